This is an optimization exercise on Yosys and OpenROAD, whose aim is small area, not a production implementation.
At most, simulation tests tie the RTL to the original design; equivalence was not proved.
Runs are listed by start time; runs that overlapped did not see each other's results, and the first one shown may already differ from the original design.
Some runs may be left out. An edit can pass the tests and still lose a function that they never use.
Only the layout flow was run in run 5; the RTL was not checked for function there.
Power and IR drop assume default switching activity.

File: config.mk
export PLATFORM = sky130hd
export DESIGN_NAME = calc_lab10
export DESIGN_NICKNAME = calc_lab10
export VERILOG_FILES = /design/flow/design.v
export SDC_FILE = /design/flow/constraint.sdc
export NUM_CORES = 4
export LEC_CHECK = 0
export CAP_MARGIN = 20
export CORE_MARGIN = 2
export CORE_UTILIZATION = 40
export SLEW_MARGIN = 20
File: constraint.sdc
create_clock -name core_clock -period 20.0 [get_ports {clk}]
set_input_delay 4.0000 -clock core_clock [delete_from_list [all_inputs] [get_ports {clk}]]
set_output_delay 4.0000 -clock core_clock [all_outputs]
set_load 0.01 [all_outputs]
File: design.v
`timescale 1ns / 1ps
module add3(
    input [3:0] in,
    output [3:0] out
    );
    assign out = in > 4'b0100 ? in + 4'b0011 : in;
endmodule
`timescale 1ns / 1ps
module bcd11(
    input [10:0] in,
    output [3:0] ones, tens, hundreds, thousands
    );
    assign thousands[3:2] = 2'b00;
    wire [3:0] tmpC1;
    add3 c1(
        .in({1'b0 , in[10:8]}),
        .out(tmpC1)
    );
    wire [3:0] tmpC2;
    add3 c2(
        .in({tmpC1[2:0],in[7]}),
        .out(tmpC2)
    );
    wire [3:0] tmpC3;
    add3 c3(
        .in({tmpC2[2:0],in[6]}),
        .out(tmpC3)
    );
    wire [3:0] tmpC4;
    add3 c4(
        .in({tmpC3[2:0],in[5]}),
        .out(tmpC4)
    );
    wire [3:0] tmpC5;
    add3 c5(
        .in({tmpC4[2:0],in[4]}),
        .out(tmpC5)
    );
    wire [3:0] tmpC6;
    add3 c6(
        .in({tmpC5[2:0],in[3]}),
        .out(tmpC6)
    );
    wire [3:0] tmpC7;
    add3 c7(
        .in({tmpC6[2:0],in[2]}),
        .out(tmpC7)
    );
    add3 c8(
        .in({tmpC7[2:0],in[1]}),
        .out({tens[0], ones[3:1]})
    );
    assign ones[0] = in[0];
    wire [3:0] tmpC9;
    add3 c9(
        .in({1'b0,tmpC1[3],tmpC2[3],tmpC3[3]}),
        .out(tmpC9)
    );
    wire [3:0] tmpC10;
    add3 c10(
        .in({tmpC9[2:0],tmpC4[3]}),
        .out(tmpC10)
    );
    wire [3:0] tmpC11;
    add3 c11(
        .in({tmpC10[2:0],tmpC5[3]}),
        .out(tmpC11)
    );
    wire [3:0] tmpC12;
    add3 c12(
        .in({tmpC11[2:0],tmpC6[3]}),
        .out(tmpC12)
    );
    add3 c13(
        .in({tmpC12[2:0],tmpC7[3]}),
        .out({hundreds[0], tens[3:1]})
    );
    wire [3:0] tmpC14;
    add3 c14(
        .in({1'b0,tmpC9[3],tmpC10[3],tmpC9[3]}),
        .out({thousands[1], tmpC14[2:0]})
    );
    add3 c15(
        .in({tmpC14[2:0],tmpC12[3]}),
        .out({thousands[0],hundreds[3:1]})
    );
endmodule
`timescale 1ns / 1ps
module mux2
    #(parameter BITS=4)
    (
    input sel,
    input [BITS-1:0] in0, in1,
    output [BITS-1:0] out
    );
    assign out = sel ? in1 : in0;
endmodule
`timescale 1ns / 1ps
module mux4(
    input [1:0] sel,
    input [3:0] in0, in1, in2, in3,
    output reg [3:0] out
    );
    always @*
        begin
            case (sel)
                2'b00: out = in0;
                2'b01: out = in1;
                2'b10: out = in2;
                2'b11: out = in3;
            endcase 
        end
endmodule
`timescale 1ns / 1ps
module an_decoder (
    input [1:0] in,
    output reg [3:0] out
    );
    always @*
        begin
            case (in)
                2'b00: out = 4'b1110;
                2'b01: out = 4'b1101;
                2'b10: out = 4'b1011;
                2'b11: out = 4'b0111;
            endcase
        end
endmodule
`timescale 1ns / 1ps
module sseg_decoder(
    input [3:0] num,
    output reg [6:0] sseg
    );
    always @*
        case(num)
            4'h0: sseg = 7'b1000000;
            4'h1: sseg = 7'b1111001;
            4'h2: sseg = 7'b0100100;
            4'h3: sseg = 7'b0110000;
            4'h4: sseg = 7'b0011001;
            4'h5: sseg = 7'b0010010;
            4'h6: sseg = 7'b0000010;
            4'h7: sseg = 7'b1111000;
            4'h8: sseg = 7'b0000000;
            4'h9: sseg = 7'b0010000;
            4'hA: sseg = 7'b0001000;
            4'hB: sseg = 7'b0000011;
            4'hC: sseg = 7'b1000110;
            4'hD: sseg = 7'b0100001;
            4'hE: sseg = 7'b0000110;
            4'hF: sseg = 7'b0001110;
        endcase
endmodule
`timescale 1ns / 1ps
module sseg4(
    input [15:0] data,
    input [1:0] digit_sel,
    input hex_dec, sign, 
    output [6:0] seg,
    output [3:0] an,
    output dp  
    );
    assign dp = 1'b1;
    an_decoder an_decoder_0(
        .in(digit_sel),
        .out(an)
    );
    wire sel_mux2_7;
    assign sel_mux2_7 = sign & ~an[3]; 
    wire [15:0] bcd_mux2;
    bcd11 bcd11_0(
        .in(data[10:0]),
        .ones(bcd_mux2[3:0]),
        .tens(bcd_mux2[7:4]),
        .hundreds(bcd_mux2[11:8]),
        .thousands(bcd_mux2[15:12])
    );
    wire [15:0] mux2_mux4;
    mux2 #(.BITS(16)) mux2_0(
        .sel(hex_dec),
        .in0(bcd_mux2),
        .in1(data[15:0]),
        .out(mux2_mux4)
    );
    wire [4:0] mux4_decoder;
    mux4 mux4_0(
        .sel(digit_sel),
        .in0(mux2_mux4[3:0]),
        .in1(mux2_mux4[7:4]),
        .in2(mux2_mux4[11:8]),
        .in3(mux2_mux4[15:12]),
        .out(mux4_decoder)
    );
    wire[6:0] decoder_mux2;
    sseg_decoder decoder0(
        .num(mux4_decoder),
        .sseg(decoder_mux2)
    );
    mux2 #(.BITS(7)) mux2_1(
        .sel(sel_mux2_7),
        .in0(decoder_mux2),
        .in1(7'b0111111),
        .out(seg)
    );
endmodule
`timescale 1ns / 1ps
module counter #(parameter N=1)(
    input clk, rst, en,
    output [1:0] msb
    );
    reg [N-1:0] Qnext, Qreg;
    always @(posedge clk, posedge rst)
        begin
            if(rst)
                Qreg <= 0;
            else 
                Qreg <= Qnext;
        end
     always @*
        begin
            if (en)
                Qnext = Qreg+1;
            else
                Qnext = Qreg;
        end
     assign msb = Qreg[N-1:N-2];
endmodule
`timescale 1ns / 1ps
module show_2c(
    input [7:0] Din,
    output reg [15:0] Dout,
    output sign
    );
    assign sign = Din[7];
    always @*
        begin
            if (sign)
                Dout = ~{{8{1'b1}},Din} + 1'b1;
            else
                Dout = {{8{1'b0}},Din};
        end
endmodule
`timescale 1ns / 1ps
module register #( parameter N =1)(
    input clk , rst , en ,
    input [N -1:0] D,
    output reg [N -1:0] Q
    );
    always @( posedge clk , posedge rst)
    begin
        if (rst ==1)
            Q <= 0;
        else if (en ==1)
            Q <= D;
    end
endmodule
`timescale 1ns / 1ps
module alu #( parameter N =8)(
    input [N-1:0] in0,
    input [N-1:0] in1,
    input [3:0] op,
    output reg [N-1:0] out
    );
    parameter ADD =0;
    parameter SUB =1;
    parameter AND =2;
    parameter OR =3;
    parameter XOR =4;
    always @*
        begin
            case(op)
                ADD: out = in0 + in1;
                SUB: out = in0 - in1;
                AND: out = in0 & in1;
                OR: out = in0 | in1;
                XOR: out = in0 ^ in1;
                default : out = in0 ; 
            endcase
        end
endmodule
`timescale 1ns / 1ps
module top_lab9(
        input [11:0] sw,
        input btnU, btnD, btnC, clk,
        output [15:0] led
    );
    wire [7:0] regist_alu;
    register #(.N(8)) register0(
        .D(sw[7:0]),
        .en(btnD),
        .clk(clk),
        .rst(btnC),
        .Q(regist_alu)
        );
    assign led[7:0] = regist_alu;
    wire [7:0] alu_regist;
    alu #(.N(8)) alu0(
        .in0(sw[7:0]),
        .in1(regist_alu),        
        .op(sw[11:8]),
        .out(alu_regist)
        );
    register #(.N(8)) register1(
        .D(alu_regist),
        .en(btnU),
        .clk(clk),
        .rst(btnC),
        .Q(led[15:8])
        );
endmodule
`timescale 1ns / 1ps
module calc_lab10(
        input [15:0]sw,
        input btnC, btnD, btnU, clk,
        output [15:0] led,
        output [6:0] seg,
        output [3:0] an,
        output dp
    );
    top_lab9 dut(
        .sw(sw[11:0]),
        .btnU(btnU),
        .btnD(btnD),
        .btnC(btnC),
        .clk(clk),
        .led(led)
        );
    wire [15:0] Dout_sseg4;
    wire sign_sseg4;
    show_2c show0(
        .Din(led[15:8]),
        .Dout(Dout_sseg4),
        .sign(sign_sseg4)
        );
    wire [1:0] msb_sseg4;
    counter #(.N(21)) c(
        .clk(clk),
        .en(1'b1),
        .rst(btnC),
        .msb(msb_sseg4)
        );
    sseg4 main(
        .data(Dout_sseg4),
        .sign(sign_sseg4),
        .hex_dec(sw[15]),
        .digit_sel(msb_sseg4),
        .seg(seg),
        .dp(dp),
        .an(an)
        );
endmodule
File: run.sh
#!/bin/bash
# synth_recipe.tcl (not shown) runs the flow's synth.tcl, then flattens the netlist and writes it again
# the make line also repeats each setting of config.mk as NAME=value (left out here)
make -C /OpenROAD-flow-scripts/flow DESIGN_CONFIG=/design/flow/config.mk WORK_HOME=/design/flow/orfs CLKGATE_MAP_FILE= SYNTH_SCRIPT=/design/flow/synth_recipe.tcl finish
==> impl_table.tex, run 1 <==
\begin{tabular}{lr}
\hline
Metric & Value \\
\hline
\multicolumn{2}{l}{\textbf{Worst hold path}} \\
\quad Classification of the worst-slack hold path & reg -> reg \\
\multicolumn{2}{l}{\textbf{Placed design}} \\
\quad Placed Instance Area & about 5500 um2 \\
\quad Routability congestion estimate from global placement & 0.846 \\
\quad Half-perimeter wire length of the detailed placement result & approximately 9.4 mm \\
\quad Number of buffer cells added on primary ports & 43 \\
\multicolumn{2}{l}{\textbf{Critical path}} \\
\quad Startpoint-to-endpoint class of the critical path & reg -> out \\
\quad Kind of launch point of the worst setup path & register \\
\quad Data arrival, critical path & around 8.5 ns \\
\quad Crit-path leading delay family & compound AO/OA/AOI/OAI gates \\
\quad Required time reported for the critical path endpoint & about 16 ns \\
\quad Bufs and invs on worst path & 2 \\
\quad Slowest cell on the critical path & sky130\_fd\_sc\_hd\_\_a211oi\_1 \\
\quad Delay contributed by the slowest stage of the critical path & about 0.64 ns \\
\quad Crit. End Element & primary output \\
\quad Maximum net fanout on the critical path & 12 \\
\quad Most frequent CP cell & sky130\_fd\_sc\_hd\_\_ha\_1 \\
\multicolumn{2}{l}{\textbf{GRT}} \\
\quad Pin count of the biggest net entering global routing & 38 \\
\quad Via count of the first global-routing pass & around 4,500 \\
\quad Overall routing resource usage & a little under a fifth \\
\quad Initial antenna violation count & 0 \\
\quad Wire length of the first global-routing pass & between 20 and 25 mm \\
\quad Global route overflow & 0 \\
\multicolumn{2}{l}{\textbf{Detailed routing}} \\
\quad Number of DRC markers after the initial detailed-route iteration & between 400 and 500 \\
\quad DRC errors left & 0 \\
\quad Total routed wirelength & 12.3 mm \\
\quad Routed WL per cell & 15.2 um \\
\quad Post-DR vias/cell & about 5.7 \\
\quad Vias after detailed routing & about 4,600 \\
\quad Antenna Violating Nets Remaining & 0 \\
\quad Length of the first detailed-routing pass in iterations & 5 \\
\multicolumn{2}{l}{\textbf{Cells and area}} \\
\quad FF+latch area & approximately 930 um2 \\
\quad Share of cells above drive strength 1 & approximately 7\% \\
\quad Post-route cell area & between 5000 and 6000 um2 \\
\quad Number of nets in the final layout & 708 \\
\quad Layout overhead on the synthesized area & 13.9\% \\
\quad Multi-input logic area & around 3700 um2 \\
\quad Filler cell count & roughly 1,200 \\
\quad ANT cells & 0 \\
\multicolumn{2}{l}{\textbf{Die}} \\
\quad \# rows & 40 \\
\quad Die area & 13,400 um2 \\
\quad Area inside the core boundary & 12,100 um2 \\
\quad Boundary pin count & 48 \\
\quad Overall die height & about 120 um \\
\quad Die boundary width & 116 um \\
\quad Starting density of the core & roughly two fifths \\
\multicolumn{2}{l}{\textbf{Timing}} \\
\quad Worst hold-check slack & 0.464 ns \\
\quad Final count of hold timing violations & 0 \\
\quad Slew at the pin with the worst max-slew slack & about 0.94 ns \\
\quad Final-report setup violation count & 0 \\
\quad Max Clock Freq & roughly 0.080 GHz \\
\quad Final critical path time including I/O delays and setup & between 10 and 15 ns \\
\quad Worst Skew & roughly 0.0050 ns \\
\quad Share of the cycle needed by the critical path after routing & between 60 and 70\% \\
\quad Relative slew margins & between 30\% and 40\% \\
\quad RSZ-0062 raised after global routing & false \\
\quad Slew Viols, Final & 0 \\
\quad Setup total negative slack & 0 ns \\
\multicolumn{2}{l}{\textbf{Logic synthesis}} \\
\quad Avg Synthesized Cell Area & 8.08 um2 \\
\quad Number of enable-type register cells in the synthesized netlist & 0 \\
\quad Predominant post-synthesis flop cell & sky130\_fd\_sc\_hd\_\_dfrtp\_1 \\
\quad Post-synthesis cell count & 616 \\
\quad Total of warnings raised by yosys & 9 \\
\quad FFs w/ async S/R, synth & 100\% \\
\quad Seq/Total Area, Yosys & between 10\% and 20\% \\
\quad Count of state elements after synthesis & 37 \\
\quad Synthesized cell area & about 5000 um2 \\
\quad Number of library cell types mapped by synthesis & 94 \\
\multicolumn{2}{l}{\textbf{Outcome}} \\
\quad Run status & timing/DRC/antenna clean \\
\multicolumn{2}{l}{\textbf{Pwr}} \\
\quad Post-layout power & approximately 760 uW \\
\quad Ratio of total power to cell area & 134 nW/um2 \\
\quad Lkg Pwr & around 0.0024 uW \\
\quad Maximum ir drop on the vdd rail & 0.0000455 V \\
\multicolumn{2}{l}{\textbf{Clocking}} \\
\quad Clock tree from TritonCTS & yes \\
\quad Post-CTS sizing & 0 \\
\quad Buffers inserted during post-CTS setup optimization & 0 \\
\quad Number of buffers inserted during clock tree synthesis & 5 \\
\quad Clock Latency Late Sink & around 0.28 ns \\
\quad CTS Root Buffer Type & sky130\_fd\_sc\_hd\_\_clkbuf\_16 \\
\quad Number of buffers added to fix hold violations after cts & 0 \\
\quad Clock tree buffer depth & 2 \\
\quad H-tree depth & 2 \\
\quad Clock Pin Slew Worst Setup and Hold Paths & around 0.060 ns \\
\quad Clock sink total & 37 \\
\multicolumn{2}{l}{\textbf{Flow run}} \\
\quad Total of max-cap violations & 0 \\
\hline
\end{tabular}
-- final timing paths --
kind	slack, ns	start	end	cells after the start
max	7.52	dut.register1.Q[2]	seg[6]	26
min	0.46	c.Qreg[5]	c.Qreg[5]	1
max reg2reg	16.90	dut.register0.Q[0]	dut.register1.Q[7]	17
min reg2reg	0.46	c.Qreg[5]	c.Qreg[5]	1
max in group asynchronous	15.55	btnC	dut.register0.Q[0]	3
min in group asynchronous	4.12	btnC	dut.register0.Q[5]	3
-- layer usage --
| layer | track usage, % | up-vias | share of wire, % |
|---|---|---|---|
| met5 | 0 | - | 0 |
| met1 | 25.4 | 2223 | 48 |
| met2 | 33.6 | 75 | 49 |
| li1 | - | 2307 | - |
| met4 | 3.61 | 0 | 0.88 |
| met3 | 1.57 | 13 | 2.4 |
-- area by class of cell --
class / count / area share [%]
flip-flops and latches: 37 / 16.3
clock inverters: 3 / 1.21
well taps: 168 / 3.71
multi-input cells: 510 / 66.1
clock buffers: 5 / 2.21
repair buffers: 44 / 7.73
inverters: 41 / 2.72
-- registers in the layout, indices dropped and copies added, names as in the netlist --
signal           cells
c.Qreg              21
dut.register0.Q      8
dut.register1.Q      8
-- cells by family after synthesis --
| family | count (synthesis) | share of synthesized area [%] |
|---|---|---|
| and+or+nand+nor | 225 | 25.7 |
| AOI/OAI and AO/OA | 164 | 24.5 |
| buffers and inverters | 76 | 6.79 |
| adders and majority gates | 49 | 12.5 |
| xor gates and xnor gates | 44 | 7.74 |
| DFF | 37 | 18.6 |
| muxes | 19 | 4.07 |
| other | 2 | 0.151 |
-- layout by cell type, fill, tap and decap left out, types with 4 or more instances in the layout --
cell / netlist / layout
sky130_fd_sc_hd__a211oi_1: 7 / 7
sky130_fd_sc_hd__a21o_1: 9 / 9
sky130_fd_sc_hd__a21oi_1: 17 / 17
sky130_fd_sc_hd__a221oi_1: 4 / 4
sky130_fd_sc_hd__a22oi_1: 4 / 4
sky130_fd_sc_hd__a31oi_1: 11 / 11
sky130_fd_sc_hd__and2_1: 11 / 11
sky130_fd_sc_hd__and3_1: 6 / 6
sky130_fd_sc_hd__and4b_1: 4 / 4
sky130_fd_sc_hd__clkbuf_16: 0 / 5
sky130_fd_sc_hd__clkdlybuf4s50_1: 0 / 43
sky130_fd_sc_hd__conb_1: 2 / 9
sky130_fd_sc_hd__dfrtp_1: 37 / 37
sky130_fd_sc_hd__ha_1: 48 / 48
sky130_fd_sc_hd__inv_1: 40 / 40
sky130_fd_sc_hd__mux2_2: 5 / 5
sky130_fd_sc_hd__mux2i_1: 12 / 12
sky130_fd_sc_hd__nand2_1: 49 / 49
sky130_fd_sc_hd__nand2b_1: 11 / 11
sky130_fd_sc_hd__nand3_1: 20 / 20
sky130_fd_sc_hd__nand3b_1: 4 / 4
sky130_fd_sc_hd__nand4_1: 7 / 7
sky130_fd_sc_hd__nor2_1: 38 / 38
sky130_fd_sc_hd__nor2b_1: 7 / 7
sky130_fd_sc_hd__nor3_1: 18 / 18
sky130_fd_sc_hd__nor3b_1: 5 / 5
sky130_fd_sc_hd__nor4b_1: 5 / 4
sky130_fd_sc_hd__o211ai_1: 11 / 11
sky130_fd_sc_hd__o21a_1: 5 / 5
sky130_fd_sc_hd__o21ai_0: 30 / 30
sky130_fd_sc_hd__o21ai_1: 4 / 4
sky130_fd_sc_hd__o22ai_1: 6 / 6
sky130_fd_sc_hd__o31ai_1: 6 / 6
sky130_fd_sc_hd__or3_1: 8 / 8
sky130_fd_sc_hd__xnor2_1: 29 / 29
sky130_fd_sc_hd__xor2_1: 15 / 15
-- Yosys cell counts (all sizes together), types with 4 or more instances --
cell / count / area share, %
a211oi: 9 / 1.7
a21o: 9 / 1.4
a21oi: 17 / 1.7
a221oi: 5 / 1.0
a22oi: 4 / 0.60
a311oi: 4 / 1.1
a31oi: 12 / 1.6
and2: 11 / 1.4
and3: 6 / 0.75
and4b: 4 / 0.80
buf: 15 / 2.2
clkbuf: 20 / 1.5
dfrtp: 37 / 19
ha: 48 / 12
inv: 41 / 3.1
mux2: 7 / 1.7
mux2i: 12 / 2.4
nand2: 49 / 3.7
nand2b: 11 / 1.4
nand3: 20 / 2.0
nand3b: 4 / 0.60
nand4: 8 / 1.1
nor2: 38 / 2.9
nor2b: 7 / 0.88
nor3: 20 / 2.2
nor3b: 5 / 0.75
nor4: 5 / 1.2
nor4b: 6 / 1.2
o211ai: 11 / 1.7
o21a: 5 / 0.75
o21ai: 35 / 3.6
o221a: 4 / 0.90
o221ai: 4 / 0.83
o22ai: 6 / 0.75
o31ai: 6 / 0.90
or2: 7 / 0.93
or3: 8 / 1.0
xnor2: 29 / 5.1
xor2: 15 / 2.6
-- per-stage QoR --
stage / utilization (%) / worst slack (ns) / cells
global route: 47.0 / 6.78 / 808
floorplan: - / 9.34 / 623
detailed placement: 45.3 / 7.80 / 800
finish: 47.0 / 7.52 / 808
CTS: 46.9 / 7.46 / 808
global placement: 45.3 / 8.01 / 800
-- report_power, final --
group          switching (uW)  internal [uW]  total, uW  leakage (uW)
Sequential               9.03           78.4       87.4      0.000469
Clock                    32.2           71.9        104     0.0000944
Combinational             314            253        567       0.00182
==> run 2: changes to the inputs <==
==> design.v (replaced) <==
module calc_lab10(
        input [15:0] sw,
        input btnC, btnD, btnU, clk,
        output [15:0] led,
        output [6:0] seg,
        output [3:0] an,
        output dp
    );
    reg [7:0] A, R;
    reg [18:0] P;       
    reg [1:0] S;        
    wire [7:0] X = sw[7:0];
    wire [3:0] op = sw[11:8];
    wire arith = ~|op[3:1];                  
    wire o_sub = arith & op[0];
    wire o_add = arith & ~op[0];
    wire o_and = (op == 4'd2);
    wire o_or  = (op == 4'd3);
    wire o_xor = (op == 4'd4);
    wire [7:0] B = ({8{o_add | o_xor}} & A) | ({8{o_sub}} & ~A) |
                   ({8{o_and}} & X & ~A) | ({8{o_or}} & ~X & A);
    wire [8:0] c;
    assign c[0] = o_sub;
    genvar i;
    generate for (i = 0; i < 8; i = i + 1) begin : carry
        assign c[i+1] = arith & ((X[i] & B[i]) | (c[i] & (X[i] | B[i])));
    end endgenerate
    wire [7:0] alu = X ^ B ^ c[7:0];
    wire z = ~|P[17:0];
    wire fb = P[18] ^ P[4] ^ P[1] ^ P[0] ^ z;
    wire wrap = P[18] & z;                   
    always @(posedge clk, posedge btnC) begin
        if (btnC) begin
            A <= 8'd0; R <= 8'd0; P <= 19'd0; S <= 2'd0;
        end else begin
            if (btnD) A <= X;
            if (btnU) R <= alu;
            P <= {P[17:0], fb};
            if (wrap) S <= S + 2'd1;
        end
    end
    assign led = {R, A};
    assign dp = 1'b1;
    assign an = ~(4'b0001 << S);
    wire neg = R[7];
    wire [7:0] M = neg ? -R : R;
    function [11:0] bcd8(input [7:0] v);
        integer k;
        reg [11:0] b;
        begin
            b = 12'd0;
            for (k = 7; k >= 0; k = k - 1) begin
                if (b[3:0] > 4'd4) b[3:0] = b[3:0] + 4'd3;
                if (b[7:4] > 4'd4) b[7:4] = b[7:4] + 4'd3;
                b = {b[10:0], v[k]};
            end
            bcd8 = b;
        end
    endfunction
    wire [11:0] dec = bcd8(M);
    reg [3:0] d;
    always @* begin
        case (S)
            2'd0: d = sw[15] ? M[3:0] : dec[3:0];
            2'd1: d = sw[15] ? M[7:4] : dec[7:4];
            2'd2: d = sw[15] ? 4'd0 : dec[11:8];
            default: d = 4'd0;
        endcase
    end
    reg [6:0] pat;
    always @* begin
        case (d)
            4'h0: pat = 7'b1000000;
            4'h1: pat = 7'b1111001;
            4'h2: pat = 7'b0100100;
            4'h3: pat = 7'b0110000;
            4'h4: pat = 7'b0011001;
            4'h5: pat = 7'b0010010;
            4'h6: pat = 7'b0000010;
            4'h7: pat = 7'b1111000;
            4'h8: pat = 7'b0000000;
            4'h9: pat = 7'b0010000;
            4'hA: pat = 7'b0001000;
            4'hB: pat = 7'b0000011;
            4'hC: pat = 7'b1000110;
            4'hD: pat = 7'b0100001;
            4'hE: pat = 7'b0000110;
            default: pat = 7'b0001110;
        endcase
    end
    assign seg = (neg && S == 2'd3) ? 7'b0111111 : pat;
endmodule
--- a/config.mk
+++ b/config.mk
@@ -5,7 +5,9 @@
 export SDC_FILE = /design/flow/constraint.sdc
 export NUM_CORES = 4
 export LEC_CHECK = 0
+export ABC_AREA = 1
 export CAP_MARGIN = 20
 export CORE_MARGIN = 2
 export CORE_UTILIZATION = 40
+export CTS_BUF_LIST = sky130_fd_sc_hd__clkbuf_1 sky130_fd_sc_hd__clkbuf_2 sky130_fd_sc_hd__clkbuf_4
 export SLEW_MARGIN = 20
==> run 2 against run 1 <==
Area after synthesis shrank 33%. Global-route usage shrank 3.0 points. Count of clock-buffer cells in the layout is the same. Still clean on timing, DRC and antenna. Setup slack gained 1.8 ns. Critical path type is now in -> out. First-iteration DRC count shrank 72%. Critical endpoint unchanged. Sequential cell count is the same. Fmax grew 17%. Largest power group unchanged.
==> impl_table.tex, run 2 <==
\begin{tabular}{lr}
\hline
Metric & Value \\
\hline
\multicolumn{2}{l}{\textbf{Logic synthesis}} \\
\quad Count of state elements after synthesis & 37 (unchanged) \\
\quad Simple logic cell fraction of the synthesized area & 34.6\% (was 25.7\%) \\
\quad Number of library cell types mapped by synthesis & 39 (was 94) \\
\quad XOR/XNOR share of the synthesized area & 3.07\% (was 7.74\%) \\
\quad Number of enable-type register cells in the synthesized netlist & 0 (unchanged) \\
\quad FFs w/ async S/R, synth & 100\% (unchanged) \\
\quad Top post-synthesis cells by count & sky130\_fd\_sc\_hd\_\_nand2\_1, sky130\_fd\_sc\_hd\_\_inv\_1, sky130\_fd\_sc\_hd\_\_nand3\_1 (was sky130\_fd\_sc\_hd\_\_nand2\_1, sky130\_fd\_sc\_hd\_\_ha\_1, sky130\_fd\_sc\_hd\_\_inv\_1) \\
\quad Post-synthesis cell count & 456 (was 616) \\
\quad Avg Synthesized Cell Area & 7.33 um2 (was 8.08 um2) \\
\quad Main area contributors after synthesis & sky130\_fd\_sc\_hd\_\_dfrtp\_1, sky130\_fd\_sc\_hd\_\_nand2\_1, sky130\_fd\_sc\_hd\_\_ha\_1, sky130\_fd\_sc\_hd\_\_inv\_1, sky130\_fd\_sc\_hd\_\_nand3\_1 (was sky130\_fd\_sc\_hd\_\_dfrtp\_1, sky130\_fd\_sc\_hd\_\_ha\_1, sky130\_fd\_sc\_hd\_\_xnor2\_1, sky130\_fd\_sc\_hd\_\_nand2\_1, sky130\_fd\_sc\_hd\_\_inv\_1) \\
\quad Adder and majority cell fraction of the synthesized area & 13.9\% (was 12.5\%) \\
\quad Synthesized cell area & 3340 um2 (was 4980 um2) \\
\quad Post-synthesis cell type with the largest combined area & sky130\_fd\_sc\_hd\_\_dfrtp\_1 (unchanged) \\
\quad Seq/Total Area, Yosys & 27.7\% (was 18.6\%) \\
\quad Share of the synthesized area in the top cell type & 27.7\% (was 18.6\%) \\
\quad Main combinational cell family by area after synthesis & simple AND/OR/NAND/NOR gates (unchanged) \\
\quad Mux share of post-synthesis cell area & 0.337\% (was 4.07\%) \\
\quad Most frequent cell after synthesis & sky130\_fd\_sc\_hd\_\_nand2\_1 (unchanged) \\
\quad Total of warnings raised by yosys & 1 (was 9) \\
\quad Fraction of the mapped netlist area in compound gates & 10.1\% (was 24.5\%) \\
\quad Predominant post-synthesis flop cell & sky130\_fd\_sc\_hd\_\_dfrtp\_1 (unchanged) \\
\multicolumn{2}{l}{\textbf{Detailed routing}} \\
\quad Antenna Violating Nets Remaining & 0 (unchanged) \\
\quad Routed WL per cell & 11.3 um (was 15.2 um) \\
\quad Number of DRC markers after the initial detailed-route iteration & 115 (was 405) \\
\quad Post-DR vias/cell & 4.80 (was 5.72) \\
\quad Total routed wirelength & 6.87 mm (was 12.3 mm) \\
\quad DRC errors left & 0 (unchanged) \\
\quad Length of the first detailed-routing pass in iterations & 5 (unchanged) \\
\quad Vias after detailed routing & 2,920 (was 4,618) \\
\multicolumn{2}{l}{\textbf{Cells and area}} \\
\quad Biggest register & P (was c.Qreg) \\
\quad Multi-input logic area & 2080 um2 (was 3750 um2) \\
\quad Filler cell count & 830 (was 1,226) \\
\quad Number of nets in the final layout & 555 (was 708) \\
\quad Post-route cell area & 3940 um2 (was 5670 um2) \\
\quad Commonest cells after routing, fill and taps aside & sky130\_fd\_sc\_hd\_\_nand2\_1, sky130\_fd\_sc\_hd\_\_inv\_1, sky130\_fd\_sc\_hd\_\_clkdlybuf4s50\_1 (was sky130\_fd\_sc\_hd\_\_nand2\_1, sky130\_fd\_sc\_hd\_\_ha\_1, sky130\_fd\_sc\_hd\_\_clkdlybuf4s50\_1) \\
\quad Share of cells above drive strength 1 & 13.9\% (was 6.88\%) \\
\quad FF+latch area & 926 um2 (unchanged) \\
\quad Largest registers & P (19), A (8), R (8) (was c.Qreg (21), dut.register0.Q (8), dut.register1.Q (8)) \\
\quad Core utilization of the finished layout & 48.2\% (was 47.0\%) \\
\quad ANT cells & 0 (unchanged) \\
\quad Layout overhead on the synthesized area & 17.9\% (was 13.9\%) \\
\quad Number of flip-flops in the largest register & 19 (was 21) \\
\quad Most common cell after layout, fill and taps aside & sky130\_fd\_sc\_hd\_\_nand2\_1 (unchanged) \\
\multicolumn{2}{l}{\textbf{Critical path}} \\
\quad Kind of launch point of the worst setup path & primary input (was register) \\
\quad Maximum net fanout on the critical path & 12 (unchanged) \\
\quad Bufs and invs on worst path & 4 (was 2) \\
\quad Slowest cell on the critical path & sky130\_fd\_sc\_hd\_\_clkdlybuf4s50\_1 (was sky130\_fd\_sc\_hd\_\_a211oi\_1) \\
\quad Data arrival, critical path & 6.64 ns (was 8.48 ns) \\
\quad Most frequent CP cell & sky130\_fd\_sc\_hd\_\_nand2\_1 (was sky130\_fd\_sc\_hd\_\_ha\_1) \\
\quad Startpoint-to-endpoint class of the critical path & in -> out (was reg -> out) \\
\quad Crit. End Element & primary output (unchanged) \\
\quad Sequence of cells on the critical path & clkdlybuf4s50\_1, inv\_1, nand4\_1, nor2\_1, nor2\_1, nand2\_1, nand2\_1, inv\_1, ha\_1, nand3\_1, nand2\_1, nand2\_1, a21oi\_2, clkdlybuf4s50\_1 \\
\quad Delay contributed by the slowest stage of the critical path & 0.54 ns (was 0.64 ns) \\
\quad Crit-path leading delay family & buffers and inverters (was compound AO/OA/AOI/OAI gates) \\
\quad Required time reported for the critical path endpoint & 16.00 ns (about the same) \\
\multicolumn{2}{l}{\textbf{Pwr}} \\
\quad Lkg Pwr & 0.00193 uW (was 0.00238 uW) \\
\quad Maximum ir drop on the vdd rail & 0.0000496 V (was 0.0000455 V) \\
\quad Ratio of total power to cell area & 127 nW/um2 (was 134 nW/um2) \\
\quad Post-layout power & 498 uW (was 758 uW) \\
\multicolumn{2}{l}{\textbf{GRT}} \\
\quad Global route overflow & 0 (unchanged) \\
\quad Overall routing resource usage & 15.9\% (was 19.0\%) \\
\quad Pin count of the biggest net entering global routing & 38 (unchanged) \\
\quad Initial antenna violation count & 0 (unchanged) \\
\quad Wire length of the first global-routing pass & 11.7 mm (was 21.3 mm) \\
\quad Via count of the first global-routing pass & 2,611 (was 4,524) \\
\multicolumn{2}{l}{\textbf{Clocking}} \\
\quad H-tree depth & 2 (unchanged) \\
\quad Buffers inserted during post-CTS setup optimization & 0 (unchanged) \\
\quad Number of buffers added to fix hold violations after cts & 0 (unchanged) \\
\quad Clock Latency Late Sink & 0.34 ns (was 0.28 ns) \\
\quad Clock tree buffer depth & 2 (unchanged) \\
\quad Clock sink total & 37 (unchanged) \\
\quad Clock tree from TritonCTS & yes (unchanged) \\
\quad Number of buffers inserted during clock tree synthesis & 5 (unchanged) \\
\quad Clock Pin Slew Worst Setup and Hold Paths & 0.12 ns (was 0.06 ns) \\
\quad CTS Root Buffer Type & sky130\_fd\_sc\_hd\_\_clkbuf\_4 (was sky130\_fd\_sc\_hd\_\_clkbuf\_16) \\
\quad Post-CTS sizing & 0 (unchanged) \\
\multicolumn{2}{l}{\textbf{Timing}} \\
\quad Worst Skew & 0.0120 ns (was 0.00497 ns) \\
\quad Slew Viols, Final & 0 (unchanged) \\
\quad Relative slew margins & 47.1\% (was 36.4\%) \\
\quad Share of the cycle needed by the critical path after routing & 53.2\% (was 62.4\%) \\
\quad Max Clock Freq & 0.0940 GHz (was 0.0801 GHz) \\
\quad RSZ-0062 raised after global routing & false (unchanged) \\
\quad Setup total negative slack & 0 ns (unchanged) \\
\quad Final-report setup violation count & 0 (unchanged) \\
\quad Final worst slack & 9.36 ns (was 7.52 ns) \\
\quad Slew at the pin with the worst max-slew slack & 0.786 ns (was 0.940 ns) \\
\quad Final count of hold timing violations & 0 (unchanged) \\
\quad Final critical path time including I/O delays and setup & 10.64 ns (was 12.48 ns) \\
\multicolumn{2}{l}{\textbf{Flow run}} \\
\quad Total of max-cap violations & 0 (unchanged) \\
\multicolumn{2}{l}{\textbf{Placed design}} \\
\quad Number of buffer cells added on primary ports & 43 (unchanged) \\
\quad Routability congestion estimate from global placement & 0.840 (was 0.846) \\
\quad Placed Instance Area & 3880 um2 (was 5470 um2) \\
\quad DP Worst Slack & 9.37 ns (was 7.80 ns) \\
\quad Half-perimeter wire length of the detailed placement result & 5.52 mm (was 9.37 mm) \\
\multicolumn{2}{l}{\textbf{Die}} \\
\quad \# rows & 33 (was 40) \\
\quad Die area & 9100 um2 (was 13,400 um2) \\
\quad Starting density of the core & 40.9\% (was 41.3\%) \\
\quad Overall die height & 95.4 um (was 116 um) \\
\quad Area inside the core boundary & 8180 um2 (was 12,100 um2) \\
\quad Die boundary width & 95.4 um (was 116 um) \\
\quad Boundary pin count & 48 (unchanged) \\
\multicolumn{2}{l}{\textbf{Outcome}} \\
\quad Run status & timing/DRC/antenna clean (unchanged) \\
\multicolumn{2}{l}{\textbf{Worst hold path}} \\
\quad Classification of the worst-slack hold path & reg -> reg (unchanged) \\
\hline
\end{tabular}
==> run 2: cell count changes after synthesis, sizes merged, moves of 9 or more <==
cell,delta
a211oi,-9
a21o,-9
and2,-10
buf,-11
clkbuf,-18
ha,-22
inv,+40
mux2i,-12
nand2,+75
nand2b,-11
nand3,+31
nor3,-16
o211ai,-10
xnor2,-26
==> run 2: power breakdown <==
group,total [uW],leakage [uW],switching [uW],internal (uW)
Combinational,376,0.00147,226,149
Sequential,84.1,0.000427,5.17,78.9
Clock,38.7,0.0000326,25.3,13.3
==> run 2: worst paths after layout <==
path | from | endpoint | slack, ns | cells after the start
setup / recovery | sw[15] | seg[6] | 9.36 | 14
hold / removal | P[14] | P[15] | 0.38 | 0
setup reg to reg | A[0] | R[7] | 15.76 | 24
hold reg to reg | P[14] | P[15] | 0.38 | 0
max in group asynchronous | btnC | P[6] | 15.63 | 3
min in group asynchronous | btnC | A[6] | 4.04 | 3
==> run 2: final cells by class <==
cell class	count	area share, %
clock buffers	5	0.953
clock inverters	3	0.445
inverters	81	7.72
multi-input cells	332	52.7
flip-flops and latches	37	23.5
well taps	105	3.34
repair buffers	45	11.3
==> run 2: per-layer routing <==
layer	wire [um]	track usage [%]	up-vias
li1	-	-	1533
met3	267	1.98	10
met2	3290	26.8	57
met4	86	4.17	0
met1	3230	21.8	1320
met5	0	0	-
==> run 2: logic make-up (layout without fill, tap and decap cells) <==
group	count (synthesis)	after routing
other cells	1	1
buf+inv	87	134
simple gates	231	231
xor+xnor	10	10
fa+ha+maj	33	33
flops	37	37
mux	1	1
compound gates	56	56
==> run 2: through the flow <==
stage,hold slack [ns],std cells
floorplan,0.354,456
global placement,0.358,600
detailed placement,0.361,600
CTS,0.385,608
global route,0.386,608
finish,0.376,608
==> run 3: changes to the inputs <==
==> flow/run.sh (new file) <==
#!/bin/bash
# Own layout flow: the standard ORFS flow (standard.sh) with
#  - synthesis through flow/my_synth.tcl, which is synth_recipe.tcl with an
#    area-oriented ABC script (flow/area.abc) and no adder extraction,
#  - minimum-size port buffers, small clock buffers and no CTS dummy loads,
#  - power recovery (downsizing of non-critical gates) after global routing.
# Each make step writes its full log under orfs/logs/; make's own output
# goes to flow_make.log.
set -euo pipefail
W=$PWD
export MY_ABC_SCRIPT=$W/flow/area.abc
bash standard.sh \
  SYNTH_SCRIPT=$W/flow/my_synth.tcl \
  ABC_AREA=1 \
  ADDER_MAP_FILE= \
  "BUFFER_PORTS_ARGS=-buffer_cell sky130_fd_sc_hd__buf_1" \
  "CTS_ARGS=-sink_clustering_enable -repair_clock_nets -dont_use_dummy_load -buf_list {sky130_fd_sc_hd__clkbuf_1 sky130_fd_sc_hd__clkbuf_2 sky130_fd_sc_hd__clkbuf_4}" \
  RECOVER_POWER=100 \
  finish > $W/flow_make.log 2>&1
==> flow/area.abc (new file) <==
strash
&get -n
&deepsyn -T 30
&put
dch -f
amap
==> flow/my_synth.tcl (new file) <==
# The standard flow's synthesis (synth_recipe.tcl) with an area-oriented ABC script:
# the abc call of ORFS's synth.tcl gets the script in MY_ABC_SCRIPT.
proc synth {args} { yosys synth -nofsm -noshare {*}$args }
proc abc {args} {
  set i [lsearch -exact $args -script]
  if { $i >= 0 && [info exists ::env(MY_ABC_SCRIPT)] } {
    lset args [expr {$i + 1}] $::env(MY_ABC_SCRIPT)
  }
  yosys abc {*}$args
}
source $::env(SCRIPTS_DIR)/synth.tcl
# left out here: clear keep_hierarchy, flatten, clean up, hide names made inside functions, write 1_2_yosys.v
==> standard.sh (new file) <==
#!/bin/bash
# synth_recipe.tcl (not shown) runs the flow's synth.tcl, then flattens the netlist and writes it again
# the make line also repeats each setting of config.mk as NAME=value (left out here)
make -C /OpenROAD-flow-scripts/flow DESIGN_CONFIG=/design/flow/config.mk WORK_HOME=/design/flow/orfs CLKGATE_MAP_FILE= SYNTH_SCRIPT=/design/flow/synth_recipe.tcl "${@:-finish}"
==> config.mk (replaced) <==
export PLATFORM = sky130hd
export DESIGN_NAME = calc_lab10
export DESIGN_NICKNAME = calc_lab10
export VERILOG_FILES = /design/flow/design.v
export SDC_FILE = /design/flow/constraint.sdc
export NUM_CORES = 4
export LEC_CHECK = 0
export CAP_MARGIN = 20
export CORE_MARGIN = 2
export CORE_UTILIZATION = 40
export SLEW_MARGIN = 20
removed: run.sh
==> run 3 against run 2 <==
Now fails the layout checks on capacitance limit, slew limit. Core utilization decreased by 2.2 points. Total power decreased by 60%. Register-to-register slack improved by 0.55 ns. Area after synthesis down 34%. Synthesized cell count is 35% lower. Non-clock buffer count decreased by 1. Via count shrank 27%. Final cell count is 31% lower. Design area fell by 37%. Critical path type unchanged. Critical endpoint is now seg[1]. Highest routed layer unchanged.
==> impl_table.tex, run 3 <==
\begin{tabular}{lr}
\hline
Metric & Value \\
\hline
\multicolumn{2}{l}{\textbf{Detailed routing}} \\
\quad Length of routed met2 wiring & 2.13 mm (was 3.29 mm) \\
\quad DRC errors left & 0 (unchanged) \\
\quad Top Metal Used & met4 (unchanged) \\
\quad Met3 layer wire length in the routed design & 192 um (was 267 um) \\
\quad Antenna Violating Nets Remaining & 0 (unchanged) \\
\quad Length of the first detailed-routing pass in iterations & 4 (was 5) \\
\quad Metal-1 WL & 2.46 mm (was 3.23 mm) \\
\quad Number of DRC markers after the initial detailed-route iteration & 58 (was 115) \\
\quad Post-DR vias/cell & 5.11 (was 4.80) \\
\quad Vias after detailed routing & 2,129 (was 2,920) \\
\quad Routed WL per cell & 11.6 um (was 11.3 um) \\
\quad Total routed wirelength & 4.84 mm (was 6.87 mm) \\
\multicolumn{2}{l}{\textbf{Logic synthesis}} \\
\quad Post-synthesis cell count & 298 (was 456) \\
\quad Seq/Total Area, Yosys & 42.0\% (was 27.7\%) \\
\quad Count of state elements after synthesis & 37 (unchanged) \\
\quad FFs w/ async S/R, synth & 100\% (unchanged) \\
\quad Number of enable-type register cells in the synthesized netlist & 0 (unchanged) \\
\quad Share of the synthesized area in the top cell type & 42.0\% (was 27.7\%) \\
\quad Post-synthesis cell type with the largest combined area & sky130\_fd\_sc\_hd\_\_dfrtp\_1 (unchanged) \\
\quad Number of library cell types mapped by synthesis & 31 (was 39) \\
\quad Main area contributors after synthesis & sky130\_fd\_sc\_hd\_\_dfrtp\_1, sky130\_fd\_sc\_hd\_\_nor2\_1, sky130\_fd\_sc\_hd\_\_clkinv\_1, sky130\_fd\_sc\_hd\_\_o22ai\_1, sky130\_fd\_sc\_hd\_\_o21ai\_0 (was sky130\_fd\_sc\_hd\_\_dfrtp\_1, sky130\_fd\_sc\_hd\_\_nand2\_1, sky130\_fd\_sc\_hd\_\_ha\_1, sky130\_fd\_sc\_hd\_\_inv\_1, sky130\_fd\_sc\_hd\_\_nand3\_1) \\
\quad Predominant post-synthesis flop cell & sky130\_fd\_sc\_hd\_\_dfrtp\_1 (unchanged) \\
\quad Total of warnings raised by yosys & 1 (unchanged) \\
\quad Top post-synthesis cells by count & sky130\_fd\_sc\_hd\_\_nor2\_1, sky130\_fd\_sc\_hd\_\_clkinv\_1, sky130\_fd\_sc\_hd\_\_dfrtp\_1 (was sky130\_fd\_sc\_hd\_\_nand2\_1, sky130\_fd\_sc\_hd\_\_inv\_1, sky130\_fd\_sc\_hd\_\_nand3\_1) \\
\quad Avg Synthesized Cell Area & 7.41 um2 (was 7.33 um2) \\
\quad Synthesized cell area & 2210 um2 (was 3340 um2) \\
\quad Most frequent cell after synthesis & sky130\_fd\_sc\_hd\_\_nor2\_1 (was sky130\_fd\_sc\_hd\_\_nand2\_1) \\
\multicolumn{2}{l}{\textbf{Cells and area}} \\
\quad Post-route cell area & 2480 um2 (was 3940 um2) \\
\quad Number of nets in the final layout & 367 (was 555) \\
\quad Share of cells above drive strength 1 & 1.45\% (was 13.9\%) \\
\quad Most common cell after layout, fill and taps aside & sky130\_fd\_sc\_hd\_\_nor2\_1 (was sky130\_fd\_sc\_hd\_\_nand2\_1) \\
\quad ANT cells & 0 (unchanged) \\
\quad Filler cell count & 573 (was 830) \\
\quad Multi-input logic area & 1100 um2 (was 2080 um2) \\
\quad Largest registers & P (19), A (8), R (8) (unchanged) \\
\quad Commonest cells after routing, fill and taps aside & sky130\_fd\_sc\_hd\_\_nor2\_1, sky130\_fd\_sc\_hd\_\_clkinv\_1, sky130\_fd\_sc\_hd\_\_buf\_1 (was sky130\_fd\_sc\_hd\_\_nand2\_1, sky130\_fd\_sc\_hd\_\_inv\_1, sky130\_fd\_sc\_hd\_\_clkdlybuf4s50\_1) \\
\quad FF+latch area & 926 um2 (unchanged) \\
\quad Number of flip-flops in the largest register & 19 (unchanged) \\
\quad Biggest register & P (unchanged) \\
\quad Layout overhead on the synthesized area & 12.6\% (was 17.9\%) \\
\quad Core utilization of the finished layout & 46.0\% (was 48.2\%) \\
\multicolumn{2}{l}{\textbf{Clocking}} \\
\quad Clock tree buffer depth & 2 (unchanged) \\
\quad Clock tree from TritonCTS & yes (unchanged) \\
\quad Number of buffers inserted during clock tree synthesis & 5 (unchanged) \\
\quad H-tree depth & 2 (unchanged) \\
\quad Clock Latency Late Sink & 0.34 ns (about the same) \\
\quad Clock sink total & 37 (unchanged) \\
\quad Post-CTS sizing & 0 (unchanged) \\
\quad Buffers inserted during post-CTS setup optimization & 0 (unchanged) \\
\quad CTS Root Buffer Type & sky130\_fd\_sc\_hd\_\_clkbuf\_4 (unchanged) \\
\quad Clock Pin Slew Worst Setup and Hold Paths & 0.12 ns (about the same) \\
\quad Number of buffers added to fix hold violations after cts & 0 (unchanged) \\
\multicolumn{2}{l}{\textbf{Timing}} \\
\quad Relative slew margins & -26.7\% (was 47.1\%) \\
\quad Final critical path time including I/O delays and setup & 9.96 ns (was 10.64 ns) \\
\quad Final worst slack & 10.04 ns (was 9.36 ns) \\
\quad Setup total negative slack & 0 ns (unchanged) \\
\quad Slew Viols, Final & 38 (was 0) \\
\quad RSZ-0062 raised after global routing & false (unchanged) \\
\quad Worst hold-check slack & 0.351 ns (was 0.376 ns) \\
\quad Slew at the pin with the worst max-slew slack & 1.90 ns (was 0.786 ns) \\
\quad Worst Skew & 0.0239 ns (was 0.0120 ns) \\
\quad Max Clock Freq & 0.100 GHz (was 0.0940 GHz) \\
\quad Final-report setup violation count & 0 (unchanged) \\
\quad Share of the cycle needed by the critical path after routing & 49.8\% (was 53.2\%) \\
\quad Final count of hold timing violations & 0 (unchanged) \\
\multicolumn{2}{l}{\textbf{Critical path}} \\
\quad Sequence of cells on the critical path & buf\_1, clkinv\_1, nor2\_1, nor3\_1, a21oi\_1, clkinv\_1, o221ai\_1, o21ai\_0, o21ai\_0, buf\_1 (was clkdlybuf4s50\_1, inv\_1, nand4\_1, nor2\_1, nor2\_1, nand2\_1, nand2\_1, inv\_1, ha\_1, nand3\_1, nand2\_1, nand2\_1, a21oi\_2, clkdlybuf4s50\_1) \\
\quad Startpoint-to-endpoint class of the critical path & in -> out (unchanged) \\
\quad Crit. End Element & primary output (unchanged) \\
\quad Maximum net fanout on the critical path & 7 (was 12) \\
\quad Slowest cell on the critical path & sky130\_fd\_sc\_hd\_\_o221ai\_1 (was sky130\_fd\_sc\_hd\_\_clkdlybuf4s50\_1) \\
\quad Required time reported for the critical path endpoint & 16.00 ns (about the same) \\
\quad Kind of launch point of the worst setup path & primary input (unchanged) \\
\quad Delay contributed by the slowest stage of the critical path & 0.37 ns (was 0.54 ns) \\
\quad Data arrival, critical path & 5.96 ns (was 6.64 ns) \\
\multicolumn{2}{l}{\textbf{GRT}} \\
\quad Pin count of the biggest net entering global routing & 38 (unchanged) \\
\quad Global route overflow & 0 (unchanged) \\
\quad Overall routing resource usage & 16.7\% (was 15.9\%) \\
\quad Via count of the first global-routing pass & 1,885 (was 2,611) \\
\quad Initial antenna violation count & 0 (unchanged) \\
\quad Wire length of the first global-routing pass & 8.26 mm (was 11.7 mm) \\
\multicolumn{2}{l}{\textbf{Die}} \\
\quad Area inside the core boundary & 5410 um2 (was 8180 um2) \\
\quad Starting density of the core & 40.8\% (was 40.9\%) \\
\quad Boundary pin count & 48 (unchanged) \\
\quad Overall die height & 78.3 um (was 95.4 um) \\
\quad Die boundary width & 78.3 um (was 95.4 um) \\
\quad \# rows & 27 (was 33) \\
\quad Die area & 6130 um2 (was 9100 um2) \\
\multicolumn{2}{l}{\textbf{Pwr}} \\
\quad Lkg Pwr & 0.000897 uW (was 0.00193 uW) \\
\quad Ratio of total power to cell area & 79.8 nW/um2 (was 127 nW/um2) \\
\quad Maximum ir drop on the vdd rail & 0.0000349 V (was 0.0000496 V) \\
\multicolumn{2}{l}{\textbf{Worst hold path}} \\
\quad Classification of the worst-slack hold path & reg -> reg (unchanged) \\
\multicolumn{2}{l}{\textbf{Placed design}} \\
\quad Routability congestion estimate from global placement & 0.836 (was 0.840) \\
\quad Number of buffer cells added on primary ports & 43 (unchanged) \\
\quad DP Worst Slack & 10.07 ns (was 9.37 ns) \\
\quad Placed Instance Area & 2450 um2 (was 3880 um2) \\
\quad Half-perimeter wire length of the detailed placement result & 3.67 mm (was 5.52 mm) \\
\multicolumn{2}{l}{\textbf{Flow run}} \\
\quad Total of max-cap violations & 1 (was 0) \\
\multicolumn{2}{l}{\textbf{Outcome}} \\
\quad Layout check failures & capacitance limit, slew limit \\
\quad Run status & finished with violations (was timing/DRC/antenna clean) \\
\hline
\end{tabular}
-- run 3: changes by cell type after synthesis, moves of 26 or more --
cell,previous run,this run
sky130_fd_sc_hd__nand2_1,100,29
sky130_fd_sc_hd__nor2_1,29,64
sky130_fd_sc_hd__clkinv_1,0,44
sky130_fd_sc_hd__ha_1,26,0
sky130_fd_sc_hd__inv_1,74,0
sky130_fd_sc_hd__nand3_1,41,3
-- run 3: worst paths after layout --
kind                           to  cells after the start  slack, ns    from
setup reg to reg             R[7]                     22      16.31    A[0]
min in group asynchronous    P[6]                      3       4.28    btnC
setup / recovery           seg[1]                     10      10.04  sw[15]
hold reg to reg             P[16]                      0       0.35   P[15]
max in group asynchronous    R[5]                      3      14.60    btnC
hold / removal              P[16]                      0       0.35   P[15]
-- run 3: logic make-up after synthesis --
kind of cell	synth area share, %
buf+inv	8.16
flops	42.0
compound gates	26.7
simple gates	23.0
other cells	0.170
-- run 3: through the flow --
| stage | total power [uW] | instances |
|---|---|---|
| 4_1_cts | 201 | 417 |
| 3_3_place_gp | 166 | 412 |
| 5_1_grt | 217 | 417 |
| 6_report | 198 | 417 |
| 2_1_floorplan | 145 | 298 |
| 3_5_place_dp | 167 | 412 |
-- run 3: final cells by class --
cell class / count / area share [%]
timing repair buffer: 44 / 6.65
clock buffer: 5 / 1.51
inverter: 44 / 6.65
sequential: 37 / 37.3
multi-input combinational: 215 / 44.3
tap: 72 / 3.63
-- run 3: power breakdown --
group	internal (uW)	switching, uW	total (uW)	leakage [uW]
Sequential	78.2	3.47	81.7	0.000424
Clock	11.7	21.4	33.2	0.0000230
Combinational	28.3	55.3	83.6	0.000450
Total	118	80.2	198	0.000897
-- run 3: critical path: cells and delay by family --
kind / cells / cell delay, ns
simple gates: 2 / 0.19
buf+inv: 4 / 0.82
compound gates: 4 / 0.94
-- run 3: routing by layer --
| metal | vias up | track usage (%) |
|---|---|---|
| li1 | 1140 | - |
| met1 | 946 | 23.2 |
| met2 | 37 | 26.2 |
| met3 | 6 | 3.68 |
| met4 | 0 | 5.26 |
| met5 | - | 0 |
==> run 4: changes to the inputs <==
--- a/flow/run.sh
+++ b/flow/run.sh
@@ -3,7 +3,7 @@
 #  - synthesis through flow/my_synth.tcl, which is synth_recipe.tcl with an
 #    area-oriented ABC script (flow/area.abc) and no adder extraction,
 #  - minimum-size port buffers, small clock buffers and no CTS dummy loads,
-#  - power recovery (downsizing of non-critical gates) after global routing.
+
 # Each make step writes its full log under orfs/logs/; make's own output
 # goes to flow_make.log.
 set -euo pipefail
@@ -15,5 +15,4 @@
   ADDER_MAP_FILE= \
   "BUFFER_PORTS_ARGS=-buffer_cell sky130_fd_sc_hd__buf_1" \
   "CTS_ARGS=-sink_clustering_enable -repair_clock_nets -dont_use_dummy_load -buf_list {sky130_fd_sc_hd__clkbuf_1 sky130_fd_sc_hd__clkbuf_2 sky130_fd_sc_hd__clkbuf_4}" \
-  RECOVER_POWER=100 \
   finish > $W/flow_make.log 2>&1
==> run 4 against run 3 <==
Critical path depth unchanged. The run now finishes clean. Fmax about the same. Core utilization increased by 0.070 points. Synthesized cell count unchanged. First-iteration DRC count decreased by 14%. Highest routed layer unchanged. Final cell count unchanged.
==> impl_table.tex, run 4 <==
\begin{tabular}{lr}
\hline
Metric & Value \\
\hline
\multicolumn{2}{l}{\textbf{GRT}} \\
\quad Via count of the first global-routing pass & 1,885 (unchanged) \\
\quad Overall routing resource usage & 16.7\% (unchanged) \\
\quad Global route overflow & 0 (unchanged) \\
\quad Initial antenna violation count & 0 (unchanged) \\
\quad Wire length of the first global-routing pass & 8.26 mm (unchanged) \\
\quad Pin count of the biggest net entering global routing & 38 (unchanged) \\
\multicolumn{2}{l}{\textbf{Timing}} \\
\quad Worst Skew & 0.0248 ns (was 0.0239 ns) \\
\quad Final count of hold timing violations & 0 (unchanged) \\
\quad Max Clock Freq & 0.100 GHz (about the same) \\
\quad Setup total negative slack & 0 ns (unchanged) \\
\quad Slew Viols, Final & 0 (was 38) \\
\quad Final-report setup violation count & 0 (unchanged) \\
\quad Share of the cycle needed by the critical path after routing & 49.8\% (about the same) \\
\quad Final critical path time including I/O delays and setup & 9.95 ns (was 9.96 ns) \\
\quad RSZ-0062 raised after global routing & false (unchanged) \\
\multicolumn{2}{l}{\textbf{Placed design}} \\
\quad Placed Instance Area & 2450 um2 (unchanged) \\
\quad Number of buffer cells added on primary ports & 43 (unchanged) \\
\quad Half-perimeter wire length of the detailed placement result & 3.67 mm (unchanged) \\
\quad Routability congestion estimate from global placement & 0.836 (unchanged) \\
\multicolumn{2}{l}{\textbf{Cells and area}} \\
\quad Share of cells above drive strength 1 & 1.74\% (was 1.45\%) \\
\quad Number of flip-flops in the largest register & 19 (unchanged) \\
\quad Biggest register & P (unchanged) \\
\quad Most common cell after layout, fill and taps aside & sky130\_fd\_sc\_hd\_\_nor2\_1 (unchanged) \\
\quad Commonest cells after routing, fill and taps aside & sky130\_fd\_sc\_hd\_\_nor2\_1, sky130\_fd\_sc\_hd\_\_clkinv\_1, sky130\_fd\_sc\_hd\_\_buf\_1 (unchanged) \\
\quad Layout overhead on the synthesized area & 12.8\% (was 12.6\%) \\
\quad Number of nets in the final layout & 367 (unchanged) \\
\quad Post-route cell area & 2490 um2 (was 2480 um2) \\
\quad ANT cells & 0 (unchanged) \\
\quad Largest registers & P (19), A (8), R (8) (unchanged) \\
\multicolumn{2}{l}{\textbf{Flow run}} \\
\quad Total of max-cap violations & 0 (was 1) \\
\multicolumn{2}{l}{\textbf{Worst hold path}} \\
\quad Worst hold endpoint & P[16] (unchanged) \\
\quad Number of instances on the worst hold path & 0 (unchanged) \\
\quad Classification of the worst-slack hold path & reg -> reg (unchanged) \\
\quad Launch point of the worst hold path & P[15] (unchanged) \\
\multicolumn{2}{l}{\textbf{Critical path}} \\
\quad Required time reported for the critical path endpoint & 16.00 ns (about the same) \\
\quad Data arrival, critical path & 5.95 ns (was 5.96 ns) \\
\quad Crit. End Element & primary output (unchanged) \\
\quad Crit Reg-Reg Endpoint & R[7] (unchanged) \\
\quad Startpoint of the worst-slack reg-to-reg timing path & A[0] (unchanged) \\
\quad R2r worst-path depth & 22 (unchanged) \\
\quad Flop2flop setup slack & 16.31 ns (about the same) \\
\quad Startpoint-to-endpoint class of the critical path & in -> out (unchanged) \\
\quad Maximum net fanout on the critical path & 7 (unchanged) \\
\quad Kind of launch point of the worst setup path & primary input (unchanged) \\
\multicolumn{2}{l}{\textbf{Clocking}} \\
\quad Buffers inserted during post-CTS setup optimization & 0 (unchanged) \\
\quad Clock Pin Slew Worst Setup and Hold Paths & 0.12 ns (about the same) \\
\quad Number of buffers added to fix hold violations after cts & 0 (unchanged) \\
\quad Number of buffers inserted during clock tree synthesis & 5 (unchanged) \\
\quad H-tree depth & 2 (unchanged) \\
\quad Clock Latency Late Sink & 0.35 ns (was 0.34 ns) \\
\quad CTS Root Buffer Type & sky130\_fd\_sc\_hd\_\_clkbuf\_4 (unchanged) \\
\quad Post-CTS sizing & 0 (unchanged) \\
\quad Clock sink total & 37 (unchanged) \\
\quad Clock tree from TritonCTS & yes (unchanged) \\
\quad Clock tree buffer depth & 2 (unchanged) \\
\multicolumn{2}{l}{\textbf{Logic synthesis}} \\
\quad FFs w/ async S/R, synth & 100\% (unchanged) \\
\quad Post-synthesis cell count & 298 (unchanged) \\
\quad Predominant post-synthesis flop cell & sky130\_fd\_sc\_hd\_\_dfrtp\_1 (unchanged) \\
\quad Avg Synthesized Cell Area & 7.41 um2 (unchanged) \\
\quad Number of enable-type register cells in the synthesized netlist & 0 (unchanged) \\
\quad Count of state elements after synthesis & 37 (unchanged) \\
\quad Post-synthesis cell type with the largest combined area & sky130\_fd\_sc\_hd\_\_dfrtp\_1 (unchanged) \\
\quad Total of warnings raised by yosys & 1 (unchanged) \\
\quad Synthesized cell area & 2210 um2 (unchanged) \\
\quad Seq/Total Area, Yosys & 42.0\% (unchanged) \\
\quad Number of library cell types mapped by synthesis & 31 (unchanged) \\
\quad Top post-synthesis cells by count & sky130\_fd\_sc\_hd\_\_nor2\_1, sky130\_fd\_sc\_hd\_\_clkinv\_1, sky130\_fd\_sc\_hd\_\_dfrtp\_1 (unchanged) \\
\quad Main area contributors after synthesis & sky130\_fd\_sc\_hd\_\_dfrtp\_1, sky130\_fd\_sc\_hd\_\_nor2\_1, sky130\_fd\_sc\_hd\_\_clkinv\_1, sky130\_fd\_sc\_hd\_\_o22ai\_1, sky130\_fd\_sc\_hd\_\_o21ai\_0 (unchanged) \\
\quad Most frequent cell after synthesis & sky130\_fd\_sc\_hd\_\_nor2\_1 (unchanged) \\
\quad Share of the synthesized area in the top cell type & 42.0\% (unchanged) \\
\multicolumn{2}{l}{\textbf{Detailed routing}} \\
\quad Length of the first detailed-routing pass in iterations & 4 (unchanged) \\
\quad Antenna Violating Nets Remaining & 0 (unchanged) \\
\quad Routed WL per cell & 11.6 um (about the same) \\
\quad Post-DR vias/cell & 5.13 (was 5.11) \\
\quad Vias after detailed routing & 2,140 (was 2,129) \\
\quad DRC errors left & 0 (unchanged) \\
\quad Total routed wirelength & 4.84 mm (about the same) \\
\quad Number of DRC markers after the initial detailed-route iteration & 50 (was 58) \\
\multicolumn{2}{l}{\textbf{Pwr}} \\
\quad Net Sw Frac & 40.4\% (about the same) \\
\quad Relative contribution of the clock network to total power & 16.7\% (about the same) \\
\quad Ratio of total power to cell area & 79.8 nW/um2 (about the same) \\
\quad Lkg Pwr & 0.000900 uW (was 0.000897 uW) \\
\quad Net switching power figure & 80.2 uW (about the same) \\
\quad Cell-internal power & 118 uW (about the same) \\
\quad Maximum ir drop on the vdd rail & 0.0000349 V (about the same) \\
\quad Combinational share of power & 42.2\% (was 42.1\%) \\
\quad Sequential Power Share & 41.1\% (was 41.2\%) \\
\multicolumn{2}{l}{\textbf{Outcome}} \\
\quad Run status & timing/DRC/antenna clean (was finished with violations) \\
\multicolumn{2}{l}{\textbf{Die}} \\
\quad \# rows & 27 (unchanged) \\
\quad Overall die height & 78.3 um (unchanged) \\
\quad Boundary pin count & 48 (unchanged) \\
\quad Die boundary width & 78.3 um (unchanged) \\
\quad Area inside the core boundary & 5410 um2 (unchanged) \\
\quad Die area & 6130 um2 (unchanged) \\
\quad Starting density of the core & 40.8\% (unchanged) \\
\hline
\end{tabular}
run 4: cells by family after synthesis:
group / share of synthesized area [%]
DFF: 42.0
buffers and inverters: 8.16
AOI/OAI and AO/OA: 26.7
and+or+nand+nor: 23.0
other: 0.170
run 4: area by class of cell:
class                           count  area [um2]
Timing Repair Buffer               44         169
Inverter                           44         165
Tap cell                           72        90.1
Fill cell                         573        2920
Clock buffer                        5        37.5
Multi-Input combinational cell    215        1100
Sequential cell                    37         926
run 4: how the worst max path moves through the flow:
stage                start     end  slack (ns)  depth (start not counted)
floorplan           sw[15]  seg[1]       10.63                          8
global placement    sw[15]  seg[1]       10.06                         10
detailed placement  sw[15]  seg[1]       10.07                         10
CTS                 sw[15]  seg[1]       10.07                         10
global route          R[1]  seg[1]        9.06                         33
finish              sw[15]  seg[1]       10.05                         10
run 4: critical path, stage by stage:
cell                       delay, ns
sky130_fd_sc_hd__buf_1          0.23
sky130_fd_sc_hd__clkinv_1       0.19
sky130_fd_sc_hd__nor2_1         0.14
sky130_fd_sc_hd__nor3_1         0.05
sky130_fd_sc_hd__a21oi_1        0.29
sky130_fd_sc_hd__clkinv_1       0.24
sky130_fd_sc_hd__o221ai_1       0.37
sky130_fd_sc_hd__o21ai_0        0.13
sky130_fd_sc_hd__o21ai_0        0.15
sky130_fd_sc_hd__buf_1          0.16
run 4: power by group through the flow:
stage / clock network (uW) / logic (uW) / registers (uW)
final: 33.2 / 83.7 / 81.7
after global routing: 38.9 / 96.3 / 82.3
after global placement: 0 / 83.0 / 83.2
after detailed placement: 0 / 83.3 / 83.2
after CTS: 35.9 / 83.7 / 81.7
after floorplan: 0 / 60.8 / 84.1
run 4: metrics by stage:
step                      instances  setup slack, ns  utilization, %  total power [uW]  hold WS [ns]
after floorplan                 298            10.63               -               145         0.346
after global placement          412            10.06            45.3               166         0.350
after detailed placement        412            10.07            45.3               167         0.356
after CTS                       417            10.07            46.0               201         0.349
after global routing            417             9.06            46.0               217         0.361
final                           417            10.05            46.0               199         0.350
run 4: per-layer routing:
layer,GRT usage (%),routed length [um],up-vias,share of wire [%]
met1,23.2,2460,957,51
met2,26.2,2130,35,44
met3,3.68,183,6,3.8
met4,5.26,65,0,1.3
met5,0,0,-,0
li1,-,-,1142,-
==> run 5: changes to the inputs <==
--- a/design.v
+++ b/design.v
@@ -11,21 +11,28 @@
     reg [1:0] S;        
     wire [7:0] X = sw[7:0];
     wire [3:0] op = sw[11:8];
-    wire arith = ~|op[3:1];                  
+    wire arith = ~|op[3:1];
     wire o_sub = arith & op[0];
-    wire o_add = arith & ~op[0];
-    wire o_and = (op == 4'd2);
-    wire o_or  = (op == 4'd3);
-    wire o_xor = (op == 4'd4);
-    wire [7:0] B = ({8{o_add | o_xor}} & A) | ({8{o_sub}} & ~A) |
-                   ({8{o_and}} & X & ~A) | ({8{o_or}} & ~X & A);
+    reg [3:0] T;    
+    always @* begin
+        case (op)
+            4'd0: T = 4'b0110;
+            4'd1: T = 4'b1001;
+            4'd2: T = 4'b1000;
+            4'd3: T = 4'b1110;
+            4'd4: T = 4'b0110;
+            default: T = 4'b1100;
+        endcase
+    end
     wire [8:0] c;
     assign c[0] = o_sub;
+    wire [7:0] alu;
     genvar i;
-    generate for (i = 0; i < 8; i = i + 1) begin : carry
-        assign c[i+1] = arith & ((X[i] & B[i]) | (c[i] & (X[i] | B[i])));
+    generate for (i = 0; i < 8; i = i + 1) begin : bits
+        wire b = A[i] ^ o_sub;
+        assign c[i+1] = arith & ((X[i] & b) | (c[i] & (X[i] | b)));
+        assign alu[i] = T[{X[i], A[i]}] ^ c[i];
     end endgenerate
-    wire [7:0] alu = X ^ B ^ c[7:0];
     wire z = ~|P[17:0];
     wire fb = P[18] ^ P[4] ^ P[1] ^ P[0] ^ z;
     wire wrap = P[18] & z;                   
@@ -43,7 +50,7 @@
     assign dp = 1'b1;
     assign an = ~(4'b0001 << S);
     wire neg = R[7];
-    wire [7:0] M = neg ? -R : R;
+    wire [7:0] M = (R ^ {8{neg}}) + neg;
     function [11:0] bcd8(input [7:0] v);
         integer k;
         reg [11:0] b;
==> flow/run.sh (replaced) <==
#!/bin/bash
# Own layout flow: the standard ORFS flow (standard.sh) with
#  - synthesis through flow/my_synth.tcl, which is synth_recipe.tcl with an
#    area-oriented ABC script (flow/area.abc) and no adder extraction; the
#    script is tried with 8 deepsyn seeds and the seed giving the smallest
#    synthesized area is used for the layout,
#  - minimum-size port buffers, small clock buffers and no CTS dummy loads.
# Each make run writes its full logs under its WORK_HOME's logs/ folder
# (trial_N/ for the seed trials, orfs/ for the layout); make's own output
# goes to trial_N.log and flow_make.log.
set -euo pipefail
W=$PWD
SYN_ARGS=(SYNTH_SCRIPT=$W/flow/my_synth.tcl ABC_AREA=1 ADDER_MAP_FILE=)

best_seed=1
best_area=
for batch in "1 2 3 4" "5 6 7 8"; do
  for s in $batch; do
    sed "s/SEED/$s/" $W/flow/area.abc > $W/area_$s.abc
    MY_ABC_SCRIPT=$W/area_$s.abc bash standard.sh WORK_HOME=$W/trial_$s \
      "${SYN_ARGS[@]}" synth > $W/trial_$s.log 2>&1 &
  done
  wait
done
for s in 1 2 3 4 5 6 7 8; do
  f=$W/trial_$s/reports/sky130hd/calc_lab10/base/synth_stat.txt
  [[ -f $f ]] || continue
  a=$(grep "Chip area for module" $f | tail -1 | awk '{print $NF}')
  echo "seed $s: synth area $a" | tee -a $W/seeds.log
  if [[ -z "$best_area" ]] || awk "BEGIN{exit !($a < $best_area)}"; then
    best_area=$a; best_seed=$s
  fi
done
echo "using seed $best_seed ($best_area)" | tee -a $W/seeds.log

export MY_ABC_SCRIPT=$W/area_$best_seed.abc
bash standard.sh \
  "${SYN_ARGS[@]}" \
  "BUFFER_PORTS_ARGS=-buffer_cell sky130_fd_sc_hd__buf_1" \
  "CTS_ARGS=-sink_clustering_enable -repair_clock_nets -dont_use_dummy_load -buf_list {sky130_fd_sc_hd__clkbuf_1 sky130_fd_sc_hd__clkbuf_2 sky130_fd_sc_hd__clkbuf_4}" \
  finish > $W/flow_make.log 2>&1
grep "Chip area for module" $W/orfs/reports/sky130hd/calc_lab10/base/synth_stat.txt | tee -a $W/seeds.log
==> flow/area.abc (replaced) <==
strash
balance
resub -K 6
rewrite
resub -K 6 -N 2
refactor -z
resub -K 8
rewrite -z
resub -K 10 -N 2 -z
balance
&get -n
&deepsyn -T 60 -S SEED
&put
dch -f
amap
==> run 5 against run 4 <==
Sequential share of layout area is 0.63 points higher. Critical path type unchanged. Non-clock buffer count stayed put. Highest routed layer unchanged. Clock skew is 0.0024 ns lower. Core utilization is 1.3 points higher. Via count is 0.61% lower. Die area is 1.7% lower.
==> impl_table.tex, run 5 <==
\begin{tabular}{lr}
\hline
Metric & Value \\
\hline
\multicolumn{2}{l}{\textbf{Critical path}} \\
\quad Kind of launch point of the worst setup path & primary input (unchanged) \\
\quad Startpoint-to-endpoint class of the critical path & in -> out (unchanged) \\
\quad Required time reported for the critical path endpoint & 16.00 ns (about the same) \\
\quad Data arrival, critical path & 6.48 ns (was 5.95 ns) \\
\quad Delay contributed by the slowest stage of the critical path & 0.45 ns (was 0.37 ns) \\
\quad Slowest cell on the critical path & sky130\_fd\_sc\_hd\_\_o21ai\_0 (was sky130\_fd\_sc\_hd\_\_o221ai\_1) \\
\quad Sequence of cells on the critical path & buf\_1, clkinv\_1, nor2\_1, a221oi\_1, o21ai\_0, clkinv\_1, o21ai\_0, o21ai\_0, nor2b\_1, o31ai\_1, buf\_1 (was buf\_1, clkinv\_1, nor2\_1, nor3\_1, a21oi\_1, clkinv\_1, o221ai\_1, o21ai\_0, o21ai\_0, buf\_1) \\
\quad Crit. End Element & primary output (unchanged) \\
\quad Most frequent CP cell & sky130\_fd\_sc\_hd\_\_o21ai\_0 \\
\quad Maximum net fanout on the critical path & 7 (unchanged) \\
\multicolumn{2}{l}{\textbf{Cells and area}} \\
\quad Layout overhead on the synthesized area & 12.9\% (was 12.8\%) \\
\quad Post-route cell area & 2450 um2 (was 2490 um2) \\
\quad Number of nets in the final layout & 354 (was 367) \\
\quad Number of flip-flops in the largest register & 19 (unchanged) \\
\quad ANT cells & 0 (unchanged) \\
\quad Core utilization of the finished layout & 47.3\% (was 46.0\%) \\
\quad Commonest cells after routing, fill and taps aside & sky130\_fd\_sc\_hd\_\_clkinv\_1, sky130\_fd\_sc\_hd\_\_buf\_1, sky130\_fd\_sc\_hd\_\_nor2\_1 (was sky130\_fd\_sc\_hd\_\_nor2\_1, sky130\_fd\_sc\_hd\_\_clkinv\_1, sky130\_fd\_sc\_hd\_\_buf\_1) \\
\quad Share of cells above drive strength 1 & 1.81\% (was 1.74\%) \\
\quad Most common cell after layout, fill and taps aside & sky130\_fd\_sc\_hd\_\_clkinv\_1 (was sky130\_fd\_sc\_hd\_\_nor2\_1) \\
\quad Biggest register & P (unchanged) \\
\quad Largest registers & P (19), A (8), R (8) (unchanged) \\
\multicolumn{2}{l}{\textbf{Clocking}} \\
\quad CTS Root Buffer Type & sky130\_fd\_sc\_hd\_\_clkbuf\_4 (unchanged) \\
\quad H-tree depth & 2 (unchanged) \\
\quad Number of buffers added to fix hold violations after cts & 0 (unchanged) \\
\quad Clock Latency Late Sink & 0.34 ns (was 0.35 ns) \\
\quad Post-CTS sizing & 0 (unchanged) \\
\quad Clock tree buffer depth & 2 (unchanged) \\
\quad Number of buffers inserted during clock tree synthesis & 5 (unchanged) \\
\quad Clock tree from TritonCTS & yes (unchanged) \\
\quad Clock Pin Slew Worst Setup and Hold Paths & 0.12 ns (about the same) \\
\quad Buffers inserted during post-CTS setup optimization & 0 (unchanged) \\
\quad Clock sink total & 37 (unchanged) \\
\multicolumn{2}{l}{\textbf{Logic synthesis}} \\
\quad Top post-synthesis cells by count & sky130\_fd\_sc\_hd\_\_clkinv\_1, sky130\_fd\_sc\_hd\_\_nor2\_1, sky130\_fd\_sc\_hd\_\_dfrtp\_1, sky130\_fd\_sc\_hd\_\_nand2\_1, sky130\_fd\_sc\_hd\_\_o21ai\_0 (was sky130\_fd\_sc\_hd\_\_nor2\_1, sky130\_fd\_sc\_hd\_\_clkinv\_1, sky130\_fd\_sc\_hd\_\_dfrtp\_1) \\
\quad Main area contributors after synthesis & sky130\_fd\_sc\_hd\_\_dfrtp\_1, sky130\_fd\_sc\_hd\_\_clkinv\_1, sky130\_fd\_sc\_hd\_\_nor2\_1, sky130\_fd\_sc\_hd\_\_nand2\_1, sky130\_fd\_sc\_hd\_\_o21ai\_0 (was sky130\_fd\_sc\_hd\_\_dfrtp\_1, sky130\_fd\_sc\_hd\_\_nor2\_1, sky130\_fd\_sc\_hd\_\_clkinv\_1, sky130\_fd\_sc\_hd\_\_o22ai\_1, sky130\_fd\_sc\_hd\_\_o21ai\_0) \\
\quad Number of enable-type register cells in the synthesized netlist & 0 (unchanged) \\
\quad Post-synthesis cell type with the largest combined area & sky130\_fd\_sc\_hd\_\_dfrtp\_1 (unchanged) \\
\quad Avg Synthesized Cell Area & 7.61 um2 (was 7.41 um2) \\
\quad Share of the synthesized area in the top cell type & 42.7\% (was 42.0\%) \\
\quad Total of warnings raised by yosys & 1 (unchanged) \\
\quad Synthesized cell area & 2170 um2 (was 2210 um2) \\
\quad Post-synthesis cell count & 285 (was 298) \\
\quad Seq/Total Area, Yosys & 42.7\% (was 42.0\%) \\
\quad Most frequent cell after synthesis & sky130\_fd\_sc\_hd\_\_clkinv\_1 (was sky130\_fd\_sc\_hd\_\_nor2\_1) \\
\quad Count of state elements after synthesis & 37 (unchanged) \\
\quad FFs w/ async S/R, synth & 100\% (unchanged) \\
\quad Predominant post-synthesis flop cell & sky130\_fd\_sc\_hd\_\_dfrtp\_1 (unchanged) \\
\quad Number of library cell types mapped by synthesis & 30 (was 31) \\
\multicolumn{2}{l}{\textbf{Pwr}} \\
\quad Lkg Pwr & 0.000904 uW (was 0.000900 uW) \\
\quad Post-layout power & 211 uW (was 199 uW) \\
\quad Ratio of total power to cell area & 86.2 nW/um2 (was 79.8 nW/um2) \\
\quad Maximum ir drop on the vdd rail & 0.0000393 V (was 0.0000349 V) \\
\multicolumn{2}{l}{\textbf{Placed design}} \\
\quad Number of buffer cells added on primary ports & 43 (unchanged) \\
\quad Half-perimeter wire length of the detailed placement result & 3.85 mm (was 3.67 mm) \\
\quad Routability congestion estimate from global placement & 0.857 (was 0.836) \\
\quad Placed Instance Area & 2410 um2 (was 2450 um2) \\
\multicolumn{2}{l}{\textbf{Die}} \\
\quad Area inside the core boundary & 5170 um2 (was 5410 um2) \\
\quad Starting density of the core & 41.9\% (was 40.8\%) \\
\quad Overall die height & 77.6 um (was 78.3 um) \\
\quad Die area & 6030 um2 (was 6130 um2) \\
\quad Die boundary width & 77.6 um (was 78.3 um) \\
\quad Boundary pin count & 48 (unchanged) \\
\quad \# rows & 26 (was 27) \\
\multicolumn{2}{l}{\textbf{Detailed routing}} \\
\quad DRC errors left & 0 (unchanged) \\
\quad Vias after detailed routing & 2,127 (was 2,140) \\
\quad Antenna Violating Nets Remaining & 0 (unchanged) \\
\quad Length of the first detailed-routing pass in iterations & 4 (unchanged) \\
\quad Number of DRC markers after the initial detailed-route iteration & 75 (was 50) \\
\quad Post-DR vias/cell & 5.29 (was 5.13) \\
\quad Total routed wirelength & 4.90 mm (was 4.84 mm) \\
\quad Routed WL per cell & 12.2 um (was 11.6 um) \\
\multicolumn{2}{l}{\textbf{Timing}} \\
\quad Slew at the pin with the worst max-slew slack & about 0.58 ns \\
\quad Final-report setup violation count & 0 (unchanged) \\
\quad Slew Viols, Final & 0 (unchanged) \\
\quad Setup total negative slack & 0 ns (unchanged) \\
\quad Worst Skew & 0.0224 ns (was 0.0248 ns) \\
\quad Final count of hold timing violations & 0 (unchanged) \\
\quad Max Clock Freq & 0.0954 GHz (was 0.100 GHz) \\
\quad Relative slew margins & between 60 and 70\% \\
\quad Share of the cycle needed by the critical path after routing & 52.4\% (was 49.8\%) \\
\quad Worst hold-check slack & 0.363 ns (was 0.350 ns) \\
\quad RSZ-0062 raised after global routing & false (unchanged) \\
\quad Final critical path time including I/O delays and setup & 10.48 ns (was 9.95 ns) \\
\multicolumn{2}{l}{\textbf{GRT}} \\
\quad Via count of the first global-routing pass & 1,989 (was 1,885) \\
\quad Global route overflow & 0 (unchanged) \\
\quad Pin count of the biggest net entering global routing & 38 (unchanged) \\
\quad Initial antenna violation count & 0 (unchanged) \\
\quad Wire length of the first global-routing pass & 9.03 mm (was 8.26 mm) \\
\quad Overall routing resource usage & 18.3\% (was 16.7\%) \\
\multicolumn{2}{l}{\textbf{Worst hold path}} \\
\quad Classification of the worst-slack hold path & reg -> reg (unchanged) \\
\multicolumn{2}{l}{\textbf{Flow run}} \\
\quad Total of max-cap violations & 0 (unchanged) \\
\multicolumn{2}{l}{\textbf{Outcome}} \\
\quad Run status & timing/DRC/antenna clean (unchanged) \\
\hline
\end{tabular}
## run 5: cell count changes after synthesis, sizes merged, moves of 4 or more
| cell | change |
|---|---|
| o22ai | -6 |
| nor2 | -26 |
| clkinv | +4 |
| o21a | -10 |
| nand2 | +8 |
| nor2b | +4 |
| a31oi | +7 |
| a221oi | +7 |
## run 5: cell type report
class,instances,area [um2]
tap,70,87.6
multi-input combinational,198,1050
timing repair buffer,44,169
fill,538,2730
clock buffer,5,37.5
inverter,48,180
sequential,37,926
## run 5: per-stage QoR
step	std cells	setup WS (ns)
after floorplan	285	10.25
after global placement	397	9.67
after detailed placement	397	9.62
after CTS	402	9.62
after global routing	402	9.22
final	402	9.52
## run 5: per-layer routing
layer / vias to the layer above / share of wire (%) / GRT usage (%)
li1: 1108 / - / -
met1: 950 / 48 / 24.2
met2: 63 / 46 / 30.3
met3: 6 / 5.5 / 3.60
met4: 0 / 1.3 / 5.89
met5: - / 0 / 0
## run 5: final timing paths
path,start,endpoint,slack (ns),cells past startpoint
min reg2reg,P[15],P[16],0.36,0
max in group asynchronous,btnC,A[3],15.94,3
max,sw[15],seg[0],9.52,11
max reg2reg,A[0],R[7],16.32,18
min in group asynchronous,btnC,P[6],3.70,3
min,P[15],P[16],0.36,0
## run 5: logic make-up after synthesis
logic type,share of synthesized area [%]
buffers and inverters,9.00
AO/OA/AOI/OAI,28.3
AND/OR/NAND/NOR,19.8
other,0.173
flip-flops,42.7
## run 5: report_power, final
group | leakage (uW) | internal [uW] | switching (uW) | total [uW]
Sequential | 0.000426 | 78.4 | 4.04 | 82.4
Combinational | 0.000455 | 32.1 | 63.6 | 95.7
Clock | 0.0000230 | 11.7 | 21.1 | 32.8
Total | 0.000904 | 122 | 88.7 | 211
## run 5: worst max-delay path, delay by kind of cell
| family | cells | cell delay [ns] |
|---|---|---|
| AOI/OAI and AO/OA | 5 | 1.24 |
| and+or+nand+nor | 2 | 0.38 |
| buffers and inverters | 4 | 0.86 |
==> run 6: changes to the inputs <==
--- a/design.v
+++ b/design.v
@@ -50,7 +50,12 @@
     assign dp = 1'b1;
     assign an = ~(4'b0001 << S);
     wire neg = R[7];
-    wire [7:0] M = (R ^ {8{neg}}) + neg;
+    wire [7:0] t;                            
+    assign t[0] = 1'b0;
+    generate for (i = 1; i < 8; i = i + 1) begin : nz
+        assign t[i] = t[i-1] | R[i-1];
+    end endgenerate
+    wire [7:0] M = R ^ ({8{neg}} & t);       
     function [11:0] bcd8(input [7:0] v);
         integer k;
         reg [11:0] b;
--- a/flow/run.sh
+++ b/flow/run.sh
@@ -11,10 +11,13 @@
 set -euo pipefail
 W=$PWD
 SYN_ARGS=(SYNTH_SCRIPT=$W/flow/my_synth.tcl ABC_AREA=1 ADDER_MAP_FILE=)
+SEED_BATCHES=("1 2 3 4" "5 6 7 8")
+CTS="-sink_clustering_enable -repair_clock_nets -dont_use_dummy_load -buf_list {sky130_fd_sc_hd__clkbuf_1 sky130_fd_sc_hd__clkbuf_2 sky130_fd_sc_hd__clkbuf_4}"
+[[ -f $W/flow/settings.sh ]] && source $W/flow/settings.sh
 
 best_seed=1
 best_area=
-for batch in "1 2 3 4" "5 6 7 8"; do
+for batch in "${SEED_BATCHES[@]}"; do
   for s in $batch; do
     sed "s/SEED/$s/" $W/flow/area.abc > $W/area_$s.abc
     MY_ABC_SCRIPT=$W/area_$s.abc bash standard.sh WORK_HOME=$W/trial_$s \
@@ -22,7 +25,7 @@
   done
   wait
 done
-for s in 1 2 3 4 5 6 7 8; do
+for s in ${SEED_BATCHES[@]}; do
   f=$W/trial_$s/reports/sky130hd/calc_lab10/base/synth_stat.txt
   [[ -f $f ]] || continue
   a=$(grep "Chip area for module" $f | tail -1 | awk '{print $NF}')
@@ -37,6 +40,6 @@
 bash standard.sh \
   "${SYN_ARGS[@]}" \
   "BUFFER_PORTS_ARGS=-buffer_cell sky130_fd_sc_hd__buf_1" \
-  "CTS_ARGS=-sink_clustering_enable -repair_clock_nets -dont_use_dummy_load -buf_list {sky130_fd_sc_hd__clkbuf_1 sky130_fd_sc_hd__clkbuf_2 sky130_fd_sc_hd__clkbuf_4}" \
+  "CTS_ARGS=$CTS" \
   finish > $W/flow_make.log 2>&1
 grep "Chip area for module" $W/orfs/reports/sky130hd/calc_lab10/base/synth_stat.txt | tee -a $W/seeds.log
==> flow/settings.sh (new file) <==
SEED_BATCHES=("1")
CTS="-sink_clustering_enable -repair_clock_nets -dont_use_dummy_load -buf_list {sky130_fd_sc_hd__clkbuf_8} -sink_clustering_size 40 -sink_clustering_max_diameter 300"
==> run 6 against run 5 <==
Critical path depth grew 19. Non-clock buffer count unchanged. Global-route usage decreased by 0.70 points. Still clean on timing, DRC and antenna. Clock power rose by 39%. Register-to-register slack improved by 0.75 ns. Fmax rose by 0.15%. Core utilization grew 0.44 points. Hold slack worse by 0.0069 ns. Area after synthesis down 0.40%.
==> impl_table.tex, run 6 <==
\begin{tabular}{lr}
\hline
Metric & Value \\
\hline
\multicolumn{2}{l}{\textbf{Cells and area}} \\
\quad Layout overhead on the synthesized area & 14.4\% (was 12.9\%) \\
\quad Number of flip-flops in the largest register & 19 (unchanged) \\
\quad Commonest cells after routing, fill and taps aside & sky130\_fd\_sc\_hd\_\_nor2\_1, sky130\_fd\_sc\_hd\_\_buf\_1, sky130\_fd\_sc\_hd\_\_dfrtp\_1, sky130\_fd\_sc\_hd\_\_clkinv\_1, sky130\_fd\_sc\_hd\_\_nand2\_1 (was sky130\_fd\_sc\_hd\_\_clkinv\_1, sky130\_fd\_sc\_hd\_\_buf\_1, sky130\_fd\_sc\_hd\_\_nor2\_1) \\
\quad Share of cells above drive strength 1 & 1.81\% (unchanged) \\
\quad Largest registers & P (19), A (8), R (8) (unchanged) \\
\quad ANT cells & 0 (unchanged) \\
\quad Number of nets in the final layout & 354 (unchanged) \\
\quad Biggest register & P (unchanged) \\
\quad Most common cell after layout, fill and taps aside & sky130\_fd\_sc\_hd\_\_nor2\_1 (was sky130\_fd\_sc\_hd\_\_clkinv\_1) \\
\quad Layout Cells excl Fill & 402 (unchanged) \\
\multicolumn{2}{l}{\textbf{Logic synthesis}} \\
\quad Post-synthesis cell count & 285 (unchanged) \\
\quad Main area contributors after synthesis & sky130\_fd\_sc\_hd\_\_dfrtp\_1, sky130\_fd\_sc\_hd\_\_nor2\_1, sky130\_fd\_sc\_hd\_\_o21ai\_0, sky130\_fd\_sc\_hd\_\_clkinv\_1, sky130\_fd\_sc\_hd\_\_a21oi\_1 (was sky130\_fd\_sc\_hd\_\_dfrtp\_1, sky130\_fd\_sc\_hd\_\_clkinv\_1, sky130\_fd\_sc\_hd\_\_nor2\_1, sky130\_fd\_sc\_hd\_\_nand2\_1, sky130\_fd\_sc\_hd\_\_o21ai\_0) \\
\quad Total of warnings raised by yosys & 1 (unchanged) \\
\quad Count of state elements after synthesis & 37 (unchanged) \\
\quad Number of library cell types mapped by synthesis & 32 (was 30) \\
\quad Share of the synthesized area in the top cell type & 42.9\% (was 42.7\%) \\
\quad FFs w/ async S/R, synth & 100\% (unchanged) \\
\quad Number of enable-type register cells in the synthesized netlist & 0 (unchanged) \\
\quad Seq/Total Area, Yosys & 42.9\% (was 42.7\%) \\
\quad Most frequent cell after synthesis & sky130\_fd\_sc\_hd\_\_nor2\_1 (was sky130\_fd\_sc\_hd\_\_clkinv\_1) \\
\quad Avg Synthesized Cell Area & 7.58 um2 (was 7.61 um2) \\
\quad Post-synthesis cell type with the largest combined area & sky130\_fd\_sc\_hd\_\_dfrtp\_1 (unchanged) \\
\quad Predominant post-synthesis flop cell & sky130\_fd\_sc\_hd\_\_dfrtp\_1 (unchanged) \\
\quad Synthesized cell area & 2160 um2 (was 2170 um2) \\
\quad Top post-synthesis cells by count & sky130\_fd\_sc\_hd\_\_nor2\_1, sky130\_fd\_sc\_hd\_\_clkinv\_1, sky130\_fd\_sc\_hd\_\_dfrtp\_1 (was sky130\_fd\_sc\_hd\_\_clkinv\_1, sky130\_fd\_sc\_hd\_\_nor2\_1, sky130\_fd\_sc\_hd\_\_dfrtp\_1, sky130\_fd\_sc\_hd\_\_nand2\_1, sky130\_fd\_sc\_hd\_\_o21ai\_0) \\
\multicolumn{2}{l}{\textbf{Timing}} \\
\quad Final count of hold timing violations & 0 (unchanged) \\
\quad Max Clock Freq & 0.0956 GHz (was 0.0954 GHz) \\
\quad Share of the cycle needed by the critical path after routing & 52.3\% (was 52.4\%) \\
\quad Final critical path time including I/O delays and setup & 10.46 ns (was 10.48 ns) \\
\quad Slew Viols, Final & 0 (unchanged) \\
\quad Setup total negative slack & 0 ns (unchanged) \\
\quad Worst Skew & 0.0161 ns (was 0.0224 ns) \\
\quad Final-report setup violation count & 0 (unchanged) \\
\quad RSZ-0062 raised after global routing & false (unchanged) \\
\quad Slew at the pin with the worst max-slew slack & 0.688 ns (was 0.576 ns) \\
\quad Relative slew margins & 53.7\% (was 61.3\%) \\
\multicolumn{2}{l}{\textbf{Detailed routing}} \\
\quad Antenna Violating Nets Remaining & 0 (unchanged) \\
\quad Post-DR vias/cell & 5.32 (was 5.29) \\
\quad DRC errors left & 0 (unchanged) \\
\quad Routed WL per cell & 12.2 um (about the same) \\
\quad Vias after detailed routing & 2,139 (was 2,127) \\
\quad Number of DRC markers after the initial detailed-route iteration & 87 (was 75) \\
\quad Total routed wirelength & 4.91 mm (was 4.90 mm) \\
\quad Length of the first detailed-routing pass in iterations & 4 (unchanged) \\
\multicolumn{2}{l}{\textbf{Die}} \\
\quad Die boundary width & 77.5 um (was 77.6 um) \\
\quad Overall die height & 77.5 um (was 77.6 um) \\
\quad Die area & 6000 um2 (was 6030 um2) \\
\quad Starting density of the core & 41.8\% (was 41.9\%) \\
\quad Boundary pin count & 48 (unchanged) \\
\quad \# rows & 26 (unchanged) \\
\quad Area inside the core boundary & 5170 um2 (unchanged) \\
\multicolumn{2}{l}{\textbf{Critical path}} \\
\quad Flop2flop setup slack & 17.07 ns (was 16.32 ns) \\
\quad Startpoint-to-endpoint class of the critical path & reg -> out (was in -> out) \\
\quad R2r worst-path depth & 17 (was 18) \\
\quad Startpoint of the worst-slack reg-to-reg timing path & A[1] (was A[0]) \\
\quad Slowest cell on the critical path & sky130\_fd\_sc\_hd\_\_nor3\_1 (was sky130\_fd\_sc\_hd\_\_o21ai\_0) \\
\quad Most frequent CP cell & sky130\_fd\_sc\_hd\_\_nor2\_1 (was sky130\_fd\_sc\_hd\_\_o21ai\_0) \\
\quad Data arrival, critical path & 6.46 ns (was 6.48 ns) \\
\quad Delay contributed by the slowest stage of the critical path & 0.56 ns (was 0.45 ns) \\
\quad Kind of launch point of the worst setup path & register (was primary input) \\
\quad Crit Reg-Reg Endpoint & R[7] (unchanged) \\
\quad Maximum net fanout on the critical path & 6 (was 7) \\
\quad Crit. End Element & primary output (unchanged) \\
\quad Required time reported for the critical path endpoint & 16.00 ns (about the same) \\
\multicolumn{2}{l}{\textbf{Worst hold path}} \\
\quad Worst hold endpoint & P[16] (unchanged) \\
\quad Classification of the worst-slack hold path & reg -> reg (unchanged) \\
\quad Number of instances on the worst hold path & 0 (unchanged) \\
\quad Launch point of the worst hold path & P[15] (unchanged) \\
\multicolumn{2}{l}{\textbf{Pwr}} \\
\quad Ratio of total power to cell area & 91.7 nW/um2 (was 86.2 nW/um2) \\
\quad Lkg Pwr & 0.000905 uW (was 0.000904 uW) \\
\quad Maximum ir drop on the vdd rail & 0.0000486 V (was 0.0000393 V) \\
\multicolumn{2}{l}{\textbf{Clocking}} \\
\quad Number of buffers inserted during clock tree synthesis & 5 (unchanged) \\
\quad Buffers inserted during post-CTS setup optimization & 0 (unchanged) \\
\quad Number of buffers added to fix hold violations after cts & 0 (unchanged) \\
\quad Clock Pin Slew Worst Setup and Hold Paths & 0.08 ns (was 0.12 ns) \\
\quad Clock sink total & 37 (unchanged) \\
\quad CTS Root Buffer Type & sky130\_fd\_sc\_hd\_\_clkbuf\_8 (was sky130\_fd\_sc\_hd\_\_clkbuf\_4) \\
\quad Clock tree from TritonCTS & yes (unchanged) \\
\quad Clock tree buffer depth & 2 (unchanged) \\
\quad H-tree depth & 2 (unchanged) \\
\quad Post-CTS sizing & 0 (unchanged) \\
\quad Clock Latency Late Sink & 0.29 ns (was 0.34 ns) \\
\multicolumn{2}{l}{\textbf{GRT}} \\
\quad Pin count of the biggest net entering global routing & 38 (unchanged) \\
\quad Overall routing resource usage & 17.6\% (was 18.3\%) \\
\quad Global route overflow & 0 (unchanged) \\
\quad Via count of the first global-routing pass & 1,939 (was 1,989) \\
\quad Wire length of the first global-routing pass & 8.71 mm (was 9.03 mm) \\
\quad Initial antenna violation count & 0 (unchanged) \\
\multicolumn{2}{l}{\textbf{Flow run}} \\
\quad Total of max-cap violations & 0 (unchanged) \\
\multicolumn{2}{l}{\textbf{Outcome}} \\
\quad Run status & timing/DRC/antenna clean (unchanged) \\
\multicolumn{2}{l}{\textbf{Placed design}} \\
\quad Cell total after placement & 397 (unchanged) \\
\quad Routability congestion estimate from global placement & 0.928 (was 0.857) \\
\quad Half-perimeter wire length of the detailed placement result & 3.84 mm (was 3.85 mm) \\
\quad Number of buffer cells added on primary ports & 43 (unchanged) \\
\hline
\end{tabular}
==> run 6: changes by cell type in the layout (fill, tap and decap cells not counted), moves of 5 or more <==
cell,delta
sky130_fd_sc_hd__nor2_1,+16
sky130_fd_sc_hd__clkinv_1,-11
sky130_fd_sc_hd__nand2_1,-7
sky130_fd_sc_hd__clkbuf_8,+5
sky130_fd_sc_hd__a21oi_1,+5
sky130_fd_sc_hd__clkbuf_4,-5
==> run 6: area by class of cell <==
cell class / count / area (um2)
Inverter: 37 / 139
Clock buffer: 5 / 68.8
Timing Repair Buffer: 44 / 169
Multi-Input combinational cell: 209 / 1080
Sequential cell: 37 / 926
Tap cell: 70 / 87.6
Fill cell: 522 / 2700
==> run 6: through the flow <==
step | hold slack (ns) | area [um2] | setup WS (ns) | total power (uW) | utilization (%)
floorplan | 0.346 | 2160 | 10.39 | 157 | -
global placement | 0.354 | 2400 | 9.91 | 181 | 46.4
detailed placement | 0.355 | 2400 | 9.88 | 182 | 46.4
CTS | 0.357 | 2470 | 9.55 | 228 | 47.8
global route | 0.377 | 2470 | 8.66 | 247 | 47.8
finish | 0.357 | 2470 | 9.54 | 226 | 47.8
==> run 6: worst max-delay path by stage <==
stage,cells past startpoint,start,slack (ns),endpoint
2_1_floorplan,9,sw[15],10.39,seg[0]
5_1_grt,30,R[1],8.66,seg[5]
3_5_place_dp,11,sw[15],9.88,seg[0]
3_3_place_gp,11,sw[15],9.91,seg[0]
6_report,30,R[0],9.54,seg[5]
4_1_cts,30,R[1],9.55,seg[5]
==> run 6: logic make-up after synthesis <==
group | share of synthesized area, %
buffers and inverters | 7.13
DFF | 42.9
other | 0.174
and+or+nand+nor | 21.4
AOI/OAI and AO/OA | 28.4
==> run 6: power breakdown <==
group	internal [uW]	leakage, uW	switching (uW)
registers	78.5	0.000421	4.40
logic	33.3	0.000448	64.7
clock network	22.4	0.0000359	23.1
total	134	0.000905	92.3
==> run 6: routing by layer <==
layer,vias up,global-route usage (%),part of all wire [%]
li1,1122,-,-
met1,959,24.3,50
met2,52,27.6,44
met3,6,4.42,4.8
met4,0,5.00,0.96
met5,-,0,0
==> run 6: worst max-delay path: cells and delay by family, from the launching register on <==
family                 cells  cell delay [ns]
and+or+nand+nor           14             2.40
buffers and inverters      2             0.37
DFF                        1             0.43
AOI/OAI and AO/OA         14             3.02
==> run 7: changes to the inputs <==
--- a/flow/run.sh
+++ b/flow/run.sh
@@ -13,6 +13,7 @@
 SYN_ARGS=(SYNTH_SCRIPT=$W/flow/my_synth.tcl ABC_AREA=1 ADDER_MAP_FILE=)
 SEED_BATCHES=("1 2 3 4" "5 6 7 8")
 CTS="-sink_clustering_enable -repair_clock_nets -dont_use_dummy_load -buf_list {sky130_fd_sc_hd__clkbuf_1 sky130_fd_sc_hd__clkbuf_2 sky130_fd_sc_hd__clkbuf_4}"
+EXTRA=()
 [[ -f $W/flow/settings.sh ]] && source $W/flow/settings.sh
 
 best_seed=1
@@ -41,5 +42,6 @@
   "${SYN_ARGS[@]}" \
   "BUFFER_PORTS_ARGS=-buffer_cell sky130_fd_sc_hd__buf_1" \
   "CTS_ARGS=$CTS" \
+  "${EXTRA[@]}" \
   finish > $W/flow_make.log 2>&1
 grep "Chip area for module" $W/orfs/reports/sky130hd/calc_lab10/base/synth_stat.txt | tee -a $W/seeds.log
==> flow/settings.sh (replaced) <==
SEED_BATCHES=("1")
EXTRA=(CORE_UTILIZATION=65)
==> run 7 against run 6 <==
First-iteration DRC count increased by 140%. Largest power group unchanged. Sequential power about the same. Via count increased by 3.6%. Routed wire length increased by 0.98%. Critical endpoint unchanged. Still clean on timing, DRC and antenna. Non-clock buffer count unchanged. Count of clock-buffer cells in the layout unchanged. Area after synthesis unchanged. Combinational power increased by 2%. Clock skew increased by 0.012 ns. Core utilization increased by 30 points. Final cell count decreased by 6.5%. Largest cell class unchanged. Total power decreased by 4.3%.
==> impl_table.tex, run 7 <==
\begin{tabular}{lr}
\hline
Metric & Value \\
\hline
\multicolumn{2}{l}{\textbf{Logic synthesis}} \\
\quad Synthesized cell area & 2160 um2 (unchanged) \\
\quad Seq/Total Area, Yosys & 42.9\% (unchanged) \\
\quad Count of state elements after synthesis & 37 (unchanged) \\
\quad Avg Synthesized Cell Area & 7.58 um2 (unchanged) \\
\quad Post-synthesis cell type with the largest combined area & sky130\_fd\_sc\_hd\_\_dfrtp\_1 (unchanged) \\
\quad FFs w/ async S/R, synth & 100\% (unchanged) \\
\quad Post-synthesis cell count & 285 (unchanged) \\
\quad Top post-synthesis cells by count & sky130\_fd\_sc\_hd\_\_nor2\_1, sky130\_fd\_sc\_hd\_\_clkinv\_1, sky130\_fd\_sc\_hd\_\_dfrtp\_1 (unchanged) \\
\quad Most frequent cell after synthesis & sky130\_fd\_sc\_hd\_\_nor2\_1 (unchanged) \\
\quad Number of enable-type register cells in the synthesized netlist & 0 (unchanged) \\
\quad Main area contributors after synthesis & sky130\_fd\_sc\_hd\_\_dfrtp\_1, sky130\_fd\_sc\_hd\_\_nor2\_1, sky130\_fd\_sc\_hd\_\_o21ai\_0, sky130\_fd\_sc\_hd\_\_clkinv\_1, sky130\_fd\_sc\_hd\_\_a21oi\_1 (unchanged) \\
\quad Total of warnings raised by yosys & 1 (unchanged) \\
\quad Share of the synthesized area in the top cell type & 42.9\% (unchanged) \\
\quad Number of library cell types mapped by synthesis & 32 (unchanged) \\
\quad Predominant post-synthesis flop cell & sky130\_fd\_sc\_hd\_\_dfrtp\_1 (unchanged) \\
\multicolumn{2}{l}{\textbf{Critical path}} \\
\quad Data arrival, critical path & 6.79 ns (was 6.46 ns) \\
\quad Kind of launch point of the worst setup path & register (unchanged) \\
\quad Maximum net fanout on the critical path & 6 (unchanged) \\
\quad Most frequent CP cell & sky130\_fd\_sc\_hd\_\_nor2\_1 (unchanged) \\
\quad Slowest cell on the critical path & sky130\_fd\_sc\_hd\_\_nor3\_1 (unchanged) \\
\quad Required time reported for the critical path endpoint & 16.00 ns (about the same) \\
\quad Startpoint-to-endpoint class of the critical path & reg -> out (unchanged) \\
\quad Crit. End Element & primary output (unchanged) \\
\quad Delay contributed by the slowest stage of the critical path & 0.57 ns (was 0.56 ns) \\
\multicolumn{2}{l}{\textbf{Pwr}} \\
\quad Combinational share of power & 46.0\% (was 43.3\%) \\
\quad Lkg Pwr & 0.000892 uW (was 0.000905 uW) \\
\quad Sequential Power Share & 38.3\% (was 36.6\%) \\
\quad Cell-internal power & 123 uW (was 134 uW) \\
\quad Relative contribution of the clock network to total power & 15.7\% (was 20.1\%) \\
\quad Net Sw Frac & 43.1\% (was 40.7\%) \\
\quad Ratio of total power to cell area & 90.1 nW/um2 (was 91.7 nW/um2) \\
\quad Maximum ir drop on the vdd rail & 0.0000706 V (was 0.0000486 V) \\
\quad Net switching power figure & 93.4 uW (was 92.3 uW) \\
\multicolumn{2}{l}{\textbf{Timing}} \\
\quad Final critical path time including I/O delays and setup & 10.79 ns (was 10.46 ns) \\
\quad Max Clock Freq & 0.0927 GHz (was 0.0956 GHz) \\
\quad Relative slew margins & 50.4\% (was 53.7\%) \\
\quad Share of the cycle needed by the critical path after routing & 53.9\% (was 52.3\%) \\
\quad Slew at the pin with the worst max-slew slack & 0.736 ns (was 0.688 ns) \\
\quad RSZ-0062 raised after global routing & false (unchanged) \\
\quad Worst Skew & 0.0283 ns (was 0.0161 ns) \\
\quad Final count of hold timing violations & 0 (unchanged) \\
\quad Slew Viols, Final & 0 (unchanged) \\
\quad Setup total negative slack & 0 ns (unchanged) \\
\quad Final-report setup violation count & 0 (unchanged) \\
\multicolumn{2}{l}{\textbf{Clocking}} \\
\quad Clock Latency Late Sink & 0.35 ns (was 0.29 ns) \\
\quad CTS Root Buffer Type & sky130\_fd\_sc\_hd\_\_clkbuf\_4 (was sky130\_fd\_sc\_hd\_\_clkbuf\_8) \\
\quad Post-CTS sizing & 0 (unchanged) \\
\quad Clock Pin Slew Worst Setup and Hold Paths & 0.10 ns (was 0.08 ns) \\
\quad Number of buffers added to fix hold violations after cts & 0 (unchanged) \\
\quad Clock sink total & 37 (unchanged) \\
\quad Number of buffers inserted during clock tree synthesis & 5 (unchanged) \\
\quad Clock tree buffer depth & 2 (unchanged) \\
\quad H-tree depth & 2 (unchanged) \\
\quad Clock tree from TritonCTS & yes (unchanged) \\
\quad Buffers inserted during post-CTS setup optimization & 0 (unchanged) \\
\multicolumn{2}{l}{\textbf{Worst hold path}} \\
\quad Classification of the worst-slack hold path & reg -> reg (unchanged) \\
\multicolumn{2}{l}{\textbf{Cells and area}} \\
\quad ANT cells & 0 (unchanged) \\
\quad Post-route cell area & 2410 um2 (was 2470 um2) \\
\quad Share of cells above drive strength 1 & 1.81\% (unchanged) \\
\quad Largest registers & P (19), A (8), R (8) (unchanged) \\
\quad Most common cell after layout, fill and taps aside & sky130\_fd\_sc\_hd\_\_nor2\_1 (unchanged) \\
\quad Number of nets in the final layout & 354 (unchanged) \\
\quad Commonest cells after routing, fill and taps aside & sky130\_fd\_sc\_hd\_\_nor2\_1, sky130\_fd\_sc\_hd\_\_buf\_1, sky130\_fd\_sc\_hd\_\_dfrtp\_1, sky130\_fd\_sc\_hd\_\_clkinv\_1, sky130\_fd\_sc\_hd\_\_nand2\_1 (unchanged) \\
\quad Biggest register & P (unchanged) \\
\quad Layout overhead on the synthesized area & 11.4\% (was 14.4\%) \\
\quad Number of flip-flops in the largest register & 19 (unchanged) \\
\quad Filler cell count & 260 (was 522) \\
\multicolumn{2}{l}{\textbf{GRT}} \\
\quad Initial antenna violation count & 0 (unchanged) \\
\quad Overall routing resource usage & 29.3\% (was 17.6\%) \\
\quad Via count of the first global-routing pass & 1,977 (was 1,939) \\
\quad Wire length of the first global-routing pass & 8.18 mm (was 8.71 mm) \\
\quad Pin count of the biggest net entering global routing & 38 (unchanged) \\
\quad Global route overflow & 0 (unchanged) \\
\multicolumn{2}{l}{\textbf{Die}} \\
\quad \# rows & 20 (was 26) \\
\quad Die boundary width & 61.6 um (was 77.5 um) \\
\quad Starting density of the core & 69.6\% (was 41.8\%) \\
\quad Boundary pin count & 48 (unchanged) \\
\quad Overall die height & 61.6 um (was 77.5 um) \\
\quad Area inside the core boundary & 3100 um2 (was 5170 um2) \\
\quad Die area & 3800 um2 (was 6000 um2) \\
\multicolumn{2}{l}{\textbf{Detailed routing}} \\
\quad Number of DRC markers after the initial detailed-route iteration & 213 (was 87) \\
\quad DRC errors left & 0 (unchanged) \\
\quad Routed WL per cell & 13.2 um (was 12.2 um) \\
\quad Antenna Violating Nets Remaining & 0 (unchanged) \\
\quad Post-DR vias/cell & 5.89 (was 5.32) \\
\quad Vias after detailed routing & 2,216 (was 2,139) \\
\quad Total routed wirelength & 4.96 mm (was 4.91 mm) \\
\quad Length of the first detailed-routing pass in iterations & 5 (was 4) \\
\multicolumn{2}{l}{\textbf{Placed design}} \\
\quad Half-perimeter wire length of the detailed placement result & 3.78 mm (was 3.84 mm) \\
\quad Routability congestion estimate from global placement & 0.896 (was 0.928) \\
\quad Placed Instance Area & 2370 um2 (was 2400 um2) \\
\quad Number of buffer cells added on primary ports & 43 (unchanged) \\
\multicolumn{2}{l}{\textbf{Flow run}} \\
\quad Total of max-cap violations & 0 (unchanged) \\
\multicolumn{2}{l}{\textbf{Outcome}} \\
\quad Run status & timing/DRC/antenna clean (unchanged) \\
\hline
\end{tabular}
-- run 7: cell count changes in the layout (fill, tap and decap cells not counted) --
| cell | before | now |
|---|---|---|
| sky130_fd_sc_hd__clkbuf_8 | 5 | 0 |
| sky130_fd_sc_hd__clkbuf_4 | 0 | 5 |
-- run 7: metrics by stage --
step           util, %  std cells  hold slack (ns)  total power (uW)  setup WS (ns)
6_report          77.5        376            0.373               217           9.21
5_1_grt           77.5        376            0.383               233           8.48
4_1_cts           77.5        376            0.374               216           9.34
3_5_place_dp      76.3        371            0.361               182           9.74
3_3_place_gp      76.3        371            0.354               179           9.89
2_1_floorplan        -        285            0.346               157          10.39
-- run 7: critical path, delay by kind of cell (launching register included) --
family	cells	cell delay, ns
AO/OA/AOI/OAI	14	3.23
AND/OR/NAND/NOR	14	2.42
flip-flops	1	0.45
buffers and inverters	2	0.36
-- run 7: logic make-up after synthesis --
group | count (synthesis) | synth area share [%]
buf+inv | 39 | 7.13
other cells | 1 | 0.174
compound gates | 99 | 28.4
simple gates | 109 | 21.4
flops | 37 | 42.9
-- run 7: path summary, 6_finish.rpt --
check                      slack, ns     end  cells past startpoint  start
max                             9.21  seg[5]                     30   R[1]
min                             0.37   P[16]                      0  P[15]
max reg2reg                    16.90    R[7]                     17   A[1]
min reg2reg                     0.37   P[16]                      0  P[15]
max in group asynchronous      15.97    A[5]                      3   btnC
min in group asynchronous       3.68    P[3]                      3   btnC
-- run 7: cell type report --
type	instances	area (um2)	area share [%]
Multi-Input combinational cell	209	1080	44.9
Sequential cell	37	926	38.5
Timing Repair Buffer	44	169	7.02
Inverter	37	139	5.77
Tap cell	44	55.1	2.29
Clock buffer	5	37.5	1.56
-- run 7: per-layer routing --
metal	GRT usage, %	wire length [um]
met5	0	0
met4	7.29	48
met3	5.67	319
met2	53.5	2420
met1	35.3	2170
-- run 7: power groups by stage --
stage / clock (uW) / combinational, uW / sequential [uW]
2_1_floorplan: 0 / 72.0 / 85.0
3_3_place_gp: 0 / 94.7 / 83.9
3_5_place_dp: 0 / 98.0 / 84.3
4_1_cts: 34.3 / 98.6 / 82.8
5_1_grt: 36.6 / 113 / 83.7
6_report: 34.0 / 99.7 / 83.0
==> run 8: changes to the inputs <==
==> flow/settings.sh (replaced) <==
SEED_BATCHES=("1")
CTS="-sink_clustering_enable -repair_clock_nets -dont_use_dummy_load -buf_list {sky130_fd_sc_hd__clkbuf_4 sky130_fd_sc_hd__clkbuf_8}"
EXTRA=(CORE_UTILIZATION=65)
==> run 8 against run 7 <==
Highest routed layer unchanged. First-iteration DRC count is the same. Combinational power barely moved. Still clean on timing, DRC and antenna. Global-route usage unchanged. Clock skew stayed put. Hold slack stayed put. Critical path depth unchanged. Non-clock buffer count is the same. Via count unchanged. Sequential cell count did not move. Clock power about the same. Critical endpoint unchanged.
==> impl_table.tex, run 8 <==
\begin{tabular}{lr}
\hline
Metric & Value \\
\hline
\multicolumn{2}{l}{\textbf{Detailed routing}} \\
\quad Post-DR vias/cell & 5.89 (unchanged) \\
\quad Routed WL per cell & 13.2 um (unchanged) \\
\quad Antenna Violating Nets Remaining & 0 (unchanged) \\
\quad Number of DRC markers after the initial detailed-route iteration & 213 (unchanged) \\
\quad Vias after detailed routing & 2,216 (unchanged) \\
\quad Total routed wirelength & 4.96 mm (unchanged) \\
\quad DRC errors left & 0 (unchanged) \\
\quad Length of the first detailed-routing pass in iterations & 5 (unchanged) \\
\multicolumn{2}{l}{\textbf{Logic synthesis}} \\
\quad FFs w/ async S/R, synth & 100\% (unchanged) \\
\quad Most frequent cell after synthesis & sky130\_fd\_sc\_hd\_\_nor2\_1 (unchanged) \\
\quad Count of state elements after synthesis & 37 (unchanged) \\
\quad Total of warnings raised by yosys & 1 (unchanged) \\
\quad Top post-synthesis cells by count & sky130\_fd\_sc\_hd\_\_nor2\_1, sky130\_fd\_sc\_hd\_\_clkinv\_1, sky130\_fd\_sc\_hd\_\_dfrtp\_1 (unchanged) \\
\quad Synthesized cell area & 2160 um2 (unchanged) \\
\quad Avg Synthesized Cell Area & 7.58 um2 (unchanged) \\
\quad Predominant post-synthesis flop cell & sky130\_fd\_sc\_hd\_\_dfrtp\_1 (unchanged) \\
\quad Share of the synthesized area in the top cell type & 42.9\% (unchanged) \\
\quad Number of library cell types mapped by synthesis & 32 (unchanged) \\
\quad Post-synthesis cell type with the largest combined area & sky130\_fd\_sc\_hd\_\_dfrtp\_1 (unchanged) \\
\quad Number of enable-type register cells in the synthesized netlist & 0 (unchanged) \\
\quad Post-synthesis cell count & 285 (unchanged) \\
\quad Main area contributors after synthesis & sky130\_fd\_sc\_hd\_\_dfrtp\_1, sky130\_fd\_sc\_hd\_\_nor2\_1, sky130\_fd\_sc\_hd\_\_o21ai\_0, sky130\_fd\_sc\_hd\_\_clkinv\_1, sky130\_fd\_sc\_hd\_\_a21oi\_1 (unchanged) \\
\quad Seq/Total Area, Yosys & 42.9\% (unchanged) \\
\multicolumn{2}{l}{\textbf{Critical path}} \\
\quad Data arrival, critical path & 6.79 ns (about the same) \\
\quad Startpoint of the worst-slack reg-to-reg timing path & A[1] (unchanged) \\
\quad Crit-path leading delay family & compound AO/OA/AOI/OAI gates (unchanged) \\
\quad Bufs and invs on worst path & 2 (unchanged) \\
\quad Startpoint-to-endpoint class of the critical path & reg -> out (unchanged) \\
\quad Required time reported for the critical path endpoint & 16.00 ns (about the same) \\
\quad Most frequent CP cell & sky130\_fd\_sc\_hd\_\_nor2\_1 (unchanged) \\
\quad Slowest cell on the critical path & sky130\_fd\_sc\_hd\_\_nor3\_1 (unchanged) \\
\quad Delay contributed by the slowest stage of the critical path & 0.57 ns (about the same) \\
\quad CP Launch Point & R[1] (unchanged) \\
\quad Kind of launch point of the worst setup path & register (unchanged) \\
\quad Crit. End Element & primary output (unchanged) \\
\quad Maximum net fanout on the critical path & 6 (unchanged) \\
\multicolumn{2}{l}{\textbf{Timing}} \\
\quad Slew Viols, Final & 0 (unchanged) \\
\quad Setup total negative slack & 0 ns (unchanged) \\
\quad Final-report setup violation count & 0 (unchanged) \\
\quad Relative slew margins & 50.4\% (unchanged) \\
\quad Final worst slack & 9.21 ns (unchanged) \\
\quad Final count of hold timing violations & 0 (unchanged) \\
\quad Slew at the pin with the worst max-slew slack & 0.736 ns (unchanged) \\
\quad Max Clock Freq & 0.0927 GHz (unchanged) \\
\quad RSZ-0062 raised after global routing & false (unchanged) \\
\quad Final critical path time including I/O delays and setup & 10.79 ns (unchanged) \\
\quad Share of the cycle needed by the critical path after routing & 53.9\% (unchanged) \\
\quad Worst Skew & 0.0283 ns (unchanged) \\
\multicolumn{2}{l}{\textbf{Pwr}} \\
\quad Maximum ir drop on the vdd rail & 0.0000706 V (unchanged) \\
\quad Lkg Pwr & 0.000892 uW (unchanged) \\
\quad Ratio of total power to cell area & 90.1 nW/um2 (unchanged) \\
\multicolumn{2}{l}{\textbf{Die}} \\
\quad Boundary pin count & 48 (unchanged) \\
\quad Die boundary width & 61.6 um (unchanged) \\
\quad Area inside the core boundary & 3100 um2 (unchanged) \\
\quad \# rows & 20 (unchanged) \\
\quad Die area & 3800 um2 (unchanged) \\
\quad Starting density of the core & 69.6\% (unchanged) \\
\quad Overall die height & 61.6 um (unchanged) \\
\multicolumn{2}{l}{\textbf{Cells and area}} \\
\quad ANT cells & 0 (unchanged) \\
\quad Largest registers & P (19), A (8), R (8) (unchanged) \\
\quad Biggest register & P (unchanged) \\
\quad Number of flip-flops in the largest register & 19 (unchanged) \\
\quad Share of cells above drive strength 1 & 1.81\% (unchanged) \\
\quad Most common cell after layout, fill and taps aside & sky130\_fd\_sc\_hd\_\_nor2\_1 (unchanged) \\
\quad Number of nets in the final layout & 354 (unchanged) \\
\quad Filler cell count & 260 (unchanged) \\
\quad Layout overhead on the synthesized area & 11.4\% (unchanged) \\
\quad Commonest cells after routing, fill and taps aside & sky130\_fd\_sc\_hd\_\_nor2\_1, sky130\_fd\_sc\_hd\_\_buf\_1, sky130\_fd\_sc\_hd\_\_dfrtp\_1, sky130\_fd\_sc\_hd\_\_clkinv\_1, sky130\_fd\_sc\_hd\_\_nand2\_1 (unchanged) \\
\multicolumn{2}{l}{\textbf{Clocking}} \\
\quad Clock tree buffer depth & 2 (unchanged) \\
\quad Buffers inserted during post-CTS setup optimization & 0 (unchanged) \\
\quad Number of buffers added to fix hold violations after cts & 0 (unchanged) \\
\quad Clock Pin Slew Worst Setup and Hold Paths & 0.10 ns (about the same) \\
\quad Clock sink total & 37 (unchanged) \\
\quad Clock Latency Late Sink & 0.35 ns (about the same) \\
\quad Post-CTS sizing & 0 (unchanged) \\
\quad H-tree depth & 2 (unchanged) \\
\quad Clock tree from TritonCTS & yes (unchanged) \\
\quad Number of buffers inserted during clock tree synthesis & 5 (unchanged) \\
\quad CTS Root Buffer Type & sky130\_fd\_sc\_hd\_\_clkbuf\_4 (unchanged) \\
\multicolumn{2}{l}{\textbf{GRT}} \\
\quad Overall routing resource usage & 29.3\% (unchanged) \\
\quad Global route overflow & 0 (unchanged) \\
\quad Initial antenna violation count & 0 (unchanged) \\
\quad Via count of the first global-routing pass & 1,977 (unchanged) \\
\quad Wire length of the first global-routing pass & 8.18 mm (unchanged) \\
\quad Pin count of the biggest net entering global routing & 38 (unchanged) \\
\multicolumn{2}{l}{\textbf{Flow run}} \\
\quad Total of max-cap violations & 0 (unchanged) \\
\multicolumn{2}{l}{\textbf{Worst hold path}} \\
\quad Classification of the worst-slack hold path & reg -> reg (unchanged) \\
\quad Launch point of the worst hold path & P[15] (unchanged) \\
\multicolumn{2}{l}{\textbf{Placed design}} \\
\quad DP Worst Slack & 9.74 ns (unchanged) \\
\quad Number of buffer cells added on primary ports & 43 (unchanged) \\
\quad Routability congestion estimate from global placement & 0.896 (unchanged) \\
\quad Half-perimeter wire length of the detailed placement result & 3.78 mm (unchanged) \\
\multicolumn{2}{l}{\textbf{Outcome}} \\
\quad Run status & timing/DRC/antenna clean (unchanged) \\
\hline
\end{tabular}
## run 8: routing by layer
metal  routed length (um)  part of all wire, %  vias up  global-route usage (%)
li1                     -                    -     1112                       -
met1                 2170                   44     1006                    35.3
met2                 2420                   49       91                    53.5
met3                  319                  6.4        7                    5.67
met4                   48                 0.97        0                    7.29
met5                    0                    0        -                       0
## run 8: worst reg2reg max path, cell delays in order, from the launching register on
cell and delay, ns:
sky130_fd_sc_hd__dfrtp_1 0.42, sky130_fd_sc_hd__clkinv_1 0.09, sky130_fd_sc_hd__nor2_1 0.05, sky130_fd_sc_hd__o32ai_1 0.36, sky130_fd_sc_hd__nor2_1 0.10, sky130_fd_sc_hd__o21ai_0 0.26, sky130_fd_sc_hd__and2_0 0.22, sky130_fd_sc_hd__nor2_1 0.09
sky130_fd_sc_hd__o21ai_0 0.29, sky130_fd_sc_hd__nor2_1 0.08, sky130_fd_sc_hd__a31oi_1 0.18, sky130_fd_sc_hd__nor2b_1 0.25, sky130_fd_sc_hd__o31a_1 0.18, sky130_fd_sc_hd__nor3_1 0.06, sky130_fd_sc_hd__nor2_1 0.12, sky130_fd_sc_hd__a21oi_1 0.05
sky130_fd_sc_hd__nor2_1 0.13, sky130_fd_sc_hd__a21oi_1 0.06
## run 8: power breakdown
group | total (uW) | internal [uW] | leakage, uW | switching, uW
combinational | 99.7 | 33.3 | 0.000448 | 66.5
sequential | 83.0 | 78.4 | 0.000421 | 4.60
clock | 34.0 | 11.7 | 0.0000230 | 22.3
## run 8: final cells by class
class                   instances  area (um2)  area share, %
clock buffers                   5        37.5           1.56
inverters                      37         139           5.77
multi-input cells             209        1080           44.9
flip-flops and latches         37         926           38.5
well taps                      44        55.1           2.29
repair buffers                 44         169           7.02
## run 8: cells by family after synthesis
family	Yosys count	synth area share, %
compound gates	99	28.4
buf+inv	39	7.13
other cells	1	0.174
simple gates	109	21.4
flops	37	42.9
## run 8: worst paths after layout
path	to	slack (ns)	depth (start not counted)
hold / removal	P[16]	0.37	0
max in group asynchronous	A[5]	15.97	3
hold reg to reg	P[16]	0.37	0
setup / recovery	seg[5]	9.21	30
setup reg to reg	R[7]	16.90	17
min in group asynchronous	P[3]	3.68	3
## run 8: metrics by stage
stage	power, uW	hold WS, ns	instances	util (%)	area (um2)
floorplan	157	0.346	285	-	2160
global placement	179	0.354	371	76.3	2370
detailed placement	182	0.361	371	76.3	2370
CTS	216	0.374	376	77.5	2410
global route	233	0.383	376	77.5	2410
finish	217	0.373	376	77.5	2410
==> run 9: changes to the inputs <==
--- a/flow/run.sh
+++ b/flow/run.sh
@@ -2,19 +2,19 @@
 # Own layout flow: the standard ORFS flow (standard.sh) with
 #  - synthesis through flow/my_synth.tcl, which is synth_recipe.tcl with an
 #    area-oriented ABC script (flow/area.abc) and no adder extraction; the
-#    script is tried with 8 deepsyn seeds and the seed giving the smallest
+#    script is tried with 12 deepsyn seeds and the seed giving the smallest
 #    synthesized area is used for the layout,
-#  - minimum-size port buffers, small clock buffers and no CTS dummy loads.
+#  - minimum-size port buffers, small clock buffers and no CTS dummy loads,
+#  - 65% core utilization.
 # Each make run writes its full logs under its WORK_HOME's logs/ folder
 # (trial_N/ for the seed trials, orfs/ for the layout); make's own output
 # goes to trial_N.log and flow_make.log.
 set -euo pipefail
 W=$PWD
 SYN_ARGS=(SYNTH_SCRIPT=$W/flow/my_synth.tcl ABC_AREA=1 ADDER_MAP_FILE=)
-SEED_BATCHES=("1 2 3 4" "5 6 7 8")
+SEED_BATCHES=("1 2 3 4" "5 6 7 8" "9 10 11 12")
 CTS="-sink_clustering_enable -repair_clock_nets -dont_use_dummy_load -buf_list {sky130_fd_sc_hd__clkbuf_1 sky130_fd_sc_hd__clkbuf_2 sky130_fd_sc_hd__clkbuf_4}"
-EXTRA=()
-[[ -f $W/flow/settings.sh ]] && source $W/flow/settings.sh
+EXTRA=(CORE_UTILIZATION=65)
 
 best_seed=1
 best_area=
removed: flow/settings.sh
==> run 9 against run 8 <==
Count of clock-buffer cells in the layout did not move. Total power fell by 3.8%. Die area fell by 0.97%. Register-to-register slack got worse by 0.37 ns. Still clean. First-iteration DRC count fell by 59%. Fmax fell by 4.0%. Clock skew fell by 0.0014 ns. Core utilization did not move. Sequential power fell by 1%.
==> impl_table.tex, run 9 <==
\begin{tabular}{lr}
\hline
Metric & Value \\
\hline
\multicolumn{2}{l}{\textbf{Timing}} \\
\quad Final critical path time including I/O delays and setup & 11.23 ns (was 10.79 ns) \\
\quad Worst Skew & 0.0269 ns (was 0.0283 ns) \\
\quad Max Clock Freq & 0.0890 GHz (was 0.0927 GHz) \\
\quad Final-report setup violation count & 0 (unchanged) \\
\quad Share of the cycle needed by the critical path after routing & 56.2\% (was 53.9\%) \\
\quad Relative slew margins & 61.1\% (was 50.4\%) \\
\quad RSZ-0062 raised after global routing & false (unchanged) \\
\quad Slew at the pin with the worst max-slew slack & 0.581 ns (was 0.736 ns) \\
\quad Slew Viols, Final & 0 (unchanged) \\
\quad Worst hold-check slack & 0.355 ns (was 0.373 ns) \\
\quad Setup total negative slack & 0 ns (unchanged) \\
\quad Final count of hold timing violations & 0 (unchanged) \\
\multicolumn{2}{l}{\textbf{Detailed routing}} \\
\quad Vias after detailed routing & 2,156 (was 2,216) \\
\quad Post-DR vias/cell & 5.87 (was 5.89) \\
\quad Total routed wirelength & 4.68 mm (was 4.96 mm) \\
\quad Number of DRC markers after the initial detailed-route iteration & 87 (was 213) \\
\quad Routed WL per cell & 12.7 um (was 13.2 um) \\
\quad DRC errors left & 0 (unchanged) \\
\quad Length of the first detailed-routing pass in iterations & 4 (was 5) \\
\quad Antenna Violating Nets Remaining & 0 (unchanged) \\
\multicolumn{2}{l}{\textbf{Worst hold path}} \\
\quad Classification of the worst-slack hold path & reg -> reg (unchanged) \\
\multicolumn{2}{l}{\textbf{Critical path}} \\
\quad Startpoint-to-endpoint class of the critical path & reg -> out (unchanged) \\
\quad Kind of launch point of the worst setup path & register (unchanged) \\
\quad Most frequent CP cell & sky130\_fd\_sc\_hd\_\_nor2\_1 (unchanged) \\
\quad Crit. End Element & primary output (unchanged) \\
\quad Required time reported for the critical path endpoint & 16.00 ns (about the same) \\
\quad Delay contributed by the slowest stage of the critical path & 0.43 ns (was 0.57 ns) \\
\quad Data arrival, critical path & 7.23 ns (was 6.79 ns) \\
\quad Maximum net fanout on the critical path & 5 (was 6) \\
\quad Slowest cell on the critical path & sky130\_fd\_sc\_hd\_\_dfrtp\_1 (was sky130\_fd\_sc\_hd\_\_nor3\_1) \\
\multicolumn{2}{l}{\textbf{Cells and area}} \\
\quad Share of cells above drive strength 1 & 2.79\% (was 1.81\%) \\
\quad Most common cell after layout, fill and taps aside & sky130\_fd\_sc\_hd\_\_nor2\_1 (unchanged) \\
\quad Biggest register & P (unchanged) \\
\quad Layout Cells excl Fill & 367 (was 376) \\
\quad Post-route cell area & 2410 um2 (unchanged) \\
\quad Number of nets in the final layout & 345 (was 354) \\
\quad Number of flip-flops in the largest register & 19 (unchanged) \\
\quad Filler cell count & 269 (was 260) \\
\quad Commonest cells after routing, fill and taps aside & sky130\_fd\_sc\_hd\_\_nor2\_1, sky130\_fd\_sc\_hd\_\_buf\_1, sky130\_fd\_sc\_hd\_\_clkinv\_1 (was sky130\_fd\_sc\_hd\_\_nor2\_1, sky130\_fd\_sc\_hd\_\_buf\_1, sky130\_fd\_sc\_hd\_\_dfrtp\_1, sky130\_fd\_sc\_hd\_\_clkinv\_1, sky130\_fd\_sc\_hd\_\_nand2\_1) \\
\quad ANT cells & 0 (unchanged) \\
\quad Largest registers & P (19), A (8), R (8) (unchanged) \\
\quad Layout overhead on the synthesized area & 12.6\% (was 11.4\%) \\
\multicolumn{2}{l}{\textbf{Pwr}} \\
\quad Post-layout power & 209 uW (was 217 uW) \\
\quad Cell-internal power & 123 uW (about the same) \\
\quad Maximum ir drop on the vdd rail & 0.0000620 V (was 0.0000706 V) \\
\quad Combinational share of power & 44.6\% (was 46.0\%) \\
\quad Net Sw Frac & 41.2\% (was 43.1\%) \\
\quad Lkg Pwr & 0.000887 uW (was 0.000892 uW) \\
\quad Relative contribution of the clock network to total power & 16.1\% (was 15.7\%) \\
\quad Net switching power figure & 85.9 uW (was 93.4 uW) \\
\quad Ratio of total power to cell area & 86.7 nW/um2 (was 90.1 nW/um2) \\
\quad Sequential Power Share & 39.3\% (was 38.3\%) \\
\multicolumn{2}{l}{\textbf{Placed design}} \\
\quad Number of buffer cells added on primary ports & 43 (unchanged) \\
\quad Routability congestion estimate from global placement & 0.874 (was 0.896) \\
\quad Half-perimeter wire length of the detailed placement result & 3.64 mm (was 3.78 mm) \\
\quad Cell total after placement & 362 (was 371) \\
\quad Placed Instance Area & 2370 um2 (unchanged) \\
\multicolumn{2}{l}{\textbf{Clocking}} \\
\quad Clock sink total & 37 (unchanged) \\
\quad Clock Pin Slew Worst Setup and Hold Paths & 0.12 ns (was 0.10 ns) \\
\quad H-tree depth & 2 (unchanged) \\
\quad Post-CTS sizing & 0 (unchanged) \\
\quad Clock tree buffer depth & 2 (unchanged) \\
\quad Clock tree from TritonCTS & yes (unchanged) \\
\quad Number of buffers inserted during clock tree synthesis & 5 (unchanged) \\
\quad Buffers inserted during post-CTS setup optimization & 0 (unchanged) \\
\quad Number of buffers added to fix hold violations after cts & 0 (unchanged) \\
\quad CTS Root Buffer Type & sky130\_fd\_sc\_hd\_\_clkbuf\_4 (unchanged) \\
\quad Clock Latency Late Sink & 0.34 ns (was 0.35 ns) \\
\multicolumn{2}{l}{\textbf{Die}} \\
\quad Boundary pin count & 48 (unchanged) \\
\quad Overall die height & 61.3 um (was 61.6 um) \\
\quad Area inside the core boundary & 3100 um2 (unchanged) \\
\quad Die boundary width & 61.3 um (was 61.6 um) \\
\quad Die area & 3760 um2 (was 3800 um2) \\
\quad \# rows & 20 (unchanged) \\
\quad Starting density of the core & 68.9\% (was 69.6\%) \\
\multicolumn{2}{l}{\textbf{GRT}} \\
\quad Wire length of the first global-routing pass & 7.33 mm (was 8.18 mm) \\
\quad Initial antenna violation count & 0 (unchanged) \\
\quad Via count of the first global-routing pass & 1,786 (was 1,977) \\
\quad Global route overflow & 0 (unchanged) \\
\quad Pin count of the biggest net entering global routing & 38 (unchanged) \\
\quad Overall routing resource usage & 27.1\% (was 29.3\%) \\
\multicolumn{2}{l}{\textbf{Logic synthesis}} \\
\quad Total of warnings raised by yosys & 1 (unchanged) \\
\quad Seq/Total Area, Yosys & 43.3\% (was 42.9\%) \\
\quad Number of enable-type register cells in the synthesized netlist & 0 (unchanged) \\
\quad Top post-synthesis cells by count & sky130\_fd\_sc\_hd\_\_nor2\_1, sky130\_fd\_sc\_hd\_\_clkinv\_1, sky130\_fd\_sc\_hd\_\_dfrtp\_1 (unchanged) \\
\quad Post-synthesis cell type with the largest combined area & sky130\_fd\_sc\_hd\_\_dfrtp\_1 (unchanged) \\
\quad Synthesized cell area & 2140 um2 (was 2160 um2) \\
\quad Avg Synthesized Cell Area & 7.83 um2 (was 7.58 um2) \\
\quad Share of the synthesized area in the top cell type & 43.3\% (was 42.9\%) \\
\quad Number of library cell types mapped by synthesis & 34 (was 32) \\
\quad Most frequent cell after synthesis & sky130\_fd\_sc\_hd\_\_nor2\_1 (unchanged) \\
\quad Main area contributors after synthesis & sky130\_fd\_sc\_hd\_\_dfrtp\_1, sky130\_fd\_sc\_hd\_\_nor2\_1, sky130\_fd\_sc\_hd\_\_clkinv\_1, sky130\_fd\_sc\_hd\_\_o21ai\_0, sky130\_fd\_sc\_hd\_\_a21oi\_1 (was sky130\_fd\_sc\_hd\_\_dfrtp\_1, sky130\_fd\_sc\_hd\_\_nor2\_1, sky130\_fd\_sc\_hd\_\_o21ai\_0, sky130\_fd\_sc\_hd\_\_clkinv\_1, sky130\_fd\_sc\_hd\_\_a21oi\_1) \\
\quad Post-synthesis cell count & 273 (was 285) \\
\quad Count of state elements after synthesis & 37 (unchanged) \\
\quad Predominant post-synthesis flop cell & sky130\_fd\_sc\_hd\_\_dfrtp\_1 (unchanged) \\
\quad FFs w/ async S/R, synth & 100\% (unchanged) \\
\multicolumn{2}{l}{\textbf{Outcome}} \\
\quad Run status & timing/DRC/antenna clean (unchanged) \\
\multicolumn{2}{l}{\textbf{Flow run}} \\
\quad Total of max-cap violations & 0 (unchanged) \\
\hline
\end{tabular}
[run 9: worst paths after layout]
| check | start | end | slack, ns | depth (start not counted) |
|---|---|---|---|---|
| max | R[1] | seg[5] | 8.77 | 39 |
| min | P[15] | P[16] | 0.36 | 0 |
| max reg2reg | A[1] | R[7] | 16.53 | 14 |
| min reg2reg | P[15] | P[16] | 0.36 | 0 |
| max in group asynchronous | btnC | R[2] | 15.94 | 3 |
| min in group asynchronous | btnC | P[1] | 3.69 | 3 |
[run 9: cell type report]
| cell class | instances | area [um2] | area share (%) |
|---|---|---|---|
| clock buffer | 5 | 37.5 | 1.56 |
| tap | 44 | 55.1 | 2.29 |
| sequential | 37 | 926 | 38.5 |
| inverter | 41 | 154 | 6.40 |
| multi-input combinational | 193 | 1040 | 43.3 |
| timing repair buffer | 47 | 191 | 7.96 |
[run 9: cell families (layout without fill, tap and decap cells)]
| logic type | count (synthesis) | after routing | share of synthesized area, % |
|---|---|---|---|
| buf+inv | 43 | 93 | 7.90 |
| flops | 37 | 37 | 43.3 |
| compound gates | 98 | 98 | 29.5 |
| other cells | 1 | 1 | 0.175 |
| simple gates | 94 | 94 | 19.1 |
[run 9: per-layer routing]
layer	GRT usage, %	vias to the layer above	part of all wire [%]
met5	0	-	0
met4	11.6	0	1.8
met3	6.72	6	6.1
met2	46.5	72	49
met1	32.6	993	43
li1	-	1085	-
[run 9: power by group through the flow]
stage | clock network (uW) | logic, uW | registers (uW)
CTS | 34.6 | 92.9 | 81.9
floorplan | 0 | 67.9 | 84.4
global route | 36.7 | 106 | 82.5
global placement | 0 | 90.2 | 83.1
finish | 33.6 | 93.0 | 81.9
detailed placement | 0 | 92.5 | 83.3
[run 9: metrics by stage]
stage	utilization, %	worst slack [ns]
after floorplan	-	9.85
after global placement	76.3	9.47
after detailed placement	76.3	9.19
after CTS	77.5	8.79
after global routing	77.5	7.69
final	77.5	8.77
[run 9: worst max-delay path, delay by kind of cell (launching register included)]
family | cells | cell delay (ns)
buf+inv | 7 | 1.01
flops | 1 | 0.43
simple gates | 18 | 2.41
compound gates | 14 | 3.08
==> run 10: changes to the inputs <==
==> flow/run.sh (replaced) <==
#!/bin/bash
# Own layout flow: the standard ORFS flow (standard.sh) with
#  - synthesis through flow/my_synth.tcl, which is synth_recipe.tcl with an
#    area-oriented ABC script (flow/area.abc), no adder extraction and no
#    _0 cell variants,
#  - minimum-size port buffers, small clock buffers and no CTS dummy loads,
#  - 65% core utilization.
# The ABC script's deepsyn step is tried with 12 seeds, each taken through
# placement (trial_N/); the seed whose placed design has the smallest cell
# area is then laid out in full (orfs/).
# Each make run writes its full logs under its WORK_HOME's logs/ folder;
# make's own output goes to trial_N.log and flow_make.log.
set -euo pipefail
W=$PWD
SEED_BATCHES=("1 2 3 4" "5 6 7 8" "9 10 11 12")
ARGS=(SYNTH_SCRIPT=$W/flow/my_synth.tcl ABC_AREA=1 ADDER_MAP_FILE=
  "BUFFER_PORTS_ARGS=-buffer_cell sky130_fd_sc_hd__buf_1"
  "CTS_ARGS=-sink_clustering_enable -repair_clock_nets -dont_use_dummy_load -buf_list {sky130_fd_sc_hd__clkbuf_1 sky130_fd_sc_hd__clkbuf_2 sky130_fd_sc_hd__clkbuf_4}"
  CORE_UTILIZATION=65)

best_seed=
best_area=
for batch in "${SEED_BATCHES[@]}"; do
  for s in $batch; do
    sed "s/SEED/$s/" $W/flow/area.abc > $W/area_$s.abc
    MY_ABC_SCRIPT=$W/area_$s.abc bash standard.sh WORK_HOME=$W/trial_$s \
      "${ARGS[@]}" place > $W/trial_$s.log 2>&1 &
  done
  wait || true
done
for s in ${SEED_BATCHES[@]}; do
  odb=$W/trial_$s/results/sky130hd/calc_lab10/base/3_place.odb
  [[ -f $odb ]] || { echo "seed $s: no placement" | tee -a $W/seeds.log; continue; }
  a=$(ODB=$odb openroad -no_init -exit $W/flow/cellarea.tcl 2> /dev/null | awk '/^CELLAREA/{print $2}')
  [[ -n "$a" ]] || continue
  echo "seed $s: placed cell area $a" | tee -a $W/seeds.log
  if [[ -z "$best_area" ]] || awk "BEGIN{exit !($a < $best_area)}"; then
    best_area=$a; best_seed=$s
  fi
done
best_seed=${best_seed:-1}
echo "using seed $best_seed ($best_area)" | tee -a $W/seeds.log

export MY_ABC_SCRIPT=$W/area_$best_seed.abc
bash standard.sh "${ARGS[@]}" finish > $W/flow_make.log 2>&1
ODB=$W/orfs/results/sky130hd/calc_lab10/base/6_final.odb openroad -no_init -exit $W/flow/cellarea.tcl 2> /dev/null | tee -a $W/seeds.log
==> flow/cellarea.tcl (new file) <==
# prints the standard-cell area (um2) of an odb, leaving out tap cells
read_db $::env(ODB)
set a 0
foreach inst [[ord::get_db_block] getInsts] {
  set m [$inst getMaster]
  if { [string match *tapvpwrvgnd* [$m getName]] } { continue }
  set a [expr {$a + [$m getWidth] * [$m getHeight]}]
}
set dbu [[ord::get_db_tech] getDbUnitsPerMicron]
puts "CELLAREA [expr {$a / double($dbu * $dbu)}]"
==> flow/my_synth.tcl (replaced) <==
proc synth {args} { yosys synth -nofsm -noshare {*}$args }
proc abc {args} {
  set i [lsearch -exact $args -script]
  if { $i >= 0 && [info exists ::env(MY_ABC_SCRIPT)] } {
    lset args [expr {$i + 1}] $::env(MY_ABC_SCRIPT)
  }
  foreach c {o21ai_0 a2111oi_0 a21boi_0 or2_0 and2_0 o311ai_0 einvn_0} {
    lappend args -dont_use sky130_fd_sc_hd__$c
  }
  yosys abc {*}$args
}
source $::env(SCRIPTS_DIR)/synth.tcl
# left out here: clear keep_hierarchy, flatten, clean up, hide names made inside functions, write 1_2_yosys.v
==> run 10 against run 9 <==
Register-to-register slack better by 0.47 ns. Die area up 0.21%. Routed wire length up 6.3%. Via count up 2.8%. Total power up 9.5%. Global-route usage up 3.2 points. Sequential share of layout area up 0.28 points. Combinational power up about 20%. Count of clock-buffer cells in the layout unchanged. Fmax up 12%. Final cell count up 1.9%. Largest cell class unchanged.
==> impl_table.tex, run 10 <==
\begin{tabular}{lr}
\hline
Metric & Value \\
\hline
\multicolumn{2}{l}{\textbf{Outcome}} \\
\quad Run status & timing/DRC/antenna clean (unchanged) \\
\multicolumn{2}{l}{\textbf{Cells and area}} \\
\quad Number of flip-flops in the largest register & 19 (unchanged) \\
\quad Share of cells above drive strength 1 & 1.82\% (was 2.79\%) \\
\quad Commonest cells after routing, fill and taps aside & sky130\_fd\_sc\_hd\_\_nor2\_1, sky130\_fd\_sc\_hd\_\_clkinv\_1, sky130\_fd\_sc\_hd\_\_buf\_1 (was sky130\_fd\_sc\_hd\_\_nor2\_1, sky130\_fd\_sc\_hd\_\_buf\_1, sky130\_fd\_sc\_hd\_\_clkinv\_1) \\
\quad Number of nets in the final layout & 352 (was 345) \\
\quad Biggest register & P (unchanged) \\
\quad ANT cells & 0 (unchanged) \\
\quad Most common cell after layout, fill and taps aside & sky130\_fd\_sc\_hd\_\_nor2\_1 (unchanged) \\
\quad Largest registers & P (19), A (8), R (8) (unchanged) \\
\quad Layout overhead on the synthesized area & 11.5\% (was 12.6\%) \\
\multicolumn{2}{l}{\textbf{GRT}} \\
\quad Via count of the first global-routing pass & 1,925 (was 1,786) \\
\quad Global route overflow & 0 (unchanged) \\
\quad Overall routing resource usage & 30.3\% (was 27.1\%) \\
\quad Wire length of the first global-routing pass & 8.35 mm (was 7.33 mm) \\
\quad Pin count of the biggest net entering global routing & 38 (unchanged) \\
\quad Initial antenna violation count & 0 (unchanged) \\
\multicolumn{2}{l}{\textbf{Pwr}} \\
\quad Lkg Pwr & 0.000884 uW (was 0.000887 uW) \\
\quad Net Sw Frac & 43.7\% (was 41.2\%) \\
\quad Maximum ir drop on the vdd rail & 0.0000646 V (was 0.0000620 V) \\
\quad Post-layout power & 228 uW (was 209 uW) \\
\quad Sequential Power Share & 36.1\% (was 39.3\%) \\
\quad Net switching power figure & 99.9 uW (was 85.9 uW) \\
\quad Cell-internal power & 129 uW (was 123 uW) \\
\quad Combinational share of power & 49.0\% (was 44.6\%) \\
\quad Ratio of total power to cell area & 95.7 nW/um2 (was 86.7 nW/um2) \\
\quad Relative contribution of the clock network to total power & 14.9\% (was 16.1\%) \\
\multicolumn{2}{l}{\textbf{Clocking}} \\
\quad Clock sink total & 37 (unchanged) \\
\quad Clock tree buffer depth & 2 (unchanged) \\
\quad Clock Latency Late Sink & 0.34 ns (about the same) \\
\quad CTS Root Buffer Type & sky130\_fd\_sc\_hd\_\_clkbuf\_4 (unchanged) \\
\quad Number of buffers added to fix hold violations after cts & 0 (unchanged) \\
\quad H-tree depth & 2 (unchanged) \\
\quad Clock Pin Slew Worst Setup and Hold Paths & 0.11 ns (was 0.12 ns) \\
\quad Buffers inserted during post-CTS setup optimization & 0 (unchanged) \\
\quad Clock tree from TritonCTS & yes (unchanged) \\
\quad Number of buffers inserted during clock tree synthesis & 5 (unchanged) \\
\quad Post-CTS sizing & 0 (unchanged) \\
\multicolumn{2}{l}{\textbf{Critical path}} \\
\quad Most frequent CP cell & sky130\_fd\_sc\_hd\_\_nor2\_1 (unchanged) \\
\quad CP Launch Point & R[7] (was R[1]) \\
\quad Kind of launch point of the worst setup path & register (unchanged) \\
\quad Slowest cell on the critical path & sky130\_fd\_sc\_hd\_\_dfrtp\_1 (unchanged) \\
\quad Crit-path leading delay family & compound AO/OA/AOI/OAI gates (unchanged) \\
\quad Bufs and invs on worst path & 5 (was 7) \\
\quad Startpoint of the worst-slack reg-to-reg timing path & A[1] (unchanged) \\
\quad Delay contributed by the slowest stage of the critical path & 0.44 ns (was 0.43 ns) \\
\quad Crit Reg-Reg Endpoint & R[7] (unchanged) \\
\quad R2r worst-path depth & 18 (was 14) \\
\quad Flop2flop setup slack & 17.00 ns (was 16.53 ns) \\
\quad Startpoint-to-endpoint class of the critical path & reg -> out (unchanged) \\
\quad Data arrival, critical path & 6.07 ns (was 7.23 ns) \\
\quad Crit. End Element & primary output (unchanged) \\
\quad Required time reported for the critical path endpoint & 16.00 ns (about the same) \\
\quad Maximum net fanout on the critical path & 6 (was 5) \\
\multicolumn{2}{l}{\textbf{Logic synthesis}} \\
\quad Most frequent cell after synthesis & sky130\_fd\_sc\_hd\_\_nor2\_1 (unchanged) \\
\quad Fraction of the mapped netlist area in compound gates & 28.5\% (was 29.5\%) \\
\quad Number of library cell types mapped by synthesis & 31 (was 34) \\
\quad Post-synthesis cell type with the largest combined area & sky130\_fd\_sc\_hd\_\_dfrtp\_1 (unchanged) \\
\quad Simple logic cell fraction of the synthesized area & 18.7\% (was 19.1\%) \\
\quad Total of warnings raised by yosys & 1 (unchanged) \\
\quad Number of enable-type register cells in the synthesized netlist & 0 (unchanged) \\
\quad Share of the synthesized area in the top cell type & 43.2\% (was 43.3\%) \\
\quad Seq/Total Area, Yosys & 43.2\% (was 43.3\%) \\
\quad FFs w/ async S/R, synth & 100\% (unchanged) \\
\quad Mux share of post-synthesis cell area & 0\% (unchanged) \\
\quad Main area contributors after synthesis & sky130\_fd\_sc\_hd\_\_dfrtp\_1, sky130\_fd\_sc\_hd\_\_nor2\_1, sky130\_fd\_sc\_hd\_\_clkinv\_1, sky130\_fd\_sc\_hd\_\_o22ai\_1, sky130\_fd\_sc\_hd\_\_a21oi\_1 (was sky130\_fd\_sc\_hd\_\_dfrtp\_1, sky130\_fd\_sc\_hd\_\_nor2\_1, sky130\_fd\_sc\_hd\_\_clkinv\_1, sky130\_fd\_sc\_hd\_\_o21ai\_0, sky130\_fd\_sc\_hd\_\_a21oi\_1) \\
\quad Post-synthesis cell count & 283 (was 273) \\
\quad Count of state elements after synthesis & 37 (unchanged) \\
\quad Adder and majority cell fraction of the synthesized area & 0\% (unchanged) \\
\quad Predominant post-synthesis flop cell & sky130\_fd\_sc\_hd\_\_dfrtp\_1 (unchanged) \\
\quad Avg Synthesized Cell Area & 7.57 um2 (was 7.83 um2) \\
\quad Main combinational cell family by area after synthesis & compound AO/OA/AOI/OAI gates (unchanged) \\
\quad Synthesized cell area & 2140 um2 (about the same) \\
\quad Top post-synthesis cells by count & sky130\_fd\_sc\_hd\_\_nor2\_1, sky130\_fd\_sc\_hd\_\_clkinv\_1, sky130\_fd\_sc\_hd\_\_dfrtp\_1 (unchanged) \\
\quad XOR/XNOR share of the synthesized area & 0.409\% (was 0\%) \\
\multicolumn{2}{l}{\textbf{Detailed routing}} \\
\quad Routed WL per cell & 13.3 um (was 12.7 um) \\
\quad Number of DRC markers after the initial detailed-route iteration & 249 (was 87) \\
\quad Length of the first detailed-routing pass in iterations & 4 (unchanged) \\
\quad DRC errors left & 0 (unchanged) \\
\quad Vias after detailed routing & 2,217 (was 2,156) \\
\quad Total routed wirelength & 4.97 mm (was 4.68 mm) \\
\quad Antenna Violating Nets Remaining & 0 (unchanged) \\
\quad Post-DR vias/cell & 5.93 (was 5.87) \\
\multicolumn{2}{l}{\textbf{Timing}} \\
\quad Relative slew margins & 52.3\% (was 61.1\%) \\
\quad Final critical path time including I/O delays and setup & 10.07 ns (was 11.23 ns) \\
\quad Final count of hold timing violations & 0 (unchanged) \\
\quad Worst Skew & 0.0315 ns (was 0.0269 ns) \\
\quad Slew at the pin with the worst max-slew slack & 0.712 ns (was 0.581 ns) \\
\quad Share of the cycle needed by the critical path after routing & 50.4\% (was 56.2\%) \\
\quad Slew Viols, Final & 0 (unchanged) \\
\quad Setup total negative slack & 0 ns (unchanged) \\
\quad Final-report setup violation count & 0 (unchanged) \\
\quad Worst hold-check slack & 0.345 ns (was 0.355 ns) \\
\quad RSZ-0062 raised after global routing & false (unchanged) \\
\quad Max Clock Freq & 0.0993 GHz (was 0.0890 GHz) \\
\multicolumn{2}{l}{\textbf{Die}} \\
\quad Area inside the core boundary & 3100 um2 (unchanged) \\
\quad Starting density of the core & 69.0\% (was 68.9\%) \\
\quad Boundary pin count & 48 (unchanged) \\
\quad Overall die height & 61.4 um (was 61.3 um) \\
\quad Die area & 3770 um2 (was 3760 um2) \\
\quad Die boundary width & 61.4 um (was 61.3 um) \\
\quad \# rows & 20 (unchanged) \\
\multicolumn{2}{l}{\textbf{Placed design}} \\
\quad Routability congestion estimate from global placement & 0.900 (was 0.874) \\
\quad Number of buffer cells added on primary ports & 43 (unchanged) \\
\quad Half-perimeter wire length of the detailed placement result & 3.78 mm (was 3.64 mm) \\
\multicolumn{2}{l}{\textbf{Worst hold path}} \\
\quad Worst hold endpoint & P[16] (unchanged) \\
\quad Classification of the worst-slack hold path & reg -> reg (unchanged) \\
\quad Launch point of the worst hold path & P[15] (unchanged) \\
\quad Number of instances on the worst hold path & 0 (unchanged) \\
\multicolumn{2}{l}{\textbf{Flow run}} \\
\quad Total of max-cap violations & 0 (unchanged) \\
\hline
\end{tabular}
-- run 10: changes by cell type in the layout (fill, tap and decap cells not counted), moves of 3 or more --
cell,before,now
sky130_fd_sc_hd__clkinv_1,41,47
sky130_fd_sc_hd__a21oi_1,23,27
sky130_fd_sc_hd__nor2_1,44,58
sky130_fd_sc_hd__nor4_1,6,3
sky130_fd_sc_hd__o22ai_1,10,24
sky130_fd_sc_hd__a221oi_1,7,3
sky130_fd_sc_hd__or2_0,3,0
sky130_fd_sc_hd__o21ai_1,0,23
sky130_fd_sc_hd__nand2_1,26,15
sky130_fd_sc_hd__nor3_1,5,9
sky130_fd_sc_hd__buf_4,4,1
sky130_fd_sc_hd__o21ai_0,27,0
-- run 10: kinds of logic (layout without fill, tap and decap cells) --
kind of cell | Yosys count | count (layout)
buffers and inverters | 49 | 96
and+or+nand+nor | 95 | 95
xor gates and xnor gates | 1 | 1
AOI/OAI and AO/OA | 100 | 100
DFF | 37 | 37
other | 1 | 1
-- run 10: cell type report --
class | instances | area, um2
clock buffers | 5 | 37.5
fillers | 267 | 714
inverters | 47 | 176
multi-input cells | 197 | 1020
flip-flops and latches | 37 | 926
well taps | 44 | 55.1
repair buffers | 44 | 169
-- run 10: worst max path at each step --
stage | to | slack, ns | cells after the start
6_report | seg[0] | 9.93 | 31
5_1_grt | seg[0] | 9.20 | 30
4_1_cts | seg[0] | 10.01 | 31
3_5_place_dp | seg[0] | 10.07 | 12
3_3_place_gp | seg[0] | 10.06 | 12
2_1_floorplan | seg[0] | 10.62 | 10
-- run 10: metal layers --
metal	wire length (um)	up-vias	GRT usage (%)
li1	-	1108	-
met1	2180	1012	40.3
met2	2390	91	48.6
met3	343	6	7.35
met4	57	0	11.6
met5	0	-	0
-- run 10: through the flow --
step | util, % | area, um2 | worst slack, ns | instances
floorplan | - | 2140 | 10.62 | 283
global placement | 75.8 | 2350 | 10.06 | 369
detailed placement | 75.8 | 2350 | 10.07 | 369
CTS | 77.0 | 2390 | 10.01 | 374
global route | 77.0 | 2390 | 9.20 | 374
finish | 77.0 | 2390 | 9.93 | 374
-- run 10: power by group through the flow --
stage,logic (uW),clock network [uW],registers [uW]
after CTS,111,35.0,82.4
after floorplan,82.8,0,84.8
after global routing,128,36.8,83.0
after global placement,108,0,83.6
final,112,34.1,82.5
after detailed placement,110,0,83.9

==> static timing again, ports no longer ideal <==
In the flow no input, the clock included, has a driving cell. The finished layouts below were timed again as built, in two steps.
Step 1 assumes that a clkbuf_16 drives the clock port and a buf_2 every other input.
Step 2, shift: input delay + t, output delay - t, t = (earliest + latest rising clock arrival at the registers) / 2. This alone moves slack from input paths to output paths.
Three values: ideal, step 1, step 2; two values: the first two.
run | t, ns | setup WS [ns] | slew at the worst register clock pin (ns) | worst slew at a driven data input, ns
run 1 | 0.308 | 7.523 / 7.492 / 7.801 | 0.06 / 0.06 | 0.03
run 2 | 0.360 | 9.357 / 9.332 / 9.332 | 0.12 / 0.12 | 0.03
run 3 | 0.356 | 10.043 / 10.021 / 10.021 | 0.12 / 0.12 | 0.04
run 4 | 0.357 | 10.048 / 10.026 / 10.026 | 0.12 / 0.12 | 0.03
run 5 | 0.352 | 9.519 / 9.495 / 9.495 | 0.12 / 0.12 | 0.03
run 6 | 0.304 | 9.535 / 9.510 / 9.814 | 0.08 / 0.08 | 0.04
run 7 | 0.363 | 9.212 / 9.187 / 9.551 | 0.12 / 0.12 | 0.03
run 8 | 0.363 | 9.212 / 9.187 / 9.551 | 0.12 / 0.12 | 0.03
run 9 | 0.361 | 8.767 / 8.740 / 9.100 | 0.12 / 0.12 | 0.04
run 10 | 0.356 | 9.930 / 9.903 / 9.963 | 0.11 / 0.11 | 0.03
For run 2, which loses most, drivers alone change the setup slack by -0.025 ns; drivers and shift together by -0.025 ns.
